Background: an optimization exercise with open tools, aiming at a short achievable clock period and few clock cycles. Do not read the settings as production practice.
Function was checked by simulation only, so behaviour that the tests miss may differ from the original.
The runs stand in the order in which they began. Some may have run side by side, so a run need not build on the results above it, and the first need not be the original design.
Not every run is shown, and edits may drop behaviour that the tests do not exercise.
The clock cells of runs 6 to 11 come from the design's own scripts or RTL, not from TritonCTS.
No driver is modelled on the clock port, so clock power and skew are understated where the tree is cut down; a real chip needs a root buffer or a tree.
No activity file was given, so power comes from the tool's default toggle rates.

$ cat design/flow/design.v
module conv(
    input rst,
    input clk, 
    output reg M0_R_req, 
    output reg [31:0]M0_addr, 
    input [31:0]M0_R_data, 
    output reg [3:0]M0_W_req, 
    output [31:0]M0_W_data,
    output reg M1_R_req, 
    output reg [31:0]M1_addr, 
    input [31:0]M1_R_data, 
    output reg [3:0]M1_W_req, 
    output reg [31:0]M1_W_data,
    input start,
    output reg finish
);
    reg [31:0]window[8:0];
    reg [31:0]weight[8:0];
    reg [31:0]bias;
    reg [3:0]state;
    reg [4:0]weight_index;
    reg [5:0]window_index;
    reg [2:0]array_index;
    reg [9:0]window_head;
    reg [2:0]move_state;
    reg [2:0]cal_state;
    reg signed [63:0]product[8:0];
    reg signed [31:0]ans;
    reg [9:0]write_back_index;
    reg stall;
    reg send;
    integer i;
    assign M0_W_data = 32'd0;
    always@(posedge clk)begin
        if(rst)begin
            state <= 0;
            finish <= 0;
            M0_R_req <= 0;
            M0_W_req <= 0;
            M1_R_req <= 0;
            M1_W_req <= 0;
        end else begin
        if(start==1&&state==0)begin
            state <= 1;
            array_index <= 0;
            window_index <= 0;
            weight_index <= 0;
            window_head <= 0;
            move_state <= 0;
            cal_state <= 0;
            write_back_index <= 0;
            send <= 1;
            stall <= 1;
        end 
        if(state==1&&start==0)begin
            if(weight_index>=10)begin
                state <= 2;
                send <= 1;
            end else if(send)begin
                M0_R_req <= 1;
                M0_W_req <= 0;
                M0_addr <= (784+weight_index)*4;
                send <= 0;
            end else begin
                M0_R_req <= 0;
                M0_W_req <= 0;
                weight_index <= weight_index + 1;
                weight[weight_index-1] <= M0_R_data;
                send <= 1;
            end
        end else if(state==2)begin
            if(send)begin
                M0_R_req <= 1;
                M0_W_req <= 0;
                M0_addr <= 793*4;
                send <= 0;
            end else begin
                bias <= M0_R_data;
                send <= 1;
                state <= 3;
            end
        end else if(state==3)begin
            if(window_index>=58)begin
                send <= 1;
                state <= 4;
                window_index <= 0;
            end else if(send)begin
                M0_R_req <= 1;
                M0_W_req <= 0;
                M0_addr <= window_index*4;
                send <= 0;
            end else begin
                if(stall)begin
                    stall <= 0;
                end else begin
                if(window_index==1)begin
                    window_index <= 28;
                    array_index <= 3;
                end else if(window_index==29)begin
                    window_index <= 56;
                    array_index <= 6;
                end else begin
                    window_index <= window_index + 1;
                    array_index <= array_index + 1;
                end
                M0_R_req <= 0;
                window[array_index] = M0_R_data;
                send <= 1;
                stall <= 1;
                end
            end
        end else if(state==4)begin
            if(send==1)begin
                if(move_state==0)begin
                    M0_addr <= (window_head+2)*4;
                end else if(move_state==1)begin
                    M0_addr <= (window_head+30)*4;
                end else begin
                    M0_addr <= (window_head+58)*4;
                end               
                M0_R_req <= 1;
                M0_W_req <= 0;
                send <= 0;
            end else begin 
                if(stall)begin
                    stall <= 0;
                end else begin
                if(move_state==0)begin
                    window[2] <= M0_R_data;
                    move_state <= move_state + 1;
                end else if(move_state==1)begin
                    window[5] <= M0_R_data;
                    move_state <= move_state + 1;
                end else begin
                    window[8] <= M0_R_data;
                    move_state <= 0;
                    state <= 5;
                end
                send <= 1;
                stall <= 1;
                end
            end
        end else if(state==5)begin
            if(cal_state==0)begin
                for(i=0; i<9; i=i+1)begin
                    product[i] <= $signed(window[i])*$signed(weight[i]);
                end
                cal_state <= 1;
            end else if(cal_state==1)begin
                for(i=0; i<9; i=i+1)begin
                    product[i][31:0] <= product[i][47:16];
                end
                cal_state <= 2;
            end else begin
                ans <= $signed(product[0][31:0])+$signed(product[1][31:0])+
                        $signed(product[2][31:0])+$signed(product[3][31:0])+
                        $signed(product[4][31:0])+$signed(product[5][31:0])+
                        $signed(product[6][31:0])+$signed(product[7][31:0])+
                        $signed(product[8][31:0]);
                cal_state <= 0;
                state <= 6;
            end
        end else if(state==6)begin
            M1_R_req <= 1;
            M1_W_req <= 4'b1111;
            M1_addr <= write_back_index*4;
            M1_W_data <= ans;
            state <= 7;
            write_back_index <= write_back_index + 1;
        end else if(state==7)begin
            if(write_back_index>=676)begin
                finish <= 1;
            end else begin
                window[0] <= window[1];
                window[1] <= window[2];
                window[3] <= window[4];
                window[4] <= window[5];
                window[6] <= window[7];
                window[7] <= window[8];
                if(window_head%28 >= 25)begin
                    window_head <= window_head + 3;
                    state <= 8;
                end else begin 
                    window_head <= window_head + 1;
                    state <= 4;
                end
            end
        end else if(state==8)begin
            if(window_index>=58)begin
                send <= 1;
                state <= 4;
                window_index <= 0;
            end else begin
                if(send)begin
                    M0_R_req <= 1;
                    M0_W_req <= 0;
                    M0_addr <= (window_head+window_index)*4;
                    send <= 0;
                end else begin
                    if(stall)begin
                        stall <= 0;
                    end else begin
                    if(window_index==1)begin
                        window_index <= 28;
                        array_index <= 3;
                    end else if(window_index==29)begin
                        window_index <= 56;
                        array_index <= 6;
                    end else begin
                        window_index <= window_index + 1;
                        array_index <= array_index + 1;
                    end
                    M0_R_req <= 0;
                    window[array_index] <= M0_R_data;
                    send <= 1;
                    stall <= 1;
                    end
                end
            end
        end
    end
    end
endmodule
$ cat design/flow/run.sh
#!/bin/bash
# synth_recipe.tcl (not shown) runs the flow's synth.tcl, then flattens the netlist and writes it again
# the make line also repeats each setting of config.mk as NAME=value (left out here)
make -C /OpenROAD-flow-scripts/flow DESIGN_CONFIG=/design/flow/config.mk WORK_HOME=/design/flow/orfs CLKGATE_MAP_FILE= SYNTH_SCRIPT=/design/flow/synth_recipe.tcl finish
$ cat design/flow/config.mk
export PLATFORM = sky130hd
export DESIGN_NAME = conv
export DESIGN_NICKNAME = conv
export VERILOG_FILES = /design/flow/design.v
export SDC_FILE = /design/flow/constraint.sdc
export NUM_CORES = 8
export LEC_CHECK = 0
export CAP_MARGIN = 20
export CORE_MARGIN = 2
export CORE_UTILIZATION = 40
export SLEW_MARGIN = 20
$ cat design/flow/constraint.sdc
create_clock -name core_clock -period 12.0 [get_ports {clk}]
set_input_delay 2.4000 -clock core_clock [delete_from_list [all_inputs] [get_ports {clk}]]
set_output_delay 2.4000 -clock core_clock [all_outputs]
set_load 0.01 [all_outputs]
==> results of run 1 <==
==> metrics by stage <==
| stage | power [mW] | util [%] | cells |
|---|---|---|---|
| floorplan | 26.62 | - | 33080 |
| global placement | 34.77 | 41.63 | 42240 |
| detailed placement | 34.96 | 41.66 | 42240 |
| CTS | 40.09 | 42.30 | 42510 |
| global route | 43.56 | 42.35 | 42590 |
| finish | 40.20 | 42.37 | 42670 |
==> logic make-up after synthesis <==
| kind of cell | Yosys count | share of synthesized area [%] |
|---|---|---|
| buffers and inverters | 10340 | 12.71 |
| and+or+nand+nor | 9902 | 13.94 |
| adders and majority gates | 9333 | 56.88 |
| AOI/OAI and AO/OA | 1477 | 2.999 |
| DFF | 1146 | 11.14 |
| xor gates and xnor gates | 807 | 2.296 |
| muxes | 6 | 0.02195 |
| other | 1 | 0.001218 |
==> worst min path at each step <==
| stage | end | cells past startpoint | slack, ns | start |
|---|---|---|---|---|
| detailed placement | M1_W_data[16]$_DFFE_PP_ | 0 | 0.40 | ans[16]$_DFFE_PP_ |
| CTS | M1_W_data[2]$_DFFE_PP_ | 0 | 0.40 | ans[2]$_DFFE_PP_ |
| finish | M1_W_data[2]$_DFFE_PP_ | 0 | 0.41 | ans[2]$_DFFE_PP_ |
| floorplan | M1_W_data[0]$_DFFE_PP_ | 0 | 0.40 | ans[0]$_DFFE_PP_ |
| global placement | M1_W_data[9]$_DFFE_PP_ | 0 | 0.40 | ans[9]$_DFFE_PP_ |
| global route | M1_W_data[2]$_DFFE_PP_ | 0 | 0.41 | ans[2]$_DFFE_PP_ |
==> area by class of cell <==
class                   instances  area, µm²  share of cell area (%)
repair buffers                753       6010                   1.847
clock buffers                 160       3769                   1.158
diodes                        158      395.4                  0.1215
clock inverters               106       1200                  0.3688
inverters                    8545      32070                   9.857
well taps                   10210      12770                   3.924
flip-flops and latches       1146      34300                   10.54
multi-input cells           21600     234900                   72.18
==> cell usage in the layout (no fill, tap or decap), drive strengths merged, types with 211 or more instances in the layout <==
master	instances
inv	8573
fa	7767
nand2	7293
and2	1755
ha	1566
edfxtp	1135
buf	686
xnor2	591
o21ai	446
a21oi	379
nor2	259
xor2	216
nand2b	211
==> metal layers <==
metal | up-vias | GRT usage, % | routed length, µm
li1 | 92490 | - | -
met1 | 116600 | 33.26 | 376500
met2 | 9897 | 41.12 | 455200
met3 | 2030 | 6.623 | 99190
met4 | 68 | 13.16 | 57490
met5 | - | 0.1846 | 644
==> power breakdown <==
group | internal, mW | switching, mW
registers | 5.51 | 0.102
clock network | 2.67 | 2.19
logic | 12.2 | 17.6
total | 20.3 | 19.9
==> critical path, stage by stage (launching register included) <==
cell and delay (ns):
edfxtp_1 0.74, buf_4 0.49, nand2_1 0.13, fa_1 0.52, inv_1 0.06, fa_1 0.45
fa_1 0.53, fa_1 0.55, inv_1 0.05, fa_1 0.50, inv_1 0.04, ha_1 0.26
inv_1 0.05, fa_1 0.53, inv_1 0.05, fa_1 0.51, ha_1 0.38, a21o_1 0.20
a2111oi_1 0.77, a31oi_1 0.48, o21ai_1 0.48, o31a_1 0.25, o21ai_0 0.15, or4_1 0.46
a31o_2 0.26, a21oi_1 0.17, xnor2_1 0.08
==> flip-flops by register name, summed over array words and instances, names as in the netlist, 4 cells and up <==
| signal | count |
|---|---|
| M0_addr | 11 |
| weight_index | 5 |
| ans | 32 |
| window | 288 |
| window_index | 6 |
| write_back_index | 10 |
| product | 432 |
| M1_addr | 10 |
| weight | 288 |
| M1_W_data | 32 |
| state | 4 |
| M0_W_req | 4 |
| window_head | 10 |
==> metrics.csv, run 1 <==
metric,value,unit
status,finished clean,
global placement routability congestion,0.9765,
reg2reg setup slack,2.46,ns
crit path time final,9.539,ns
initial antenna violation count,121,
Total GRT Usage,26.02,%
critical path class,reg -> reg,
die area,776500,µm²
Fin Setup TNS,0,ns
# Max-Cap Violations,0,
vias post-DR,221100,
total CTS buffers,147,
Worst-Skew Late Latency,0.95,ns
Synth-to-Final Area Change,5.716,%
final wirelength,989000,µm
layout cells sized above 1,3.154,%
count of cells resized by post-cts repair,0,
asr flop ratio synth,0,%
CP Launch Point,window[4][5]$_DFFE_PP_,
port bufs,98,
CP Capture Type,flop,
Critical Path AT,10.16,ns
Mean Syn Cell Area,9.325,µm²
height of the chip,881.2,µm
Finished Cell Area,325400,µm²
Synth area leaders,"fa_1, edfxtp_1, inv_1",
final net count,41590,
final period utilization,79.49,%
"FF+latch count, synth",1146,
Leak,164.3,nW
Ports,206,
FMAX,104.8,MHz
Min Hold Slack,0.4074,ns
post-synthesis cell area,307800,µm²
hold buffers post-CTS,0,
final slew viol count,0,
register area share after synthesis,11.14,%
vias in the first global route,238900,
max_slew headroom,8.498,%
Post-synth EDFFs,1135,
post-synth top area cell,fa_1,
Max Fanout on Critical Path,26,
fillcell total,75060,
H-tree depth,4,
clk root buf,clkbuf_16,
slew of the pin with the lowest slew margin,1.363,ns
Yosys top cell area share,50.52,%
reg2reg end,product[4][46]$_DFFE_PP_,
RSZ-0062 raised after global routing,false,
WP data required,12.62,ns
clock tree buffer depth,4,
drt drc,0,
cells after synthesis,33010,
most frequent cells after synthesis,"inv_1, fa_1, nand2_1",
WL/cell,23.18,µm
CP Capture Point,product[4][46]$_DFFE_PP_,
Clock Sink Count,1146,
initial drt markers,18140,
Worst Hold Class,reg -> reg,
DP Area,319900,µm²
Core ar.,767900,µm²
Worst Clk Skew,0.1209,ns
Starting Density,40.08,%
worst vdd ir,709.4,µV
Critical Path Source Type,flop,
ys flop type,edfxtp_1,
Worst R2R Start,window[4][5]$_DFFE_PP_,
"count leader, synth",inv_1,
Die Wd,881.2,µm
GR Overflow Total,0,
R2R depth,26,
final setup fails,0,
Clock transition at path regs,0.07,ns
largest net degree at the start of global routing,157,
Final Hold Fails,0,
PwrDens,123.5,nW/µm²
Synth cell types,87,
Final HPWL DP,766400,µm
floorplan row count,322,
Place WS,2.431,ns
Detail Route Antenna Nets,0,
DRT Pass-1 Iters,9,
Vias/cell,5.181,
first-pass GRT wire length,1511000,µm
CTS tree,yes,
post-layout worst setup margin,2.461,ns
Post-CTS Setup Repair Bufs,0,
yosys warns,3,
==> inputs of run 2 (changes only) <==
==> design/flow/design.v (replaced) <==
module conv(
    input rst,
    input clk,
    output reg M0_R_req,
    output [31:0] M0_addr,
    input [31:0] M0_R_data,
    output [3:0] M0_W_req,
    output [31:0] M0_W_data,
    output reg M1_R_req,
    output [31:0] M1_addr,
    input [31:0] M1_R_data,
    output reg [3:0] M1_W_req,
    output reg [31:0] M1_W_data,
    input start,
    output reg finish
);
    assign M0_W_req  = 4'd0;
    assign M0_W_data = 32'd0;
    reg        busy;           
    reg  [9:0] raddr;          
    reg  [9:0] rcnt;           
    reg        rv;             
    reg  [3:0] wsel;           
    reg  [4:0] col;            
    reg  [4:0] row;            
    reg        colok, rowok;   
    reg        ov0, ov1;       
    reg  [9:0] waddr;          
    assign M0_addr = {20'd0, raddr, 2'b00};
    assign M1_addr = {20'd0, waddr, 2'b00};
    wire pix_in = rv & (wsel == 4'd9);
    always @(posedge clk) begin
        if (rst) begin
            busy     <= 1'b0;
            finish   <= 1'b0;
            M0_R_req <= 1'b0;
            rv       <= 1'b0;
            ov0      <= 1'b0;
            ov1      <= 1'b0;
            M1_R_req <= 1'b0;
            M1_W_req <= 4'd0;
            raddr    <= 10'd784;
            waddr    <= 10'd0;
        end else begin
            if (start && !busy && !finish) begin
                busy     <= 1'b1;
                M0_R_req <= 1'b1;
                raddr    <= 10'd784;
                rcnt     <= 10'd0;
                wsel     <= 4'd0;
                col      <= 5'd0;
                row      <= 5'd0;
                colok    <= 1'b0;
                rowok    <= 1'b0;
                waddr    <= 10'd0;
            end
            if (M0_R_req) begin
                rcnt  <= rcnt + 10'd1;
                raddr <= (raddr == 10'd792) ? 10'd0 : raddr + 10'd1;
                if (rcnt == 10'd792) M0_R_req <= 1'b0;
            end
            rv <= M0_R_req;
            if (rv) begin
                if (wsel != 4'd9) wsel <= wsel + 4'd1;
                if (pix_in) begin
                    if (col == 5'd27) begin
                        col   <= 5'd0;
                        colok <= 1'b0;
                        row   <= row + 5'd1;
                        if (row == 5'd1) rowok <= 1'b1;
                    end else begin
                        col <= col + 5'd1;
                        if (col == 5'd1) colok <= 1'b1;
                    end
                end
            end
            ov0 <= pix_in & colok & rowok;
            ov1 <= ov0;
            M1_R_req <= ov1;
            M1_W_req <= {4{ov1}};
            if (M1_R_req) waddr <= waddr + 10'd1;
            if (M1_R_req && waddr == 10'd675) begin
                finish <= 1'b1;
                busy   <= 1'b0;
            end
        end
    end
    reg [31:0] w [0:8];
    reg [34:0] w3 [0:8];
    integer q;
    always @(posedge clk) begin
        for (q = 0; q < 9; q = q + 1) begin
            if (rv && wsel == q) w[q] <= M0_R_data;
            w3[q] <= {{3{w[q][31]}}, w[q]} + {{2{w[q][31]}}, w[q], 1'b0};
        end
    end
    reg [10:0] bneg, bm1, bm2, bm3, bm4;
    wire [34:0] xe = {M0_R_data[31], M0_R_data[31], M0_R_data, 1'b0};
    integer k;
    always @(posedge clk) begin
        for (k = 0; k < 11; k = k + 1) begin
            case (xe[3*k +: 4])
                4'b0000, 4'b1111: {bneg[k], bm1[k], bm2[k], bm3[k], bm4[k]} <= {xe[3*k+3], 4'b0000};
                4'b0001, 4'b0010, 4'b1101, 4'b1110: {bneg[k], bm1[k], bm2[k], bm3[k], bm4[k]} <= {xe[3*k+3], 4'b1000};
                4'b0011, 4'b0100, 4'b1011, 4'b1100: {bneg[k], bm1[k], bm2[k], bm3[k], bm4[k]} <= {xe[3*k+3], 4'b0100};
                4'b0101, 4'b0110, 4'b1001, 4'b1010: {bneg[k], bm1[k], bm2[k], bm3[k], bm4[k]} <= {xe[3*k+3], 4'b0010};
                default: {bneg[k], bm1[k], bm2[k], bm3[k], bm4[k]} <= {xe[3*k+3], 4'b0001};
            endcase
        end
    end
    wire [47:0] pc0_0;
    reg  [47:0] pr0_0;
    wire [47:0] pc0_1;
    reg  [47:0] pr0_1;
    wire [47:0] pc0_2;
    reg  [47:0] pr0_2;
    conv_mul mul0(.w(w[0]), .w3(w3[0]), .neg(bneg), .m1(bm1), .m2(bm2), .m3(bm3), .m4(bm4), .o0(pc0_0), .o1(pc0_1), .o2(pc0_2));
    wire [47:0] pc1_0;
    reg  [47:0] pr1_0;
    wire [47:0] pc1_1;
    reg  [47:0] pr1_1;
    wire [47:0] pc1_2;
    reg  [47:0] pr1_2;
    conv_mul mul1(.w(w[1]), .w3(w3[1]), .neg(bneg), .m1(bm1), .m2(bm2), .m3(bm3), .m4(bm4), .o0(pc1_0), .o1(pc1_1), .o2(pc1_2));
    wire [47:0] pc2_0;
    reg  [47:0] pr2_0;
    wire [47:0] pc2_1;
    reg  [47:0] pr2_1;
    wire [47:0] pc2_2;
    reg  [47:0] pr2_2;
    conv_mul mul2(.w(w[2]), .w3(w3[2]), .neg(bneg), .m1(bm1), .m2(bm2), .m3(bm3), .m4(bm4), .o0(pc2_0), .o1(pc2_1), .o2(pc2_2));
    wire [47:0] pc3_0;
    reg  [47:0] pr3_0;
    wire [47:0] pc3_1;
    reg  [47:0] pr3_1;
    wire [47:0] pc3_2;
    reg  [47:0] pr3_2;
    conv_mul mul3(.w(w[3]), .w3(w3[3]), .neg(bneg), .m1(bm1), .m2(bm2), .m3(bm3), .m4(bm4), .o0(pc3_0), .o1(pc3_1), .o2(pc3_2));
    wire [47:0] pc4_0;
    reg  [47:0] pr4_0;
    wire [47:0] pc4_1;
    reg  [47:0] pr4_1;
    wire [47:0] pc4_2;
    reg  [47:0] pr4_2;
    conv_mul mul4(.w(w[4]), .w3(w3[4]), .neg(bneg), .m1(bm1), .m2(bm2), .m3(bm3), .m4(bm4), .o0(pc4_0), .o1(pc4_1), .o2(pc4_2));
    wire [47:0] pc5_0;
    reg  [47:0] pr5_0;
    wire [47:0] pc5_1;
    reg  [47:0] pr5_1;
    wire [47:0] pc5_2;
    reg  [47:0] pr5_2;
    conv_mul mul5(.w(w[5]), .w3(w3[5]), .neg(bneg), .m1(bm1), .m2(bm2), .m3(bm3), .m4(bm4), .o0(pc5_0), .o1(pc5_1), .o2(pc5_2));
    wire [47:0] pc6_0;
    reg  [47:0] pr6_0;
    wire [47:0] pc6_1;
    reg  [47:0] pr6_1;
    wire [47:0] pc6_2;
    reg  [47:0] pr6_2;
    conv_mul mul6(.w(w[6]), .w3(w3[6]), .neg(bneg), .m1(bm1), .m2(bm2), .m3(bm3), .m4(bm4), .o0(pc6_0), .o1(pc6_1), .o2(pc6_2));
    wire [47:0] pc7_0;
    reg  [47:0] pr7_0;
    wire [47:0] pc7_1;
    reg  [47:0] pr7_1;
    wire [47:0] pc7_2;
    reg  [47:0] pr7_2;
    conv_mul mul7(.w(w[7]), .w3(w3[7]), .neg(bneg), .m1(bm1), .m2(bm2), .m3(bm3), .m4(bm4), .o0(pc7_0), .o1(pc7_1), .o2(pc7_2));
    wire [47:0] pc8_0;
    reg  [47:0] pr8_0;
    wire [47:0] pc8_1;
    reg  [47:0] pr8_1;
    wire [47:0] pc8_2;
    reg  [47:0] pr8_2;
    conv_mul mul8(.w(w[8]), .w3(w3[8]), .neg(bneg), .m1(bm1), .m2(bm2), .m3(bm3), .m4(bm4), .o0(pc8_0), .o1(pc8_1), .o2(pc8_2));
    always @(posedge clk) begin
        pr0_0 <= pc0_0;
        pr0_1 <= pc0_1;
        pr0_2 <= pc0_2;
        pr1_0 <= pc1_0;
        pr1_1 <= pc1_1;
        pr1_2 <= pc1_2;
        pr2_0 <= pc2_0;
        pr2_1 <= pc2_1;
        pr2_2 <= pc2_2;
        pr3_0 <= pc3_0;
        pr3_1 <= pc3_1;
        pr3_2 <= pc3_2;
        pr4_0 <= pc4_0;
        pr4_1 <= pc4_1;
        pr4_2 <= pc4_2;
        pr5_0 <= pc5_0;
        pr5_1 <= pc5_1;
        pr5_2 <= pc5_2;
        pr6_0 <= pc6_0;
        pr6_1 <= pc6_1;
        pr6_2 <= pc6_2;
        pr7_0 <= pc7_0;
        pr7_1 <= pc7_1;
        pr7_2 <= pc7_2;
        pr8_0 <= pc8_0;
        pr8_1 <= pc8_1;
        pr8_2 <= pc8_2;
    end
    reg [31:0] r [0:7];
    reg [31:0] d2 [0:24];
    reg [31:0] d5 [0:24];
    wire [47:0] s0 = (pr0_0 + pr0_1 + pr0_2);
    wire [47:0] s1 = ({r[0], 16'd0} + pr1_0 + pr1_1 + pr1_2);
    wire [47:0] s2 = ({r[1], 16'd0} + pr2_0 + pr2_1 + pr2_2);
    wire [47:0] s3 = ({d2[24], 16'd0} + pr3_0 + pr3_1 + pr3_2);
    wire [47:0] s4 = ({r[3], 16'd0} + pr4_0 + pr4_1 + pr4_2);
    wire [47:0] s5 = ({r[4], 16'd0} + pr5_0 + pr5_1 + pr5_2);
    wire [47:0] s6 = ({d5[24], 16'd0} + pr6_0 + pr6_1 + pr6_2);
    wire [47:0] s7 = ({r[6], 16'd0} + pr7_0 + pr7_1 + pr7_2);
    wire [47:0] s8 = ({r[7], 16'd0} + pr8_0 + pr8_1 + pr8_2);
    integer j;
    always @(posedge clk) begin
        r[0] <= s0[47:16];
        r[1] <= s1[47:16];
        r[2] <= s2[47:16];
        r[3] <= s3[47:16];
        r[4] <= s4[47:16];
        r[5] <= s5[47:16];
        r[6] <= s6[47:16];
        r[7] <= s7[47:16];
        d2[0] <= r[2];
        d5[0] <= r[5];
        for (j = 1; j < 25; j = j + 1) begin
            d2[j] <= d2[j-1];
            d5[j] <= d5[j-1];
        end
        M1_W_data <= s8[47:16];
    end
endmodule
module conv_mul(
    input  [31:0] w,               
    input  [34:0] w3,               
    input  [10:0] neg,             
    input  [10:0] m1, m2, m3, m4,  
    output [47:0] o0, o1, o2
);
    wire [34:0] w1 = {{3{w[31]}}, w};
    wire [34:0] w2 = {{2{w[31]}}, w, 1'b0};
    wire [34:0] w4 = {{1{w[31]}}, w, 2'b0};
    wire [34:0] mag0 = ({35{m1[0]}} & w1) | ({35{m2[0]}} & w2) | ({35{m3[0]}} & w3) | ({35{m4[0]}} & w4);
    wire [34:0] v0 = mag0 ^ {35{neg[0]}};
    wire [47:0] pp0 = {13'd0, {~v0[34], v0[33:0]}};
    wire [34:0] mag1 = ({35{m1[1]}} & w1) | ({35{m2[1]}} & w2) | ({35{m3[1]}} & w3) | ({35{m4[1]}} & w4);
    wire [34:0] v1 = mag1 ^ {35{neg[1]}};
    wire [47:0] pp1 = {10'd0, {~v1[34], v1[33:0]}, 3'd0};
    wire [34:0] mag2 = ({35{m1[2]}} & w1) | ({35{m2[2]}} & w2) | ({35{m3[2]}} & w3) | ({35{m4[2]}} & w4);
    wire [34:0] v2 = mag2 ^ {35{neg[2]}};
    wire [47:0] pp2 = {7'd0, {~v2[34], v2[33:0]}, 6'd0};
    wire [34:0] mag3 = ({35{m1[3]}} & w1) | ({35{m2[3]}} & w2) | ({35{m3[3]}} & w3) | ({35{m4[3]}} & w4);
    wire [34:0] v3 = mag3 ^ {35{neg[3]}};
    wire [47:0] pp3 = {4'd0, {~v3[34], v3[33:0]}, 9'd0};
    wire [34:0] mag4 = ({35{m1[4]}} & w1) | ({35{m2[4]}} & w2) | ({35{m3[4]}} & w3) | ({35{m4[4]}} & w4);
    wire [34:0] v4 = mag4 ^ {35{neg[4]}};
    wire [47:0] pp4 = {1'd0, {~v4[34], v4[33:0]}, 12'd0};
    wire [34:0] mag5 = ({35{m1[5]}} & w1) | ({35{m2[5]}} & w2) | ({35{m3[5]}} & w3) | ({35{m4[5]}} & w4);
    wire [34:0] v5 = mag5 ^ {35{neg[5]}};
    wire [47:0] pp5 = {v5[32:0], 15'd0};
    wire [34:0] mag6 = ({35{m1[6]}} & w1) | ({35{m2[6]}} & w2) | ({35{m3[6]}} & w3) | ({35{m4[6]}} & w4);
    wire [34:0] v6 = mag6 ^ {35{neg[6]}};
    wire [47:0] pp6 = {v6[29:0], 18'd0};
    wire [34:0] mag7 = ({35{m1[7]}} & w1) | ({35{m2[7]}} & w2) | ({35{m3[7]}} & w3) | ({35{m4[7]}} & w4);
    wire [34:0] v7 = mag7 ^ {35{neg[7]}};
    wire [47:0] pp7 = {v7[26:0], 21'd0};
    wire [34:0] mag8 = ({35{m1[8]}} & w1) | ({35{m2[8]}} & w2) | ({35{m3[8]}} & w3) | ({35{m4[8]}} & w4);
    wire [34:0] v8 = mag8 ^ {35{neg[8]}};
    wire [47:0] pp8 = {v8[23:0], 24'd0};
    wire [34:0] mag9 = ({35{m1[9]}} & w1) | ({35{m2[9]}} & w2) | ({35{m3[9]}} & w3) | ({35{m4[9]}} & w4);
    wire [34:0] v9 = mag9 ^ {35{neg[9]}};
    wire [47:0] pp9 = {v9[20:0], 27'd0};
    wire [34:0] mag10 = ({35{m1[10]}} & w1) | ({35{m2[10]}} & w2) | ({35{m3[10]}} & w3) | ({35{m4[10]}} & w4);
    wire [34:0] v10 = mag10 ^ {35{neg[10]}};
    wire [47:0] pp10 = {v10[17:0], 30'd0};
    wire [47:0] nc = {1'b1, 1'b0, 1'b1, 1'b1, 1'b0, 1'b1, 1'b1, 1'b0, 1'b1, 1'b1, 1'b0, 1'b1, 1'b1, 1'b1, 1'b0, 1'b0, 1'b0, neg[10], 1'b0, 1'b0, neg[9], 1'b0, 1'b0, neg[8], 1'b0, 1'b0, neg[7], 1'b0, 1'b0, neg[6], 1'b0, 1'b0, neg[5], 1'b0, 1'b0, neg[4], 1'b0, 1'b0, neg[3], 1'b0, 1'b0, neg[2], 1'b0, 1'b0, neg[1], 1'b0, 1'b0, neg[0]};
    wire [47:0] tl0s0 = pp0 ^ pp1 ^ pp2;
    wire [47:0] tl0c0 = {(pp0[46:0] & pp1[46:0]) | (pp0[46:0] & pp2[46:0]) | (pp1[46:0] & pp2[46:0]), 1'b0};
    wire [47:0] tl0s1 = pp3 ^ pp4 ^ pp5;
    wire [47:0] tl0c1 = {(pp3[46:0] & pp4[46:0]) | (pp3[46:0] & pp5[46:0]) | (pp4[46:0] & pp5[46:0]), 1'b0};
    wire [47:0] tl0s2 = pp6 ^ pp7 ^ pp8;
    wire [47:0] tl0c2 = {(pp6[46:0] & pp7[46:0]) | (pp6[46:0] & pp8[46:0]) | (pp7[46:0] & pp8[46:0]), 1'b0};
    wire [47:0] tl0s3 = pp9 ^ pp10 ^ nc;
    wire [47:0] tl0c3 = {(pp9[46:0] & pp10[46:0]) | (pp9[46:0] & nc[46:0]) | (pp10[46:0] & nc[46:0]), 1'b0};
    wire [47:0] tl1s0 = tl0s0 ^ tl0c0 ^ tl0s1;
    wire [47:0] tl1c0 = {(tl0s0[46:0] & tl0c0[46:0]) | (tl0s0[46:0] & tl0s1[46:0]) | (tl0c0[46:0] & tl0s1[46:0]), 1'b0};
    wire [47:0] tl1s1 = tl0c1 ^ tl0s2 ^ tl0c2;
    wire [47:0] tl1c1 = {(tl0c1[46:0] & tl0s2[46:0]) | (tl0c1[46:0] & tl0c2[46:0]) | (tl0s2[46:0] & tl0c2[46:0]), 1'b0};
    wire [47:0] tl2s0 = tl1s0 ^ tl1c0 ^ tl1s1;
    wire [47:0] tl2c0 = {(tl1s0[46:0] & tl1c0[46:0]) | (tl1s0[46:0] & tl1s1[46:0]) | (tl1c0[46:0] & tl1s1[46:0]), 1'b0};
    wire [47:0] tl2s1 = tl1c1 ^ tl0s3 ^ tl0c3;
    wire [47:0] tl2c1 = {(tl1c1[46:0] & tl0s3[46:0]) | (tl1c1[46:0] & tl0c3[46:0]) | (tl0s3[46:0] & tl0c3[46:0]), 1'b0};
    wire [47:0] tl3s0 = tl2s0 ^ tl2c0 ^ tl2s1;
    wire [47:0] tl3c0 = {(tl2s0[46:0] & tl2c0[46:0]) | (tl2s0[46:0] & tl2s1[46:0]) | (tl2c0[46:0] & tl2s1[46:0]), 1'b0};
    assign o0 = tl3s0;
    assign o1 = tl3c0;
    assign o2 = tl2c1;
endmodule
==> metrics.csv, run 2 <==
metric,value,unit
CTS tree,yes,
largest net degree at the start of global routing,140,
Synth cell types,85,
first-pass GRT wire length,1397000,µm
vias in the first global route,205400,
floorplan row count,295,
initial drt markers,30960,
Leak,118.9,nW
die area,653600,µm²
GR Overflow Total,0,
max_slew headroom,-2.448,%
layout cells sized above 1,5.535,%
fillcell total,61020,
initial antenna violation count,73,
PwrDens,329.1,nW/µm²
Starting Density,40.12,%
count of cells resized by post-cts repair,0,
Post-CTS Setup Repair Bufs,0,
Die Wd,808.4,µm
# Max-Cap Violations,0,
CP most frequent cell,fa_1,
Clock transition at path regs,0.06,ns
Worst R2R Start,bneg[5]$_DFF_P_,
asr flop ratio synth,0,%
Post-synth EDFFs,314,
worst vdd ir,605.6,µV
final wirelength,950600,µm
Clock Sink Count,3597,
Detail Route Antenna Nets,0,
Yosys top cell area share,25.39,%
hold buffers post-CTS,0,
Critical Path AT,6.97,ns
FMAX,165.0,MHz
Critical Path Source Type,flop,
clock tree buffer depth,4,
status,failed layout checks,
global placement routability congestion,0.9193,
"count leader, synth",inv_1,
RSZ-0062 raised after global routing,false,
critical path class,reg -> reg,
reg2reg setup slack,5.94,ns
Synth area leaders,"dfxtp_1, fa_1, xnor2_1",
vias post-DR,207100,
Place WS,6.295,ns
Min-Delay Endpoint,d2[11][6]$_DFF_P_,
port bufs,93,
Vias/cell,6.325,
ys flop type,dfxtp_1,
Final HPWL DP,593000,µm
post-synthesis cell area,258800,µm²
clk root buf,clkbuf_16,
register area share after synthesis,29.03,%
Worst Clk Skew,0.1448,ns
Synth-to-Final Area Change,7.799,%
Blocking Checks,max-slew violations,
total CTS buffers,393,
Core ar.,645200,µm²
most frequent cells after synthesis,"inv_1, dfxtp_1, xnor2_1",
post-synth top area cell,dfxtp_1,
Ports,206,
"most common cell after layout, fill and taps aside",inv_1,
Max stage delay on crit path,0.85,ns
slew of the pin with the lowest slew margin,1.537,ns
hold depth,0,
Hold Startpoint,d2[10][6]$_DFF_P_,
"FF+latch count, synth",3597,
Total GRT Usage,28.14,%
cells after synthesis,25360,
Min Hold Slack,0.2589,ns
yosys warns,11,
crit path time final,6.059,ns
drt drc,0,
H-tree depth,5,
height of the chip,808.4,µm
CP Capture Type,flop,
Mean Syn Cell Area,10.21,µm²
WP data required,12.91,ns
final net count,27640,
biggest regs,"d2 (800), d5 (800), w3 (306)",
Worst Hold Class,reg -> reg,
final period utilization,50.49,%
R2R depth,9,
crit-path cells,"inv_8, buf_4, buf_4, xnor2_1, fa_1, fa_1, fa_1, inv_1, fa_1",
most frequent cells in the layout,"inv_1, dfxtp_1, xnor2_1, a22o_1, a221oi_1",
final setup fails,0,
WL/cell,29.03,µm
Fin Setup TNS,0,ns
DRT Pass-1 Iters,14,
Final Hold Fails,0,
final slew viol count,27,
slowest CP cell,buf_4,
Worst-Skew Late Latency,1.11,ns
Max Fanout on Critical Path,65,
reg2reg end,pr0_0[30]$_DFF_P_,
post-layout worst setup margin,5.941,ns
-- run 2: worst max path at each step --
stage                    start           endpoint  slack (ns)  cells after the start
3_5_place_dp   bneg[5]$_DFF_P_  pr0_0[34]$_DFF_P_        6.29                      9
4_1_cts        bneg[5]$_DFF_P_  pr0_0[15]$_DFF_P_        6.18                     11
5_1_grt        bneg[5]$_DFF_P_  pr0_0[15]$_DFF_P_        5.98                     11
6_report       bneg[5]$_DFF_P_  pr0_0[30]$_DFF_P_        5.94                      9
2_1_floorplan  bneg[1]$_DFF_P_  pr0_0[15]$_DFF_P_        7.56                     13
3_3_place_gp   bneg[5]$_DFF_P_  pr8_0[15]$_DFF_P_        6.29                     11
-- run 2: logic make-up after synthesis --
kind of cell	share of synthesized area, %
AOI/OAI and AO/OA	21.42
and+or+nand+nor	2.347
xor gates and xnor gates	11.99
muxes	0.04737
other	0.001449
adders and majority gates	25.73
DFF	29.03
buffers and inverters	9.431
-- run 2: layout make-up --
cell class	instances	area (µm²)	area share (%)
multi-input cells	15420	159600	57.22
flip-flops and latches	3597	75350	27.01
inverters	3662	13780	4.939
clock buffers	529	11060	3.964
well taps	8613	10780	3.862
repair buffers	601	5246	1.880
clock inverters	200	2851	1.022
diodes	123	307.8	0.1103
-- run 2: routing by layer --
metal	part of all wire [%]	global-route usage (%)	up-vias
li1	-	-	84830
met1	38	35.72	101600
met2	40	39.85	16470
met3	14	10.83	4156
met4	7.5	18.02	41
met5	0.041	0.1315	-
-- run 2: stage by stage --
step           utilization (%)  instances  power [mW]  area, µm²
2_1_floorplan                -      25440       56.85     259100
3_3_place_gp             41.01      31890       77.82     264600
3_5_place_dp             41.01      31890       78.41     264600
4_1_cts                  43.17      32610       91.90     278500
5_1_grt                  43.22      32680       99.95     278900
6_report                 43.25      32750       91.84     279000
-- run 2: report_power, final --
part	switching, mW	internal (mW)
clock network	5.37	7.48
registers	2.03	18.5
logic	36.3	22.1
total	43.7	48.1
-- run 2: worst max-delay path, delay by kind of cell, from the launching register on --
kind	cells	cell delay, ns
flops	1	0.62
fa+ha+maj	4	2.08
xor+xnor	1	0.22
buf+inv	4	2.70
Testbench counts for the RTL of run 2, summed over its fixed seeds: cycles 25,536.
==> inputs of run 3 (changes only) <==
==> design/flow/design.v (replaced) <==
module conv(
    input rst,
    input clk,
    output reg M0_R_req,
    output [31:0] M0_addr,
    input [31:0] M0_R_data,
    output [3:0] M0_W_req,
    output [31:0] M0_W_data,
    output reg M1_R_req,
    output [31:0] M1_addr,
    input [31:0] M1_R_data,
    output reg [3:0] M1_W_req,
    output reg [31:0] M1_W_data,
    input start,
    output reg finish
);
    assign M0_W_req  = 4'd0;
    assign M0_W_data = 32'd0;
    reg        busy;           
    reg  [9:0] raddr;          
    reg  [9:0] rcnt;           
    reg        rv;             
    reg  [3:0] wsel;           
    reg  [4:0] col;            
    reg  [4:0] row;            
    reg        colok, rowok;   
    reg  [3:0] ov;             
    reg  [9:0] waddr;          
    assign M0_addr = {20'd0, raddr, 2'b00};
    assign M1_addr = {20'd0, waddr, 2'b00};
    wire pix_in = rv & (wsel == 4'd9);
    always @(posedge clk) begin
        if (rst) begin
            busy     <= 1'b0;
            finish   <= 1'b0;
            M0_R_req <= 1'b0;
            rv       <= 1'b0;
            ov       <= 4'd0;
            M1_R_req <= 1'b0;
            M1_W_req <= 4'd0;
            raddr    <= 10'd784;
            waddr    <= 10'd0;
        end else begin
            if (start && !busy && !finish) begin
                busy     <= 1'b1;
                M0_R_req <= 1'b1;
                raddr    <= 10'd784;
                rcnt     <= 10'd0;
                wsel     <= 4'd0;
                col      <= 5'd0;
                row      <= 5'd0;
                colok    <= 1'b0;
                rowok    <= 1'b0;
                waddr    <= 10'd0;
            end
            if (M0_R_req) begin
                rcnt  <= rcnt + 10'd1;
                raddr <= (raddr == 10'd792) ? 10'd0 : raddr + 10'd1;
                if (rcnt == 10'd792) M0_R_req <= 1'b0;
            end
            rv <= M0_R_req;
            if (rv) begin
                if (wsel != 4'd9) wsel <= wsel + 4'd1;
                if (pix_in) begin
                    if (col == 5'd27) begin
                        col   <= 5'd0;
                        colok <= 1'b0;
                        row   <= row + 5'd1;
                        if (row == 5'd1) rowok <= 1'b1;
                    end else begin
                        col <= col + 5'd1;
                        if (col == 5'd1) colok <= 1'b1;
                    end
                end
            end
            ov <= {ov[2:0], pix_in & colok & rowok};
            M1_R_req <= ov[3];
            M1_W_req <= {4{ov[3]}};
            if (M1_R_req) waddr <= waddr + 10'd1;
            if (M1_R_req && waddr == 10'd675) begin
                finish <= 1'b1;
                busy   <= 1'b0;
            end
        end
    end
    wire [31:0] ph0, pc0;
    wire        pk0;
    conv_mul mul0(.clk(clk), .x(M0_R_data), .wload(rv && wsel == 4'd0), .sh(ph0), .ch(pc0), .c16(pk0));
    wire [31:0] ph1, pc1;
    wire        pk1;
    conv_mul mul1(.clk(clk), .x(M0_R_data), .wload(rv && wsel == 4'd1), .sh(ph1), .ch(pc1), .c16(pk1));
    wire [31:0] ph2, pc2;
    wire        pk2;
    conv_mul mul2(.clk(clk), .x(M0_R_data), .wload(rv && wsel == 4'd2), .sh(ph2), .ch(pc2), .c16(pk2));
    wire [31:0] ph3, pc3;
    wire        pk3;
    conv_mul mul3(.clk(clk), .x(M0_R_data), .wload(rv && wsel == 4'd3), .sh(ph3), .ch(pc3), .c16(pk3));
    wire [31:0] ph4, pc4;
    wire        pk4;
    conv_mul mul4(.clk(clk), .x(M0_R_data), .wload(rv && wsel == 4'd4), .sh(ph4), .ch(pc4), .c16(pk4));
    wire [31:0] ph5, pc5;
    wire        pk5;
    conv_mul mul5(.clk(clk), .x(M0_R_data), .wload(rv && wsel == 4'd5), .sh(ph5), .ch(pc5), .c16(pk5));
    wire [31:0] ph6, pc6;
    wire        pk6;
    conv_mul mul6(.clk(clk), .x(M0_R_data), .wload(rv && wsel == 4'd6), .sh(ph6), .ch(pc6), .c16(pk6));
    wire [31:0] ph7, pc7;
    wire        pk7;
    conv_mul mul7(.clk(clk), .x(M0_R_data), .wload(rv && wsel == 4'd7), .sh(ph7), .ch(pc7), .c16(pk7));
    wire [31:0] ph8, pc8;
    wire        pk8;
    conv_mul mul8(.clk(clk), .x(M0_R_data), .wload(rv && wsel == 4'd8), .sh(ph8), .ch(pc8), .c16(pk8));
    reg [31:0] rs [0:8];
    reg [31:0] rc [0:8];
    reg [31:0] d2 [0:24];
    reg [31:0] d5 [0:24];
    wire [31:0] pkv0 = {31'd0, pk0};
    wire [31:0] ns0 = ph0 ^ pc0 ^ pkv0;
    wire [31:0] nc0 = {(ph0[30:0] & pc0[30:0]) | (ph0[30:0] & pkv0[30:0]) | (pc0[30:0] & pkv0[30:0]), 1'b0};
    wire [31:0] us1 = rs[0] ^ rc[0] ^ ph1;
    wire [31:0] uc1 = {(rs[0][30:0] & rc[0][30:0]) | (rs[0][30:0] & ph1[30:0]) | (rc[0][30:0] & ph1[30:0]), 1'b0};
    wire [31:0] uk1 = {uc1[31:1], pk1};
    wire [31:0] ns1 = us1 ^ uk1 ^ pc1;
    wire [31:0] nc1 = {(us1[30:0] & uk1[30:0]) | (us1[30:0] & pc1[30:0]) | (uk1[30:0] & pc1[30:0]), 1'b0};
    wire [31:0] us2 = rs[1] ^ rc[1] ^ ph2;
    wire [31:0] uc2 = {(rs[1][30:0] & rc[1][30:0]) | (rs[1][30:0] & ph2[30:0]) | (rc[1][30:0] & ph2[30:0]), 1'b0};
    wire [31:0] uk2 = {uc2[31:1], pk2};
    wire [31:0] ns2 = us2 ^ uk2 ^ pc2;
    wire [31:0] nc2 = {(us2[30:0] & uk2[30:0]) | (us2[30:0] & pc2[30:0]) | (uk2[30:0] & pc2[30:0]), 1'b0};
    wire [31:0] ts3 = d2[24] ^ ph3 ^ pc3;
    wire [31:0] tc3 = {(d2[24][30:0] & ph3[30:0]) | (d2[24][30:0] & pc3[30:0]) | (ph3[30:0] & pc3[30:0]), 1'b0};
    wire [31:0] ns3 = ts3;
    wire [31:0] nc3 = {tc3[31:1], pk3};
    wire [31:0] us4 = rs[3] ^ rc[3] ^ ph4;
    wire [31:0] uc4 = {(rs[3][30:0] & rc[3][30:0]) | (rs[3][30:0] & ph4[30:0]) | (rc[3][30:0] & ph4[30:0]), 1'b0};
    wire [31:0] uk4 = {uc4[31:1], pk4};
    wire [31:0] ns4 = us4 ^ uk4 ^ pc4;
    wire [31:0] nc4 = {(us4[30:0] & uk4[30:0]) | (us4[30:0] & pc4[30:0]) | (uk4[30:0] & pc4[30:0]), 1'b0};
    wire [31:0] us5 = rs[4] ^ rc[4] ^ ph5;
    wire [31:0] uc5 = {(rs[4][30:0] & rc[4][30:0]) | (rs[4][30:0] & ph5[30:0]) | (rc[4][30:0] & ph5[30:0]), 1'b0};
    wire [31:0] uk5 = {uc5[31:1], pk5};
    wire [31:0] ns5 = us5 ^ uk5 ^ pc5;
    wire [31:0] nc5 = {(us5[30:0] & uk5[30:0]) | (us5[30:0] & pc5[30:0]) | (uk5[30:0] & pc5[30:0]), 1'b0};
    wire [31:0] ts6 = d5[24] ^ ph6 ^ pc6;
    wire [31:0] tc6 = {(d5[24][30:0] & ph6[30:0]) | (d5[24][30:0] & pc6[30:0]) | (ph6[30:0] & pc6[30:0]), 1'b0};
    wire [31:0] ns6 = ts6;
    wire [31:0] nc6 = {tc6[31:1], pk6};
    wire [31:0] us7 = rs[6] ^ rc[6] ^ ph7;
    wire [31:0] uc7 = {(rs[6][30:0] & rc[6][30:0]) | (rs[6][30:0] & ph7[30:0]) | (rc[6][30:0] & ph7[30:0]), 1'b0};
    wire [31:0] uk7 = {uc7[31:1], pk7};
    wire [31:0] ns7 = us7 ^ uk7 ^ pc7;
    wire [31:0] nc7 = {(us7[30:0] & uk7[30:0]) | (us7[30:0] & pc7[30:0]) | (uk7[30:0] & pc7[30:0]), 1'b0};
    wire [31:0] us8 = rs[7] ^ rc[7] ^ ph8;
    wire [31:0] uc8 = {(rs[7][30:0] & rc[7][30:0]) | (rs[7][30:0] & ph8[30:0]) | (rc[7][30:0] & ph8[30:0]), 1'b0};
    wire [31:0] uk8 = {uc8[31:1], pk8};
    wire [31:0] ns8 = us8 ^ uk8 ^ pc8;
    wire [31:0] nc8 = {(us8[30:0] & uk8[30:0]) | (us8[30:0] & pc8[30:0]) | (uk8[30:0] & pc8[30:0]), 1'b0};
    integer j;
    always @(posedge clk) begin
        rs[0] <= ns0;
        rc[0] <= nc0;
        rs[1] <= ns1;
        rc[1] <= nc1;
        rs[2] <= ns2;
        rc[2] <= nc2;
        rs[3] <= ns3;
        rc[3] <= nc3;
        rs[4] <= ns4;
        rc[4] <= nc4;
        rs[5] <= ns5;
        rc[5] <= nc5;
        rs[6] <= ns6;
        rc[6] <= nc6;
        rs[7] <= ns7;
        rc[7] <= nc7;
        rs[8] <= ns8;
        rc[8] <= nc8;
        d2[0] <= rs[2] + rc[2];
        d5[0] <= rs[5] + rc[5];
        for (j = 1; j < 25; j = j + 1) begin
            d2[j] <= d2[j-1];
            d5[j] <= d5[j-1];
        end
        M1_W_data <= rs[8] + rc[8];
    end
endmodule
module conv_mul(
    input             clk,
    input      [31:0] x,         
    input             wload,     
    output reg [31:0] sh,
    output reg [31:0] ch,
    output reg        c16
);
    reg [31:0] w;                
    reg [34:0] w3;               
    reg [10:0] neg, m1, m2, m3, m4;   
    wire [34:0] xe = {x[31], x[31], x, 1'b0};
    integer k;
    always @(posedge clk) begin
        if (wload) w <= x;
        w3 <= {{3{w[31]}}, w} + {{2{w[31]}}, w, 1'b0};
        for (k = 0; k < 11; k = k + 1) begin
            neg[k] <= xe[3*k+3];
            case (xe[3*k +: 4])
                4'b0000, 4'b1111: {m1[k], m2[k], m3[k], m4[k]} <= 4'b0000;
                4'b0001, 4'b0010, 4'b1101, 4'b1110: {m1[k], m2[k], m3[k], m4[k]} <= 4'b1000;
                4'b0011, 4'b0100, 4'b1011, 4'b1100: {m1[k], m2[k], m3[k], m4[k]} <= 4'b0100;
                4'b0101, 4'b0110, 4'b1001, 4'b1010: {m1[k], m2[k], m3[k], m4[k]} <= 4'b0010;
                default: {m1[k], m2[k], m3[k], m4[k]} <= 4'b0001;
            endcase
        end
    end
    wire [34:0] w1 = {{3{w[31]}}, w};
    wire [34:0] w2 = {{2{w[31]}}, w, 1'b0};
    wire [34:0] w4 = {{1{w[31]}}, w, 2'b0};
    wire [34:0] mag0 = ({35{m1[0]}} & w1) | ({35{m2[0]}} & w2) | ({35{m3[0]}} & w3) | ({35{m4[0]}} & w4);
    wire [34:0] v0 = mag0 ^ {35{neg[0]}};
    wire [47:0] pp0 = {13'd0, {~v0[34], v0[33:0]}};
    wire [34:0] mag1 = ({35{m1[1]}} & w1) | ({35{m2[1]}} & w2) | ({35{m3[1]}} & w3) | ({35{m4[1]}} & w4);
    wire [34:0] v1 = mag1 ^ {35{neg[1]}};
    wire [47:0] pp1 = {10'd0, {~v1[34], v1[33:0]}, 3'd0};
    wire [34:0] mag2 = ({35{m1[2]}} & w1) | ({35{m2[2]}} & w2) | ({35{m3[2]}} & w3) | ({35{m4[2]}} & w4);
    wire [34:0] v2 = mag2 ^ {35{neg[2]}};
    wire [47:0] pp2 = {7'd0, {~v2[34], v2[33:0]}, 6'd0};
    wire [34:0] mag3 = ({35{m1[3]}} & w1) | ({35{m2[3]}} & w2) | ({35{m3[3]}} & w3) | ({35{m4[3]}} & w4);
    wire [34:0] v3 = mag3 ^ {35{neg[3]}};
    wire [47:0] pp3 = {4'd0, {~v3[34], v3[33:0]}, 9'd0};
    wire [34:0] mag4 = ({35{m1[4]}} & w1) | ({35{m2[4]}} & w2) | ({35{m3[4]}} & w3) | ({35{m4[4]}} & w4);
    wire [34:0] v4 = mag4 ^ {35{neg[4]}};
    wire [47:0] pp4 = {1'd0, {~v4[34], v4[33:0]}, 12'd0};
    wire [34:0] mag5 = ({35{m1[5]}} & w1) | ({35{m2[5]}} & w2) | ({35{m3[5]}} & w3) | ({35{m4[5]}} & w4);
    wire [34:0] v5 = mag5 ^ {35{neg[5]}};
    wire [47:0] pp5 = {v5[32:0], 15'd0};
    wire [34:0] mag6 = ({35{m1[6]}} & w1) | ({35{m2[6]}} & w2) | ({35{m3[6]}} & w3) | ({35{m4[6]}} & w4);
    wire [34:0] v6 = mag6 ^ {35{neg[6]}};
    wire [47:0] pp6 = {v6[29:0], 18'd0};
    wire [34:0] mag7 = ({35{m1[7]}} & w1) | ({35{m2[7]}} & w2) | ({35{m3[7]}} & w3) | ({35{m4[7]}} & w4);
    wire [34:0] v7 = mag7 ^ {35{neg[7]}};
    wire [47:0] pp7 = {v7[26:0], 21'd0};
    wire [34:0] mag8 = ({35{m1[8]}} & w1) | ({35{m2[8]}} & w2) | ({35{m3[8]}} & w3) | ({35{m4[8]}} & w4);
    wire [34:0] v8 = mag8 ^ {35{neg[8]}};
    wire [47:0] pp8 = {v8[23:0], 24'd0};
    wire [34:0] mag9 = ({35{m1[9]}} & w1) | ({35{m2[9]}} & w2) | ({35{m3[9]}} & w3) | ({35{m4[9]}} & w4);
    wire [34:0] v9 = mag9 ^ {35{neg[9]}};
    wire [47:0] pp9 = {v9[20:0], 27'd0};
    wire [34:0] mag10 = ({35{m1[10]}} & w1) | ({35{m2[10]}} & w2) | ({35{m3[10]}} & w3) | ({35{m4[10]}} & w4);
    wire [34:0] v10 = mag10 ^ {35{neg[10]}};
    wire [47:0] pp10 = {v10[17:0], 30'd0};
    wire [47:0] nc = {1'b1, 1'b0, 1'b1, 1'b1, 1'b0, 1'b1, 1'b1, 1'b0, 1'b1, 1'b1, 1'b0, 1'b1, 1'b1, 1'b1, 1'b0, 1'b0, 1'b0, neg[10], 1'b0, 1'b0, neg[9], 1'b0, 1'b0, neg[8], 1'b0, 1'b0, neg[7], 1'b0, 1'b0, neg[6], 1'b0, 1'b0, neg[5], 1'b0, 1'b0, neg[4], 1'b0, 1'b0, neg[3], 1'b0, 1'b0, neg[2], 1'b0, 1'b0, neg[1], 1'b0, 1'b0, neg[0]};
    wire [47:0] b0s0 = pp0 ^ pp1 ^ pp2;
    wire [47:0] b0c0 = {(pp0[46:0] & pp1[46:0]) | (pp0[46:0] & pp2[46:0]) | (pp1[46:0] & pp2[46:0]), 1'b0};
    wire [47:0] b0s1 = pp3 ^ pp4 ^ pp5;
    wire [47:0] b0c1 = {(pp3[46:0] & pp4[46:0]) | (pp3[46:0] & pp5[46:0]) | (pp4[46:0] & pp5[46:0]), 1'b0};
    wire [47:0] b0s2 = pp6 ^ pp7 ^ pp8;
    wire [47:0] b0c2 = {(pp6[46:0] & pp7[46:0]) | (pp6[46:0] & pp8[46:0]) | (pp7[46:0] & pp8[46:0]), 1'b0};
    wire [47:0] b0s3 = pp9 ^ pp10 ^ nc;
    wire [47:0] b0c3 = {(pp9[46:0] & pp10[46:0]) | (pp9[46:0] & nc[46:0]) | (pp10[46:0] & nc[46:0]), 1'b0};
    wire [47:0] b1s0 = b0s0 ^ b0c0 ^ b0s1;
    wire [47:0] b1c0 = {(b0s0[46:0] & b0c0[46:0]) | (b0s0[46:0] & b0s1[46:0]) | (b0c0[46:0] & b0s1[46:0]), 1'b0};
    wire [47:0] b1s1 = b0c1 ^ b0s2 ^ b0c2;
    wire [47:0] b1c1 = {(b0c1[46:0] & b0s2[46:0]) | (b0c1[46:0] & b0c2[46:0]) | (b0s2[46:0] & b0c2[46:0]), 1'b0};
    wire [47:0] b2s0 = b1s0 ^ b1c0 ^ b1s1;
    wire [47:0] b2c0 = {(b1s0[46:0] & b1c0[46:0]) | (b1s0[46:0] & b1s1[46:0]) | (b1c0[46:0] & b1s1[46:0]), 1'b0};
    wire [47:0] b2s1 = b1c1 ^ b0s3 ^ b0c3;
    wire [47:0] b2c1 = {(b1c1[46:0] & b0s3[46:0]) | (b1c1[46:0] & b0c3[46:0]) | (b0s3[46:0] & b0c3[46:0]), 1'b0};
    reg [47:0] t0;
    reg [47:0] t1;
    reg [47:0] t2;
    reg [47:0] t3;
    always @(posedge clk) begin
        t0 <= b2s0;
        t1 <= b2c0;
        t2 <= b2s1;
        t3 <= b2c1;
    end
    wire [47:0] c0s0 = t0 ^ t1 ^ t2;
    wire [47:0] c0c0 = {(t0[46:0] & t1[46:0]) | (t0[46:0] & t2[46:0]) | (t1[46:0] & t2[46:0]), 1'b0};
    wire [47:0] c1s0 = c0s0 ^ c0c0 ^ t3;
    wire [47:0] c1c0 = {(c0s0[46:0] & c0c0[46:0]) | (c0s0[46:0] & t3[46:0]) | (c0c0[46:0] & t3[46:0]), 1'b0};
    wire [16:0] lo = {1'b0, c1s0[15:0]} + {1'b0, c1c0[15:0]};
    always @(posedge clk) begin
        sh  <= c1s0[47:16];
        ch  <= c1c0[47:16];
        c16 <= lo[16];
    end
endmodule
==> design/flow/flow/run.sh (new file) <==
#!/bin/bash
set -euo pipefail
MARGIN=${MARGIN:-8.6}
bash standard.sh synth > synth.log 2>&1
bash standard.sh SETUP_SLACK_MARGIN=$MARGIN finish > layout.log 2>&1
==> design/flow/standard.sh (new file) <==
#!/bin/bash
# synth_recipe.tcl (not shown) runs the flow's synth.tcl, then flattens the netlist and writes it again
# the make line also repeats each setting of config.mk as NAME=value (left out here)
make -C /OpenROAD-flow-scripts/flow DESIGN_CONFIG=/design/flow/config.mk WORK_HOME=/design/flow/orfs CLKGATE_MAP_FILE= SYNTH_SCRIPT=/design/flow/synth_recipe.tcl "${@:-finish}"
--- a/design/flow/config.mk
+++ b/design/flow/config.mk
@@ -7,5 +7,7 @@
 export LEC_CHECK = 0
 export CAP_MARGIN = 20
 export CORE_MARGIN = 2
-export CORE_UTILIZATION = 40
+export CORE_UTILIZATION = 65
+export PLACE_DENSITY = 0.75
 export SLEW_MARGIN = 20
+export SYNTH_HIERARCHICAL = 1
removed: design/flow/run.sh
==> metrics.csv, run 3 <==
metric,value,unit
critical path's top delay family,flip-flops,
Vias/cell,6.858,
height of the chip,674.1,µm
GR Overflow Total,0,
clk root buf,clkbuf_16,
Post-synth EDFFs,314,
Finished Cell Area,314300,µm²
cells after synthesis,26030,
status,finished clean,
Detail Route Antenna Nets,0,
vias post-DR,213500,
total CTS buffers,528,
FMAX,251.6,MHz
DP Area,294400,µm²
Compound-Gate Fraction of Synth Area,19.05,%
most frequent cells in the layout,"dfxtp_1, fa_1, xnor2_1, a221oi_1, a22o_1",
crit-path cells,buf_2,
asr flop ratio synth,0,%
H-tree depth,6,
Synth cell types,85,
final slew viol count,0,
Mean Syn Cell Area,11.21,µm²
Ports,206,
# Max-Cap Violations,0,
Synth Area in XOR/XNOR,10.49,%
floorplan row count,246,
biggest regs,"d2 (800), d5 (800), rs (288)",
global placement routability congestion,0.9637,
Critical Path Source Type,flop,
PwrDens,250.7,nW/µm²
Worst Clk Skew,0.06585,ns
die area,454400,µm²
Clock Sink Count,5244,
Fin Setup TNS,0,ns
yosys warns,12,
Starting Density,65.13,%
WP data required,9.60,ns
Post-Synth Adder-Cell Area,23.92,%
critical path class,reg -> out,
Max stage delay on crit path,0.38,ns
vias in the first global route,214800,
Clock transition at path regs,0.06,ns
slowest CP cell,dfxtp_4,
CP Buf/Inv Count,1,
first-pass GRT wire length,1363000,µm
Synth area leaders,"dfxtp_1, fa_1, xnor2_1",
CTS tree,yes,
DRT met1 WL,305300,µm
final net count,28810,
register area share after synthesis,37.05,%
final setup fails,0,
Total GRT Usage,39.42,%
final wirelength,911500,µm
"count leader, synth",dfxtp_1,
port bufs,93,
worst vdd ir,200.1,µV
post-synth top area cell,dfxtp_1,
Die Wd,674.1,µm
hold buffers post-CTS,0,
largest family of logic cells by synthesized area,adder cells,
"FF+latch count, synth",5244,
Critical Path AT,1.57,ns
final period utilization,33.12,%
max_slew headroom,17.38,%
initial antenna violation count,69,
crit path time final,3.975,ns
routed wl met3,110300,µm
slew of the pin with the lowest slew margin,1.230,ns
Worst Hold Class,reg -> reg,
largest net degree at the start of global routing,38,
Max Fanout on Critical Path,6,
Leak,130.6,nW
"most common cell after layout, fill and taps aside",dfxtp_1,
multiplexer share of the synthesized area,0.4274,%
layout cells sized above 1,8.249,%
ys flop type,dfxtp_1,
initial drt markers,29740,
Synth-to-Final Area Change,7.675,%
Core ar.,448200,µm²
clock tree buffer depth,4,
Yosys top cell area share,33.81,%
drt drc,0,
most frequent cells after synthesis,"dfxtp_1, fa_1, xnor2_1",
Final HPWL DP,590400,µm
Synth Area in Simple Gates,2.662,%
RSZ-0062 raised after global routing,true,
Worst-Skew Late Latency,1.12,ns
Top Layer Used,met5,
DRT Pass-1 Iters,13,
CP Capture Type,primary output,
Met2 Wirelength,402500,µm
post-synthesis cell area,291900,µm²
Final Hold Fails,0,
WL/cell,29.27,µm
run 3: report_power, final:
part,total (mW),internal (mW),switching (mW)
logic,31.5,13.5,18.0
registers,30.1,25.7,4.38
clock network,17.2,9.77,7.39
run 3: cell type report:
class | instances | area [µm²]
Sequential cell | 5244 | 108400
Antenna cell | 53 | 132.6
Inverter | 2128 | 7988
Timing Repair Buffer | 799 | 6406
Clock buffer | 723 | 15040
Fill cell | 31490 | 133900
Tap cell | 5952 | 7447
Multi-Input combinational cell | 16000 | 165500
Clock inverter | 236 | 3363
run 3: metal layers:
metal / up-vias / GRT usage [%]
met1: 103500 / 45.77
met2: 16220 / 60.39
met5: - / 0.1807
li1: 89090 / -
met4: 32 / 33.01
met3: 4660 / 11.54
run 3: what timing repair did:
action,in CTS,in global routing
buffers inserted,62,48
endpoints found under the setup margin,219,265
resized for setup,330,75
cloned,0,0
run 3: modules after synthesis, one instance, submodules excluded:
module	times used	cells	area (µm²)	flip-flops and latches
conv	1	3798	61630	2256
conv_mul	9	2470	25580	332
run 3: worst paths after layout:
kind | end | slack (ns) | from | cells past startpoint
worst max-delay path | M1_W_req[1] | 8.03 | M1_W_req[0]$_SDFF_PP0_ | 1
worst min-delay path | d2[8][14]$_DFF_P_ | 0.28 | d2[7][14]$_DFF_P_ | 0
worst max register to register | mul6.t0[29]$_DFF_P_ | 8.60 | mul6.w3[5]$_DFF_P_ | 8
worst min register to register | d2[8][14]$_DFF_P_ | 0.28 | d2[7][14]$_DFF_P_ | 0
run 3: logic make-up (layout without fill, tap and decap cells):
kind of cell	after synthesis	after routing
AOI/OAI and AO/OA	6750	6750
xor gates and xnor gates	3483	3483
adders and majority gates	4054	4054
buffers and inverters	4862	3886
DFF	5244	5244
muxes	112	112
other	1	133
and+or+nand+nor	1522	1522
run 3: stage by stage:
step / util [%] / hold WS [ns] / setup WS, ns / power (mW) / cells
global route: 70.11 / 0.2690 / 7.988 / 83.43 / 31110
CTS: 69.93 / 0.2694 / 7.965 / 78.76 / 31030
detailed placement: 65.70 / 0.3121 / 7.241 / 60.63 / 30010
finish: 70.13 / 0.2763 / 8.025 / 78.78 / 31140
floorplan: - / 0.3096 / 8.581 / 46.82 / 26110
global placement: 65.69 / 0.3097 / 7.279 / 58.96 / 30010
Testbench counts for the RTL of run 3, summed over its fixed seeds: cycles 25,600.
==> inputs of run 4 (changes only) <==
--- a/design/flow/design.v
+++ b/design/flow/design.v
@@ -24,7 +24,7 @@
     reg  [4:0] col;            
     reg  [4:0] row;            
     reg        colok, rowok;   
-    reg  [3:0] ov;             
+    reg  [2:0] ov;             
     reg  [9:0] waddr;          
     assign M0_addr = {20'd0, raddr, 2'b00};
     assign M1_addr = {20'd0, waddr, 2'b00};
@@ -35,7 +35,7 @@
             finish   <= 1'b0;
             M0_R_req <= 1'b0;
             rv       <= 1'b0;
-            ov       <= 4'd0;
+            ov       <= 3'd0;
             M1_R_req <= 1'b0;
             M1_W_req <= 4'd0;
             raddr    <= 10'd784;
@@ -73,9 +73,9 @@
                     end
                 end
             end
-            ov <= {ov[2:0], pix_in & colok & rowok};
-            M1_R_req <= ov[3];
-            M1_W_req <= {4{ov[3]}};
+            ov <= {ov[1:0], pix_in & colok & rowok};
+            M1_R_req <= ov[2];
+            M1_W_req <= {4{ov[2]}};
             if (M1_R_req) waddr <= waddr + 10'd1;
             if (M1_R_req && waddr == 10'd675) begin
                 finish <= 1'b1;
@@ -83,78 +83,133 @@
             end
         end
     end
-    wire [31:0] ph0, pc0;
-    wire        pk0;
-    conv_mul mul0(.clk(clk), .x(M0_R_data), .wload(rv && wsel == 4'd0), .sh(ph0), .ch(pc0), .c16(pk0));
-    wire [31:0] ph1, pc1;
-    wire        pk1;
-    conv_mul mul1(.clk(clk), .x(M0_R_data), .wload(rv && wsel == 4'd1), .sh(ph1), .ch(pc1), .c16(pk1));
-    wire [31:0] ph2, pc2;
-    wire        pk2;
-    conv_mul mul2(.clk(clk), .x(M0_R_data), .wload(rv && wsel == 4'd2), .sh(ph2), .ch(pc2), .c16(pk2));
-    wire [31:0] ph3, pc3;
-    wire        pk3;
-    conv_mul mul3(.clk(clk), .x(M0_R_data), .wload(rv && wsel == 4'd3), .sh(ph3), .ch(pc3), .c16(pk3));
-    wire [31:0] ph4, pc4;
-    wire        pk4;
-    conv_mul mul4(.clk(clk), .x(M0_R_data), .wload(rv && wsel == 4'd4), .sh(ph4), .ch(pc4), .c16(pk4));
-    wire [31:0] ph5, pc5;
-    wire        pk5;
-    conv_mul mul5(.clk(clk), .x(M0_R_data), .wload(rv && wsel == 4'd5), .sh(ph5), .ch(pc5), .c16(pk5));
-    wire [31:0] ph6, pc6;
-    wire        pk6;
-    conv_mul mul6(.clk(clk), .x(M0_R_data), .wload(rv && wsel == 4'd6), .sh(ph6), .ch(pc6), .c16(pk6));
-    wire [31:0] ph7, pc7;
-    wire        pk7;
-    conv_mul mul7(.clk(clk), .x(M0_R_data), .wload(rv && wsel == 4'd7), .sh(ph7), .ch(pc7), .c16(pk7));
-    wire [31:0] ph8, pc8;
-    wire        pk8;
-    conv_mul mul8(.clk(clk), .x(M0_R_data), .wload(rv && wsel == 4'd8), .sh(ph8), .ch(pc8), .c16(pk8));
+    wire [47:0] t0_0, t0_1, t0_2, t0_3;
+    conv_mul mul0(.clk(clk), .x(M0_R_data), .wload(rv && wsel == 4'd0), .t0(t0_0), .t1(t0_1), .t2(t0_2), .t3(t0_3));
+    wire [47:0] t1_0, t1_1, t1_2, t1_3;
+    conv_mul mul1(.clk(clk), .x(M0_R_data), .wload(rv && wsel == 4'd1), .t0(t1_0), .t1(t1_1), .t2(t1_2), .t3(t1_3));
+    wire [47:0] t2_0, t2_1, t2_2, t2_3;
+    conv_mul mul2(.clk(clk), .x(M0_R_data), .wload(rv && wsel == 4'd2), .t0(t2_0), .t1(t2_1), .t2(t2_2), .t3(t2_3));
+    wire [47:0] t3_0, t3_1, t3_2, t3_3;
+    conv_mul mul3(.clk(clk), .x(M0_R_data), .wload(rv && wsel == 4'd3), .t0(t3_0), .t1(t3_1), .t2(t3_2), .t3(t3_3));
+    wire [47:0] t4_0, t4_1, t4_2, t4_3;
+    conv_mul mul4(.clk(clk), .x(M0_R_data), .wload(rv && wsel == 4'd4), .t0(t4_0), .t1(t4_1), .t2(t4_2), .t3(t4_3));
+    wire [47:0] t5_0, t5_1, t5_2, t5_3;
+    conv_mul mul5(.clk(clk), .x(M0_R_data), .wload(rv && wsel == 4'd5), .t0(t5_0), .t1(t5_1), .t2(t5_2), .t3(t5_3));
+    wire [47:0] t6_0, t6_1, t6_2, t6_3;
+    conv_mul mul6(.clk(clk), .x(M0_R_data), .wload(rv && wsel == 4'd6), .t0(t6_0), .t1(t6_1), .t2(t6_2), .t3(t6_3));
+    wire [47:0] t7_0, t7_1, t7_2, t7_3;
+    conv_mul mul7(.clk(clk), .x(M0_R_data), .wload(rv && wsel == 4'd7), .t0(t7_0), .t1(t7_1), .t2(t7_2), .t3(t7_3));
+    wire [47:0] t8_0, t8_1, t8_2, t8_3;
+    conv_mul mul8(.clk(clk), .x(M0_R_data), .wload(rv && wsel == 4'd8), .t0(t8_0), .t1(t8_1), .t2(t8_2), .t3(t8_3));
     reg [31:0] rs [0:8];
     reg [31:0] rc [0:8];
     reg [31:0] d2 [0:24];
     reg [31:0] d5 [0:24];
-    wire [31:0] pkv0 = {31'd0, pk0};
-    wire [31:0] ns0 = ph0 ^ pc0 ^ pkv0;
-    wire [31:0] nc0 = {(ph0[30:0] & pc0[30:0]) | (ph0[30:0] & pkv0[30:0]) | (pc0[30:0] & pkv0[30:0]), 1'b0};
-    wire [31:0] us1 = rs[0] ^ rc[0] ^ ph1;
-    wire [31:0] uc1 = {(rs[0][30:0] & rc[0][30:0]) | (rs[0][30:0] & ph1[30:0]) | (rc[0][30:0] & ph1[30:0]), 1'b0};
-    wire [31:0] uk1 = {uc1[31:1], pk1};
-    wire [31:0] ns1 = us1 ^ uk1 ^ pc1;
-    wire [31:0] nc1 = {(us1[30:0] & uk1[30:0]) | (us1[30:0] & pc1[30:0]) | (uk1[30:0] & pc1[30:0]), 1'b0};
-    wire [31:0] us2 = rs[1] ^ rc[1] ^ ph2;
-    wire [31:0] uc2 = {(rs[1][30:0] & rc[1][30:0]) | (rs[1][30:0] & ph2[30:0]) | (rc[1][30:0] & ph2[30:0]), 1'b0};
-    wire [31:0] uk2 = {uc2[31:1], pk2};
-    wire [31:0] ns2 = us2 ^ uk2 ^ pc2;
-    wire [31:0] nc2 = {(us2[30:0] & uk2[30:0]) | (us2[30:0] & pc2[30:0]) | (uk2[30:0] & pc2[30:0]), 1'b0};
-    wire [31:0] ts3 = d2[24] ^ ph3 ^ pc3;
-    wire [31:0] tc3 = {(d2[24][30:0] & ph3[30:0]) | (d2[24][30:0] & pc3[30:0]) | (ph3[30:0] & pc3[30:0]), 1'b0};
-    wire [31:0] ns3 = ts3;
-    wire [31:0] nc3 = {tc3[31:1], pk3};
-    wire [31:0] us4 = rs[3] ^ rc[3] ^ ph4;
-    wire [31:0] uc4 = {(rs[3][30:0] & rc[3][30:0]) | (rs[3][30:0] & ph4[30:0]) | (rc[3][30:0] & ph4[30:0]), 1'b0};
-    wire [31:0] uk4 = {uc4[31:1], pk4};
-    wire [31:0] ns4 = us4 ^ uk4 ^ pc4;
-    wire [31:0] nc4 = {(us4[30:0] & uk4[30:0]) | (us4[30:0] & pc4[30:0]) | (uk4[30:0] & pc4[30:0]), 1'b0};
-    wire [31:0] us5 = rs[4] ^ rc[4] ^ ph5;
-    wire [31:0] uc5 = {(rs[4][30:0] & rc[4][30:0]) | (rs[4][30:0] & ph5[30:0]) | (rc[4][30:0] & ph5[30:0]), 1'b0};
-    wire [31:0] uk5 = {uc5[31:1], pk5};
-    wire [31:0] ns5 = us5 ^ uk5 ^ pc5;
-    wire [31:0] nc5 = {(us5[30:0] & uk5[30:0]) | (us5[30:0] & pc5[30:0]) | (uk5[30:0] & pc5[30:0]), 1'b0};
-    wire [31:0] ts6 = d5[24] ^ ph6 ^ pc6;
-    wire [31:0] tc6 = {(d5[24][30:0] & ph6[30:0]) | (d5[24][30:0] & pc6[30:0]) | (ph6[30:0] & pc6[30:0]), 1'b0};
-    wire [31:0] ns6 = ts6;
-    wire [31:0] nc6 = {tc6[31:1], pk6};
-    wire [31:0] us7 = rs[6] ^ rc[6] ^ ph7;
-    wire [31:0] uc7 = {(rs[6][30:0] & rc[6][30:0]) | (rs[6][30:0] & ph7[30:0]) | (rc[6][30:0] & ph7[30:0]), 1'b0};
-    wire [31:0] uk7 = {uc7[31:1], pk7};
-    wire [31:0] ns7 = us7 ^ uk7 ^ pc7;
-    wire [31:0] nc7 = {(us7[30:0] & uk7[30:0]) | (us7[30:0] & pc7[30:0]) | (uk7[30:0] & pc7[30:0]), 1'b0};
-    wire [31:0] us8 = rs[7] ^ rc[7] ^ ph8;
-    wire [31:0] uc8 = {(rs[7][30:0] & rc[7][30:0]) | (rs[7][30:0] & ph8[30:0]) | (rc[7][30:0] & ph8[30:0]), 1'b0};
-    wire [31:0] uk8 = {uc8[31:1], pk8};
-    wire [31:0] ns8 = us8 ^ uk8 ^ pc8;
-    wire [31:0] nc8 = {(us8[30:0] & uk8[30:0]) | (us8[30:0] & pc8[30:0]) | (uk8[30:0] & pc8[30:0]), 1'b0};
+    wire [47:0] q0_0s0 = t0_0 ^ t0_1 ^ t0_2;
+    wire [47:0] q0_0c0 = {(t0_0[46:0] & t0_1[46:0]) | (t0_0[46:0] & t0_2[46:0]) | (t0_1[46:0] & t0_2[46:0]), 1'b0};
+    wire [47:0] q0_1s0 = q0_0s0 ^ q0_0c0 ^ t0_3;
+    wire [47:0] q0_1c0 = {(q0_0s0[46:0] & q0_0c0[46:0]) | (q0_0s0[46:0] & t0_3[46:0]) | (q0_0c0[46:0] & t0_3[46:0]), 1'b0};
+    wire [16:0] lo0 = {1'b0, q0_1s0[15:0]} + {1'b0, q0_1c0[15:0]};
+    wire [31:0] ns0 = q0_1s0[47:16] ^ q0_1c0[47:16];
+    wire [31:0] nc0 = {q0_1s0[46:16] & q0_1c0[46:16], lo0[16]};
+    wire [47:0] as1 = {rs[0], 16'd0};
+    wire [47:0] ac1 = {rc[0], 16'd0};
+    wire [47:0] q1_0s0 = t1_0 ^ t1_1 ^ t1_2;
+    wire [47:0] q1_0c0 = {(t1_0[46:0] & t1_1[46:0]) | (t1_0[46:0] & t1_2[46:0]) | (t1_1[46:0] & t1_2[46:0]), 1'b0};
+    wire [47:0] q1_0s1 = t1_3 ^ as1 ^ ac1;
+    wire [47:0] q1_0c1 = {(t1_3[46:0] & as1[46:0]) | (t1_3[46:0] & ac1[46:0]) | (as1[46:0] & ac1[46:0]), 1'b0};
+    wire [47:0] q1_1s0 = q1_0s0 ^ q1_0c0 ^ q1_0s1;
+    wire [47:0] q1_1c0 = {(q1_0s0[46:0] & q1_0c0[46:0]) | (q1_0s0[46:0] & q1_0s1[46:0]) | (q1_0c0[46:0] & q1_0s1[46:0]), 1'b0};
+    wire [47:0] q1_2s0 = q1_1s0 ^ q1_1c0 ^ q1_0c1;
+    wire [47:0] q1_2c0 = {(q1_1s0[46:0] & q1_1c0[46:0]) | (q1_1s0[46:0] & q1_0c1[46:0]) | (q1_1c0[46:0] & q1_0c1[46:0]), 1'b0};
+    wire [16:0] lo1 = {1'b0, q1_2s0[15:0]} + {1'b0, q1_2c0[15:0]};
+    wire [31:0] ns1 = q1_2s0[47:16] ^ q1_2c0[47:16];
+    wire [31:0] nc1 = {q1_2s0[46:16] & q1_2c0[46:16], lo1[16]};
+    wire [47:0] as2 = {rs[1], 16'd0};
+    wire [47:0] ac2 = {rc[1], 16'd0};
+    wire [47:0] q2_0s0 = t2_0 ^ t2_1 ^ t2_2;
+    wire [47:0] q2_0c0 = {(t2_0[46:0] & t2_1[46:0]) | (t2_0[46:0] & t2_2[46:0]) | (t2_1[46:0] & t2_2[46:0]), 1'b0};
+    wire [47:0] q2_0s1 = t2_3 ^ as2 ^ ac2;
+    wire [47:0] q2_0c1 = {(t2_3[46:0] & as2[46:0]) | (t2_3[46:0] & ac2[46:0]) | (as2[46:0] & ac2[46:0]), 1'b0};
+    wire [47:0] q2_1s0 = q2_0s0 ^ q2_0c0 ^ q2_0s1;
+    wire [47:0] q2_1c0 = {(q2_0s0[46:0] & q2_0c0[46:0]) | (q2_0s0[46:0] & q2_0s1[46:0]) | (q2_0c0[46:0] & q2_0s1[46:0]), 1'b0};
+    wire [47:0] q2_2s0 = q2_1s0 ^ q2_1c0 ^ q2_0c1;
+    wire [47:0] q2_2c0 = {(q2_1s0[46:0] & q2_1c0[46:0]) | (q2_1s0[46:0] & q2_0c1[46:0]) | (q2_1c0[46:0] & q2_0c1[46:0]), 1'b0};
+    wire [16:0] lo2 = {1'b0, q2_2s0[15:0]} + {1'b0, q2_2c0[15:0]};
+    wire [31:0] ns2 = q2_2s0[47:16] ^ q2_2c0[47:16];
+    wire [31:0] nc2 = {q2_2s0[46:16] & q2_2c0[46:16], lo2[16]};
+    wire [47:0] a3 = {d2[24], 16'd0};
+    wire [47:0] q3_0s0 = t3_0 ^ t3_1 ^ t3_2;
+    wire [47:0] q3_0c0 = {(t3_0[46:0] & t3_1[46:0]) | (t3_0[46:0] & t3_2[46:0]) | (t3_1[46:0] & t3_2[46:0]), 1'b0};
+    wire [47:0] q3_1s0 = q3_0s0 ^ q3_0c0 ^ t3_3;
+    wire [47:0] q3_1c0 = {(q3_0s0[46:0] & q3_0c0[46:0]) | (q3_0s0[46:0] & t3_3[46:0]) | (q3_0c0[46:0] & t3_3[46:0]), 1'b0};
+    wire [47:0] q3_2s0 = q3_1s0 ^ q3_1c0 ^ a3;
+    wire [47:0] q3_2c0 = {(q3_1s0[46:0] & q3_1c0[46:0]) | (q3_1s0[46:0] & a3[46:0]) | (q3_1c0[46:0] & a3[46:0]), 1'b0};
+    wire [16:0] lo3 = {1'b0, q3_2s0[15:0]} + {1'b0, q3_2c0[15:0]};
+    wire [31:0] ns3 = q3_2s0[47:16] ^ q3_2c0[47:16];
+    wire [31:0] nc3 = {q3_2s0[46:16] & q3_2c0[46:16], lo3[16]};
+    wire [47:0] as4 = {rs[3], 16'd0};
+    wire [47:0] ac4 = {rc[3], 16'd0};
+    wire [47:0] q4_0s0 = t4_0 ^ t4_1 ^ t4_2;
+    wire [47:0] q4_0c0 = {(t4_0[46:0] & t4_1[46:0]) | (t4_0[46:0] & t4_2[46:0]) | (t4_1[46:0] & t4_2[46:0]), 1'b0};
+    wire [47:0] q4_0s1 = t4_3 ^ as4 ^ ac4;
+    wire [47:0] q4_0c1 = {(t4_3[46:0] & as4[46:0]) | (t4_3[46:0] & ac4[46:0]) | (as4[46:0] & ac4[46:0]), 1'b0};
+    wire [47:0] q4_1s0 = q4_0s0 ^ q4_0c0 ^ q4_0s1;
+    wire [47:0] q4_1c0 = {(q4_0s0[46:0] & q4_0c0[46:0]) | (q4_0s0[46:0] & q4_0s1[46:0]) | (q4_0c0[46:0] & q4_0s1[46:0]), 1'b0};
+    wire [47:0] q4_2s0 = q4_1s0 ^ q4_1c0 ^ q4_0c1;
+    wire [47:0] q4_2c0 = {(q4_1s0[46:0] & q4_1c0[46:0]) | (q4_1s0[46:0] & q4_0c1[46:0]) | (q4_1c0[46:0] & q4_0c1[46:0]), 1'b0};
+    wire [16:0] lo4 = {1'b0, q4_2s0[15:0]} + {1'b0, q4_2c0[15:0]};
+    wire [31:0] ns4 = q4_2s0[47:16] ^ q4_2c0[47:16];
+    wire [31:0] nc4 = {q4_2s0[46:16] & q4_2c0[46:16], lo4[16]};
+    wire [47:0] as5 = {rs[4], 16'd0};
+    wire [47:0] ac5 = {rc[4], 16'd0};
+    wire [47:0] q5_0s0 = t5_0 ^ t5_1 ^ t5_2;
+    wire [47:0] q5_0c0 = {(t5_0[46:0] & t5_1[46:0]) | (t5_0[46:0] & t5_2[46:0]) | (t5_1[46:0] & t5_2[46:0]), 1'b0};
+    wire [47:0] q5_0s1 = t5_3 ^ as5 ^ ac5;
+    wire [47:0] q5_0c1 = {(t5_3[46:0] & as5[46:0]) | (t5_3[46:0] & ac5[46:0]) | (as5[46:0] & ac5[46:0]), 1'b0};
+    wire [47:0] q5_1s0 = q5_0s0 ^ q5_0c0 ^ q5_0s1;
+    wire [47:0] q5_1c0 = {(q5_0s0[46:0] & q5_0c0[46:0]) | (q5_0s0[46:0] & q5_0s1[46:0]) | (q5_0c0[46:0] & q5_0s1[46:0]), 1'b0};
+    wire [47:0] q5_2s0 = q5_1s0 ^ q5_1c0 ^ q5_0c1;
+    wire [47:0] q5_2c0 = {(q5_1s0[46:0] & q5_1c0[46:0]) | (q5_1s0[46:0] & q5_0c1[46:0]) | (q5_1c0[46:0] & q5_0c1[46:0]), 1'b0};
+    wire [16:0] lo5 = {1'b0, q5_2s0[15:0]} + {1'b0, q5_2c0[15:0]};
+    wire [31:0] ns5 = q5_2s0[47:16] ^ q5_2c0[47:16];
+    wire [31:0] nc5 = {q5_2s0[46:16] & q5_2c0[46:16], lo5[16]};
+    wire [47:0] a6 = {d5[24], 16'd0};
+    wire [47:0] q6_0s0 = t6_0 ^ t6_1 ^ t6_2;
+    wire [47:0] q6_0c0 = {(t6_0[46:0] & t6_1[46:0]) | (t6_0[46:0] & t6_2[46:0]) | (t6_1[46:0] & t6_2[46:0]), 1'b0};
+    wire [47:0] q6_1s0 = q6_0s0 ^ q6_0c0 ^ t6_3;
+    wire [47:0] q6_1c0 = {(q6_0s0[46:0] & q6_0c0[46:0]) | (q6_0s0[46:0] & t6_3[46:0]) | (q6_0c0[46:0] & t6_3[46:0]), 1'b0};
+    wire [47:0] q6_2s0 = q6_1s0 ^ q6_1c0 ^ a6;
+    wire [47:0] q6_2c0 = {(q6_1s0[46:0] & q6_1c0[46:0]) | (q6_1s0[46:0] & a6[46:0]) | (q6_1c0[46:0] & a6[46:0]), 1'b0};
+    wire [16:0] lo6 = {1'b0, q6_2s0[15:0]} + {1'b0, q6_2c0[15:0]};
+    wire [31:0] ns6 = q6_2s0[47:16] ^ q6_2c0[47:16];
+    wire [31:0] nc6 = {q6_2s0[46:16] & q6_2c0[46:16], lo6[16]};
+    wire [47:0] as7 = {rs[6], 16'd0};
+    wire [47:0] ac7 = {rc[6], 16'd0};
+    wire [47:0] q7_0s0 = t7_0 ^ t7_1 ^ t7_2;
+    wire [47:0] q7_0c0 = {(t7_0[46:0] & t7_1[46:0]) | (t7_0[46:0] & t7_2[46:0]) | (t7_1[46:0] & t7_2[46:0]), 1'b0};
+    wire [47:0] q7_0s1 = t7_3 ^ as7 ^ ac7;
+    wire [47:0] q7_0c1 = {(t7_3[46:0] & as7[46:0]) | (t7_3[46:0] & ac7[46:0]) | (as7[46:0] & ac7[46:0]), 1'b0};
+    wire [47:0] q7_1s0 = q7_0s0 ^ q7_0c0 ^ q7_0s1;
+    wire [47:0] q7_1c0 = {(q7_0s0[46:0] & q7_0c0[46:0]) | (q7_0s0[46:0] & q7_0s1[46:0]) | (q7_0c0[46:0] & q7_0s1[46:0]), 1'b0};
+    wire [47:0] q7_2s0 = q7_1s0 ^ q7_1c0 ^ q7_0c1;
+    wire [47:0] q7_2c0 = {(q7_1s0[46:0] & q7_1c0[46:0]) | (q7_1s0[46:0] & q7_0c1[46:0]) | (q7_1c0[46:0] & q7_0c1[46:0]), 1'b0};
+    wire [16:0] lo7 = {1'b0, q7_2s0[15:0]} + {1'b0, q7_2c0[15:0]};
+    wire [31:0] ns7 = q7_2s0[47:16] ^ q7_2c0[47:16];
+    wire [31:0] nc7 = {q7_2s0[46:16] & q7_2c0[46:16], lo7[16]};
+    wire [47:0] as8 = {rs[7], 16'd0};
+    wire [47:0] ac8 = {rc[7], 16'd0};
+    wire [47:0] q8_0s0 = t8_0 ^ t8_1 ^ t8_2;
+    wire [47:0] q8_0c0 = {(t8_0[46:0] & t8_1[46:0]) | (t8_0[46:0] & t8_2[46:0]) | (t8_1[46:0] & t8_2[46:0]), 1'b0};
+    wire [47:0] q8_0s1 = t8_3 ^ as8 ^ ac8;
+    wire [47:0] q8_0c1 = {(t8_3[46:0] & as8[46:0]) | (t8_3[46:0] & ac8[46:0]) | (as8[46:0] & ac8[46:0]), 1'b0};
+    wire [47:0] q8_1s0 = q8_0s0 ^ q8_0c0 ^ q8_0s1;
+    wire [47:0] q8_1c0 = {(q8_0s0[46:0] & q8_0c0[46:0]) | (q8_0s0[46:0] & q8_0s1[46:0]) | (q8_0c0[46:0] & q8_0s1[46:0]), 1'b0};
+    wire [47:0] q8_2s0 = q8_1s0 ^ q8_1c0 ^ q8_0c1;
+    wire [47:0] q8_2c0 = {(q8_1s0[46:0] & q8_1c0[46:0]) | (q8_1s0[46:0] & q8_0c1[46:0]) | (q8_1c0[46:0] & q8_0c1[46:0]), 1'b0};
+    wire [16:0] lo8 = {1'b0, q8_2s0[15:0]} + {1'b0, q8_2c0[15:0]};
+    wire [31:0] ns8 = q8_2s0[47:16] ^ q8_2c0[47:16];
+    wire [31:0] nc8 = {q8_2s0[46:16] & q8_2c0[46:16], lo8[16]};
     integer j;
     always @(posedge clk) begin
         rs[0] <= ns0;
@@ -188,9 +243,10 @@
     input             clk,
     input      [31:0] x,         
     input             wload,     
-    output reg [31:0] sh,
-    output reg [31:0] ch,
-    output reg        c16
+    output reg [47:0] t0,
+    output reg [47:0] t1,
+    output reg [47:0] t2,
+    output reg [47:0] t3
 );
     reg [31:0] w;                
     reg [34:0] w3;               
@@ -264,24 +320,10 @@
     wire [47:0] b2c0 = {(b1s0[46:0] & b1c0[46:0]) | (b1s0[46:0] & b1s1[46:0]) | (b1c0[46:0] & b1s1[46:0]), 1'b0};
     wire [47:0] b2s1 = b1c1 ^ b0s3 ^ b0c3;
     wire [47:0] b2c1 = {(b1c1[46:0] & b0s3[46:0]) | (b1c1[46:0] & b0c3[46:0]) | (b0s3[46:0] & b0c3[46:0]), 1'b0};
-    reg [47:0] t0;
-    reg [47:0] t1;
-    reg [47:0] t2;
-    reg [47:0] t3;
     always @(posedge clk) begin
         t0 <= b2s0;
         t1 <= b2c0;
         t2 <= b2s1;
         t3 <= b2c1;
     end
-    wire [47:0] c0s0 = t0 ^ t1 ^ t2;
-    wire [47:0] c0c0 = {(t0[46:0] & t1[46:0]) | (t0[46:0] & t2[46:0]) | (t1[46:0] & t2[46:0]), 1'b0};
-    wire [47:0] c1s0 = c0s0 ^ c0c0 ^ t3;
-    wire [47:0] c1c0 = {(c0s0[46:0] & c0c0[46:0]) | (c0s0[46:0] & t3[46:0]) | (c0c0[46:0] & t3[46:0]), 1'b0};
-    wire [16:0] lo = {1'b0, c1s0[15:0]} + {1'b0, c1c0[15:0]};
-    always @(posedge clk) begin
-        sh  <= c1s0[47:16];
-        ch  <= c1c0[47:16];
-        c16 <= lo[16];
-    end
 endmodule
==> design/flow/flow/run.sh (replaced) <==
#!/bin/bash
set -euo pipefail
MARGIN=${MARGIN:-8.6}
HERE=$(pwd)
bash standard.sh synth > synth.log 2>&1
bash standard.sh SETUP_SLACK_MARGIN=$MARGIN POST_CTS_TCL=$HERE/flow/post_cts.tcl finish > layout.log 2>&1
==> design/flow/flow/post_cts.tcl (new file) <==
set block [ord::get_db_block]
set clk_net [$block findNet clk]
set root {}
set loads [$clk_net getITerms]
if {[llength $loads] == 1} {
  set it [lindex $loads 0]
  set inst [$it getInst]
  if {[string match "sky130_fd_sc_hd__clkbuf_*" [[$inst getMaster] getName]]} {
    set root $inst
  }
}
if {$root ne {}} {
  set out_net [[$root findITerm X] getNet]
  set sinks {}
  foreach it [$out_net getITerms] {
    if {[$it getInst] ne $root} { lappend sinks $it }
  }
  if {[llength $sinks] <= 4 && [llength [$out_net getBTerms]] == 0} {
    puts "post_cts: removing root clock buffer [$root getName] ([llength $sinks] loads)"
    foreach it $sinks {
      $it disconnect
      $it connect $clk_net
    }
    [$root findITerm A] disconnect
    [$root findITerm X] disconnect
    odb::dbInst_destroy $root
    odb::dbNet_destroy $out_net
  } else {
    puts "post_cts: root buffer kept ([llength $sinks] loads)"
  }
}
estimate_parasitics -placement
report_clock_skew
repair_timing_helper
detailed_placement
check_placement -verbose
report_clock_skew
report_worst_slack -max
==> design/flow/config.mk (replaced) <==
export PLATFORM = sky130hd
export DESIGN_NAME = conv
export DESIGN_NICKNAME = conv
export VERILOG_FILES = /design/flow/design.v
export SDC_FILE = /design/flow/constraint.sdc
export NUM_CORES = 8
export LEC_CHECK = 0
export CAP_MARGIN = 30
export CORE_MARGIN = 2
export CORE_UTILIZATION = 65
export PLACE_DENSITY = 0.75
export SLEW_MARGIN = 30
export SYNTH_HIERARCHICAL = 1
==> metrics.csv, run 4 <==
metric,value,unit
status,finished clean,
worst vdd ir,568.0,µV
Yosys top cell area share,29.04,%
slowest CP cell,dfxtp_2,
Detail Route Antenna Nets,0,
fillcell total,33630,
post-synth top area cell,dfxtp_1,
Ports,206,
WP data required,9.60,ns
Finished Cell Area,318700,µm²
Clock Sink Count,4665,
drt drc,0,
GR Overflow Total,0,
Critical Path AT,1.41,ns
Psw,39.68,mW
clock power share,16.3,%
Reg area,96880,µm²
Place WS,7.145,ns
Synth area leaders,"dfxtp_1, fa_1, a221oi_1",
Critical Path Source Type,flop,
multi-input logic area,177300,µm²
CTS tree,yes,
critical path class,reg -> out,
initial antenna violation count,48,
yosys warns,12,
register area share after synthesis,32.18,%
Total GRT Usage,38.54,%
Post-synth EDFFs,314,
"most common cell after layout, fill and taps aside",dfxtp_1,
Clock transition at path regs,0.07,ns
Leak,137.7,nW
DP Area,301400,µm²
Logic pwr share,54.7,%
slew of the pin with the lowest slew margin,1.195,ns
Synth Area in Simple Gates,2.757,%
CP Capture Type,primary output,
most frequent cells after synthesis,"dfxtp_1, inv_1, fa_1",
floorplan row count,249,
DP Cell Count,32420,
final setup fails,0,
WL/cell,27.48,µm
vias post-DR,222400,
Vias/cell,6.653,
final net count,31410,
die area,466900,µm²
final wirelength,918800,µm
FMAX,262.5,MHz
final slew viol count,0,
critical path's top delay family,flip-flops,
Synth-to-Final Area Change,6.248,%
biggest regs,"d2 (800), d5 (800)",
"count leader, synth",dfxtp_1,
Pwr Total,92.10,mW
first-pass GRT wire length,1389000,µm
Mean Syn Cell Area,10.61,µm²
Max stage delay on crit path,0.33,ns
multiplexer share of the synthesized area,0.3784,%
Worst Hold Class,reg -> reg,
PwrDens,289.0,nW/µm²
CP Buf/Inv Count,2,
internal power,52.42,mW
Final HPWL DP,616800,µm
global placement routability congestion,0.9779,
# Max-Cap Violations,0,
asr flop ratio synth,0,%
largest family of logic cells by synthesized area,adder cells,
Synth Area in XOR/XNOR,10.19,%
Core ar.,459800,µm²
Starting Density,65.22,%
max_slew headroom,20.21,%
final period utilization,31.75,%
Post-Synth Adder-Cell Area,26.19,%
Max Fanout on Critical Path,2,
most frequent cells in the layout,"dfxtp_1, inv_1, fa_1, a221oi_1, xnor2_1",
Final Hold Fails,0,
port bufs,93,
RSZ-0062 raised after global routing,true,
Final Non-Filler Cells,33430,
Fin Setup TNS,0,ns
"FF+latch count, synth",4665,
Flop pwr share,29.0,%
crit-path cells,"buf_12, buf_6",
Worst-Skew Late Latency,0.85,ns
vias in the first global route,222500,
post-synthesis cell area,299900,µm²
Worst Clk Skew,0.1111,ns
layout cells sized above 1,7.438,%
cells after synthesis,28260,
initial drt markers,30420,
height of the chip,683.3,µm
Compound-Gate Fraction of Synth Area,18.96,%
ys flop type,dfxtp_1,
Die Wd,683.3,µm
DRT Pass-1 Iters,11,
post-layout worst setup margin,8.190,ns
Synth cell types,96,
switch share,43.09,%
largest net degree at the start of global routing,46,
crit path time final,3.810,ns
==> run 4: changes by cell type in the layout (fill, tap and decap cells not counted), moves of 48 or more <==
cell,previous run,this run
inv_1,2127,3801
dfxtp_1,4757,4142
conb_1,80,476
fa_1,2545,2896
ha_1,1487,1629
clkbuf_16,537,464
nand2_1,430,490
nor2_1,242,300
a31oi_1,17,66
nand2b_1,64,16
o21a_1,19,67
==> run 4: path summary, 6_finish.rpt <==
path / startpoint / end / slack, ns / depth (start not counted)
setup / recovery: M0_R_req$_SDFF_PP0_ / M0_R_req / 8.19 / 2
setup reg to reg: mul1.m4[4]$_DFF_P_ / mul1.t0[24]$_DFF_P_ / 8.62 / 7
hold / removal: d5[0][23]$_DFF_P_ / d5[1][23]$_DFF_P_ / 0.27 / 0
hold reg to reg: d5[0][23]$_DFF_P_ / d5[1][23]$_DFF_P_ / 0.27 / 0
==> run 4: cell type report <==
cell class              count  area share (%)
inverters                3802           4.478
repair buffers            791           2.022
clock buffers             611           4.040
well taps                6149           2.414
clock inverters           235          0.9529
multi-input cells       17110           55.63
diodes                     73         0.05732
flip-flops and latches   4665           30.40
==> run 4: kinds of logic (layout without fill, tap and decap cells) <==
kind of cell    after synthesis  in the layout
flops                      4665           4665
xor+xnor                   3474           3474
compound gates             6904           6904
simple gates               1608           1608
mux                         101            101
fa+ha+maj                  4544           4544
other cells                  10            549
buf+inv                    6951           5439
==> run 4: Yosys stat by module (local to each module, per instance) <==
module	cells	copies in the design	area, µm²
conv_mul	2353	9	23040
conv	7080	1	92610
==> run 4: power groups by stage <==
stage / sequential, mW / clock [mW] / combinational, mW
final: 26.7 / 15.0 / 50.4
after floorplan: 25.2 / 0 / 29.8
after detailed placement: 26.9 / 0 / 48.8
after global placement: 26.7 / 0 / 46.9
after global routing: 27.2 / 15.8 / 56.3
==> run 4: worst register-to-register path: cells and delay by family (launching register included) <==
family	cells	cell delay, ns
adders and majority gates	3	1.54
DFF	1	1.01
AOI/OAI and AO/OA	2	0.38
xor gates and xnor gates	1	0.28
buffers and inverters	1	0.07
==> run 4: per-layer routing <==
layer / vias to the layer above / GRT usage (%) / wire length (µm)
li1: 93630 / - / -
met3: 4654 / 9.776 / 104200
met5: - / 0.04082 / 117
met2: 16120 / 59.94 / 413000
met1: 108000 / 45.90 / 314300
met4: 16 / 30.02 / 87070
==> run 4: metrics by stage <==
stage / hold slack [ns] / util [%]
after floorplan: 0.3096 / -
after global placement: 0.3096 / 65.50
after detailed placement: 0.3121 / 65.54
after global routing: 0.2800 / 69.28
final: 0.2686 / 69.30
Testbench counts for the RTL of run 4, summed over its fixed seeds: cycles 25,568.
==> inputs of run 5 (changes only) <==
--- a/design/flow/design.v
+++ b/design/flow/design.v
@@ -1,22 +1,24 @@
 module conv(
     input rst,
     input clk,
-    output reg M0_R_req,
+    output M0_R_req,
     output [31:0] M0_addr,
     input [31:0] M0_R_data,
     output [3:0] M0_W_req,
     output [31:0] M0_W_data,
-    output reg M1_R_req,
+    output M1_R_req,
     output [31:0] M1_addr,
     input [31:0] M1_R_data,
-    output reg [3:0] M1_W_req,
+    output [3:0] M1_W_req,
     output reg [31:0] M1_W_data,
     input start,
-    output reg finish
+    output finish
 );
     assign M0_W_req  = 4'd0;
     assign M0_W_data = 32'd0;
     reg        busy;           
+    reg        done;           
+    reg        req;            
     reg  [9:0] raddr;          
     reg  [9:0] rcnt;           
     reg        rv;             
@@ -25,40 +27,40 @@
     reg  [4:0] row;            
     reg        colok, rowok;   
     reg  [2:0] ov;             
+    reg        wr;             
     reg  [9:0] waddr;          
-    assign M0_addr = {20'd0, raddr, 2'b00};
-    assign M1_addr = {20'd0, waddr, 2'b00};
+    wire go      = start & ~busy & ~done;           
+    wire lastw   = wr & (waddr == 10'd675);         
+    wire n_busy  = ~rst & ((busy & ~lastw) | go);
+    wire n_done  = ~rst & (done | lastw);
+    wire n_req   = ~rst & ((req & (rcnt != 10'd792)) | go);
+    wire [9:0] n_raddr = rst ? 10'd784 :
+                         req ? ((raddr == 10'd792) ? 10'd0 : raddr + 10'd1) :
+                         go ? 10'd784 : raddr;
+    wire n_wr    = ~rst & ov[2];
+    wire [9:0] n_waddr = rst ? 10'd0 : wr ? waddr + 10'd1 : go ? 10'd0 : waddr;
     wire pix_in = rv & (wsel == 4'd9);
     always @(posedge clk) begin
+        busy  <= n_busy;
+        done  <= n_done;
+        req   <= n_req;
+        raddr <= n_raddr;
+        wr    <= n_wr;
+        waddr <= n_waddr;
         if (rst) begin
-            busy     <= 1'b0;
-            finish   <= 1'b0;
-            M0_R_req <= 1'b0;
-            rv       <= 1'b0;
-            ov       <= 3'd0;
-            M1_R_req <= 1'b0;
-            M1_W_req <= 4'd0;
-            raddr    <= 10'd784;
-            waddr    <= 10'd0;
+            rv <= 1'b0;
+            ov <= 3'd0;
         end else begin
-            if (start && !busy && !finish) begin
-                busy     <= 1'b1;
-                M0_R_req <= 1'b1;
-                raddr    <= 10'd784;
-                rcnt     <= 10'd0;
-                wsel     <= 4'd0;
-                col      <= 5'd0;
-                row      <= 5'd0;
-                colok    <= 1'b0;
-                rowok    <= 1'b0;
-                waddr    <= 10'd0;
+            if (go) begin
+                rcnt  <= 10'd0;
+                wsel  <= 4'd0;
+                col   <= 5'd0;
+                row   <= 5'd0;
+                colok <= 1'b0;
+                rowok <= 1'b0;
             end
-            if (M0_R_req) begin
-                rcnt  <= rcnt + 10'd1;
-                raddr <= (raddr == 10'd792) ? 10'd0 : raddr + 10'd1;
-                if (rcnt == 10'd792) M0_R_req <= 1'b0;
-            end
-            rv <= M0_R_req;
+            if (req) rcnt <= rcnt + 10'd1;
+            rv <= req;
             if (rv) begin
                 if (wsel != 4'd9) wsel <= wsel + 4'd1;
                 if (pix_in) begin
@@ -74,15 +76,20 @@
                 end
             end
             ov <= {ov[1:0], pix_in & colok & rowok};
-            M1_R_req <= ov[2];
-            M1_W_req <= {4{ov[2]}};
-            if (M1_R_req) waddr <= waddr + 10'd1;
-            if (M1_R_req && waddr == 10'd675) begin
-                finish <= 1'b1;
-                busy   <= 1'b0;
-            end
         end
     end
+    wire [9:0] oraddr, owaddr;
+    conv_oreg #(1)  o_finish (.clk(clk), .d(n_done), .q(finish));
+    conv_oreg #(1)  o_m0req  (.clk(clk), .d(n_req), .q(M0_R_req));
+    conv_oreg #(10) o_m0addr (.clk(clk), .d(n_raddr), .q(oraddr));
+    conv_oreg #(1)  o_m1req  (.clk(clk), .d(n_wr), .q(M1_R_req));
+    conv_oreg #(1)  o_m1we0  (.clk(clk), .d(n_wr), .q(M1_W_req[0]));
+    conv_oreg #(1)  o_m1we1  (.clk(clk), .d(n_wr), .q(M1_W_req[1]));
+    conv_oreg #(1)  o_m1we2  (.clk(clk), .d(n_wr), .q(M1_W_req[2]));
+    conv_oreg #(1)  o_m1we3  (.clk(clk), .d(n_wr), .q(M1_W_req[3]));
+    conv_oreg #(10) o_m1addr (.clk(clk), .d(n_waddr), .q(owaddr));
+    assign M0_addr = {20'd0, oraddr, 2'b00};
+    assign M1_addr = {20'd0, owaddr, 2'b00};
     wire [47:0] t0_0, t0_1, t0_2, t0_3;
     conv_mul mul0(.clk(clk), .x(M0_R_data), .wload(rv && wsel == 4'd0), .t0(t0_0), .t1(t0_1), .t2(t0_2), .t3(t0_3));
     wire [47:0] t1_0, t1_1, t1_2, t1_3;
@@ -327,3 +334,10 @@
         t3 <= b2c1;
     end
 endmodule
+module conv_oreg #(parameter N = 1) (
+    input              clk,
+    input      [N-1:0] d,
+    output reg [N-1:0] q
+);
+    always @(posedge clk) q <= d;
+endmodule
--- a/design/flow/config.mk
+++ b/design/flow/config.mk
@@ -8,6 +8,8 @@
 export CAP_MARGIN = 30
 export CORE_MARGIN = 2
 export CORE_UTILIZATION = 65
+export CTS_CLUSTER_DIAMETER = 70
+export CTS_CLUSTER_SIZE = 22
 export PLACE_DENSITY = 0.75
 export SLEW_MARGIN = 30
 export SYNTH_HIERARCHICAL = 1
==> metrics.csv, run 5 <==
metric,value,unit
global placement routability congestion,0.9762,
die area,465500,µm²
Clock Sink Count,4692,
max_slew headroom,26.00,%
Leak,134.7,nW
reg2reg end,mul1.t0[30]$_DFF_P_,
final wirelength,884800,µm
crit-path cells,buf_6,
post-layout util,68.03,%
Hold Startpoint,d5[13][14]$_DFF_P_,
Fin Setup TNS,0,ns
reg2reg setup slack,8.62,ns
final slew viol count,0,
Detail Route Antenna Nets,0,
Final Hold Fails,0,
Top Layer Used,met5,
WL/cell,26.95,µm
Synth-to-Final Area Change,4.395,%
vias in the first global route,216200,
Final Non-Filler Cells,32840,
slew of the pin with the lowest slew margin,1.110,ns
port bufs,93,
Ports,206,
critical path's top delay family,flip-flops,
DRT met1 WL,306600,µm
Vias/cell,6.597,
initial drt markers,28750,
final period utilization,30.46,%
Met2 Wirelength,391700,µm
final net count,31030,
PwrDens,283.2,nW/µm²
status,finished clean,
worst vdd ir,415.0,µV
CTS tree,yes,
CP Buf/Inv Count,1,
Worst R2R Start,mul1.w3[15]$_DFF_P_,
Die Wd,682.3,µm
DRT Pass-1 Iters,14,
"FF+latch count, synth",4692,
yosys warns,14,
# Max-Cap Violations,0,
Yosys top cell area share,29.31,%
"count leader, synth",dfxtp_1,
height of the chip,682.3,µm
initial antenna violation count,48,
hold depth,0,
Total GRT Usage,37.49,%
post-synthesis cell area,299000,µm²
Finished Cell Area,312200,µm²
cells after synthesis,28000,
biggest regs,"d2 (800), d5 (800)",
DP Area,300600,µm²
most frequent cells after synthesis,"dfxtp_1, inv_1, fa_1",
most frequent cells in the layout,"dfxtp_1, inv_1, fa_1, xnor2_1, a22o_1",
FMAX,273.6,MHz
Worst Hold Class,reg -> reg,
final setup fails,0,
first-pass GRT wire length,1342000,µm
"most common cell after layout, fill and taps aside",dfxtp_1,
slowest CP cell,dfxtp_4,
R2R depth,8,
post-synth top area cell,dfxtp_1,
register area share after synthesis,32.46,%
Worst-Skew Late Latency,0.76,ns
Core ar.,458900,µm²
floorplan row count,249,
Worst Clk Skew,0.05156,ns
GR Overflow Total,0,
Critical Path AT,1.26,ns
routed wl met3,101500,µm
crit path time final,3.656,ns
Min-Delay Endpoint,d5[14][14]$_DFF_P_,
CP Capture Type,primary output,
layout cells sized above 1,6.474,%
Max Fanout on Critical Path,1,
Max stage delay on crit path,0.37,ns
DP Cell Count,32190,
vias post-DR,216600,
Starting Density,65.16,%
Critical Path Source Type,flop,
Final HPWL DP,599000,µm
Mean Syn Cell Area,10.68,µm²
largest net degree at the start of global routing,43,
WP data required,9.60,ns
Synth area leaders,"dfxtp_1, fa_1, xnor2_1",
critical path class,reg -> out,
Post-synth EDFFs,314,
Clock transition at path regs,0.09,ns
RSZ-0062 raised after global routing,true,
drt drc,0,
ys flop type,dfxtp_1,
asr flop ratio synth,0,%
Synth cell types,93,
## run 5: power breakdown
group          switching [mW]  internal, mW  leakage (nW)  total [mW]
Combinational            29.7          20.8          90.1        50.5
Clock                    5.93          5.34          4.96        11.3
Sequential               3.39          23.2          39.7        26.6
## run 5: worst max-delay path by stage
stage          depth (start not counted)               endpoint         startpoint
2_1_floorplan                          3  rcnt[0]$_SDFFCE_PN0P_              start
3_3_place_gp                           6     mul2.m2[2]$_DFF_P_       M0_R_data[5]
3_5_place_dp                           6     mul7.m2[2]$_DFF_P_       M0_R_data[5]
5_1_grt                                1               M0_R_req  o_m0req.q$_DFF_P_
6_report                               1               M0_R_req  o_m0req.q$_DFF_P_
## run 5: cell families (layout without fill, tap and decap cells)
group	Yosys count	count (layout)	synth area share, %
buffers and inverters	6924	5088	9.338
xor gates and xnor gates	3482	3482	10.24
AOI/OAI and AO/OA	6792	6792	18.92
and+or+nand+nor	1449	1449	2.359
muxes	106	106	0.3975
adders and majority gates	4544	4544	26.27
DFF	4692	4692	32.46
other	10	534	0.01255
## run 5: cell type report
cell class / count / area (µm²)
flip-flops and latches: 4692 / 97360
diodes: 58 / 145.1
inverters: 3807 / 14290
well taps: 6149 / 7694
multi-input cells: 16850 / 176000
fillers: 34210 / 146700
repair buffers: 779 / 6382
clock buffers: 353 / 8097
clock inverters: 149 / 2198
## run 5: metal layers
metal  GRT usage [%]  vias up
met4           28.33       18
li1                -    91840
met2           57.65    14890
met5         0.02083        -
met3           9.855     4187
met1           45.25   105700
## run 5: worst register-to-register path, delay by kind of cell, from the launching register on
| family | cells | cell delay [ns] |
|---|---|---|
| fa+ha+maj | 3 | 1.57 |
| flops | 1 | 1.03 |
| compound gates | 2 | 0.31 |
| xor+xnor | 1 | 0.21 |
| buf+inv | 2 | 0.12 |
## run 5: per-stage QoR
step	hold slack (ns)	worst slack (ns)	power, mW
floorplan	0.3096	8.623	55.21
global placement	0.3099	7.250	74.23
detailed placement	0.3121	7.197	76.32
global route	0.2895	8.319	95.79
finish	0.2962	8.344	88.41
## run 5: Yosys stat by module, one instance, submodules excluded, excerpt
module | area [µm²] | flops+latches
conv | 92390 | 2262
conv_mul | 22900 | 267
Testbench counts for the RTL of run 5, summed over its fixed seeds: cycles 25,568.
==> inputs of run 6 (changes only) <==
==> design/flow/design.v (replaced) <==
module conv(
    input rst,
    input clk,
    output M0_R_req,
    output [31:0] M0_addr,
    input [31:0] M0_R_data,
    output [3:0] M0_W_req,
    output [31:0] M0_W_data,
    output M1_R_req,
    output [31:0] M1_addr,
    input [31:0] M1_R_data,
    output [3:0] M1_W_req,
    output reg [31:0] M1_W_data,
    input start,
    output finish
);
    assign M0_W_req  = 4'd0;
    assign M0_W_data = 32'd0;
    reg        busy;           
    reg        done;           
    reg        req;            
    reg  [9:0] raddr;          
    reg  [9:0] rcnt;           
    reg        rv;             
    reg [31:0] xin;            
    reg        xv;             
    reg  [3:0] wsel;           
    reg  [4:0] col;            
    reg  [4:0] row;            
    reg        colok, rowok;   
    reg  [2:0] ov;             
    reg        wr;             
    reg  [9:0] waddr;          
    wire go      = start & ~busy & ~done;           
    wire lastw   = wr & (waddr == 10'd675);         
    wire n_busy  = ~rst & ((busy & ~lastw) | go);
    wire n_done  = ~rst & (done | lastw);
    wire n_req   = ~rst & ((req & (rcnt != 10'd792)) | go);
    wire [9:0] n_raddr = rst ? 10'd784 :
                         req ? ((raddr == 10'd792) ? 10'd0 : raddr + 10'd1) :
                         go ? 10'd784 : raddr;
    wire n_wr    = ~rst & ov[2];
    wire [9:0] n_waddr = rst ? 10'd0 : wr ? waddr + 10'd1 : go ? 10'd0 : waddr;
    wire pix_in = xv & (wsel == 4'd9);
    always @(posedge clk) begin
        busy  <= n_busy;
        done  <= n_done;
        req   <= n_req;
        raddr <= n_raddr;
        wr    <= n_wr;
        waddr <= n_waddr;
        xin <= M0_R_data;
        if (rst) begin
            rv <= 1'b0;
            xv <= 1'b0;
            ov <= 3'd0;
        end else begin
            if (go) begin
                rcnt  <= 10'd0;
                wsel  <= 4'd0;
                col   <= 5'd0;
                row   <= 5'd0;
                colok <= 1'b0;
                rowok <= 1'b0;
            end
            if (req) rcnt <= rcnt + 10'd1;
            rv <= req;
            xv <= rv;
            if (xv) begin
                if (wsel != 4'd9) wsel <= wsel + 4'd1;
                if (pix_in) begin
                    if (col == 5'd27) begin
                        col   <= 5'd0;
                        colok <= 1'b0;
                        row   <= row + 5'd1;
                        if (row == 5'd1) rowok <= 1'b1;
                    end else begin
                        col <= col + 5'd1;
                        if (col == 5'd1) colok <= 1'b1;
                    end
                end
            end
            ov <= {ov[1:0], pix_in & colok & rowok};
        end
    end
    wire [9:0] oraddr, owaddr;
    conv_oreg #(1)  o_finish (.clk(clk), .d(n_done), .q(finish));
    conv_oreg #(1)  o_m0req  (.clk(clk), .d(n_req), .q(M0_R_req));
    conv_oreg #(10) o_m0addr (.clk(clk), .d(n_raddr), .q(oraddr));
    conv_oreg #(1)  o_m1req  (.clk(clk), .d(n_wr), .q(M1_R_req));
    conv_oreg #(1)  o_m1we0  (.clk(clk), .d(n_wr), .q(M1_W_req[0]));
    conv_oreg #(1)  o_m1we1  (.clk(clk), .d(n_wr), .q(M1_W_req[1]));
    conv_oreg #(1)  o_m1we2  (.clk(clk), .d(n_wr), .q(M1_W_req[2]));
    conv_oreg #(1)  o_m1we3  (.clk(clk), .d(n_wr), .q(M1_W_req[3]));
    conv_oreg #(10) o_m1addr (.clk(clk), .d(n_waddr), .q(owaddr));
    assign M0_addr = {20'd0, oraddr, 2'b00};
    assign M1_addr = {20'd0, owaddr, 2'b00};
    wire [47:0] t0_0, t0_1, t0_2, t0_3;
    conv_mul mul0(.clk(clk), .x(xin), .wload(xv && wsel == 4'd0), .t0(t0_0), .t1(t0_1), .t2(t0_2), .t3(t0_3));
    wire [47:0] t1_0, t1_1, t1_2, t1_3;
    conv_mul mul1(.clk(clk), .x(xin), .wload(xv && wsel == 4'd1), .t0(t1_0), .t1(t1_1), .t2(t1_2), .t3(t1_3));
    wire [47:0] t2_0, t2_1, t2_2, t2_3;
    conv_mul mul2(.clk(clk), .x(xin), .wload(xv && wsel == 4'd2), .t0(t2_0), .t1(t2_1), .t2(t2_2), .t3(t2_3));
    wire [47:0] t3_0, t3_1, t3_2, t3_3;
    conv_mul mul3(.clk(clk), .x(xin), .wload(xv && wsel == 4'd3), .t0(t3_0), .t1(t3_1), .t2(t3_2), .t3(t3_3));
    wire [47:0] t4_0, t4_1, t4_2, t4_3;
    conv_mul mul4(.clk(clk), .x(xin), .wload(xv && wsel == 4'd4), .t0(t4_0), .t1(t4_1), .t2(t4_2), .t3(t4_3));
    wire [47:0] t5_0, t5_1, t5_2, t5_3;
    conv_mul mul5(.clk(clk), .x(xin), .wload(xv && wsel == 4'd5), .t0(t5_0), .t1(t5_1), .t2(t5_2), .t3(t5_3));
    wire [47:0] t6_0, t6_1, t6_2, t6_3;
    conv_mul mul6(.clk(clk), .x(xin), .wload(xv && wsel == 4'd6), .t0(t6_0), .t1(t6_1), .t2(t6_2), .t3(t6_3));
    wire [47:0] t7_0, t7_1, t7_2, t7_3;
    conv_mul mul7(.clk(clk), .x(xin), .wload(xv && wsel == 4'd7), .t0(t7_0), .t1(t7_1), .t2(t7_2), .t3(t7_3));
    wire [47:0] t8_0, t8_1, t8_2, t8_3;
    conv_mul mul8(.clk(clk), .x(xin), .wload(xv && wsel == 4'd8), .t0(t8_0), .t1(t8_1), .t2(t8_2), .t3(t8_3));
    reg [31:0] rs [0:8];
    reg [31:0] rc [0:8];
    reg [31:0] d2 [0:24];
    reg [31:0] d5 [0:24];
    wire [47:0] q0_s1 = t0_0 ^ t0_1 ^ t0_2;
    wire [47:0] q0_c1 = {(t0_0[46:0] & t0_1[46:0]) | (t0_0[46:0] & t0_2[46:0]) | (t0_1[46:0] & t0_2[46:0]), 1'b0};
    wire [47:0] q0_s3 = q0_s1 ^ q0_c1 ^ t0_3;
    wire [47:0] q0_c3 = {(q0_s1[46:0] & q0_c1[46:0]) | (q0_s1[46:0] & t0_3[46:0]) | (q0_c1[46:0] & t0_3[46:0]), 1'b0};
    wire [16:0] lo0 = {1'b0, q0_s3[15:0]} + {1'b0, q0_c3[15:0]};
    wire [31:0] hs0 = q0_s3[47:16];
    wire [31:0] hc0 = q0_c3[47:16];
    wire [31:0] ns0 = hs0 ^ hc0;
    wire [31:0] nc0 = {hs0[30:0] & hc0[30:0], lo0[16]};
    wire [47:0] q1_s1 = t1_0 ^ t1_1 ^ t1_2;
    wire [47:0] q1_c1 = {(t1_0[46:0] & t1_1[46:0]) | (t1_0[46:0] & t1_2[46:0]) | (t1_1[46:0] & t1_2[46:0]), 1'b0};
    wire [47:0] as1 = {rs[0], 16'd0};
    wire [47:0] ac1 = {rc[0], 16'd0};
    wire [47:0] q1_s2 = t1_3 ^ as1 ^ ac1;
    wire [47:0] q1_c2 = {(t1_3[46:0] & as1[46:0]) | (t1_3[46:0] & ac1[46:0]) | (as1[46:0] & ac1[46:0]), 1'b0};
    wire [47:0] q1_s3 = q1_s1 ^ q1_c1 ^ q1_s2;
    wire [47:0] q1_c3 = {(q1_s1[46:0] & q1_c1[46:0]) | (q1_s1[46:0] & q1_s2[46:0]) | (q1_c1[46:0] & q1_s2[46:0]), 1'b0};
    wire [16:0] lo1 = {1'b0, q1_s3[15:0]} + {1'b0, q1_c3[15:0]};
    wire [31:0] hs1 = q1_s3[47:16];
    wire [31:0] hc1 = q1_c3[47:16];
    wire [31:0] h31 = q1_c2[47:16];
    wire [31:0] ns1 = hs1 ^ hc1 ^ h31;
    wire [31:0] nc1 = {(hs1[30:0] & hc1[30:0]) | (hs1[30:0] & h31[30:0]) | (hc1[30:0] & h31[30:0]), lo1[16]};
    wire [47:0] q2_s1 = t2_0 ^ t2_1 ^ t2_2;
    wire [47:0] q2_c1 = {(t2_0[46:0] & t2_1[46:0]) | (t2_0[46:0] & t2_2[46:0]) | (t2_1[46:0] & t2_2[46:0]), 1'b0};
    wire [47:0] as2 = {rs[1], 16'd0};
    wire [47:0] ac2 = {rc[1], 16'd0};
    wire [47:0] q2_s2 = t2_3 ^ as2 ^ ac2;
    wire [47:0] q2_c2 = {(t2_3[46:0] & as2[46:0]) | (t2_3[46:0] & ac2[46:0]) | (as2[46:0] & ac2[46:0]), 1'b0};
    wire [47:0] q2_s3 = q2_s1 ^ q2_c1 ^ q2_s2;
    wire [47:0] q2_c3 = {(q2_s1[46:0] & q2_c1[46:0]) | (q2_s1[46:0] & q2_s2[46:0]) | (q2_c1[46:0] & q2_s2[46:0]), 1'b0};
    wire [16:0] lo2 = {1'b0, q2_s3[15:0]} + {1'b0, q2_c3[15:0]};
    wire [31:0] hs2 = q2_s3[47:16];
    wire [31:0] hc2 = q2_c3[47:16];
    wire [31:0] h32 = q2_c2[47:16];
    wire [31:0] ns2 = hs2 ^ hc2 ^ h32;
    wire [31:0] nc2 = {(hs2[30:0] & hc2[30:0]) | (hs2[30:0] & h32[30:0]) | (hc2[30:0] & h32[30:0]), lo2[16]};
    wire [47:0] q3_s1 = t3_0 ^ t3_1 ^ t3_2;
    wire [47:0] q3_c1 = {(t3_0[46:0] & t3_1[46:0]) | (t3_0[46:0] & t3_2[46:0]) | (t3_1[46:0] & t3_2[46:0]), 1'b0};
    wire [31:0] a3 = d2[24];
    wire [47:0] q3_s3 = q3_s1 ^ q3_c1 ^ t3_3;
    wire [47:0] q3_c3 = {(q3_s1[46:0] & q3_c1[46:0]) | (q3_s1[46:0] & t3_3[46:0]) | (q3_c1[46:0] & t3_3[46:0]), 1'b0};
    wire [16:0] lo3 = {1'b0, q3_s3[15:0]} + {1'b0, q3_c3[15:0]};
    wire [31:0] hs3 = q3_s3[47:16];
    wire [31:0] hc3 = q3_c3[47:16];
    wire [31:0] h33 = a3;
    wire [31:0] ns3 = hs3 ^ hc3 ^ h33;
    wire [31:0] nc3 = {(hs3[30:0] & hc3[30:0]) | (hs3[30:0] & h33[30:0]) | (hc3[30:0] & h33[30:0]), lo3[16]};
    wire [47:0] q4_s1 = t4_0 ^ t4_1 ^ t4_2;
    wire [47:0] q4_c1 = {(t4_0[46:0] & t4_1[46:0]) | (t4_0[46:0] & t4_2[46:0]) | (t4_1[46:0] & t4_2[46:0]), 1'b0};
    wire [47:0] as4 = {rs[3], 16'd0};
    wire [47:0] ac4 = {rc[3], 16'd0};
    wire [47:0] q4_s2 = t4_3 ^ as4 ^ ac4;
    wire [47:0] q4_c2 = {(t4_3[46:0] & as4[46:0]) | (t4_3[46:0] & ac4[46:0]) | (as4[46:0] & ac4[46:0]), 1'b0};
    wire [47:0] q4_s3 = q4_s1 ^ q4_c1 ^ q4_s2;
    wire [47:0] q4_c3 = {(q4_s1[46:0] & q4_c1[46:0]) | (q4_s1[46:0] & q4_s2[46:0]) | (q4_c1[46:0] & q4_s2[46:0]), 1'b0};
    wire [16:0] lo4 = {1'b0, q4_s3[15:0]} + {1'b0, q4_c3[15:0]};
    wire [31:0] hs4 = q4_s3[47:16];
    wire [31:0] hc4 = q4_c3[47:16];
    wire [31:0] h34 = q4_c2[47:16];
    wire [31:0] ns4 = hs4 ^ hc4 ^ h34;
    wire [31:0] nc4 = {(hs4[30:0] & hc4[30:0]) | (hs4[30:0] & h34[30:0]) | (hc4[30:0] & h34[30:0]), lo4[16]};
    wire [47:0] q5_s1 = t5_0 ^ t5_1 ^ t5_2;
    wire [47:0] q5_c1 = {(t5_0[46:0] & t5_1[46:0]) | (t5_0[46:0] & t5_2[46:0]) | (t5_1[46:0] & t5_2[46:0]), 1'b0};
    wire [47:0] as5 = {rs[4], 16'd0};
    wire [47:0] ac5 = {rc[4], 16'd0};
    wire [47:0] q5_s2 = t5_3 ^ as5 ^ ac5;
    wire [47:0] q5_c2 = {(t5_3[46:0] & as5[46:0]) | (t5_3[46:0] & ac5[46:0]) | (as5[46:0] & ac5[46:0]), 1'b0};
    wire [47:0] q5_s3 = q5_s1 ^ q5_c1 ^ q5_s2;
    wire [47:0] q5_c3 = {(q5_s1[46:0] & q5_c1[46:0]) | (q5_s1[46:0] & q5_s2[46:0]) | (q5_c1[46:0] & q5_s2[46:0]), 1'b0};
    wire [16:0] lo5 = {1'b0, q5_s3[15:0]} + {1'b0, q5_c3[15:0]};
    wire [31:0] hs5 = q5_s3[47:16];
    wire [31:0] hc5 = q5_c3[47:16];
    wire [31:0] h35 = q5_c2[47:16];
    wire [31:0] ns5 = hs5 ^ hc5 ^ h35;
    wire [31:0] nc5 = {(hs5[30:0] & hc5[30:0]) | (hs5[30:0] & h35[30:0]) | (hc5[30:0] & h35[30:0]), lo5[16]};
    wire [47:0] q6_s1 = t6_0 ^ t6_1 ^ t6_2;
    wire [47:0] q6_c1 = {(t6_0[46:0] & t6_1[46:0]) | (t6_0[46:0] & t6_2[46:0]) | (t6_1[46:0] & t6_2[46:0]), 1'b0};
    wire [31:0] a6 = d5[24];
    wire [47:0] q6_s3 = q6_s1 ^ q6_c1 ^ t6_3;
    wire [47:0] q6_c3 = {(q6_s1[46:0] & q6_c1[46:0]) | (q6_s1[46:0] & t6_3[46:0]) | (q6_c1[46:0] & t6_3[46:0]), 1'b0};
    wire [16:0] lo6 = {1'b0, q6_s3[15:0]} + {1'b0, q6_c3[15:0]};
    wire [31:0] hs6 = q6_s3[47:16];
    wire [31:0] hc6 = q6_c3[47:16];
    wire [31:0] h36 = a6;
    wire [31:0] ns6 = hs6 ^ hc6 ^ h36;
    wire [31:0] nc6 = {(hs6[30:0] & hc6[30:0]) | (hs6[30:0] & h36[30:0]) | (hc6[30:0] & h36[30:0]), lo6[16]};
    wire [47:0] q7_s1 = t7_0 ^ t7_1 ^ t7_2;
    wire [47:0] q7_c1 = {(t7_0[46:0] & t7_1[46:0]) | (t7_0[46:0] & t7_2[46:0]) | (t7_1[46:0] & t7_2[46:0]), 1'b0};
    wire [47:0] as7 = {rs[6], 16'd0};
    wire [47:0] ac7 = {rc[6], 16'd0};
    wire [47:0] q7_s2 = t7_3 ^ as7 ^ ac7;
    wire [47:0] q7_c2 = {(t7_3[46:0] & as7[46:0]) | (t7_3[46:0] & ac7[46:0]) | (as7[46:0] & ac7[46:0]), 1'b0};
    wire [47:0] q7_s3 = q7_s1 ^ q7_c1 ^ q7_s2;
    wire [47:0] q7_c3 = {(q7_s1[46:0] & q7_c1[46:0]) | (q7_s1[46:0] & q7_s2[46:0]) | (q7_c1[46:0] & q7_s2[46:0]), 1'b0};
    wire [16:0] lo7 = {1'b0, q7_s3[15:0]} + {1'b0, q7_c3[15:0]};
    wire [31:0] hs7 = q7_s3[47:16];
    wire [31:0] hc7 = q7_c3[47:16];
    wire [31:0] h37 = q7_c2[47:16];
    wire [31:0] ns7 = hs7 ^ hc7 ^ h37;
    wire [31:0] nc7 = {(hs7[30:0] & hc7[30:0]) | (hs7[30:0] & h37[30:0]) | (hc7[30:0] & h37[30:0]), lo7[16]};
    wire [47:0] q8_s1 = t8_0 ^ t8_1 ^ t8_2;
    wire [47:0] q8_c1 = {(t8_0[46:0] & t8_1[46:0]) | (t8_0[46:0] & t8_2[46:0]) | (t8_1[46:0] & t8_2[46:0]), 1'b0};
    wire [47:0] as8 = {rs[7], 16'd0};
    wire [47:0] ac8 = {rc[7], 16'd0};
    wire [47:0] q8_s2 = t8_3 ^ as8 ^ ac8;
    wire [47:0] q8_c2 = {(t8_3[46:0] & as8[46:0]) | (t8_3[46:0] & ac8[46:0]) | (as8[46:0] & ac8[46:0]), 1'b0};
    wire [47:0] q8_s3 = q8_s1 ^ q8_c1 ^ q8_s2;
    wire [47:0] q8_c3 = {(q8_s1[46:0] & q8_c1[46:0]) | (q8_s1[46:0] & q8_s2[46:0]) | (q8_c1[46:0] & q8_s2[46:0]), 1'b0};
    wire [16:0] lo8 = {1'b0, q8_s3[15:0]} + {1'b0, q8_c3[15:0]};
    wire [31:0] hs8 = q8_s3[47:16];
    wire [31:0] hc8 = q8_c3[47:16];
    wire [31:0] h38 = q8_c2[47:16];
    wire [31:0] ns8 = hs8 ^ hc8 ^ h38;
    wire [31:0] nc8 = {(hs8[30:0] & hc8[30:0]) | (hs8[30:0] & h38[30:0]) | (hc8[30:0] & h38[30:0]), lo8[16]};
    integer j;
    always @(posedge clk) begin
        rs[0] <= ns0;
        rc[0] <= nc0;
        rs[1] <= ns1;
        rc[1] <= nc1;
        rs[2] <= ns2;
        rc[2] <= nc2;
        rs[3] <= ns3;
        rc[3] <= nc3;
        rs[4] <= ns4;
        rc[4] <= nc4;
        rs[5] <= ns5;
        rc[5] <= nc5;
        rs[6] <= ns6;
        rc[6] <= nc6;
        rs[7] <= ns7;
        rc[7] <= nc7;
        rs[8] <= ns8;
        rc[8] <= nc8;
        d2[0] <= rs[2] + rc[2];
        d5[0] <= rs[5] + rc[5];
        for (j = 1; j < 25; j = j + 1) begin
            d2[j] <= d2[j-1];
            d5[j] <= d5[j-1];
        end
        M1_W_data <= rs[8] + rc[8];
    end
endmodule
module conv_mul(
    input             clk,
    input      [31:0] x,         
    input             wload,     
    output reg [47:0] t0,
    output reg [47:0] t1,
    output reg [47:0] t2,
    output reg [47:0] t3
);
    reg [31:0] w;                
    reg [31:0] wq;               
    reg [34:0] w3;               
    reg [10:0] neg, m1, m2, m3, m4;   
    wire [34:0] xe = {x[31], x[31], x, 1'b0};
    integer k;
    always @(posedge clk) begin
        if (wload) w <= x;
        wq <= w;
        w3 <= {{3{w[31]}}, w} + {{2{w[31]}}, w, 1'b0};
        for (k = 0; k < 11; k = k + 1) begin
            neg[k] <= xe[3*k+3];
            case (xe[3*k +: 4])
                4'b0000, 4'b1111: {m1[k], m2[k], m3[k], m4[k]} <= 4'b0000;
                4'b0001, 4'b0010, 4'b1101, 4'b1110: {m1[k], m2[k], m3[k], m4[k]} <= 4'b1000;
                4'b0011, 4'b0100, 4'b1011, 4'b1100: {m1[k], m2[k], m3[k], m4[k]} <= 4'b0100;
                4'b0101, 4'b0110, 4'b1001, 4'b1010: {m1[k], m2[k], m3[k], m4[k]} <= 4'b0010;
                default: {m1[k], m2[k], m3[k], m4[k]} <= 4'b0001;
            endcase
        end
    end
    wire [34:0] w1 = {{3{wq[31]}}, wq};
    wire [34:0] w2 = {{2{wq[31]}}, wq, 1'b0};
    wire [34:0] w4 = {{1{wq[31]}}, wq, 2'b0};
    wire [34:0] mag0 = ({35{m1[0]}} & w1) | ({35{m2[0]}} & w2) | ({35{m3[0]}} & w3) | ({35{m4[0]}} & w4);
    wire [34:0] v0 = mag0 ^ {35{neg[0]}};
    wire [47:0] pp0 = {13'd0, {~v0[34], v0[33:0]}};
    wire [34:0] mag1 = ({35{m1[1]}} & w1) | ({35{m2[1]}} & w2) | ({35{m3[1]}} & w3) | ({35{m4[1]}} & w4);
    wire [34:0] v1 = mag1 ^ {35{neg[1]}};
    wire [47:0] pp1 = {10'd0, {~v1[34], v1[33:0]}, 3'd0};
    wire [34:0] mag2 = ({35{m1[2]}} & w1) | ({35{m2[2]}} & w2) | ({35{m3[2]}} & w3) | ({35{m4[2]}} & w4);
    wire [34:0] v2 = mag2 ^ {35{neg[2]}};
    wire [47:0] pp2 = {7'd0, {~v2[34], v2[33:0]}, 6'd0};
    wire [34:0] mag3 = ({35{m1[3]}} & w1) | ({35{m2[3]}} & w2) | ({35{m3[3]}} & w3) | ({35{m4[3]}} & w4);
    wire [34:0] v3 = mag3 ^ {35{neg[3]}};
    wire [47:0] pp3 = {4'd0, {~v3[34], v3[33:0]}, 9'd0};
    wire [34:0] mag4 = ({35{m1[4]}} & w1) | ({35{m2[4]}} & w2) | ({35{m3[4]}} & w3) | ({35{m4[4]}} & w4);
    wire [34:0] v4 = mag4 ^ {35{neg[4]}};
    wire [47:0] pp4 = {1'd0, {~v4[34], v4[33:0]}, 12'd0};
    wire [34:0] mag5 = ({35{m1[5]}} & w1) | ({35{m2[5]}} & w2) | ({35{m3[5]}} & w3) | ({35{m4[5]}} & w4);
    wire [34:0] v5 = mag5 ^ {35{neg[5]}};
    wire [47:0] pp5 = {v5[32:0], 15'd0};
    wire [34:0] mag6 = ({35{m1[6]}} & w1) | ({35{m2[6]}} & w2) | ({35{m3[6]}} & w3) | ({35{m4[6]}} & w4);
    wire [34:0] v6 = mag6 ^ {35{neg[6]}};
    wire [47:0] pp6 = {v6[29:0], 18'd0};
    wire [34:0] mag7 = ({35{m1[7]}} & w1) | ({35{m2[7]}} & w2) | ({35{m3[7]}} & w3) | ({35{m4[7]}} & w4);
    wire [34:0] v7 = mag7 ^ {35{neg[7]}};
    wire [47:0] pp7 = {v7[26:0], 21'd0};
    wire [34:0] mag8 = ({35{m1[8]}} & w1) | ({35{m2[8]}} & w2) | ({35{m3[8]}} & w3) | ({35{m4[8]}} & w4);
    wire [34:0] v8 = mag8 ^ {35{neg[8]}};
    wire [47:0] pp8 = {v8[23:0], 24'd0};
    wire [34:0] mag9 = ({35{m1[9]}} & w1) | ({35{m2[9]}} & w2) | ({35{m3[9]}} & w3) | ({35{m4[9]}} & w4);
    wire [34:0] v9 = mag9 ^ {35{neg[9]}};
    wire [47:0] pp9 = {v9[20:0], 27'd0};
    wire [34:0] mag10 = ({35{m1[10]}} & w1) | ({35{m2[10]}} & w2) | ({35{m3[10]}} & w3) | ({35{m4[10]}} & w4);
    wire [34:0] v10 = mag10 ^ {35{neg[10]}};
    wire [47:0] pp10 = {v10[17:0], 30'd0};
    wire [47:0] nc = {1'b1, 1'b0, 1'b1, 1'b1, 1'b0, 1'b1, 1'b1, 1'b0, 1'b1, 1'b1, 1'b0, 1'b1, 1'b1, 1'b1, 1'b0, 1'b0, 1'b0, neg[10], 1'b0, 1'b0, neg[9], 1'b0, 1'b0, neg[8], 1'b0, 1'b0, neg[7], 1'b0, 1'b0, neg[6], 1'b0, 1'b0, neg[5], 1'b0, 1'b0, neg[4], 1'b0, 1'b0, neg[3], 1'b0, 1'b0, neg[2], 1'b0, 1'b0, neg[1], 1'b0, 1'b0, neg[0]};
    wire [47:0] b0s0 = pp0 ^ pp1 ^ pp2;
    wire [47:0] b0c0 = {(pp0[46:0] & pp1[46:0]) | (pp0[46:0] & pp2[46:0]) | (pp1[46:0] & pp2[46:0]), 1'b0};
    wire [47:0] b0s1 = pp3 ^ pp4 ^ pp5;
    wire [47:0] b0c1 = {(pp3[46:0] & pp4[46:0]) | (pp3[46:0] & pp5[46:0]) | (pp4[46:0] & pp5[46:0]), 1'b0};
    wire [47:0] b0s2 = pp6 ^ pp7 ^ pp8;
    wire [47:0] b0c2 = {(pp6[46:0] & pp7[46:0]) | (pp6[46:0] & pp8[46:0]) | (pp7[46:0] & pp8[46:0]), 1'b0};
    wire [47:0] b0s3 = pp9 ^ pp10 ^ nc;
    wire [47:0] b0c3 = {(pp9[46:0] & pp10[46:0]) | (pp9[46:0] & nc[46:0]) | (pp10[46:0] & nc[46:0]), 1'b0};
    wire [47:0] b1s0 = b0s0 ^ b0c0 ^ b0s1;
    wire [47:0] b1c0 = {(b0s0[46:0] & b0c0[46:0]) | (b0s0[46:0] & b0s1[46:0]) | (b0c0[46:0] & b0s1[46:0]), 1'b0};
    wire [47:0] b1s1 = b0c1 ^ b0s2 ^ b0c2;
    wire [47:0] b1c1 = {(b0c1[46:0] & b0s2[46:0]) | (b0c1[46:0] & b0c2[46:0]) | (b0s2[46:0] & b0c2[46:0]), 1'b0};
    wire [47:0] b2s0 = b1s0 ^ b1c0 ^ b1s1;
    wire [47:0] b2c0 = {(b1s0[46:0] & b1c0[46:0]) | (b1s0[46:0] & b1s1[46:0]) | (b1c0[46:0] & b1s1[46:0]), 1'b0};
    wire [47:0] b2s1 = b1c1 ^ b0s3 ^ b0c3;
    wire [47:0] b2c1 = {(b1c1[46:0] & b0s3[46:0]) | (b1c1[46:0] & b0c3[46:0]) | (b0s3[46:0] & b0c3[46:0]), 1'b0};
    always @(posedge clk) begin
        t0 <= b2s0;
        t1 <= b2c0;
        t2 <= b2s1;
        t3 <= b2c1;
    end
endmodule
module conv_oreg #(parameter N = 1) (
    input              clk,
    input      [N-1:0] d,
    output reg [N-1:0] q
);
    always @(posedge clk) q <= d;
endmodule
==> design/flow/flow/run.sh (replaced) <==
#!/bin/bash
set -euo pipefail
MARGIN=${MARGIN:-9.0}
export CT_BITS=${CT_BITS:-"2 2 2 2"}
export CT_CELLS=${CT_CELLS:-"clkinv_16 clkinv_16 clkinv_16 clkinv_16"}
HERE=$(pwd)
bash standard.sh synth > synth.log 2>&1
bash standard.sh SETUP_SLACK_MARGIN=$MARGIN POST_CTS_TCL=$HERE/flow/post_cts.tcl finish > layout.log 2>&1
==> design/flow/flow/ctree.tcl (new file) <==

proc ct_env {name default} {
  if {[info exists ::env($name)]} { return $::env($name) }
  return $default
}

# bisect a list of {x y payload} into 2^levels groups, splitting each group at
# the median of its wider side
proc ct_split {items levels} {
  if {$levels == 0 || [llength $items] < 2} { return [list $items] }
  set xs [lmap it $items {lindex $it 0}]
  set ys [lmap it $items {lindex $it 1}]
  set dx [expr {[tcl::mathfunc::max {*}$xs] - [tcl::mathfunc::min {*}$xs]}]
  set dy [expr {[tcl::mathfunc::max {*}$ys] - [tcl::mathfunc::min {*}$ys]}]
  set k [expr {$dx >= $dy ? 0 : 1}]
  set sorted [lsort -real -index $k $items]
  set h [expr {[llength $sorted] / 2}]
  set a [ct_split [lrange $sorted 0 [expr {$h - 1}]] [expr {$levels - 1}]]
  set b [ct_split [lrange $sorted $h end] [expr {$levels - 1}]]
  return [concat $a $b]
}

proc ct_centre {pts} {
  set sx 0.0; set sy 0.0
  foreach it $pts {
    set sx [expr {$sx + [lindex $it 0]}]
    set sy [expr {$sy + [lindex $it 1]}]
  }
  set n [llength $pts]
  return [list [expr {round($sx / $n)}] [expr {round($sy / $n)}]]
}

# a tree node: {x y kids} where kids are nodes, or {x y sinks} at the last level
proc ct_node {items lvl} {
  if {$lvl == [llength $::ct_bits] - 1} {
    set xy [ct_centre $items]
    return [list [lindex $xy 0] [lindex $xy 1] $items]
  }
  set kids {}
  foreach g [ct_split $items [lindex $::ct_bits [expr {$lvl + 1}]]] {
    if {[llength $g]} { lappend kids [ct_node $g [expr {$lvl + 1}]] }
  }
  set xy [ct_centre $kids]
  return [list [lindex $xy 0] [lindex $xy 1] $kids]
}

proc ct_pin {inst dir} {
  foreach it [$inst getITerms] {
    if {$dir eq "in" && [$it isInputSignal]} { return $it }
    if {$dir eq "out" && [$it isOutputSignal]} { return $it }
  }
  error "ctree: no $dir pin on [$inst getName]"
}

proc ct_inst {node parent_net lvl} {
  set master [lindex $::ct_masters $lvl]
  set name "ctree_${lvl}_${::ct_count}"
  incr ::ct_count
  set inst [odb::dbInst_create $::ct_block $master $name]
  set w [$master getWidth]
  set h [$master getHeight]
  $inst setLocation [expr {[lindex $node 0] - $w / 2}] [expr {[lindex $node 1] - $h / 2}]
  $inst setPlacementStatus PLACED
  [ct_pin $inst in] connect $parent_net
  set net [odb::dbNet_create $::ct_block "ctnet_${lvl}_${::ct_count}"]
  $net setSigType CLOCK
  [ct_pin $inst out] connect $net
  if {$lvl == [llength $::ct_bits] - 1} {
    foreach s [lindex $node 2] { [lindex $s 2] connect $net }
    incr ::ct_leaves
  } else {
    foreach k [lindex $node 2] { ct_inst $k $net [expr {$lvl + 1}] }
  }
}

set ::ct_block [ord::get_db_block]
set ::ct_bits [ct_env CT_BITS "2 3 3"]
set ::ct_masters {}
set ninv 0
foreach c [ct_env CT_CELLS "clkbuf_16 clkbuf_16 clkbuf_16"] {
  set m [[ord::get_db] findMaster "sky130_fd_sc_hd__$c"]
  if {$m eq "NULL"} { error "ctree: no cell $c" }
  if {[string match "*inv*" $c]} { incr ninv }
  lappend ::ct_masters $m
}
if {[llength $::ct_masters] != [llength $::ct_bits]} { error "ctree: CT_CELLS and CT_BITS differ in length" }
if {$ninv % 2} { error "ctree: odd number of inverting levels" }
if {[lindex $::ct_bits 0] != 2} { error "ctree: the port drives 4 cells: CT_BITS must start with 2" }
set clk [$::ct_block findNet clk]

# the existing tree: cells reached from the clock port, and the sinks
set bufs {}
set nets {}
set sinks {}
set queue [list $clk]
while {[llength $queue]} {
  set n [lindex $queue 0]
  set queue [lrange $queue 1 end]
  foreach it [$n getITerms] {
    if {[$it isOutputSignal]} { continue }
    set inst [$it getInst]
    set m [[$inst getMaster] getName]
    if {[string match "sky130_fd_sc_hd__clkbuf_*" $m] || [string match "sky130_fd_sc_hd__clkinv*" $m]} {
      lappend bufs $inst
      set out {}
      foreach o [$inst getITerms] {
        if {[$o isOutputSignal] && [$o getNet] ne "NULL"} { set out [$o getNet] }
      }
      # TritonCTS's dummy loads have no output net
      if {$out eq {}} { continue }
      if {[string match "sky130_fd_sc_hd__clkinv*" $m]} { error "ctree: clock inverter [$inst getName]" }
      lappend nets $out
      lappend queue $out
    } else {
      lappend sinks $it
    }
  }
}
puts "ctree: removing [llength $bufs] clock tree cells; [llength $sinks] sinks"
foreach it $sinks { $it disconnect }
foreach b $bufs {
  foreach it [$b getITerms] { if {[$it getNet] ne "NULL"} { $it disconnect } }
  odb::dbInst_destroy $b
}
foreach n $nets { odb::dbNet_destroy $n }

set items {}
foreach it $sinks {
  set xy [$it getAvgXY]
  if {[lindex $xy 0] == 0} {
    set loc [[$it getInst] getLocation]
    set xy [list 1 [lindex $loc 0] [lindex $loc 1]]
  }
  lappend items [list [lindex $xy 1] [lindex $xy 2] $it]
}

set ::ct_count 0
set ::ct_leaves 0
foreach g [ct_split $items 2] {
  ct_inst [ct_node $g 0] $clk 0
}
puts "ctree: built $::ct_count cells ($::ct_leaves driving flip-flops), levels {$::ct_bits}, cells {[ct_env CT_CELLS {clkbuf_16 clkbuf_16 clkbuf_16}]}"
==> design/flow/flow/post_cts.tcl (replaced) <==
# Replace TritonCTS's clock tree with flow/ctree.tcl's, then legalize and
# repair timing again.
source [file join [file dirname [info script]] ctree.tcl]
detailed_placement
estimate_parasitics -placement
report_clock_skew
repair_timing_helper
detailed_placement
check_placement -verbose
report_clock_skew
report_worst_slack -max
--- a/design/flow/config.mk
+++ b/design/flow/config.mk
@@ -8,8 +8,6 @@
 export CAP_MARGIN = 30
 export CORE_MARGIN = 2
 export CORE_UTILIZATION = 65
-export CTS_CLUSTER_DIAMETER = 70
-export CTS_CLUSTER_SIZE = 22
 export PLACE_DENSITY = 0.75
 export SLEW_MARGIN = 30
 export SYNTH_HIERARCHICAL = 1
==> metrics.csv, run 6 <==
metric,value,unit
"most common cell after layout, fill and taps aside",dfxtp_1,
initial drt markers,31600,
Synth area leaders,"dfxtp_1, fa_1, a22o_1",
Vias/cell,6.790,
Core ar.,456400,µm²
Worst Hold Class,reg -> reg,
die area,463800,µm²
"count leader, synth",dfxtp_1,
Worst-Skew Late Latency,0.64,ns
Detail Route Antenna Nets,0,
critical path's top delay family,flip-flops,
Clock transition at path regs,0.06,ns
Final Hold Fails,0,
asr flop ratio synth,0,%
Synth-to-Final Area Change,10.15,%
slew of the pin with the lowest slew margin,1.067,ns
DP Cell Count,31210,
cells after synthesis,27090,
Starting Density,65.27,%
Fin Setup TNS,0,ns
post-synthesis cell area,297900,µm²
first-pass GRT wire length,1354000,µm
vias in the first global route,213900,
global placement routability congestion,0.9797,
GR Overflow Total,0,
WP data required,9.60,ns
WL/cell,29.18,µm
max_slew headroom,28.89,%
largest net degree at the start of global routing,46,
crit path time final,3.444,ns
Max Fanout on Critical Path,1,
RSZ-0062 raised after global routing,true,
height of the chip,681.0,µm
final wirelength,936000,µm
Yosys top cell area share,31.46,%
CP Buf/Inv Count,1,
reg2reg end,mul4.t0[28]$_DFF_P_,
PwrDens,248.4,nW/µm²
Critical Path Source Type,flop,
"FF+latch count, synth",4995,
Synth Area in XOR/XNOR,10.14,%
register area share after synthesis,34.62,%
# Max-Cap Violations,0,
multiplexer share of the synthesized area,0.4872,%
post-synth top area cell,dfxtp_1,
biggest regs,"d2 (800), d5 (800)",
FMAX,290.3,MHz
Min-Delay Endpoint,d2[20][17]$_DFF_P_,
Critical Path AT,1.04,ns
Post-Synth Adder-Cell Area,24.89,%
final slew viol count,0,
reg2reg setup slack,8.80,ns
initial antenna violation count,61,
status,finished clean,
Hold Startpoint,d2[19][17]$_DFF_P_,
Mean Syn Cell Area,11.00,µm²
Synth Area in Simple Gates,2.633,%
Ports,206,
CP Capture Type,primary output,
Leak,134.4,nW
Worst R2R Start,mul4.m4[5]$_DFF_P_,
most frequent cells in the layout,"dfxtp_1, fa_1, inv_1, a22o_1, xnor2_1",
most frequent cells after synthesis,"dfxtp_1, fa_1, inv_1",
final setup fails,0,
post-layout util,71.89,%
slowest CP cell,dfxtp_2,
R2R depth,8,
Max stage delay on crit path,0.32,ns
DRT Pass-1 Iters,11,
Die Wd,681.0,µm
Total GRT Usage,38.21,%
Post-synth EDFFs,314,
hold depth,0,
critical path class,reg -> out,
Compound-Gate Fraction of Synth Area,19.08,%
fillcell total,31310,
final period utilization,28.70,%
Final HPWL DP,601700,µm
Worst Clk Skew,0.08018,ns
ys flop type,dfxtp_1,
vias post-DR,217800,
Synth cell types,98,
Clock Sink Count,4995,
worst vdd ir,306.1,µV
Final Non-Filler Cells,32080,
largest family of logic cells by synthesized area,adder cells,
drt drc,0,
crit-path cells,buf_6,
layout cells sized above 1,13.84,%
yosys warns,14,
floorplan row count,248,
Min Hold Slack,0.2711,ns
final net count,30020,
port bufs,93,
-- run 6: kinds of logic (layout without fill, tap and decap cells) --
group	Yosys count	after routing
buffers and inverters	5945	4259
xor gates and xnor gates	3434	3434
adders and majority gates	4192	4192
DFF	4995	4995
and+or+nand+nor	1531	1531
AOI/OAI and AO/OA	6852	6852
muxes	132	132
other	10	560
-- run 6: final cells by class --
cell class,instances,area [µm²],area share (%)
multi-input combinational,16620,179900,54.82
sequential,4995,104500,31.85
inverter,3141,20740,6.319
timing repair buffer,1022,13140,4.005
tap,6125,7664,2.335
clock inverter,96,2001,0.6097
antenna,84,210.2,0.06406
-- run 6: per-module statistics from Yosys (local to each module, per instance), excerpt --
module	times used	flip-flops and latches
conv_mul	9	297
conv	1	2295
-- run 6: worst max-delay path by stage --
stage / start / end / slack, ns / depth (start not counted)
global route: M1_W_data[22]$_DFF_P_ / M1_W_data[22] / 8.52 / 1
floorplan: start / o_m1addr.q[4]$_DFF_P_ / 8.78 / 6
finish: o_m1addr.q[0]$_DFF_P_ / M1_addr[2] / 8.56 / 1
global placement: rst / wsel[0]$_DFFE_PN_ / 7.99 / 3
detailed placement: rst / wsel[2]$_DFFE_PN_ / 7.95 / 3
-- run 6: routing by layer --
layer,vias up,wire (µm),GRT usage (%),part of all wire (%)
met5,-,176,0,0.019
met4,22,97920,30.12,10
met3,4694,114600,9.636,12
met2,16520,403100,57.30,43
met1,106100,320200,47.22,34
li1,90480,-,-,-
-- run 6: where the power goes --
group / switching, mW / total (mW) / internal (mW)
logic: 24.1 / 41.9 / 17.9
registers: 3.68 / 27.7 / 24.1
clock network: 8.58 / 11.9 / 3.28
total: 36.3 / 81.5 / 45.2
-- run 6: stage by stage --
| step | cell area (µm²) | setup WS (ns) | total power, mW |
|---|---|---|---|
| final | 328200 | 8.556 | 81.52 |
| after floorplan | 299800 | 8.776 | 50.32 |
| after global routing | 328100 | 8.517 | 87.29 |
| after global placement | 299200 | 7.990 | 65.88 |
| after detailed placement | 299400 | 7.948 | 67.13 |
Testbench counts for the RTL of run 6, summed over its fixed seeds: cycles 25,600.
==> inputs of run 7 (changes only) <==
--- a/design/flow/design.v
+++ b/design/flow/design.v
@@ -22,8 +22,6 @@
     reg  [9:0] raddr;          
     reg  [9:0] rcnt;           
     reg        rv;             
-    reg [31:0] xin;            
-    reg        xv;             
     reg  [3:0] wsel;           
     reg  [4:0] col;            
     reg  [4:0] row;            
@@ -41,7 +39,7 @@
                          go ? 10'd784 : raddr;
     wire n_wr    = ~rst & ov[2];
     wire [9:0] n_waddr = rst ? 10'd0 : wr ? waddr + 10'd1 : go ? 10'd0 : waddr;
-    wire pix_in = xv & (wsel == 4'd9);
+    wire pix_in = rv & (wsel == 4'd9);
     always @(posedge clk) begin
         busy  <= n_busy;
         done  <= n_done;
@@ -49,10 +47,8 @@
         raddr <= n_raddr;
         wr    <= n_wr;
         waddr <= n_waddr;
-        xin <= M0_R_data;
         if (rst) begin
             rv <= 1'b0;
-            xv <= 1'b0;
             ov <= 3'd0;
         end else begin
             if (go) begin
@@ -65,8 +61,7 @@
             end
             if (req) rcnt <= rcnt + 10'd1;
             rv <= req;
-            xv <= rv;
-            if (xv) begin
+            if (rv) begin
                 if (wsel != 4'd9) wsel <= wsel + 4'd1;
                 if (pix_in) begin
                     if (col == 5'd27) begin
@@ -96,23 +91,23 @@
     assign M0_addr = {20'd0, oraddr, 2'b00};
     assign M1_addr = {20'd0, owaddr, 2'b00};
     wire [47:0] t0_0, t0_1, t0_2, t0_3;
-    conv_mul mul0(.clk(clk), .x(xin), .wload(xv && wsel == 4'd0), .t0(t0_0), .t1(t0_1), .t2(t0_2), .t3(t0_3));
+    conv_mul mul0(.clk(clk), .x(M0_R_data), .wload(rv && wsel == 4'd0), .t0(t0_0), .t1(t0_1), .t2(t0_2), .t3(t0_3));
     wire [47:0] t1_0, t1_1, t1_2, t1_3;
-    conv_mul mul1(.clk(clk), .x(xin), .wload(xv && wsel == 4'd1), .t0(t1_0), .t1(t1_1), .t2(t1_2), .t3(t1_3));
+    conv_mul mul1(.clk(clk), .x(M0_R_data), .wload(rv && wsel == 4'd1), .t0(t1_0), .t1(t1_1), .t2(t1_2), .t3(t1_3));
     wire [47:0] t2_0, t2_1, t2_2, t2_3;
-    conv_mul mul2(.clk(clk), .x(xin), .wload(xv && wsel == 4'd2), .t0(t2_0), .t1(t2_1), .t2(t2_2), .t3(t2_3));
+    conv_mul mul2(.clk(clk), .x(M0_R_data), .wload(rv && wsel == 4'd2), .t0(t2_0), .t1(t2_1), .t2(t2_2), .t3(t2_3));
     wire [47:0] t3_0, t3_1, t3_2, t3_3;
-    conv_mul mul3(.clk(clk), .x(xin), .wload(xv && wsel == 4'd3), .t0(t3_0), .t1(t3_1), .t2(t3_2), .t3(t3_3));
+    conv_mul mul3(.clk(clk), .x(M0_R_data), .wload(rv && wsel == 4'd3), .t0(t3_0), .t1(t3_1), .t2(t3_2), .t3(t3_3));
     wire [47:0] t4_0, t4_1, t4_2, t4_3;
-    conv_mul mul4(.clk(clk), .x(xin), .wload(xv && wsel == 4'd4), .t0(t4_0), .t1(t4_1), .t2(t4_2), .t3(t4_3));
+    conv_mul mul4(.clk(clk), .x(M0_R_data), .wload(rv && wsel == 4'd4), .t0(t4_0), .t1(t4_1), .t2(t4_2), .t3(t4_3));
     wire [47:0] t5_0, t5_1, t5_2, t5_3;
-    conv_mul mul5(.clk(clk), .x(xin), .wload(xv && wsel == 4'd5), .t0(t5_0), .t1(t5_1), .t2(t5_2), .t3(t5_3));
+    conv_mul mul5(.clk(clk), .x(M0_R_data), .wload(rv && wsel == 4'd5), .t0(t5_0), .t1(t5_1), .t2(t5_2), .t3(t5_3));
     wire [47:0] t6_0, t6_1, t6_2, t6_3;
-    conv_mul mul6(.clk(clk), .x(xin), .wload(xv && wsel == 4'd6), .t0(t6_0), .t1(t6_1), .t2(t6_2), .t3(t6_3));
+    conv_mul mul6(.clk(clk), .x(M0_R_data), .wload(rv && wsel == 4'd6), .t0(t6_0), .t1(t6_1), .t2(t6_2), .t3(t6_3));
     wire [47:0] t7_0, t7_1, t7_2, t7_3;
-    conv_mul mul7(.clk(clk), .x(xin), .wload(xv && wsel == 4'd7), .t0(t7_0), .t1(t7_1), .t2(t7_2), .t3(t7_3));
+    conv_mul mul7(.clk(clk), .x(M0_R_data), .wload(rv && wsel == 4'd7), .t0(t7_0), .t1(t7_1), .t2(t7_2), .t3(t7_3));
     wire [47:0] t8_0, t8_1, t8_2, t8_3;
-    conv_mul mul8(.clk(clk), .x(xin), .wload(xv && wsel == 4'd8), .t0(t8_0), .t1(t8_1), .t2(t8_2), .t3(t8_3));
+    conv_mul mul8(.clk(clk), .x(M0_R_data), .wload(rv && wsel == 4'd8), .t0(t8_0), .t1(t8_1), .t2(t8_2), .t3(t8_3));
     reg [31:0] rs [0:8];
     reg [31:0] rc [0:8];
     reg [31:0] d2 [0:24];
==> metrics.csv, run 7 <==
metric,value,unit
post-layout util,72.53,%
Top Layer Used,met5,
Vias/cell,6.925,
DRT met1 WL,311600,µm
Mean Syn Cell Area,10.98,µm²
GR Overflow Total,0,
clock power share,14.0,%
Yosys top cell area share,31.48,%
layout cells sized above 1,14.17,%
slew of the pin with the lowest slew margin,1.010,ns
asr flop ratio synth,0,%
Synth area leaders,"dfxtp_1, fa_1, a221oi_1",
"FF+latch count, synth",4962,
critical path's top delay family,flip-flops,
yosys warns,14,
final period utilization,29.02,%
Post-synth EDFFs,314,
Detail Route Antenna Nets,0,
Worst Clk Skew,0.08362,ns
R2R depth,10,
slowest CP cell,dfxtp_2,
Die Wd,678.3,µm
cells after synthesis,26920,
Clock transition at path regs,0.06,ns
height of the chip,678.3,µm
Pwr Total,83.94,mW
Worst-Skew Late Latency,0.67,ns
global placement routability congestion,0.9850,
max_slew headroom,32.56,%
drt drc,0,
Critical Path Source Type,flop,
Leak,133.9,nW
final wirelength,982700,µm
vias in the first global route,216200,
final slew viol count,0,
CP Buf/Inv Count,1,
internal power,45.61,mW
floorplan row count,247,
Met2 Wirelength,425300,µm
Core ar.,452800,µm²
vias post-DR,221100,
final setup fails,0,
Final HPWL DP,599900,µm
FMAX,287.2,MHz
CP Launch Point,o_m0addr.q[2]$_DFF_P_,
final net count,29960,
initial antenna violation count,89,
WP data required,9.60,ns
largest net degree at the start of global routing,36,
Synth cell types,90,
WL/cell,30.78,µm
Final Hold Fails,0,
register area share after synthesis,34.67,%
PwrDens,255.6,nW/µm²
worst vdd ir,515.7,µV
CP Capture Point,M0_addr[4],
Fin Setup TNS,0,ns
Clock Sink Count,4962,
Worst R2R Start,mul4.m3[1]$_DFF_P_,
Max Fanout on Critical Path,1,
Starting Density,65.28,%
WP depth,1,
reg2reg setup slack,8.81,ns
post-synth top area cell,dfxtp_1,
post-synthesis cell area,295600,µm²
reg2reg end,mul4.t0[27]$_DFF_P_,
status,finished clean,
Ports,206,
Logic pwr share,53.0,%
# Max-Cap Violations,0,
DRT Pass-1 Iters,17,
most frequent cells after synthesis,"dfxtp_1, fa_1, inv_1",
port bufs,93,
crit path time final,3.482,ns
die area,460100,µm²
switch share,45.67,%
Critical Path AT,1.08,ns
initial drt markers,32110,
Worst Hold Class,reg -> reg,
crit-path cells,buf_6,
critical path class,reg -> out,
RSZ-0062 raised after global routing,true,
biggest regs,"d2 (800), d5 (800)",
routed wl met3,122600,µm
most frequent cells in the layout,"dfxtp_1, fa_1, inv_1, a22o_1, xnor2_1",
Max stage delay on crit path,0.36,ns
"most common cell after layout, fill and taps aside",dfxtp_1,
Psw,38.33,mW
Total GRT Usage,40.10,%
first-pass GRT wire length,1394000,µm
"count leader, synth",dfxtp_1,
ys flop type,dfxtp_1,
Flop pwr share,33.0,%
Synth-to-Final Area Change,11.10,%
CP Capture Type,primary output,
[run 7: changes by cell type in the layout (fill, tap and decap cells not counted), sizes merged, moves of 41 or more]
cell / before / now
a21oi: 368 / 429
buf: 909 / 988
inv: 2843 / 2789
xnor2: 2367 / 2449
nand4: 77 / 31
xor2: 1058 / 1009
a21o: 256 / 137
o211ai: 102 / 46
nand2: 447 / 488
diode: 84 / 151
[run 7: metal layers]
layer	GRT usage [%]	vias up
met4	38.78	40
met3	11.68	6051
met2	60.52	17690
met1	45.30	107200
met5	0.2187	-
li1	-	90170
[run 7: per-module statistics from Yosys (local to each module, per instance), excerpt]
module    cell area, µm²  times used
conv               83930           1
conv_mul           23450           9
[run 7: power groups by stage]
| stage | clock [mW] | sequential, mW | combinational [mW] |
|---|---|---|---|
| 6_report | 11.7 | 27.7 | 44.5 |
| 5_1_grt | 12.7 | 28.2 | 48.0 |
| 3_5_place_dp | 0 | 27.8 | 40.8 |
| 3_3_place_gp | 0 | 27.6 | 39.5 |
| 2_1_floorplan | 0 | 26.1 | 24.3 |
[run 7: worst min-delay path by stage]
stage,endpoint,start,cells past startpoint
floorplan,d2[10][0]$_DFF_P_,d2[9][0]$_DFF_P_,0
global placement,d5[14][20]$_DFF_P_,d5[13][20]$_DFF_P_,0
detailed placement,d2[10][2]$_DFF_P_,d2[9][2]$_DFF_P_,0
global route,d5[3][14]$_DFF_P_,d5[2][14]$_DFF_P_,0
finish,d2[4][27]$_DFF_P_,d2[3][27]$_DFF_P_,0
[run 7: per-stage QoR]
stage	cells	setup slack, ns	area, µm²	hold slack [ns]
after detailed placement	30900	7.275	296700	0.3121
after global placement	30900	7.304	296500	0.3095
after floorplan	27390	8.744	297400	0.3096
after global routing	31870	8.490	328200	0.3077
final	31930	8.518	328400	0.2916
[run 7: worst register-to-register path, stage by stage, from the launching register on]
cell and delay (ns):
dfxtp_4 0.37, buf_12 0.14, clkbuf_16 0.15, a22o_1 0.21
a221oi_2 0.22, xnor2_1 0.19, fa_1 0.46, inv_1 0.12
fa_1 0.42, inv_1 0.28, fa_1 0.49
[run 7: kinds of logic (layout without fill, tap and decap cells)]
logic type,count (synthesis),after routing,share of synthesized area [%]
compound gates,6765,6765,18.76
xor+xnor,3467,3467,10.32
fa+ha+maj,4192,4192,25.09
buf+inv,5855,4269,8.044
flops,4962,4962,34.67
mux,104,104,0.3954
other cells,10,627,0.01270
simple gates,1568,1569,2.715
[run 7: final cells by class]
type                            instances  area [µm²]
Multi-Input combinational cell      16570      178900
Inverter                             3085       20520
Fill cell                           30090      124400
Antenna cell                          151       377.9
Clock inverter                         90        1803
Sequential cell                      4962      103800
Timing Repair Buffer                 1094       15410
Tap cell                             5976        7477
Testbench counts for the RTL of run 7, summed over its fixed seeds: cycles 25,568.
==> inputs of run 8 (changes only) <==
--- a/design/flow/flow/run.sh
+++ b/design/flow/flow/run.sh
@@ -1,4 +1,11 @@
 #!/bin/bash
+# Own layout flow: the standard synthesis unchanged, then the standard
+# ORFS steps with these changes:
+#  - after clock tree synthesis, flow/post_cts.tcl moves the flip-flops that
+#    drive output ports next to their port buffers (flow/outflops.tcl) and
+#    replaces TritonCTS's tree with flow/ctree.tcl's: four levels of clock
+#    inverters made by recursive bisection of the flip-flops, whose 4
+#    first-level cells the clock port drives itself.
 set -euo pipefail
 MARGIN=${MARGIN:-9.0}
 export CT_BITS=${CT_BITS:-"2 2 2 2"}
--- a/design/flow/flow/ctree.tcl
+++ b/design/flow/flow/ctree.tcl
@@ -140,3 +140,55 @@
   ct_inst [ct_node $g 0] $clk 0
 }
 puts "ctree: built $::ct_count cells ($::ct_leaves driving flip-flops), levels {$::ct_bits}, cells {[ct_env CT_CELLS {clkbuf_16 clkbuf_16 clkbuf_16}]}"
+
+# Split the clusters of last-level cells whose flip-flop clock pins see a
+# slew over limit_ps (estimated from placement): half of the flip-flops move
+# to a new cell of the same kind, driven by the same net.
+proc ct_max_sink_slew {net_name} {
+  set w 0
+  foreach pin [get_pins -of_objects [get_nets $net_name]] {
+    if {[get_property $pin direction] ne "input"} { continue }
+    foreach a {min max} { foreach e {rise fall} {
+      set sl [sta::time_ui_sta [get_property $pin slew_${a}_$e]]
+      if {$sl > $w} { set w $sl }
+    } }
+  }
+  return [expr {$w * 1e12}]
+}
+
+proc ct_fix_slew {limit_ps} {
+  set last [expr {[llength $::ct_bits] - 1}]
+  set split 0
+  foreach inst [$::ct_block getInsts] {
+    if {![string match "ctree_${last}_*" [$inst getName]]} { continue }
+    set out [[ct_pin $inst out] getNet]
+    set s [ct_max_sink_slew [$out getName]]
+    if {$s <= $limit_ps || $split >= 32} { continue }
+    set items {}
+    foreach it [$out getITerms] {
+      if {[$it getInst] eq $inst} { continue }
+      set xy [$it getAvgXY]
+      lappend items [list [lindex $xy 1] [lindex $xy 2] $it]
+    }
+    if {[llength $items] < 2} { continue }
+    lassign [ct_split $items 1] g1 g2
+    set master [$inst getMaster]
+    set name "ctree_${last}_${::ct_count}"
+    incr ::ct_count
+    set new [odb::dbInst_create $::ct_block $master $name]
+    set xy [ct_centre $g2]
+    $new setLocation [expr {[lindex $xy 0] - [$master getWidth] / 2}] [expr {[lindex $xy 1] - [$master getHeight] / 2}]
+    $new setPlacementStatus PLACED
+    [ct_pin $new in] connect [[ct_pin $inst in] getNet]
+    set net [odb::dbNet_create $::ct_block "ctnet_${last}_${::ct_count}"]
+    $net setSigType CLOCK
+    [ct_pin $new out] connect $net
+    foreach s2 $g2 { [lindex $s2 2] disconnect; [lindex $s2 2] connect $net }
+    set xy [ct_centre $g1]
+    $inst setLocation [expr {[lindex $xy 0] - [$master getWidth] / 2}] [expr {[lindex $xy 1] - [$master getHeight] / 2}]
+    $inst setPlacementStatus PLACED
+    incr split
+    puts "ctree: split [$inst getName] ([format %.1f $s] ps)"
+  }
+  return $split
+}
==> design/flow/flow/outflops.tcl (new file) <==
# Move each flip-flop that drives an output port's buffer (and nothing else)
# onto that buffer's spot, next to the port; detailed placement then
# legalizes them side by side. This shortens the wire from the flip-flop to
# the buffer on the clock-to-output paths. The port buffers become buf_8.
set block [ord::get_db_block]
set moved 0
set ::outbuf_cell sky130_fd_sc_hd__buf_8
foreach bt [$block getBTerms] {
  if {[$bt getIoType] ne "OUTPUT"} { continue }
  set net [$bt getNet]
  if {$net eq "NULL"} { continue }
  set buf {}
  foreach it [$net getITerms] { if {[$it isOutputSignal]} { set buf [$it getInst] } }
  if {$buf eq {}} { continue }
  set in {}
  foreach it [$buf getITerms] { if {[$it isInputSignal]} { set in $it } }
  if {$in eq {} || [$in getNet] eq "NULL"} { continue }
  set n2 [$in getNet]
  if {[llength [$n2 getITerms]] != 2 || [llength [$n2 getBTerms]] != 0} { continue }
  set ff {}
  foreach it [$n2 getITerms] {
    if {[$it isOutputSignal] && [string match "sky130_fd_sc_hd__*df*" [[[$it getInst] getMaster] getName]]} {
      set ff [$it getInst]
    }
  }
  if {$ff eq {}} { continue }
  # the port buffer: a strong buffer (its load is only the port)
  set bm [[$buf getMaster] getName]
  if {[string match "sky130_fd_sc_hd__buf_*" $bm] && $bm ne $::outbuf_cell} {
    $buf swapMaster [[ord::get_db] findMaster $::outbuf_cell]
  }
  set loc [$buf getLocation]
  $ff setLocation [lindex $loc 0] [lindex $loc 1]
  $ff setPlacementStatus PLACED
  incr moved
}
puts "outflops: moved $moved output flip-flops next to their port buffers"
detailed_placement
==> design/flow/flow/post_cts.tcl (replaced) <==
# Move the output flip-flops next to their port buffers, replace TritonCTS's
# clock tree with flow/ctree.tcl's, legalize, split the clusters whose clock
# slew is high, and repair timing again.
source [file join [file dirname [info script]] outflops.tcl]
source [file join [file dirname [info script]] ctree.tcl]
detailed_placement
estimate_parasitics -placement
for {set i 0} {$i < 2} {incr i} {
  if {[ct_fix_slew [ct_env CT_SLEW_PS 95]] == 0} { break }
  detailed_placement
  estimate_parasitics -placement
}
report_clock_skew
repair_timing_helper
detailed_placement
check_placement -verbose
report_clock_skew
report_worst_slack -max
==> metrics.csv, run 8 <==
metric,value,unit
post-layout util,72.54,%
Ports,206,
asr flop ratio synth,0,%
final net count,29940,
Total GRT Usage,40.18,%
"most common cell after layout, fill and taps aside",dfxtp_1,
height of the chip,678.3,µm
global placement routability congestion,0.9850,
ys flop type,dfxtp_1,
DRT Pass-1 Iters,10,
"FF+latch count, synth",4962,
layout cells sized above 1,14.20,%
Worst Hold Class,reg -> reg,
critical path class,reg -> out,
Worst-Skew Late Latency,0.66,ns
Max Fanout on Critical Path,1,
Fin Setup TNS,0,ns
biggest regs,"d2 (800), d5 (800)",
Mean Syn Cell Area,10.98,µm²
max_slew headroom,33.09,%
slew of the pin with the lowest slew margin,1.002,ns
CP Capture Type,primary output,
Synth cell types,90,
PwrDens,256.2,nW/µm²
vias post-DR,221300,
FMAX,288.7,MHz
WP data required,9.60,ns
most frequent cells after synthesis,"dfxtp_1, fa_1, inv_1",
Core ar.,452800,µm²
Final Hold Fails,0,
reg2reg setup slack,8.82,ns
register area share after synthesis,34.67,%
post-synth top area cell,dfxtp_1,
Synth area leaders,"dfxtp_1, fa_1, a221oi_1",
largest net degree at the start of global routing,36,
most frequent cells in the layout,"dfxtp_1, fa_1, inv_1, a22o_1, xnor2_1",
crit-path cells,buf_8,
Starting Density,65.28,%
"count leader, synth",dfxtp_1,
Worst Clk Skew,0.08535,ns
post-synthesis cell area,295600,µm²
Leak,133.9,nW
Die Wd,678.3,µm
Critical Path Source Type,flop,
Vias/cell,6.935,
Final HPWL DP,599900,µm
Post-synth EDFFs,314,
Clock transition at path regs,0.06,ns
cells after synthesis,26920,
GR Overflow Total,0,
Synth-to-Final Area Change,11.11,%
drt drc,0,
final setup fails,0,
status,finished clean,
final period utilization,28.86,%
initial drt markers,32180,
worst vdd ir,607.7,µV
CP Buf/Inv Count,1,
crit path time final,3.464,ns
port bufs,93,
RSZ-0062 raised after global routing,true,
vias in the first global route,216500,
Detail Route Antenna Nets,0,
WL/cell,30.77,µm
Max stage delay on crit path,0.35,ns
first-pass GRT wire length,1398000,µm
Clock Sink Count,4962,
yosys warns,14,
# Max-Cap Violations,0,
critical path's top delay family,flip-flops,
final slew viol count,0,
die area,460100,µm²
Yosys top cell area share,31.48,%
slowest CP cell,dfxtp_2,
initial antenna violation count,88,
Critical Path AT,1.06,ns
final wirelength,981800,µm
floorplan row count,247,
## run 8: kinds of logic (layout without fill, tap and decap cells)
group,Yosys count,count (layout),share of synthesized area (%)
flip-flops,4962,4962,34.67
XOR/XNOR,3467,3467,10.32
AND/OR/NAND/NOR,1568,1569,2.715
adder cells (fa/ha/maj),4192,4192,25.09
other,10,619,0.01270
buffers and inverters,5855,4249,8.044
AO/OA/AOI/OAI,6765,6765,18.76
multiplexers,104,104,0.3954
## run 8: where the power goes
| part | switching (mW) | total, mW | internal [mW] |
|---|---|---|---|
| logic | 26.0 | 44.6 | 18.6 |
| registers | 3.79 | 27.8 | 24.0 |
| clock network | 8.59 | 11.7 | 3.12 |
| total | 38.4 | 84.1 | 45.7 |
## run 8: Yosys stat by module (local to each module, per instance), a selection
| module | area [µm²] | copies in the design | cells inside | flops+latches |
|---|---|---|---|---|
| conv | 83930 | 1 | 5647 | 2262 |
| conv_mul | 23450 | 9 | 2361 | 297 |
## run 8: path summary, 6_finish.rpt
check	start	cells after the start	to
setup / recovery	o_m1addr.q[1]$_DFF_P_	1	M1_addr[3]
hold / removal	d2[3][27]$_DFF_P_	0	d2[4][27]$_DFF_P_
setup reg to reg	rs[5][0]$_DFF_P_	12	d5[0][26]$_DFF_P_
hold reg to reg	d2[3][27]$_DFF_P_	0	d2[4][27]$_DFF_P_
## run 8: layout make-up
type | instances | area (µm²)
Clock inverter | 90 | 1803
Timing Repair Buffer | 1074 | 15420
Multi-Input combinational cell | 16570 | 179000
Fill cell | 30130 | 124300
Inverter | 3085 | 20520
Tap cell | 5976 | 7477
Antenna cell | 143 | 357.8
Sequential cell | 4962 | 103900
## run 8: stage by stage
stage                     area (µm²)  std cells  power [mW]  worst slack, ns  hold slack (ns)
after floorplan               297400      27390       50.34            8.744           0.3096
after global placement        296500      30900       67.07            7.304           0.3095
after detailed placement      296700      30900       68.63            7.275           0.3121
after global routing          328300      31850       89.19            8.508           0.2979
final                         328400      31900       84.13            8.536           0.2773
## run 8: per-layer routing
layer / vias up / track usage [%] / routed length, µm
met1: 107100 / 45.31 / 310500
met2: 17970 / 60.53 / 427400
met3: 6024 / 11.80 / 122400
met4: 44 / 39.11 / 121200
li1: 90120 / - / -
met5: - / 0.3228 / 288
==> inputs of run 9 (changes only) <==
--- a/design/flow/flow/outflops.tcl
+++ b/design/flow/flow/outflops.tcl
@@ -1,10 +1,9 @@
 # Move each flip-flop that drives an output port's buffer (and nothing else)
 # onto that buffer's spot, next to the port; detailed placement then
 # legalizes them side by side. This shortens the wire from the flip-flop to
-# the buffer on the clock-to-output paths. The port buffers become buf_8.
+# the buffer on the clock-to-output paths.
 set block [ord::get_db_block]
 set moved 0
-set ::outbuf_cell sky130_fd_sc_hd__buf_8
 foreach bt [$block getBTerms] {
   if {[$bt getIoType] ne "OUTPUT"} { continue }
   set net [$bt getNet]
@@ -24,11 +23,6 @@
     }
   }
   if {$ff eq {}} { continue }
-  # the port buffer: a strong buffer (its load is only the port)
-  set bm [[$buf getMaster] getName]
-  if {[string match "sky130_fd_sc_hd__buf_*" $bm] && $bm ne $::outbuf_cell} {
-    $buf swapMaster [[ord::get_db] findMaster $::outbuf_cell]
-  }
   set loc [$buf getLocation]
   $ff setLocation [lindex $loc 0] [lindex $loc 1]
   $ff setPlacementStatus PLACED
==> metrics.csv, run 9 <==
metric,value,unit
Max stage delay on crit path,0.31,ns
post-layout worst setup margin,8.503,ns
ys flop type,dfxtp_1,
global placement routability congestion,0.9850,
most frequent cells after synthesis,"dfxtp_1, fa_1, inv_1",
initial antenna violation count,93,
initial drt markers,31890,
CP Launch Point,o_m0addr.q[5]$_DFF_P_,
Yosys top cell area share,31.48,%
Max Fanout on Critical Path,1,
reg2reg setup slack,8.81,ns
vias post-DR,220700,
first-pass GRT wire length,1397000,µm
RSZ-0062 raised after global routing,true,
Detail Route Antenna Nets,0,
Mean Syn Cell Area,10.98,µm²
Clock Sink Count,4962,
Min-Delay Endpoint,d2[4][27]$_DFF_P_,
Synth area leaders,"dfxtp_1, fa_1, a221oi_1",
clock power share,13.9,%
Fin Setup TNS,0,ns
Logic pwr share,53.1,%
post-synthesis cell area,295600,µm²
slowest CP cell,dfxtp_2,
height of the chip,678.3,µm
register area share after synthesis,34.67,%
CP Capture Type,primary output,
Starting Density,65.28,%
WL/cell,30.83,µm
final net count,29970,
port bufs,93,
Psw,38.50,mW
floorplan row count,247,
drt drc,0,
critical path's top delay family,flip-flops,
asr flop ratio synth,0,%
Synth cell types,90,
Worst R2R Start,rs[5][0]$_DFF_P_,
switch share,45.72,%
Critical Path AT,1.10,ns
WP data required,9.60,ns
post-synth top area cell,dfxtp_1,
crit-path cells,buf_2,
worst vdd ir,541.2,µV
Leak,133.8,nW
hold depth,0,
cells after synthesis,26920,
crit path time final,3.497,ns
fillcell total,30220,
critical path class,reg -> out,
max_slew headroom,32.34,%
final slew viol count,0,
reg2reg end,d5[0][26]$_DFF_P_,
slew of the pin with the lowest slew margin,1.013,ns
status,finished clean,
WP depth,1,
Final Hold Fails,0,
Reg area,103800,µm²
Hold Startpoint,d2[3][27]$_DFF_P_,
FMAX,286.0,MHz
internal power,45.72,mW
Ports,206,
Place WS,7.275,ns
Vias/cell,6.909,
PwrDens,256.6,nW/µm²
Clock transition at path regs,0.06,ns
final wirelength,984700,µm
"most common cell after layout, fill and taps aside",dfxtp_1,
Final Non-Filler Cells,31940,
Core ar.,452800,µm²
CP Buf/Inv Count,1,
multi-input logic area,178900,µm²
R2R depth,12,
biggest regs,"d2 (800), d5 (800)",
layout cells sized above 1,14.19,%
Final HPWL DP,599900,µm
largest net degree at the start of global routing,36,
most frequent cells in the layout,"dfxtp_1, fa_1, inv_1, a22o_1, xnor2_1",
# Max-Cap Violations,0,
post-layout util,72.49,%
DRT Pass-1 Iters,13,
Worst Hold Class,reg -> reg,
DP Cell Count,30900,
Synth-to-Final Area Change,11.04,%
yosys warns,14,
die area,460100,µm²
Worst-Skew Late Latency,0.69,ns
Worst Clk Skew,0.08043,ns
GR Overflow Total,0,
Post-synth EDFFs,314,
Total GRT Usage,40.19,%
Flop pwr share,32.9,%
Die Wd,678.3,µm
"FF+latch count, synth",4962,
Critical Path Source Type,flop,
final period utilization,29.14,%
vias in the first global route,216400,
final setup fails,0,
"count leader, synth",dfxtp_1,
## run 9: cell types whose count changed in the layout (fill, tap and decap cells not counted), moves of 5 or more
cell / delta
buf_8: -65
buf_6: +44
buf_4: +30
a221oi_2: -26
a221oi_1: +24
dfxtp_1: +17
buf_2: +14
buf_12: +11
clkbuf_16: -11
diode_2: +11
dfxtp_2: -9
dfxtp_4: -8
ha_1: -6
buf_16: +5
## run 9: logic make-up (layout without fill, tap and decap cells)
kind of cell               Yosys count  in the layout  share of synthesized area [%]
buffers and inverters             5855           4277                          8.044
xor gates and xnor gates          3467           3467                          10.32
other                               10            630                        0.01270
and+or+nand+nor                   1568           1569                          2.715
muxes                              104            104                         0.3954
AOI/OAI and AO/OA                 6765           6765                          18.76
DFF                               4962           4962                          34.67
adders and majority gates         4192           4192                          25.09
## run 9: worst max-delay path by stage
stage | to | slack (ns)
floorplan | o_m1addr.q[5]$_DFF_P_ | 8.74
global placement | mul6.m2[3]$_DFF_P_ | 7.30
detailed placement | mul6.m2[3]$_DFF_P_ | 7.28
global route | M0_addr[7] | 8.47
finish | M0_addr[7] | 8.50
## run 9: power by group through the flow
| stage | clock network (mW) | registers (mW) | logic (mW) |
|---|---|---|---|
| after detailed placement | 0 | 27.8 | 40.8 |
| after floorplan | 0 | 26.1 | 24.3 |
| after global routing | 12.7 | 28.2 | 48.3 |
| after global placement | 0 | 27.6 | 39.5 |
| final | 11.7 | 27.7 | 44.8 |
## run 9: per-module statistics from Yosys, one instance, submodules excluded, a selection
| module | copies in the design | cells |
|---|---|---|
| conv | 1 | 5647 |
| conv_mul | 9 | 2361 |
## run 9: layout make-up
class,count,share of cell area [%]
Antenna cell,154,0.1174
Clock inverter,90,0.5494
Inverter,3085,6.252
Multi-Input combinational cell,16570,54.51
Sequential cell,4962,31.64
Tap cell,5976,2.278
Timing Repair Buffer,1102,4.652
## run 9: through the flow
step                cell area, µm²  power [mW]  hold WS, ns
floorplan                   297400       50.34       0.3096
global placement            296500       67.07       0.3095
detailed placement          296700       68.63       0.3121
global route                328100       89.24       0.3077
finish                      328200       84.23       0.2980
## run 9: layer usage
layer / part of all wire, % / global-route usage, %
met1: 32 / 45.44
met2: 43 / 60.66
met4: 13 / 38.98
met3: 12 / 11.60
met5: 0.021 / 0.1354
==> inputs of run 10 (changes only) <==
==> design/flow/flow/run.sh (replaced) <==
#!/bin/bash
# Own layout flow: the standard synthesis unchanged, then the standard
# ORFS steps with these changes:
#  - flow/pin_clk.tcl puts the clock pin in the middle of the left edge;
#  - after clock tree synthesis, flow/post_cts.tcl moves the flip-flops that
#    drive output ports next to their port buffers (flow/outflops.tcl) and
#    replaces TritonCTS's tree with flow/ctree.tcl's: four levels of clock
#    inverters made by recursive bisection of the flip-flops, whose 4
#    first-level cells the clock port drives itself.
set -euo pipefail
MARGIN=${MARGIN:-9.0}
export CT_BITS=${CT_BITS:-"2 2 2 2"}
export CT_CELLS=${CT_CELLS:-"clkinv_16 clkinv_16 clkinv_16 clkinv_16"}
HERE=$(pwd)
bash standard.sh synth > synth.log 2>&1
bash standard.sh SETUP_SLACK_MARGIN=$MARGIN PRE_IO_PLACEMENT_TCL=$HERE/flow/pin_clk.tcl POST_CTS_TCL=$HERE/flow/post_cts.tcl finish > layout.log 2>&1
==> design/flow/flow/pin_clk.tcl (new file) <==
# Put the clock pin in the middle of the die's left edge (instead of where
# the pin placer would put it), which shortens the clock port's wires to the
# four first-level clock cells, one per quarter of the die.
set die [[ord::get_db_block] getDieArea]
set y [expr {([$die yMax] + [$die yMin]) / 2000.0}]
place_pin -pin_name clk -layer $::env(IO_PLACER_H) -location [list 0 $y] -pin_size {0.8 0.3} -force_to_die_boundary
==> metrics.csv, run 10 <==
metric,value,unit
status,finished clean,
Finished Cell Area,328200,µm²
DRT Pass-1 Iters,14,
fillcell total,30450,
cells after synthesis,26920,
critical path's top delay family,flip-flops,
final net count,29980,
post-layout worst setup margin,8.553,ns
Starting Density,65.28,%
DP Area,296800,µm²
WL/cell,31.28,µm
"most common cell after layout, fill and taps aside",dfxtp_1,
post-synthesis cell area,295600,µm²
WP data required,9.60,ns
vias post-DR,222200,
height of the chip,678.3,µm
yosys warns,14,
CP Buf/Inv Count,1,
slowest CP cell,dfxtp_1,
Max Fanout on Critical Path,1,
Mean Syn Cell Area,10.98,µm²
final wirelength,998600,µm
Final Non-Filler Cells,31930,
global placement routability congestion,0.9837,
max_slew headroom,24.78,%
crit path time final,3.447,ns
critical path class,reg -> out,
Die Wd,678.3,µm
reg2reg setup slack,8.78,ns
final period utilization,28.72,%
FMAX,290.1,MHz
post-layout util,72.48,%
PwrDens,255.0,nW/µm²
floorplan row count,247,
Synth-to-Final Area Change,11.03,%
"count leader, synth",dfxtp_1,
# Max-Cap Violations,0,
Max stage delay on crit path,0.32,ns
final setup fails,0,
layout cells sized above 1,14.07,%
R2R depth,11,
initial drt markers,33330,
register area share after synthesis,34.67,%
Synth cell types,90,
first-pass GRT wire length,1414000,µm
post-synth top area cell,dfxtp_1,
RSZ-0062 raised after global routing,true,
die area,460100,µm²
final slew viol count,0,
Detail Route Antenna Nets,0,
Post-synth EDFFs,314,
vias in the first global route,217000,
worst vdd ir,556.0,µV
Leak,133.9,nW
port bufs,93,
most frequent cells in the layout,"dfxtp_1, fa_1, inv_1, a22o_1, xnor2_1",
most frequent cells after synthesis,"dfxtp_1, fa_1, inv_1",
crit-path cells,buf_2,
WP depth,1,
Yosys top cell area share,31.48,%
Worst Clk Skew,0.08439,ns
Synth area leaders,"dfxtp_1, fa_1, a221oi_1",
ys flop type,dfxtp_1,
CP Capture Type,primary output,
Clock Sink Count,4962,
Fin Setup TNS,0,ns
Total GRT Usage,40.72,%
biggest regs,"d2 (800), d5 (800)",
"FF+latch count, synth",4962,
Worst Hold Class,reg -> reg,
Place WS,7.396,ns
Clock transition at path regs,0.06,ns
Vias/cell,6.958,
drt drc,0,
initial antenna violation count,121,
GR Overflow Total,0,
Worst-Skew Late Latency,0.62,ns
Critical Path AT,1.05,ns
Final HPWL DP,599300,µm
slew of the pin with the lowest slew margin,1.127,ns
Final Hold Fails,0,
CP Capture Point,M0_addr[6],
reg2reg end,d5[0][24]$_DFF_P_,
DP Cell Count,30910,
Core ar.,452800,µm²
Worst R2R Start,rs[5][0]$_DFF_P_,
Critical Path Source Type,flop,
largest net degree at the start of global routing,36,
CP Launch Point,o_m0addr.q[4]$_DFF_P_,
Ports,205,
asr flop ratio synth,0,%
## run 10: metal layers
| metal | share of wire [%] | vias up | GRT usage, % | routed length, µm |
|---|---|---|---|---|
| li1 | - | 90200 | - | - |
| met4 | 12 | 36 | 37.91 | 121900 |
| met5 | 0.031 | - | 0 | 313 |
| met2 | 43 | 18350 | 61.41 | 432100 |
| met3 | 13 | 6115 | 12.32 | 127100 |
| met1 | 32 | 107500 | 46.35 | 317300 |
## run 10: kinds of logic after synthesis
group | synth area share [%]
other cells | 0.01270
fa+ha+maj | 25.09
mux | 0.3954
simple gates | 2.715
compound gates | 18.76
buf+inv | 8.044
xor+xnor | 10.32
flops | 34.67
## run 10: per-module statistics from Yosys (local to each module, per instance), a selection
module    times used  cells inside
conv_mul           9          2361
conv               1          5647
## run 10: worst min-delay path by stage
stage / cells past startpoint / endpoint / from
after global placement: 0 / d2[13][20]$_DFF_P_ / d2[12][20]$_DFF_P_
after global routing: 0 / d2[7][28]$_DFF_P_ / d2[6][28]$_DFF_P_
after floorplan: 0 / d2[10][0]$_DFF_P_ / d2[9][0]$_DFF_P_
final: 0 / d2[2][13]$_DFF_P_ / d2[1][13]$_DFF_P_
after detailed placement: 0 / d2[10][1]$_DFF_P_ / d2[9][1]$_DFF_P_
## run 10: where the power goes
part           internal (mW)  total [mW]  switching [mW]
registers               24.0        27.8            3.82
clock network           2.90        11.4            8.53
logic                   18.5        44.5            25.9
## run 10: layout make-up
class                   instances  area [µm²]  share of cell area (%)
clock inverters                62        1371                  0.4179
repair buffers               1118       15810                   4.817
flip-flops and latches       4962      103800                   31.63
well taps                    5976        7477                   2.278
inverters                    3085       20520                   6.252
diodes                        155       387.9                  0.1182
multi-input cells           16570      178800                   54.48
## run 10: metrics by stage
stage / total power [mW] / hold slack (ns)
after floorplan: 50.34 / 0.3096
after global routing: 88.57 / 0.2949
after detailed placement: 68.46 / 0.3121
final: 83.69 / 0.2543
after global placement: 66.85 / 0.3095
==> inputs of run 11 (changes only) <==
--- a/design/flow/flow/ctree.tcl
+++ b/design/flow/flow/ctree.tcl
@@ -64,6 +64,8 @@
   [ct_pin $inst in] connect $parent_net
   set net [odb::dbNet_create $::ct_block "ctnet_${lvl}_${::ct_count}"]
   $net setSigType CLOCK
+  # the upper levels' long wires get TritonCTS's double-spacing rule
+  if {$lvl < [llength $::ct_bits] - 1 && $::ct_ndr ne "NULL"} { $net setNonDefaultRule $::ct_ndr }
   [ct_pin $inst out] connect $net
   if {$lvl == [llength $::ct_bits] - 1} {
     foreach s [lindex $node 2] { [lindex $s 2] connect $net }
@@ -74,6 +76,7 @@
 }
 
 set ::ct_block [ord::get_db_block]
+set ::ct_ndr [$::ct_block findNonDefaultRule CTS_NDR_0]
 set ::ct_bits [ct_env CT_BITS "2 3 3"]
 set ::ct_masters {}
 set ninv 0
==> metrics.csv, run 11 <==
metric,value,unit
status,finished clean,
Post-synth EDFFs,314,
layout cells sized above 1,14.22,%
Worst Clk Skew,0.07521,ns
Critical Path AT,1.03,ns
Critical Path Source Type,flop,
port bufs,93,
yosys warns,14,
most frequent cells after synthesis,"dfxtp_1, fa_1, inv_1",
post-synthesis cell area,295600,µm²
Final Non-Filler Cells,31900,
most frequent cells in the layout,"dfxtp_1, fa_1, inv_1, a22o_1, xnor2_1",
height of the chip,678.3,µm
crit path time final,3.431,ns
Clock transition at path regs,0.06,ns
Worst Hold Class,reg -> reg,
biggest regs,"d2 (800), d5 (800)",
Fin Setup TNS,0,ns
Ports,205,
worst vdd ir,557.8,µV
Synth cell types,90,
RSZ-0062 raised after global routing,true,
Worst-Skew Late Latency,0.59,ns
floorplan row count,247,
slowest CP cell,dfxtp_1,
first-pass GRT wire length,1418000,µm
initial drt markers,34360,
drt drc,0,
final slew viol count,0,
Starting Density,65.28,%
slew of the pin with the lowest slew margin,1.137,ns
max_slew headroom,24.23,%
Clock Sink Count,4962,
DRT Pass-1 Iters,13,
Mean Syn Cell Area,10.98,µm²
Die Wd,678.3,µm
fillcell total,30430,
DP Cell Count,30910,
CP Capture Type,primary output,
vias post-DR,222900,
vias in the first global route,216400,
final setup fails,0,
Core ar.,452800,µm²
Max Fanout on Critical Path,1,
cells after synthesis,26920,
reg2reg setup slack,8.82,ns
"count leader, synth",dfxtp_1,
Max stage delay on crit path,0.32,ns
register area share after synthesis,34.67,%
initial antenna violation count,111,
Final HPWL DP,599300,µm
largest net degree at the start of global routing,36,
final wirelength,1001000,µm
crit-path cells,buf_2,
Total GRT Usage,42.05,%
Synth-to-Final Area Change,11.09,%
critical path's top delay family,flip-flops,
Vias/cell,6.988,
"most common cell after layout, fill and taps aside",dfxtp_1,
CP Buf/Inv Count,1,
# Max-Cap Violations,0,
"FF+latch count, synth",4962,
Leak,133.9,nW
Detail Route Antenna Nets,0,
WL/cell,31.39,µm
critical path class,reg -> out,
asr flop ratio synth,0,%
global placement routability congestion,0.9837,
WP data required,9.60,ns
FMAX,291.5,MHz
post-synth top area cell,dfxtp_1,
Final Hold Fails,0,
GR Overflow Total,0,
PwrDens,255.3,nW/µm²
die area,460100,µm²
final period utilization,28.59,%
Synth area leaders,"dfxtp_1, fa_1, a221oi_1",
final net count,29990,
ys flop type,dfxtp_1,
Yosys top cell area share,31.48,%
## run 11: worst paths after layout
kind / start / end / cells after the start
setup / recovery: o_m1addr.q[7]$_DFF_P_ / M1_addr[9] / 1
hold / removal: d2[1][13]$_DFF_P_ / d2[2][13]$_DFF_P_ / 0
setup reg to reg: rs[2][14]$_DFF_P_ / d2[0][31]$_DFF_P_ / 10
hold reg to reg: d2[1][13]$_DFF_P_ / d2[2][13]$_DFF_P_ / 0
## run 11: final cells by class
cell class              count  area (µm²)  share of cell area, %
multi-input cells       16570      178900                  54.49
well taps                5976        7477                  2.277
repair buffers           1125       15970                  4.862
diodes                    116       290.3                0.08841
flip-flops and latches   4962      103800                  31.62
clock inverters            62        1371                 0.4176
inverters                3085       20520                  6.250
## run 11: kinds of logic (layout without fill, tap and decap cells)
logic type / count (synthesis) / count (layout) / share of synthesized area [%]
buffers and inverters: 5855 / 4272 / 8.044
adders and majority gates: 4192 / 4192 / 25.09
AOI/OAI and AO/OA: 6765 / 6765 / 18.76
and+or+nand+nor: 1568 / 1568 / 2.715
muxes: 104 / 104 / 0.3954
other: 10 / 592 / 0.01270
DFF: 4962 / 4962 / 34.67
xor gates and xnor gates: 3467 / 3467 / 10.32
## run 11: report_power, final
part           internal [mW]  leakage (nW)  switching, mW  total (mW)
logic                   18.6          87.3           26.0        44.6
clock network           2.90          4.54           8.50        11.4
registers               24.0          42.1           3.81        27.8
## run 11: per-stage QoR
step | utilization [%] | power (mW) | worst slack, ns | instance area, µm² | hold WS, ns
after global placement | 65.51 | 66.85 | 7.415 | 296600 | 0.3095
after floorplan | - | 50.34 | 8.744 | 297400 | 0.3096
after global routing | 72.49 | 88.74 | 8.537 | 328200 | 0.2964
after detailed placement | 65.56 | 68.46 | 7.396 | 296800 | 0.3121
final | 72.52 | 83.82 | 8.569 | 328400 | 0.2673
## run 11: layer usage
metal,vias to the layer above,wire (µm),track usage (%)
met2,18660,435500,61.62
met4,54,116900,40.90
met3,6171,129400,15.47
li1,90210,-,-
met5,-,402,0.3228
met1,107800,319100,46.85
## run 11: Yosys stat by module (local to each module, per instance), a selection
module | flops+latches | area (µm²)
conv | 2262 | 83930
conv_mul | 297 | 23450
## run 11: worst reg2reg max path: stages, from the launching register on
cell	delay, ns
dfxtp_1	0.30
ha_1	0.42
nand2_1	0.14
o21ai_0	0.36
o32ai_2	0.16
nor3b_2	0.20
buf_4	0.17
nor2_1	0.10
o31ai_1	0.35
a21oi_1	0.16
xnor2_2	0.64

separate check: timing with driven ports:
The flow's constraints put no driver on any port. The routed layouts listed below were extracted and timed again, unchanged, in two steps.
Step 1 (the two cells are an assumption about what drives the block):
set clk [get_ports {clk}]
set_driving_cell -lib_cell sky130_fd_sc_hd__clkbuf_16 $clk
set_driving_cell -lib_cell sky130_fd_sc_hd__buf_2 [delete_from_list [all_inputs] $clk]
Step 2, shift: input delay + t, output delay - t, t = (earliest + latest rising clock arrival at the registers) / 2. This alone moves slack from input paths to output paths.
Three values: no drivers, after step 1, after step 2; two values: the first two.
run	t (ns)	setup WS [ns]	latest minus earliest clock arrival (ns)
run 1	1.015	2.461 / 2.461 / 2.461	0.132 / 0.132
run 2	1.176	5.941 / 5.941 / 5.941	0.148 / 0.148
run 3	1.207	8.025 / 7.901 / 7.454	0.077 / 0.076
run 4	1.031	8.190 / 7.945 / 7.668	0.128 / 0.127
run 5	0.976	8.344 / 8.105 / 7.767	0.064 / 0.064
run 6	1.002	8.556 / 8.139 / 8.408	0.119 / 0.121
run 7	1.004	8.518 / 8.125 / 7.899	0.103 / 0.106
run 8	1.004	8.536 / 8.139 / 7.872	0.091 / 0.090
run 9	1.026	8.503 / 8.120 / 7.876	0.101 / 0.097
run 10	0.978	8.553 / 8.154 / 7.890	0.092 / 0.093
run 11	0.957	8.569 / 8.174 / 7.967	0.106 / 0.107
For run 8, which loses most, drivers alone change the setup slack by -0.397 ns; drivers and shift together by -0.664 ns.
